Source: an optimization exercise on an open RTL-to-GDS flow (aim: small area, a short achievable clock period and few clock cycles). Production flows keep margins and buffers that such runs may drop.
Where RTL was checked, it was by simulation tests only, not by an equivalence proof against the original.
Runs are listed by start time; runs that overlapped did not see each other's results, and the first one shown may already differ from the original design.
Not every run is shown, and edits may drop behaviour that the tests do not exercise.
For runs 2 to 6, 9, 11 to 13, 15, 18, 19, 21 to 27 and 30, only the layout was checked, not whether the RTL still works.

**design/flow/config.mk**
```make
export PLATFORM = sky130hd
export DESIGN_NAME = GCD
export DESIGN_NICKNAME = GCD
export VERILOG_FILES = /design/flow/design.v
export SDC_FILE = /design/flow/constraint.sdc
export NUM_CORES = 4
export LEC_CHECK = 0
export CAP_MARGIN = 20
export CORE_MARGIN = 2
export CORE_UTILIZATION = 40
export SLEW_MARGIN = 20
```
**design/flow/constraint.sdc**
```tcl
create_clock -name core_clock -period 38.0 [get_ports {clk}]
set_input_delay 7.6000 -clock core_clock [delete_from_list [all_inputs] [get_ports {clk}]]
set_output_delay 7.6000 -clock core_clock [all_outputs]
set_load 0.01 [all_outputs]
```
**design/flow/design.v**
```verilog
`timescale 1ns / 1ps
module GCD(
    input         clk,
    input         rst,         
    input         start,       
    input  [15:0] a_in,
    input  [15:0] b_in,
    output        done,        
    output [15:0] Gcd,
    output [55:0] seg          
    );
    wire [3:0] ones, tens, hundreds, thousand1, thousand10, thousand100, million, million10;
    wire [6:0] _ones, _tens, _hundreds, _thousand1, _thousand10, _thousand100, _million, _million10;
    wire [55:0] disarray;
    reg [15:0] A, B, Temp, Rem, Quo;
    reg [15:0] GcdReg;
    reg        DoneReg;
    reg        Busy;
    reg [2:0] STATE;
    conversion c1(ones, _ones); conversion c6(tens, _tens); conversion c2(hundreds, _hundreds); conversion c3(thousand1, _thousand1); conversion c4(thousand10, _thousand10); conversion c5(thousand100, _thousand100);
    BCD BcdConversion({11'd0, GcdReg}, ones, tens, hundreds, thousand1, thousand10, thousand100, million, million10);
    conversion c7(million, _million); conversion c8(million10, _million10);
    assign disarray = {_million10,_million,_thousand100,_thousand10,_thousand1,_hundreds,_tens,_ones};
    assign seg = disarray;
    assign Gcd = GcdReg;
    assign done = DoneReg;
always @ (posedge clk) begin
    if (rst) begin
        Busy    <= 1'b0;
        DoneReg <= 1'b0;
        STATE   <= 3'd6;
    end else begin
        DoneReg <= 1'b0;
        if (!Busy) begin
            if (start) begin
                A     <= a_in;
                B     <= b_in;
                Busy  <= 1'b1;
                STATE <= 3'd6;
            end
        end else begin
            case (STATE)
            3'd0:    begin Quo <= A / B; STATE <= 3'd1; end
            3'd1:    begin Rem <= A % B; STATE <= 3'd2; end
            3'd2:    begin Temp <= B; STATE <= 3'd3; end
            3'd3:    begin A <= Temp; STATE <= 3'd4; end
            3'd4:    begin B <= Rem; STATE <= 3'd5; end
            3'd5:    begin Temp <= B; STATE <= 3'd6; end
            3'd6:    begin if (B != 16'd0) STATE <= 3'd0;
                     else STATE <= 3'd7; end
            3'd7:    begin GcdReg <= A; DoneReg <= 1'b1; Busy <= 1'b0; STATE <= 3'd6; end
            default: STATE <= 3'd7;
            endcase
        end
    end
end
endmodule
module BCD(
input [26:0] binary,
output reg [3:0] ones,
output reg [3:0] tens,
output reg [3:0] hundreds,
output reg [3:0] thousand1,
output reg [3:0] thousand10,
output reg [3:0] thousand100,
output reg [3:0] million,
output reg [3:0] million10
);
integer i;
always @ (binary) begin
ones = 4'b0000; tens = 4'b0000; hundreds = 4'b0000; thousand1 = 4'b0000; thousand10 = 4'b0000; thousand100 = 4'b0000; million = 4'b0000; million10 = 4'b0000;
for (i=26;i>=0;i=i-1) begin
if (million10 >= 4'b0101)
    million10 = million10 + 3;
if (million >= 4'b0101)
        million = million + 3;
if (thousand100 >= 4'b0101)
        thousand100 = thousand100 + 3;
if (thousand10 >= 4'b0101)
        thousand10 = thousand10 + 3;
if (thousand1 >= 4'b0101)
        thousand1 = thousand1 + 3;
if (hundreds >= 4'b0101)
        hundreds = hundreds + 3;
if (tens >= 4'b0101)
        tens = tens + 3;
if (ones >= 4'b0101)
        ones = ones + 3;
million10 = million10 << 1;
million10[0] = million[3];
million = million << 1;
million[0] = thousand100[3];
thousand100 = thousand100 << 1;
thousand100[0] = thousand10[3];
thousand10 = thousand10 << 1;
thousand10[0] = thousand1[3];
thousand1 = thousand1 << 1;
thousand1[0] = hundreds[3];
hundreds = hundreds << 1;
hundreds[0] = tens[3];
tens = tens << 1;
tens[0] = ones[3];
ones = ones << 1;
ones[0] = binary[i];
end
if (million10 == 4'b0000) begin million10 = 4'b1111;
    if (million == 4'b0000) begin million = 4'b1111;
        if (thousand100 == 4'b0000) begin thousand100 = 4'b1111;
            if (thousand10 == 4'b0000) begin thousand10 = 4'b1111;
                if (thousand1 == 4'b0000) begin thousand1 = 4'b1111;
                    if (hundreds == 4'b0000) begin hundreds = 4'b1111;
                        if (tens == 4'b0000) begin tens = 4'b1111;
                            if (ones == 4'b0000) begin ones = 4'b1111;
end
    end
        end
            end
                end
                    end
                        end
                            end
end
endmodule
module conversion(
    input [3:0]number,
    output reg [6:0]led
    );
    always @(number[3:0]) begin
        case (number[3:0])
            4'b0000: led = ~(7'b0111111);
            4'b0001: led = ~(7'b0000110);
            4'b0010: led = ~(7'b1011011);
            4'b0011: led = ~(7'b1001111);
            4'b0100: led = ~(7'b1100110);
            4'b0101: led = ~(7'b1101101);
            4'b0110: led = ~(7'b1111101);
            4'b0111: led = ~(7'b0000111);
            4'b1000: led = ~(7'b1111111);
            4'b1001: led = ~(7'b1101111);
            4'b1111: led = ~(7'b0000000);
            default: led = ~(7'b0000000);
        endcase
    end
endmodule
```
**design/flow/run.sh**
```bash
#!/bin/bash
# synth_recipe.tcl (not shown) runs the flow's synth.tcl, then flattens the netlist and writes it again
# the make line also repeats each setting of config.mk as NAME=value (left out here)
make -C /OpenROAD-flow-scripts/flow DESIGN_CONFIG=/design/flow/config.mk WORK_HOME=/design/flow/orfs CLKGATE_MAP_FILE= SYNTH_SCRIPT=/design/flow/synth_recipe.tcl finish
```
==> impl_metrics.yaml, run 1 <==
status:
  status: "finished clean"
yosys:
  synthArstFlopShare_pct: 0
  synth_adder_area_share_pct: 19.6
  ys.flop_type: "edfxtp_1"
  synth_compound_area_share_pct: 25.2
  synthMuxAreaShare_pct: 9.81
  ys_seq_elements: 85
  synth_xor_area_share_pct: 2.47
  synth_area_leaders: "ha_1 (19%), edfxtp_1 (16%), mux2_2 (6.6%), o21a_1 (5.1%), nor3_1 (4.1%)"
  synth.distinct_cells: 112
  synthesis.instances: 1851
  ys_seq_area_share_pct: 16.4
  yosysTopAreaCell: "ha_1"
  avgSynthCellArea_sq_um: 8.22
  synth.top_cell.area_share_pct: 19.5
  netlist_area_sq_um: 15200
  ys_warn_count: 3
  synth_edf_count: 80
  synth-simple-area-share_pct: 21.0
  synth_top_family_by_area: "compound AO/OA/AOI/OAI gates"
floorplan:
  start_util_pct: 40.5
  die_x_um: 199
  die_y_um: 199
  die_area_sq_um: 39600
  rows: 71
  ios: 108
  core_area_sq_um: 37600
global_route:
  use_met3_pct: 1.92
  grtUsageTotal_pct: 19.1
  gr-usage-met2_pct: 31.3
  grt_max_degree: 43
  grt_pass1_wl_um: 62200
  gr-max-usage-layer: "met2"
  grt_use_met1_pct: 26.9
  gr-total-overflow: 0
  grt_pass1_vias: 12700
  antenna_found_initial: 2
job:
  maxCapViolCount: 0
sta:
  period_minus_slack_ns: 35.86
  fmax_mhz: 27.9
  clock_skew_ns: 0.0102
  drv_slew: 0
  setup_tns_ns: 0
  worstMarginPinSlew_ns: 1.07
  slew_headroom_pct: 28.8
  hold_viol: 0
  finalSetupViolations: 0
  min_period_over_period_pct: 94.4
setup_path:
  cp-start-kind: "flip-flop"
  cp.required_ns: 38.11
  crit_path_max_incr_delay_ns: 0.66
  crit_family: "compound AO/OA/AOI/OAI gates"
  crit_top_cell: "o21a_1"
  cpMaxStageDelayCell: "or4b_2"
  path_class: "reg -> reg"
  worstPathMaxFanout: 14
  worstPathArrival_ns: 35.96
  worstSetupEndpointType: "flip-flop"
  crit_buf_inv: 6
layout:
  final_core_util_pct: 46.3
  fin_nets: 2224
  area_growth_pct: 14.2
  layout-drive-gt1-share_pct: 13.3
drt:
  vias: 13900
  drtIter0Drc: 671
  wl_per_cell_um: 15.9
  drtPass1Iterations: 6
  final_antenna_net_count: 0
  finalWirelength_um: 39300
  drc: 0
  routed_via_density: 5.63
clock_network:
  cts_buffers: 9
  cts_sinks: 85
  clockBufferDepth: 2
  insertion_delay_ns: 0.36
  tritoncts: "built"
  clk_pin_slew_worst_paths_ns: 0.08
  cts_root_buf: "clkbuf_16"
  htreeDepth: 3
placement:
  dp_hpwl_um: 30900
  io_buffers: 88
  gp_congestion: 0.869
worst_hold_path:
  hp-class: "reg -> reg"
==> metal layers <==
layer  share of wire, %  vias up  wire [um]
met1                 49     6505      19400
li1                   -     7128          -
met5              0.033        -         13
met3                3.5       51       1380
met2                 45      210      17700
met4                1.8        2        711
==> Yosys cell counts, types with 6 or more instances <==
master	n
nor3_1	124
nand4_1	13
nor4_1	12
o31ai_1	57
o221ai_1	6
ha_1	237
a211oi_2	7
a21oi_1	98
or2_1	8
mux2i_1	36
o2111ai_1	10
nor2_1	130
inv_1	119
xnor2_1	29
or3_1	18
or4_1	10
nand3_1	35
and2_1	22
o21a_1	104
mux2_2	89
a31oi_1	18
o31a_1	6
xor2_1	12
a31o_1	6
a21o_1	47
nand2b_1	44
nand2_1	123
buf_4	21
clkbuf_1	39
o211ai_1	11
and3_1	11
or2_2	9
edfxtp_1	80
a32o_1	6
o21ai_0	61
nor2b_1	32
o21ai_1	10
o21bai_1	9
==> state kept, by name, indices dropped and copies added, names as in the netlist <==
| signal | cells |
|---|---|
| Temp | 16 |
| B | 16 |
| DoneReg | 1 |
| A | 16 |
| GcdReg | 16 |
| Busy | 1 |
| STATE | 3 |
| Rem | 16 |
==> cells in the final DEF (no fill, tap or decap), drive strengths merged, types with 36 or more instances in the layout <==
cell type	netlist	final
mux2i	41	41
clkdlybuf4s50	0	88
nand2b	44	44
o21a	104	104
a21oi	100	100
nand2	124	124
edfxtp	80	80
nor2	130	130
a21o	48	50
o31ai	59	59
buf	31	51
nand3	36	36
inv	123	128
nor3	126	126
mux2	93	93
ha	237	237
o21ai	72	72
==> logic make-up after synthesis <==
kind of cell / after synthesis
other: 1
buffers and inverters: 194
AOI/OAI and AO/OA: 531
xor gates and xnor gates: 42
adders and majority gates: 238
muxes: 134
and+or+nand+nor: 626
DFF: 85
==> per-stage QoR <==
stage | hold slack, ns | setup WS (ns) | area, sq um | cells
after floorplan | 0.426 | 0.424 | 15300 | 1869
after global placement | 0.443 | 0.647 | 16600 | 2416
after detailed placement | 0.453 | -0.266 | 16600 | 2416
after CTS | 0.472 | 0.0312 | 16900 | 2435
after global routing | 0.500 | -0.210 | 17400 | 2468
final | 0.471 | 2.14 | 17400 | 2468
==> cell type report <==
type                    instances  area (sq um)
diodes                          1          2.50
clock buffers                   9           225
clock inverters                 7          75.1
fillers                      3669         20200
inverters                     124           465
multi-input cells            1592         12200
flip-flops and latches         85          2500
well taps                     511           639
repair buffers                139          1270
==> timing repair <==
item | in CTS | in global routing
pin swaps | 1 | 18
resized for setup | 1 | 51
gates cloned | 0 | 5
buffers inserted | 3 | 27
setup endpoints to repair | 16 | 16
hold buffers | 0 | 0
==> final timing paths <==
kind | to | cells past startpoint | start | slack, ns
worst min-delay path | Temp[5]$_DFFE_PP_ | 0 | B[5]$_DFFE_PP_ | 0.47
worst max-delay path | Rem[13]$_DFFE_PP_ | 184 | B[13]$_DFFE_PP_ | 2.14
worst max register to register | Rem[13]$_DFFE_PP_ | 184 | B[13]$_DFFE_PP_ | 2.14
worst min register to register | Temp[5]$_DFFE_PP_ | 0 | B[5]$_DFFE_PP_ | 0.47
Testbench counts, summed over its fixed seeds: cycles 199,224.
Power of run 1 is left out: the tool's default activity adds up to more than one toggle a clock period on the data nets, which glitch-free logic cannot reach.
==> run 2, diff against run 1 <==
==> design/flow/design.v (replaced) <==
`timescale 1ns / 1ps
module GCD(
    input         clk,
    input         rst,         
    input         start,       
    input  [15:0] a_in,
    input  [15:0] b_in,
    output        done,        
    output [15:0] Gcd,
    output [55:0] seg          
    );
    localparam STEPS = 3;      
    reg [15:0] A, B;
    reg        Busy;
    reg        DoneReg;
    reg [3:0]  D0, D1, D2, D3;  
    reg [2:0]  D4;              
    wire [15:0] R    = A | B;             
    wire [15:0] T    = R & (~R + 16'd1);  
    wire        Term = (A == 16'd0) || (B == 16'd0);
    function [31:0] gstep(input [15:0] a, input [15:0] b, input [15:0] t);
        reg        ao, bo;
        reg [16:0] dab, dba;
        begin
            ao  = |(a & t);
            bo  = |(b & t);
            dab = {1'b0, a} - {1'b0, b};
            dba = {1'b0, b} - {1'b0, a};
            if (!ao)           gstep = {1'b0, a[15:1], b};
            else if (!bo)      gstep = {a, 1'b0, b[15:1]};
            else if (!dab[16]) gstep = {dab[16:1], b};
            else               gstep = {a, dba[16:1]};
        end
    endfunction
    reg [15:0] an, bn;
    integer s;
    always @* begin
        an = A; bn = B;
        for (s = 0; s < STEPS; s = s + 1)
            {an, bn} = gstep(an, bn, T);
    end
    reg [19:0] bcd;
    reg [3:0]  d0, d1, d2, d3;
    reg [2:0]  d4;
    integer i;
    always @* begin
        bcd = 20'd0;
        for (i = 15; i >= 0; i = i - 1) begin
            if (bcd[3:0]   >= 4'd5) bcd[3:0]   = bcd[3:0]   + 4'd3;
            if (bcd[7:4]   >= 4'd5) bcd[7:4]   = bcd[7:4]   + 4'd3;
            if (bcd[11:8]  >= 4'd5) bcd[11:8]  = bcd[11:8]  + 4'd3;
            if (bcd[15:12] >= 4'd5) bcd[15:12] = bcd[15:12] + 4'd3;
            bcd = {bcd[18:0], R[i]};
        end
        d4 = bcd[18:16];
        d3 = bcd[15:12];
        d2 = bcd[11:8];
        d1 = bcd[7:4];
        d0 = bcd[3:0];
        if (d4 == 3'd0) begin
            if (d3 == 4'd0) begin
                d3 = 4'hF;
                if (d2 == 4'd0) begin
                    d2 = 4'hF;
                    if (d1 == 4'd0) begin
                        d1 = 4'hF;
                        if (d0 == 4'd0) d0 = 4'hF;
                    end
                end
            end
        end
    end
    function [6:0] seg7(input [3:0] d);
        case (d)
            4'd0: seg7 = 7'b1000000;
            4'd1: seg7 = 7'b1111001;
            4'd2: seg7 = 7'b0100100;
            4'd3: seg7 = 7'b0110000;
            4'd4: seg7 = 7'b0011001;
            4'd5: seg7 = 7'b0010010;
            4'd6: seg7 = 7'b0000010;
            4'd7: seg7 = 7'b1111000;
            4'd8: seg7 = 7'b0000000;
            4'd9: seg7 = 7'b0010000;
            default: seg7 = 7'b1111111;
        endcase
    endfunction
    assign seg  = {7'h7F, 7'h7F, 7'h7F,
                   seg7(D4 == 3'd0 ? 4'hF : {1'b0, D4}),
                   seg7(D3), seg7(D2), seg7(D1), seg7(D0)};
    assign Gcd  = R;
    assign done = DoneReg;
    always @(posedge clk) begin
        D0 <= d0; D1 <= d1; D2 <= d2; D3 <= d3; D4 <= d4;
        if (start) begin
            A <= a_in;
            B <= b_in;
        end else begin
            A <= an;
            B <= bn;
        end
        if (rst) begin
            Busy    <= 1'b0;
            DoneReg <= 1'b0;
        end else begin
            DoneReg <= Busy && Term && !start;
            if (start)     Busy <= 1'b1;
            else if (Term) Busy <= 1'b0;
        end
    end
endmodule
==> impl_metrics.yaml, run 2 <==
setup_path:
  worstPathArrival_ns: 16.17
  worstPathMaxFanout: 14
  crit_top_cell: "ha_1"
  crit_path_max_incr_delay_ns: 0.47
  cpMaxStageDelayCell: "dfxtp_1"
  cp.required_ns: 38.24
  worstSetupEndpointType: "flip-flop"
  crit_buf_inv: 10
  crit_family: "compound AO/OA/AOI/OAI gates"
  cp-start-kind: "flip-flop"
  path_class: "reg -> reg"
layout:
  fin_nets: 2534
  final_common_cell: "nor2_1"
  diodes: 0
  layout-drive-gt1-share_pct: 7.72
  final_cell_mix: "nor2_1 (222), nand2_1 (183), inv_1 (181)"
  area_growth_pct: 8.43
  design_area_sq_um: 17700
  fill_cells: 4221
  top_regs: "A x16, B x16"
floorplan:
  core_area_sq_um: 40600
  die_area_sq_um: 42500
  rows: 74
  start_util_pct: 40.3
  die_x_um: 206
  die_y_um: 206
  ios: 108
sta:
  period_minus_slack_ns: 15.93
  clock_skew_ns: 0.00887
  hold_viol: 0
  setup_tns_ns: 0
  drv_slew: 0
  min_period_over_period_pct: 41.9
  worstMarginPinSlew_ns: 1.11
  slew_headroom_pct: 24.4
  fmax_mhz: 62.8
  finalSetupViolations: 0
  rsz0062_at_grt: "no"
yosys:
  ys_seq_elements: 65
  ys_seq_area_share_pct: 7.97
  synth_common_cells: "nor2_1 (223), nand2_1 (183), inv_1 (181), a21oi_1 (178), ha_1 (165)"
  synth.top_cell.area_share_pct: 12.6
  synthesis.instances: 2332
  ys_warn_count: 1
  yosysTopAreaCell: "ha_1"
  netlist_area_sq_um: 16300
  ys.flop_type: "dfxtp_1"
  synth_area_leaders: "ha_1 (13%), dfxtp_1 (8.0%), a21oi_1 (5.5%), nor2_1 (5.1%), nand2_1 (4.2%)"
  avgSynthCellArea_sq_um: 7.00
  synth.distinct_cells: 133
  synthArstFlopShare_pct: 0
  yosys.cell_count.top_type: "nor2_1"
  synth_edf_count: 0
global_route:
  antenna_found_initial: 0
  grt_max_degree: 61
  grt_pass1_vias: 16600
  gr-total-overflow: 0
  grt_pass1_wl_um: 88300
  grtUsageTotal_pct: 25.9
clock_network:
  clk_pin_slew_worst_paths_ns: 0.06
  tritoncts: "built"
  htreeDepth: 3
  cts_sinks: 65
  insertion_delay_ns: 0.37
  ctsResizeCount: 0
  post_cts_buffers: 0
  cts_buffers: 9
  clockBufferDepth: 2
  cts_root_buf: "clkbuf_16"
  ctsHoldBuffers: 0
drt:
  wl_per_cell_um: 19.5
  drtPass1Iterations: 5
  drtIter0Drc: 1549
  drc: 0
  final_antenna_net_count: 0
  vias: 17500
  routed_via_density: 6.11
  finalWirelength_um: 55800
worst_hold_path:
  hp-class: "reg -> reg"
job:
  maxCapViolCount: 0
placement:
  gp_congestion: 1.02
  io_buffers: 86
  place_area_sq_um: 17400
  dp_hpwl_um: 45000
status:
  status: "finished clean"
==> run 2: cell count changes in the layout (fill, tap and decap cells not counted), sizes merged, moves of 41 or more <==
cell | before | now
edfxtp | 80 | 0
nand2 | 124 | 185
nor2 | 130 | 227
xnor2 | 30 | 74
dfxtp | 5 | 65
ha | 237 | 165
o21ai | 72 | 155
o21a | 104 | 16
mux2 | 93 | 26
a21oi | 100 | 185
inv | 128 | 192
o31ai | 59 | 18
nor3 | 126 | 54
==> run 2: cells by family after synthesis <==
family | Yosys count | share of synthesized area (%)
AO/OA/AOI/OAI | 823 | 35.5
flip-flops | 65 | 7.97
other | 1 | 0.0230
XOR/XNOR | 101 | 5.99
adder cells (fa/ha/maj) | 171 | 13.4
multiplexers | 93 | 6.32
AND/OR/NAND/NOR | 735 | 22.1
buffers and inverters | 343 | 8.68
==> run 2: metrics by stage <==
step	hold slack [ns]	util (%)	cells	setup slack (ns)
2_1_floorplan	0.412	-	2352	24.11
3_3_place_gp	0.425	43.0	2849	22.85
3_5_place_dp	0.431	43.0	2849	22.24
4_1_cts	0.445	43.7	2864	22.14
5_1_grt	0.468	43.7	2864	20.53
6_report	0.445	43.7	2864	22.07
==> run 2: layout make-up <==
cell class / instances / area [sq um] / share of cell area [%]
inverter: 197 / 739 / 4.18
clock inverter: 4 / 20.0 / 0.113
sequential: 65 / 1300 / 7.35
multi-input combinational: 1944 / 13700 / 77.3
clock buffer: 11 / 243 / 1.37
timing repair buffer: 111 / 1040 / 5.89
tap: 532 / 666 / 3.76
==> run 2: worst paths after layout <==
check,startpoint,end,slack (ns),cells past startpoint
setup / recovery,A[15]$_DFF_P_,seg7$func$/design/flow/design.v:90$5478.$result[3]$_DFF_P_,22.07,75
hold / removal,Busy$_SDFFE_PP0P_,DoneReg$_SDFF_PP0_,0.44,2
setup reg to reg,A[15]$_DFF_P_,seg7$func$/design/flow/design.v:90$5478.$result[3]$_DFF_P_,22.07,75
hold reg to reg,Busy$_SDFFE_PP0P_,DoneReg$_SDFF_PP0_,0.44,2
==> run 2: routing by layer <==
metal	routed length [um]	vias to the layer above	global-route usage, %
met3	2520	138	2.84
li1	-	8508	-
met2	26900	628	45.3
met5	0	-	0
met4	2770	0	12.7
met1	23600	8218	31.4
==> run 2: tightest hold or removal path, delay by kind of cell (launching register included) <==
family	cells	cell delay (ns)
and+or+nand+nor	1	0.06
DFF	1	0.31
AOI/OAI and AO/OA	1	0.04
Power of run 2 is left out for the same reason.
==> run 3, diff against run 2 <==
==> design/flow/design.v (replaced) <==
`timescale 1ns / 1ps
module GCD(
    input         clk,
    input         rst,         
    input         start,       
    input  [15:0] a_in,
    input  [15:0] b_in,
    output        done,        
    output [15:0] Gcd,
    output [55:0] seg          
    );
    localparam STEPS = 3;      
    reg [16:0] F, G;
    reg [5:0]  D;
    reg [3:0]  K;
    reg        Busy;
    reg        Slow;           
    reg        Low;            
    reg [2:0]  Cnt;            
    reg        DoneReg;
    reg [18:0] Dg;             
    function [43:0] gstep(input [16:0] f, input [16:0] g, input [5:0] d,
                          input [3:0] k);
        reg        sub, swap;
        reg [17:0] sm;
        reg [16:0] fo, go;
        reg [5:0]  dx;
        reg [1:0]  dec;
        begin
            sub  = !(f[1] ^ g[1]);
            sm   = {g[16], g} + ({f[16], f} ^ {18{sub}}) + {17'd0, sub};
            swap = d[5];
            case ({f[0], g[0]})
            2'b00: begin    
                fo = {f[16], f[16:1]};
                go = {g[16], g[16:1]};
            end
            2'b01: begin    
                fo = g;
                go = {f[16], f[16:1]};
            end
            2'b10: begin    
                fo = f;
                go = g[1] ? {g[16], g[16:1]} : {{2{g[16]}}, g[16:2]};
            end
            default: begin
                fo = swap ? g : f;
                go = sm[2] ? {sm[17], sm[17:2]} : {{2{sm[17]}}, sm[17:3]};
            end
            endcase
            dx  = ((!f[0] && g[0]) || (f[0] && g[0] && swap)) ? ~d : d;
            dec = !f[0] ? 2'd0
                : !g[0] ? (g[1] ? 2'd1 : 2'd2)
                : swap  ? (sm[2] ? 2'd0 : 2'd1)
                :         (sm[2] ? 2'd1 : 2'd2);
            gstep = {fo, go, dx - {4'd0, dec}, k + {3'd0, !f[0] && !g[0]}};
        end
    endfunction
    reg [16:0] fn, gn, fp, gp;
    reg [5:0]  dn;
    reg [3:0]  kn, kp;
    integer s;
    always @* begin
        fn = F; gn = G; dn = D; kn = K;
        fp = F; gp = G; kp = K;
        for (s = 0; s < STEPS; s = s + 1) begin
            if (s == STEPS - 1) begin fp = fn; gp = gn; kp = kn; end
            {fn, gn, dn, kn} = gstep(fn, gn, dn, kn);
        end
    end
    wire        TermP = (gp == 17'd0) && (fp[0] || fp == 17'd0);
    wire [16:0] Absf  = fp[16] ? -fp : fp;
    wire        Big   = |Absf[15:8];
    wire        Fast  = !Big && (kp == 4'd0);
    function [3:0] add3(input [3:0] x);
        case (x)
            4'd5: add3 = 4'd8;
            4'd6: add3 = 4'd9;
            4'd7: add3 = 4'd10;
            4'd8: add3 = 4'd11;
            4'd9: add3 = 4'd12;
            default: add3 = x;
        endcase
    endfunction
    function [9:0] bcd8(input [7:0] v);
        reg [11:0] r;
        integer i;
        begin
            r = 12'd0;
            for (i = 7; i >= 0; i = i - 1) begin
                r[3:0] = add3(r[3:0]);
                r[7:4] = add3(r[7:4]);
                r = {r[10:0], v[i]};
            end
            bcd8 = r[9:0];
        end
    endfunction
    function [18:0] dabble(input [18:0] d, input bit_in);
        dabble = {d[17:16],
                  add3(d[15:12]), add3(d[11:8]), add3(d[7:4]), add3(d[3:0]),
                  bit_in};
    endfunction
    wire [9:0] B8 = bcd8(Big ? Absf[15:8] : Absf[7:0]);
    wire z4 = (Dg[18:16] == 3'd0);
    wire z3 = z4 && (Dg[15:12] == 4'd0);
    wire z2 = z3 && (Dg[11:8] == 4'd0);
    wire z1 = z2 && (Dg[7:4] == 4'd0);
    wire z0 = z1 && (Dg[3:0] == 4'd0);
    function [6:0] seg7(input blank, input [3:0] d);
        if (blank) seg7 = 7'b1111111;
        else case (d)
            4'd0: seg7 = 7'b1000000;
            4'd1: seg7 = 7'b1111001;
            4'd2: seg7 = 7'b0100100;
            4'd3: seg7 = 7'b0110000;
            4'd4: seg7 = 7'b0011001;
            4'd5: seg7 = 7'b0010010;
            4'd6: seg7 = 7'b0000010;
            4'd7: seg7 = 7'b1111000;
            4'd8: seg7 = 7'b0000000;
            4'd9: seg7 = 7'b0010000;
            default: seg7 = 7'b1111111;
        endcase
    endfunction
    assign seg  = {7'h7F, 7'h7F, 7'h7F,
                   seg7(z4, {1'b0, Dg[18:16]}),
                   seg7(z3, Dg[15:12]), seg7(z2, Dg[11:8]),
                   seg7(z1, Dg[7:4]), seg7(z0, Dg[3:0])};
    assign Gcd  = F[15:0];
    assign done = DoneReg;
    wire Conv = Busy && !Slow && TermP;
    always @(posedge clk) begin
        if (start) begin
            F <= {1'b0, a_in};
            G <= {1'b0, b_in};
            D <= 6'd0;
            K <= 4'd0;
        end else if (Slow) begin
            if (!Low) begin
                F <= {F[15:0], 1'b0};
                K <= K - 4'd1;
            end
        end else begin
            F <= Conv ? Absf : fn;
            G <= gn;
            D <= dn;
            K <= kn;
        end
        if (Slow) Dg <= dabble(Dg, Low ? F[Cnt] : 1'b0);
        else      Dg <= {9'd0, B8};
        if (Slow) Cnt <= Cnt - 3'd1;
        else      Cnt <= 3'd7;
        if (rst) begin
            Busy    <= 1'b0;
            Slow    <= 1'b0;
            DoneReg <= 1'b0;
        end else begin
            DoneReg <= 1'b0;
            if (start) begin
                Busy <= 1'b1;
            end else if (Slow) begin
                if (Low) begin
                    if (Cnt == 3'd0) begin
                        Low <= 1'b0;
                        if (K == 4'd0) begin
                            Slow    <= 1'b0;
                            Busy    <= 1'b0;
                            DoneReg <= 1'b1;
                        end
                    end
                end else if (K == 4'd1) begin
                    Slow    <= 1'b0;
                    Busy    <= 1'b0;
                    DoneReg <= 1'b1;
                end
            end else if (Conv) begin
                if (Fast) begin
                    Busy    <= 1'b0;
                    DoneReg <= 1'b1;
                end else begin
                    Slow <= 1'b1;
                    Low  <= Big;
                end
            end
        end
    end
endmodule
--- a/design/flow/config.mk
+++ b/design/flow/config.mk
@@ -5,6 +5,7 @@
 export SDC_FILE = /design/flow/constraint.sdc
 export NUM_CORES = 4
 export LEC_CHECK = 0
+export ABC_AREA = 1
 export CAP_MARGIN = 20
 export CORE_MARGIN = 2
 export CORE_UTILIZATION = 40
==> impl_metrics.yaml, run 3 <==
clock_network:
  ctsResizeCount: 0
  tritoncts: "built"
  cts_root_buf: "clkbuf_16"
  ctsHoldBuffers: 0
  clockBufferDepth: 2
  post_cts_buffers: 0
  cts_sinks: 98
  htreeDepth: 3
  insertion_delay_ns: 0.37
  clk_pin_slew_worst_paths_ns: 0.07
  cts_buffers: 9
yosys:
  synth.top_cell.area_share_pct: 13.3
  netlist_area_sq_um: 14700
  ys_seq_area_share_pct: 15.6
  synth.distinct_cells: 64
  synth_edf_count: 33
  synth_area_leaders: "nand2_1 (13%), dfxtp_1 (8.9%), ha_1 (8.8%), inv_1 (8.1%), o21ai_0 (6.9%)"
  ys.flop_type: "dfxtp_1"
  yosysTopAreaCell: "nand2_1"
  synthesis.instances: 2365
  synth_common_cells: "nand2_1 (519), inv_1 (315), o21ai_0 (202), a21oi_1 (182), nand3_1 (163)"
  ys_warn_count: 1
  synthArstFlopShare_pct: 0
  ys_seq_elements: 98
  yosys.cell_count.top_type: "nand2_1"
  avgSynthCellArea_sq_um: 6.21
global_route:
  grt_max_degree: 45
  grt_pass1_vias: 15100
  grtUsageTotal_pct: 27.3
  grt_pass1_wl_um: 82500
  antenna_found_initial: 0
  gr-total-overflow: 0
drt:
  drc: 0
  wl_per_cell_um: 18.5
  routed_via_density: 5.55
  final_antenna_net_count: 0
  drtPass1Iterations: 5
  vias: 15800
  drtIter0Drc: 1545
  finalWirelength_um: 52800
floorplan:
  rows: 70
  die_area_sq_um: 38300
  die_x_um: 196
  start_util_pct: 40.4
  die_y_um: 196
  core_area_sq_um: 36300
  ios: 108
setup_path:
  crit_buf_inv: 2
  path_class: "reg -> out"
  cpMaxStageDelayCell: "clkdlybuf4s50_1"
  worstPathArrival_ns: 3.78
  worstPathMaxFanout: 8
  cp-start-kind: "flip-flop"
  cp.required_ns: 30.40
  worstSetupEndpointType: "output port"
  crit_chain: "nor3_1 -> nand4_1 -> nor3_1 -> inv_1 -> nor4_2 -> nand4_1 -> nand2_1 -> clkdlybuf4s50_1"
  crit_family: "simple AND/OR/NAND/NOR gates"
  crit_path_max_incr_delay_ns: 0.55
layout:
  area_growth_pct: 8.74
  final_cell_mix: "nand2_1 (519), inv_1 (314), o21ai_0 (202)"
  layout-drive-gt1-share_pct: 9.72
  diodes: 0
  final_common_cell: "nand2_1"
  fin_nets: 2523
sta:
  slew_headroom_pct: 35.9
  clock_skew_ns: 0.0117
  hold_viol: 0
  rsz0062_at_grt: "no"
  min_period_over_period_pct: 29.9
  worstMarginPinSlew_ns: 0.959
  fmax_mhz: 87.9
  finalSetupViolations: 0
  period_minus_slack_ns: 11.38
  setup_tns_ns: 0
  drv_slew: 0
job:
  maxCapViolCount: 0
placement:
  gp_congestion: 0.982
  io_buffers: 86
  dp_hpwl_um: 41800
worst_hold_path:
  hp-class: "reg -> reg"
status:
  status: "finished clean"
run 3: per-layer routing:
metal | global-route usage, % | wire length, um | vias to the layer above
met3 | 3.56 | 3880 | 122
met4 | 12.8 | 2500 | 0
li1 | - | - | 7786
met5 | 0 | 0 | -
met2 | 46.1 | 24500 | 614
met1 | 34.5 | 21900 | 7324
run 3: final cells by class:
class,instances,area (sq um)
fillers,3850,20400
multi-input cells,1812,10500
flip-flops and latches,98,2290
inverters,359,1360
repair buffers,101,981
well taps,468,586
clock buffers,10,239
clock inverters,6,60.1
run 3: through the flow:
stage	area, sq um	instances	util, %	setup WS [ns]	hold slack (ns)
floorplan	14800	2385	-	28.14	0.410
global placement	15700	2837	43.1	26.77	0.422
detailed placement	15700	2837	43.1	26.62	0.429
CTS	15900	2853	43.9	26.19	0.445
global route	16000	2854	43.9	25.98	0.479
finish	16000	2854	43.9	26.62	0.446
run 3: cells by family after synthesis:
family          Yosys count  synth area share, %
simple gates           1010                 32.4
compound gates          569                 22.5
fa+ha+maj               107                 9.32
buf+inv                 475                 13.7
other cells               1               0.0255
xor+xnor                105                 6.47
flops                    98                 15.6
run 3: worst paths after layout:
check	slack [ns]	end	cells after the start	start
max	26.62	seg[0]	8	Dg[17]$_SDFF_PN0_
min	0.45	Cnt[0]$_SDFF_PN1_	1	Cnt[0]$_SDFF_PN1_
max reg2reg	28.25	D[4]$_SDFFE_PP0N_	40	G[1]$_DFFE_PN_
min reg2reg	0.45	Cnt[0]$_SDFF_PN1_	1	Cnt[0]$_SDFF_PN1_
run 3: worst reg2reg max path: cells and delay by family (launching register included):
family                     cells  cell delay (ns)
DFF                            1             0.37
and+or+nand+nor               15             2.99
xor gates and xnor gates       2             0.49
buffers and inverters         11             2.63
AOI/OAI and AO/OA              6             1.22
adders and majority gates      6             1.96
Power of run 3 is left out for the same reason.
==> run 4, diff against run 3 <==
--- a/design/flow/config.mk
+++ b/design/flow/config.mk
@@ -5,7 +5,7 @@
 export SDC_FILE = /design/flow/constraint.sdc
 export NUM_CORES = 4
 export LEC_CHECK = 0
-export ABC_AREA = 1
+export ABC_CLOCK_PERIOD_IN_PS = 9000
 export CAP_MARGIN = 20
 export CORE_MARGIN = 2
 export CORE_UTILIZATION = 40
==> impl_metrics.yaml, run 4 <==
sta:
  rsz0062_at_grt: "no"
  finalSetupViolations: 0
  worstMarginPinSlew_ns: 1.07
  clock_skew_ns: 0.0167
  setup_tns_ns: 0
  min_period_over_period_pct: 32.8
  slew_headroom_pct: 28.4
  drv_slew: 0
  hold_viol: 0
  fmax_mhz: 80.3
  period_minus_slack_ns: 12.46
setup_path:
  cpMaxStageDelayCell: "xnor2_2"
  cp.required_ns: 38.22
  worstPathArrival_ns: 12.68
  reg2reg_from: "G[1]$_DFFE_PN_"
  path_class: "reg -> reg"
  crit_path_max_incr_delay_ns: 0.91
  critPathLaunch: "G[1]$_DFFE_PN_"
  worstPathMaxFanout: 29
  cp-start-kind: "flip-flop"
  worstSetupEndpointType: "flip-flop"
  crit_top_cell: "ha_1"
clock_network:
  cts_sinks: 98
  clockBufferDepth: 2
  tritoncts: "built"
  cts_buffers: 9
  clk_pin_slew_worst_paths_ns: 0.08
  post_cts_buffers: 0
  ctsHoldBuffers: 0
  htreeDepth: 3
  cts_root_buf: "clkbuf_16"
  insertion_delay_ns: 0.36
  ctsResizeCount: 0
placement:
  io_buffers: 86
  gp_congestion: 0.984
  dp_hpwl_um: 43400
worst_hold_path:
  hp-class: "reg -> reg"
  hp-start: "Cnt[0]$_SDFF_PN1_"
yosys:
  avgSynthCellArea_sq_um: 7.40
  netlist_area_sq_um: 14900
  ys_warn_count: 1
  yosysTopAreaCell: "dfxtp_1"
  synthArstFlopShare_pct: 0
  ys.flop_type: "dfxtp_1"
  synth_area_leaders: "dfxtp_1 (8.7%), ha_1 (8.6%), edfxtp_1 (6.6%), a21oi_1 (5.3%), xnor2_1 (5.1%)"
  synthesis.instances: 2014
  yosys.cell_count.top_type: "nand2_1"
  synth.distinct_cells: 110
  synth.top_cell.area_share_pct: 8.73
  ys_seq_area_share_pct: 15.4
  ys_seq_elements: 98
  synth_edf_count: 33
  synth_common_cells: "nand2_1 (191), a21oi_1 (158), nor2_1 (145), o21ai_0 (129), clkbuf_1 (113)"
floorplan:
  core_area_sq_um: 36600
  ios: 108
  die_x_um: 197
  die_area_sq_um: 38800
  die_y_um: 197
  start_util_pct: 40.7
  rows: 70
drt:
  drc: 0
  routed_via_density: 6.46
  finalWirelength_um: 56900
  vias: 15900
  final_antenna_net_count: 0
  drtPass1Iterations: 9
  wl_per_cell_um: 23.1
  drtIter0Drc: 2128
status:
  status: "finished clean"
layout:
  diodes: 0
  layout-drive-gt1-share_pct: 7.27
  final_cell_mix: "nand2_1 (191), a21oi_1 (158), nor2_1 (145)"
  final_common_cell: "nand2_1"
  fin_nets: 2132
  area_growth_pct: 8.67
job:
  maxCapViolCount: 0
global_route:
  grt_pass1_vias: 14900
  grtUsageTotal_pct: 28.5
  grt_max_degree: 50
  antenna_found_initial: 1
  gr-total-overflow: 0
  grt_pass1_wl_um: 86200
[run 4: cell types whose count changed in the layout (fill, tap and decap cells not counted), moves of 31 or more]
cell / change
nand2_1: -328
inv_1: -222
nand3_1: -121
o21ai_0: -74
xnor2_1: +65
nand2_2: -54
xor2_1: -51
mux2i_1: +42
a21o_1: +35
nand2b_1: +34
a221oi_1: +32
inv_2: -31
[run 4: critical path: cells and delay by family (launching register included)]
family | cells | cell delay (ns)
DFF | 1 | 0.72
and+or+nand+nor | 10 | 2.82
xor gates and xnor gates | 8 | 3.03
buffers and inverters | 5 | 1.62
AOI/OAI and AO/OA | 7 | 1.95
adders and majority gates | 6 | 2.14
[run 4: cells by family (layout without fill, tap and decap cells)]
kind of cell / Yosys count / in the layout / share of synthesized area (%)
fa+ha+maj: 108 / 108 / 9.25
other cells: 1 / 21 / 0.0252
flops: 98 / 98 / 15.4
mux: 58 / 58 / 4.18
simple gates: 620 / 620 / 20.3
compound gates: 734 / 734 / 35.4
xor+xnor: 121 / 121 / 7.39
buf+inv: 274 / 235 / 8.03
[run 4: routing by layer]
metal / GRT usage [%] / share of wire [%] / vias to the layer above
met5: 0 / 0 / -
met3: 4.64 / 8.4 / 170
li1: - / - / 7472
met4: 14.6 / 5.3 / 0
met2: 45.2 / 45 / 765
met1: 37.3 / 42 / 7512
[run 4: final cells by class]
| cell class | count | area (sq um) |
|---|---|---|
| tap | 468 | 586 |
| fill | 3684 | 20400 |
| clock inverter | 7 | 80.1 |
| multi-input combinational | 1662 | 11500 |
| inverter | 99 | 372 |
| clock buffer | 9 | 225 |
| sequential | 98 | 2290 |
| timing repair buffer | 120 | 1110 |
[run 4: worst paths after layout]
check / cells after the start / slack, ns / to
setup reg to reg: 36 / 25.54 / D[4]$_SDFFE_PP0N_
hold / removal: 1 / 0.47 / Cnt[0]$_SDFF_PN1_
setup / recovery: 36 / 25.54 / D[4]$_SDFFE_PP0N_
hold reg to reg: 1 / 0.47 / Cnt[0]$_SDFF_PN1_
[run 4: per-stage QoR]
step	instances	area (sq um)	worst slack, ns	hold slack, ns	utilization [%]
after floorplan	2034	15000	27.96	0.424	-
after global placement	2447	15900	25.72	0.462	43.4
after detailed placement	2447	15900	25.42	0.456	43.4
after CTS	2463	16200	25.35	0.473	44.2
after global routing	2463	16200	24.53	0.488	44.2
final	2463	16200	25.54	0.472	44.2
Power of run 4 is left out for the same reason.
==> run 5, diff against run 4 <==
--- a/design/flow/design.v
+++ b/design/flow/design.v
@@ -9,7 +9,7 @@
     output [15:0] Gcd,
     output [55:0] seg          
     );
-    localparam STEPS = 3;      
+    localparam STEPS = 2;      
     reg [16:0] F, G;
     reg [5:0]  D;
     reg [3:0]  K;
@@ -69,7 +69,7 @@
         end
     end
     wire        TermP = (gp == 17'd0) && (fp[0] || fp == 17'd0);
-    wire [16:0] Absf  = fp[16] ? -fp : fp;
+    wire [16:0] Absf  = {fp[16:1] ^ {16{fp[16]}}, fp[0]};
     wire        Big   = |Absf[15:8];
     wire        Fast  = !Big && (kp == 4'd0);
     function [3:0] add3(input [3:0] x);
@@ -101,34 +101,39 @@
                   bit_in};
     endfunction
     wire [9:0] B8 = bcd8(Big ? Absf[15:8] : Absf[7:0]);
-    wire z4 = (Dg[18:16] == 3'd0);
-    wire z3 = z4 && (Dg[15:12] == 4'd0);
-    wire z2 = z3 && (Dg[11:8] == 4'd0);
-    wire z1 = z2 && (Dg[7:4] == 4'd0);
-    wire z0 = z1 && (Dg[3:0] == 4'd0);
-    function [6:0] seg7(input blank, input [3:0] d);
-        if (blank) seg7 = 7'b1111111;
-        else case (d)
-            4'd0: seg7 = 7'b1000000;
-            4'd1: seg7 = 7'b1111001;
-            4'd2: seg7 = 7'b0100100;
-            4'd3: seg7 = 7'b0110000;
-            4'd4: seg7 = 7'b0011001;
-            4'd5: seg7 = 7'b0010010;
-            4'd6: seg7 = 7'b0000010;
-            4'd7: seg7 = 7'b1111000;
-            4'd8: seg7 = 7'b0000000;
-            4'd9: seg7 = 7'b0010000;
-            default: seg7 = 7'b1111111;
-        endcase
+    function [4:0] zflags(input [18:0] d);
+        reg z4, z3, z2, z1, z0;
+        begin
+            z4 = (d[18:16] == 3'd0);
+            z3 = z4 && (d[15:12] == 4'd0);
+            z2 = z3 && (d[11:8] == 4'd0);
+            z1 = z2 && (d[7:4] == 4'd0);
+            z0 = z1 && (d[3:0] == 4'd0);
+            zflags = {z4, z3, z2, z1, z0};
+        end
     endfunction
+    function [6:0] seg7(input blank, input [3:0] x);
+        reg a, b, c, d, e, f, g;
+        begin
+            a = (!x[3] && !x[2] && !x[1] && x[0]) || (x[2] && !x[1] && !x[0]);
+            b = x[2] && (x[1] ^ x[0]);
+            c = !x[2] && x[1] && !x[0];
+            d = a || (x[2] && x[1] && x[0]);
+            e = x[0] || (x[2] && !x[1]);
+            f = (!x[3] && !x[2] && (x[1] || x[0])) || (x[2] && x[1] && x[0]);
+            g = (!x[3] && !x[2] && !x[1]) || (x[2] && x[1] && x[0]);
+            seg7 = {g, f, e, d, c, b, a} | {7{blank}};
+        end
+    endfunction
+    reg [4:0] Zr;              
     assign seg  = {7'h7F, 7'h7F, 7'h7F,
-                   seg7(z4, {1'b0, Dg[18:16]}),
-                   seg7(z3, Dg[15:12]), seg7(z2, Dg[11:8]),
-                   seg7(z1, Dg[7:4]), seg7(z0, Dg[3:0])};
+                   seg7(Zr[4], {1'b0, Dg[18:16]}),
+                   seg7(Zr[3], Dg[15:12]), seg7(Zr[2], Dg[11:8]),
+                   seg7(Zr[1], Dg[7:4]), seg7(Zr[0], Dg[3:0])};
     assign Gcd  = F[15:0];
     assign done = DoneReg;
     wire Conv = Busy && !Slow && TermP;
+    wire [18:0] DgNext = dabble(Dg, Low ? F[Cnt] : 1'b0);
     always @(posedge clk) begin
         if (start) begin
             F <= {1'b0, a_in};
@@ -146,8 +151,14 @@
             D <= dn;
             K <= kn;
         end
-        if (Slow) Dg <= dabble(Dg, Low ? F[Cnt] : 1'b0);
-        else      Dg <= {9'd0, B8};
+        if (Slow) begin
+            Dg <= DgNext;
+            Zr <= zflags(DgNext);
+        end else begin
+            Dg <= {9'd0, B8};
+            Zr <= {2'b11, Absf[7:0] < 8'd100, Absf[7:0] < 8'd10,
+                   Absf[7:0] == 8'd0};
+        end
         if (Slow) Cnt <= Cnt - 3'd1;
         else      Cnt <= 3'd7;
         if (rst) begin
--- a/design/flow/config.mk
+++ b/design/flow/config.mk
@@ -5,7 +5,7 @@
 export SDC_FILE = /design/flow/constraint.sdc
 export NUM_CORES = 4
 export LEC_CHECK = 0
-export ABC_CLOCK_PERIOD_IN_PS = 9000
+export ABC_AREA = 1
 export CAP_MARGIN = 20
 export CORE_MARGIN = 2
 export CORE_UTILIZATION = 40
==> impl_metrics.yaml, run 5 <==
status:
  status: "finished clean"
layout:
  fill_cells: 2888
  layout-drive-gt1-share_pct: 6.74
  diodes: 0
  fin_nets: 1899
  area_growth_pct: 10.3
  largest-register: "Dg"
  top_regs: "Dg x19, F x17, G x17"
  final_cell_mix: "nand2_1 (407), inv_1 (187), nor2_1 (147)"
  final_common_cell: "nand2_1"
  largest_reg_flops: 19
setup_path:
  crit_family: "buffers and inverters"
  critPathLaunch: "Dg[8]$_DFF_P_"
  worstSetupEndpointType: "output port"
  reg2reg_slack_ns: 31.62
  cp-start-kind: "flip-flop"
  reg2reg_from: "G[1]$_DFFE_PN_"
  crit_chain: "inv_1 -> ha_1 -> o311ai_0 -> clkdlybuf4s50_1"
  worstPathMaxFanout: 6
  crit_buf_inv: 2
  reg2reg_to: "D[5]$_SDFFE_PP0N_"
  cp.required_ns: 30.40
  cpMaxStageDelayCell: "clkdlybuf4s50_1"
  worstPathArrival_ns: 2.11
  path_class: "reg -> out"
  worst_r2r_path_depth: 29
  crit_path_max_incr_delay_ns: 0.60
sta:
  finalSetupViolations: 0
  fmax_mhz: 103
  whs_ns: 0.468
  min_period_over_period_pct: 25.5
  setup_tns_ns: 0
  worstMarginPinSlew_ns: 0.930
  rsz0062_at_grt: "no"
  hold_viol: 0
  period_minus_slack_ns: 9.71
  drv_slew: 0
  slew_headroom_pct: 37.8
  clock_skew_ns: 0.00611
yosys:
  synthArstFlopShare_pct: 0
  synth_edf_count: 33
  synth.top_cell.area_share_pct: 14.0
  ys_seq_area_share_pct: 16.8
  ys_warn_count: 1
  synth.distinct_cells: 58
  synth_area_leaders: "nand2_1 (14%), edfxtp_1 (9.1%), ha_1 (8.2%), dfxtp_1 (7.7%), a21oi_1 (6.5%)"
  synth_common_cells: "nand2_1 (407), inv_1 (188), nor2_1 (147), a21oi_1 (141), nand3_1 (139)"
  ys.flop_type: "dfxtp_1"
  avgSynthCellArea_sq_um: 6.19
  ys_seq_elements: 75
  yosysTopAreaCell: "nand2_1"
  netlist_area_sq_um: 10900
  synthesis.instances: 1763
  yosys.cell_count.top_type: "nand2_1"
drt:
  wl_met3_um: 3100
  vias: 12000
  wl_per_cell_um: 17.7
  drc: 0
  route.met2.wl_um: 15900
  drtPass1Iterations: 8
  final_antenna_net_count: 0
  finalWirelength_um: 37900
  routed_via_density: 5.62
  drtIter0Drc: 1163
  top_layer: "met4"
  wl_met1_um: 18000
global_route:
  grt_max_degree: 44
  antenna_found_initial: 0
  grt_pass1_wl_um: 59600
  gr-total-overflow: 0
  grt_pass1_vias: 10700
  grtUsageTotal_pct: 26.2
clock_network:
  insertion_delay_ns: 0.36
  cts_sinks: 75
  post_cts_buffers: 0
  ctsHoldBuffers: 0
  clk_pin_slew_worst_paths_ns: 0.07
  htreeDepth: 3
  clockBufferDepth: 2
  ctsResizeCount: 0
  cts_root_buf: "clkbuf_16"
  tritoncts: "built"
  cts_buffers: 9
placement:
  dp_hpwl_um: 29000
  io_buffers: 86
  gp_congestion: 0.993
worst_hold_path:
  hp-start: "Dg[17]$_SDFF_PN0_"
  whs_path_depth: 2
  hold_end: "Dg[18]$_SDFF_PN0_"
  hp-class: "reg -> reg"
floorplan:
  die_y_um: 169
  die_x_um: 169
  die_area_sq_um: 28600
  rows: 60
  start_util_pct: 40.6
  core_area_sq_um: 26900
  ios: 108
job:
  maxCapViolCount: 0
[run 5: how the worst max path moves through the flow]
stage | end | slack, ns | cells after the start
after floorplan | F[12]$_DFFE_PP_ | 28.87 | 5
after global placement | F[15]$_DFFE_PP_ | 28.07 | 5
after detailed placement | F[14]$_DFFE_PP_ | 28.39 | 4
after CTS | seg[19] | 28.27 | 4
after global routing | seg[5] | 28.11 | 4
final | seg[19] | 28.29 | 4
[run 5: kinds of logic after synthesis]
logic type / count (synthesis) / synth area share, %
AO/OA/AOI/OAI: 428 / 23.2
XOR/XNOR: 75 / 6.15
adder cells (fa/ha/maj): 74 / 8.61
buffers and inverters: 305 / 12.7
flip-flops: 75 / 16.8
other: 1 / 0.0343
AND/OR/NAND/NOR: 805 / 32.6
[run 5: metal layers]
| metal | vias up | GRT usage (%) |
|---|---|---|
| met5 | - | 0 |
| met4 | 0 | 7.66 |
| met3 | 43 | 3.85 |
| met2 | 504 | 38.4 |
| met1 | 5532 | 39.5 |
| li1 | 5923 | - |
[run 5: final cells by class]
type                            count  area (sq um)  area share, %
Multi-Input combinational cell   1403          7780           64.6
Clock inverter                      7          63.8          0.530
Clock buffer                        9           225           1.87
Sequential cell                    75          1830           15.2
Timing Repair Buffer               99           958           7.96
Inverter                          202           758           6.29
Tap cell                          341           427           3.54
[run 5: worst min-delay path, cell delays in order, from the launching register on]
cell and delay, ns:
dfxtp_1 0.33, nand2_1 0.07, inv_1 0.03
[run 5: metrics by stage]
| step | setup WS [ns] | utilization (%) | instances | instance area [sq um] |
|---|---|---|---|---|
| finish | 28.29 | 44.8 | 2136 | 12000 |
| floorplan | 28.87 | - | 1783 | 11000 |
| detailed placement | 28.39 | 43.7 | 2120 | 11800 |
| global placement | 28.07 | 43.7 | 2120 | 11800 |
| CTS | 28.27 | 44.8 | 2136 | 12000 |
| global route | 28.11 | 44.8 | 2136 | 12000 |
Power of run 5 is left out for the same reason.
==> run 6, diff against run 5 <==
--- a/design/flow/design.v
+++ b/design/flow/design.v
@@ -9,7 +9,7 @@
     output [15:0] Gcd,
     output [55:0] seg          
     );
-    localparam STEPS = 2;      
+    localparam STEPS = 3;      
     reg [16:0] F, G;
     reg [5:0]  D;
     reg [3:0]  K;
==> impl_metrics.yaml, run 6 <==
floorplan:
  die_y_um: 188
  start_util_pct: 40.5
  ios: 108
  die_area_sq_um: 35400
  die_x_um: 188
  core_area_sq_um: 33400
  rows: 67
yosys:
  synth.distinct_cells: 72
  yosys.cell_count.top_type: "nand2_1"
  synth_edf_count: 33
  yosysTopAreaCell: "nand2_1"
  ys_warn_count: 1
  synth_area_leaders: "nand2_1 (13%), ha_1 (8.8%), edfxtp_1 (7.3%), a21oi_1 (7.2%), nand3_1 (7.2%)"
  synthesis.instances: 2209
  synthArstFlopShare_pct: 0
  ys.flop_type: "dfxtp_1"
  netlist_area_sq_um: 13600
  ys_seq_area_share_pct: 13.5
  synth.top_cell.area_share_pct: 13.0
  avgSynthCellArea_sq_um: 6.14
  synth_common_cells: "nand2_1 (468), inv_1 (254), a21oi_1 (195), nand3_1 (195), o21ai_0 (178)"
  ys_seq_elements: 75
drt:
  drtPass1Iterations: 6
  wl_per_cell_um: 19.4
  drtIter0Drc: 1797
  routed_via_density: 5.77
  finalWirelength_um: 51700
  vias: 15400
  drc: 0
  final_antenna_net_count: 0
sta:
  setup_ws_ns: 27.61
  fmax_mhz: 96.2
  drv_slew: 0
  finalSetupViolations: 0
  clock_skew_ns: 0.00709
  slew_headroom_pct: 34.9
  setup_tns_ns: 0
  worstMarginPinSlew_ns: 0.976
  period_minus_slack_ns: 10.39
  hold_viol: 0
  min_period_over_period_pct: 27.4
  rsz0062_at_grt: "no"
global_route:
  grt_pass1_wl_um: 79800
  grtUsageTotal_pct: 28.5
  use_met3_pct: 3.16
  gr-usage-met2_pct: 44.2
  gr-max-usage-layer: "met2"
  grt_pass1_vias: 13900
  grt_use_met1_pct: 40.4
  antenna_found_initial: 0
  grt_max_degree: 47
  gr-total-overflow: 0
layout:
  multiInputGateArea_sq_um: 10100
  final_cell_mix: "nand2_1 (468), inv_1 (254), a21oi_1 (195), nand3_1 (195), o21ai_0 (178)"
  largest-register: "Dg"
  largest_reg_flops: 19
  final_core_util_pct: 44.2
  final_common_cell: "nand2_1"
  instances_no_fill: 2671
  diodes: 0
  area_growth_pct: 9.14
  seq_area_sq_um: 1830
  fin_nets: 2352
  layout-drive-gt1-share_pct: 7.02
  top_regs: "Dg x19, F x17, G x17"
  fill_cells: 3539
worst_hold_path:
  whs_path_depth: 2
  hp-start: "Busy$_SDFFE_PP0P_"
  hold_end: "Busy$_SDFFE_PP0P_"
  hp-class: "reg -> reg"
setup_path:
  crit_family: "buffers and inverters"
  crit_chain: "clkdlybuf4s50_1 -> buf_4 -> nor2_1 -> clkinv_1 -> o211ai_1"
  crit_buf_inv: 3
  reg2reg_slack_ns: 28.97
  cp.required_ns: 38.15
  reg2reg_from: "G[1]$_DFFE_PN_"
  worstPathMaxFanout: 36
  cp-start-kind: "input port"
  worstPathArrival_ns: 10.54
  worstSetupEndpointType: "flip-flop"
  worst_r2r_path_depth: 40
  crit_path_max_incr_delay_ns: 0.99
  reg2reg_to: "D[4]$_SDFFE_PP0N_"
  path_class: "in -> reg"
  cpMaxStageDelayCell: "clkinv_1"
clock_network:
  cts_buffers: 9
  tritoncts: "built"
  cts_sinks: 75
  clockBufferDepth: 2
  post_cts_buffers: 0
  htreeDepth: 3
  insertion_delay_ns: 0.35
  ctsResizeCount: 0
  cts_root_buf: "clkbuf_16"
  ctsHoldBuffers: 0
  clk_pin_slew_worst_paths_ns: 0.07
placement:
  gp_congestion: 0.955
  place_ws_ns: 27.24
  io_buffers: 86
  dp_cells: 2655
  dp_hpwl_um: 41300
job:
  maxCapViolCount: 0
status:
  status: "finished clean"
-- run 6: cell types whose count changed after synthesis, sizes merged, moves of 13 or more --
cell    delta
a21oi     +54
clkbuf    +13
ha        +23
inv       +79
nand2     +74
nand3     +62
nand4     +16
nor2      -21
o21ai     +56
o22ai     +13
xor2      +16
-- run 6: per-layer routing --
layer / wire (um) / up-vias
met3: 3950 / 91
met2: 22500 / 707
li1: - / 7480
met4: 1930 / 0
met5: 0 / -
met1: 23300 / 7140
-- run 6: cells by family after synthesis --
kind of cell	after synthesis	share of synthesized area, %
flip-flops	75	13.5
XOR/XNOR	102	6.64
adder cells (fa/ha/maj)	99	9.36
other	1	0.0277
buffers and inverters	407	12.9
AO/OA/AOI/OAI	586	25.6
AND/OR/NAND/NOR	939	31.9
-- run 6: metrics by stage --
stage	area [sq um]	hold WS (ns)
floorplan	13600	0.433
global placement	14500	0.447
detailed placement	14500	0.461
CTS	14800	0.471
global route	14800	0.492
finish	14800	0.470
-- run 6: layout make-up --
class	instances	area share (%)
inverters	283	7.25
flip-flops and latches	75	12.4
clock buffers	10	1.55
clock inverters	6	0.482
multi-input cells	1747	67.9
repair buffers	102	6.63
well taps	448	3.79
-- run 6: worst register-to-register path, delay by kind of cell, from the launching register on --
family          cells  cell delay [ns]
xor+xnor            4             0.83
fa+ha+maj           6             2.11
flops               1             0.33
compound gates      4             0.51
simple gates       19             4.19
buf+inv             7             0.96
-- run 6: worst max-delay path by stage --
stage | start | endpoint | slack, ns | depth (start not counted)
3_3_place_gp | start | F[13]$_DFFE_PP_ | 27.43 | 5
4_1_cts | start | F[14]$_DFFE_PP_ | 27.62 | 5
5_1_grt | start | F[14]$_DFFE_PP_ | 27.32 | 5
3_5_place_dp | start | F[14]$_DFFE_PP_ | 27.24 | 5
2_1_floorplan | start | F[13]$_DFFE_PP_ | 28.96 | 4
6_report | start | F[14]$_DFFE_PP_ | 27.61 | 5
Power of run 6 is left out for the same reason.
==> run 7, diff against run 6 <==
--- a/design/flow/design.v
+++ b/design/flow/design.v
@@ -11,7 +11,7 @@
     );
     localparam STEPS = 3;      
     reg [16:0] F, G;
-    reg [5:0]  D;
+    reg [4:0]  D;
     reg [3:0]  K;
     reg        Busy;
     reg        Slow;           
@@ -19,17 +19,17 @@
     reg [2:0]  Cnt;            
     reg        DoneReg;
     reg [18:0] Dg;             
-    function [43:0] gstep(input [16:0] f, input [16:0] g, input [5:0] d,
+    function [42:0] gstep(input [16:0] f, input [16:0] g, input [4:0] d,
                           input [3:0] k);
         reg        sub, swap;
-        reg [17:0] sm;
+        reg [15:0] sq;
         reg [16:0] fo, go;
-        reg [5:0]  dx;
+        reg [4:0]  dx;
         reg [1:0]  dec;
         begin
             sub  = !(f[1] ^ g[1]);
-            sm   = {g[16], g} + ({f[16], f} ^ {18{sub}}) + {17'd0, sub};
-            swap = d[5];
+            sq   = {g[16], g[16:2]} + ({f[16], f[16:2]} ^ {16{sub}}) + 16'd1;
+            swap = d[4];
             case ({f[0], g[0]})
             2'b00: begin    
                 fo = {f[16], f[16:1]};
@@ -45,19 +45,19 @@
             end
             default: begin
                 fo = swap ? g : f;
-                go = sm[2] ? {sm[17], sm[17:2]} : {{2{sm[17]}}, sm[17:3]};
+                go = sq[0] ? {sq[15], sq} : {{2{sq[15]}}, sq[15:1]};
             end
             endcase
             dx  = ((!f[0] && g[0]) || (f[0] && g[0] && swap)) ? ~d : d;
             dec = !f[0] ? 2'd0
                 : !g[0] ? (g[1] ? 2'd1 : 2'd2)
-                : swap  ? (sm[2] ? 2'd0 : 2'd1)
-                :         (sm[2] ? 2'd1 : 2'd2);
-            gstep = {fo, go, dx - {4'd0, dec}, k + {3'd0, !f[0] && !g[0]}};
+                : swap  ? (sq[0] ? 2'd0 : 2'd1)
+                :         (sq[0] ? 2'd1 : 2'd2);
+            gstep = {fo, go, dx - {3'd0, dec}, k + {3'd0, !f[0] && !g[0]}};
         end
     endfunction
     reg [16:0] fn, gn, fp, gp;
-    reg [5:0]  dn;
+    reg [4:0]  dn;
     reg [3:0]  kn, kp;
     integer s;
     always @* begin
@@ -138,7 +138,7 @@
         if (start) begin
             F <= {1'b0, a_in};
             G <= {1'b0, b_in};
-            D <= 6'd0;
+            D <= 5'd0;
             K <= 4'd0;
         end else if (Slow) begin
             if (!Low) begin
==> impl_metrics.yaml, run 7 <==
status:
  status: "finished clean"
yosys:
  yosysTopAreaCell: "nand2_1"
  ys_seq_elements: 74
  ys_warn_count: 1
  yosys.cell_count.top_type: "nand2_1"
  synthesis.instances: 2035
  ys.flop_type: "dfxtp_1"
  synth_area_leaders: "nand2_1 (14%), ha_1 (9.3%), edfxtp_1 (7.9%), inv_1 (7.9%), dfxtp_1 (6.5%)"
  netlist_area_sq_um: 12500
  synth_edf_count: 33
  synthArstFlopShare_pct: 0
  avgSynthCellArea_sq_um: 6.16
  ys_seq_area_share_pct: 14.4
  synth.top_cell.area_share_pct: 13.5
  synth.distinct_cells: 56
  synth_common_cells: "nand2_1 (452), inv_1 (263), nand3_1 (158), a21oi_1 (156), o21ai_0 (146)"
clock_network:
  cts_sinks: 74
  ctsResizeCount: 0
  cts_root_buf: "clkbuf_16"
  cts_buffers: 9
  tritoncts: "built"
  ctsHoldBuffers: 0
  clk_pin_slew_worst_paths_ns: 0.06
  post_cts_buffers: 0
  htreeDepth: 3
  insertion_delay_ns: 0.36
  clockBufferDepth: 2
placement:
  dp_hpwl_um: 35300
  io_buffers: 86
  gp_congestion: 0.976
  dp_cells: 2431
worst_hold_path:
  hold_end: "Dg[18]$_SDFF_PN0_"
  hp-class: "reg -> reg"
  whs_path_depth: 2
  hp-start: "Dg[17]$_SDFF_PN0_"
setup_path:
  worst_r2r_path_depth: 38
  path_class: "in -> reg"
  reg2reg_from: "G[1]$_DFFE_PN_"
  cpMaxStageDelayCell: "inv_1"
  reg2reg_slack_ns: 29.26
  cp-start-kind: "input port"
  reg2reg_to: "G[15]$_DFFE_PN_"
  worstPathArrival_ns: 10.07
  crit_path_max_incr_delay_ns: 0.75
  crit_family: "buffers and inverters"
  worstSetupEndpointType: "flip-flop"
  cp.required_ns: 38.26
  worstPathMaxFanout: 31
  crit_buf_inv: 3
  crit_chain: "clkdlybuf4s50_1 -> buf_4 -> inv_1 -> nand2_1 -> o22ai_1"
sta:
  clock_skew_ns: 0.00989
  whs_ns: 0.471
  setup_tns_ns: 0
  worstMarginPinSlew_ns: 1.01
  period_minus_slack_ns: 9.81
  min_period_over_period_pct: 25.8
  drv_slew: 0
  slew_headroom_pct: 32.4
  rsz0062_at_grt: "no"
  fmax_mhz: 102
  finalSetupViolations: 0
  hold_viol: 0
floorplan:
  ios: 108
  core_area_sq_um: 30700
  die_x_um: 181
  die_y_um: 181
  rows: 64
  start_util_pct: 40.8
  die_area_sq_um: 32800
drt:
  finalWirelength_um: 45500
  drc: 0
  drtPass1Iterations: 6
  drtIter0Drc: 1610
  wl_per_cell_um: 18.6
  vias: 14200
  routed_via_density: 5.79
  final_antenna_net_count: 0
global_route:
  antenna_found_initial: 0
  grtUsageTotal_pct: 27.1
  grt_pass1_vias: 12700
  grt_max_degree: 48
  gr-total-overflow: 0
  grt_pass1_wl_um: 70900
layout:
  final_core_util_pct: 44.8
  fin_nets: 2181
  largest_reg_flops: 19
  top_regs: "Dg x19, F x17, G x17"
  final_common_cell: "nand2_1"
  final_cell_mix: "nand2_1 (452), inv_1 (262), nand3_1 (158)"
  area_growth_pct: 9.91
  seq_area_sq_um: 1810
  layout-drive-gt1-share_pct: 5.07
  diodes: 0
  multiInputGateArea_sq_um: 9090
  instances_no_fill: 2447
  largest-register: "Dg"
  fill_cells: 3306
job:
  maxCapViolCount: 0
-- run 7: metal layers --
layer / track usage [%] / vias to the layer above / part of all wire, %
met5: 0 / - / 0
met4: 10.7 / 0 / 4.2
met3: 5.44 / 98 / 10
met2: 40.2 / 688 / 41
met1: 38.2 / 6513 / 44
li1: - / 6863 / -
-- run 7: cells by family (layout without fill, tap and decap cells) --
family | count (synthesis) | count (layout) | synth area share (%)
AOI/OAI and AO/OA | 522 | 522 | 25.0
xor gates and xnor gates | 112 | 112 | 8.00
adders and majority gates | 100 | 100 | 10.4
buffers and inverters | 408 | 404 | 13.8
DFF | 74 | 74 | 14.4
muxes | 1 | 1 | 0.0798
other | 1 | 21 | 0.0299
and+or+nand+nor | 817 | 817 | 28.2
-- run 7: final cells by class --
type / instances / share of cell area (%)
multi-input cells: 1573 / 66.0
clock buffers: 11 / 2.00
clock inverters: 5 / 0.290
repair buffers: 105 / 7.28
inverters: 283 / 7.72
flip-flops and latches: 74 / 13.1
well taps: 396 / 3.59
-- run 7: tightest hold or removal path, stage by stage (launching register included) --
cell and delay [ns]:
dfxtp_1 0.33, nand2_1 0.07, inv_1 0.03
-- run 7: per-stage QoR --
stage	worst slack [ns]	area, sq um
final	28.19	13800
after global routing	27.99	13800
after CTS	28.13	13800
after detailed placement	27.75	13500
after global placement	27.93	13400
after floorplan	29.16	12600
-- run 7: how the worst max path moves through the flow --
stage	startpoint	endpoint	slack (ns)	cells after the start
global placement	start	F[9]$_DFFE_PP_	27.93	5
floorplan	Dg[8]$_DFF_P_	seg[19]	29.16	3
finish	start	K[2]$_SDFFE_PP0P_	28.19	5
CTS	start	F[2]$_DFFE_PP_	28.13	5
global route	start	K[2]$_SDFFE_PP0P_	27.99	5
detailed placement	start	F[2]$_DFFE_PP_	27.75	5
Testbench counts for the RTL of run 7, summed over its fixed seeds: cycles 22,027.
Power of run 7 is left out for the same reason.
==> run 8, diff against run 7 <==
--- a/design/flow/config.mk
+++ b/design/flow/config.mk
@@ -5,8 +5,9 @@
 export SDC_FILE = /design/flow/constraint.sdc
 export NUM_CORES = 4
 export LEC_CHECK = 0
-export ABC_AREA = 1
+export ABC_CLOCK_PERIOD_IN_PS = 8000
 export CAP_MARGIN = 20
 export CORE_MARGIN = 2
 export CORE_UTILIZATION = 40
+export GPL_TIMING_DRIVEN = 0
 export SLEW_MARGIN = 20
==> impl_metrics.yaml, run 8 <==
status:
  status: "finished clean"
sta:
  clock_skew_ns: 0.00983
  slew_headroom_pct: 20.7
  whs_ns: 0.459
  hold_viol: 0
  worstMarginPinSlew_ns: 1.19
  min_period_over_period_pct: 35.8
  drv_slew: 0
  period_minus_slack_ns: 13.61
  fmax_mhz: 73.5
  rsz0062_at_grt: "no"
  finalSetupViolations: 0
  setup_tns_ns: 0
global_route:
  gr-total-overflow: 0
  antenna_found_initial: 2
  grt_max_degree: 17
  grt_pass1_vias: 13300
  grt_pass1_wl_um: 80100
  grtUsageTotal_pct: 30.6
yosys:
  synth_top_family_by_area: "compound AO/OA/AOI/OAI gates"
  synth_xor_area_share_pct: 7.27
  yosysTopAreaCell: "ha_1"
  synth_area_leaders: "ha_1 (8.9%), edfxtp_1 (7.5%), dfxtp_1 (6.3%), a21oi_1 (5.8%), xnor2_1 (5.7%)"
  ys_seq_elements: 74
  synthMuxAreaShare_pct: 7.78
  synth_adder_area_share_pct: 10.0
  ys_seq_area_share_pct: 13.8
  yosys.cell_count.top_type: "nand2_1"
  avgSynthCellArea_sq_um: 7.36
  ys_warn_count: 1
  synth_edf_count: 33
  synth_common_cells: "nand2_1 (175), a21oi_1 (153), nor2_1 (142), o21ai_0 (137), ha_1 (93)"
  synthArstFlopShare_pct: 0
  ys.flop_type: "dfxtp_1"
  synth-simple-area-share_pct: 18.0
  netlist_area_sq_um: 13100
  synth.top_cell.area_share_pct: 8.86
  synth_compound_area_share_pct: 34.2
  synthesis.instances: 1783
  synth.distinct_cells: 103
floorplan:
  die_area_sq_um: 34300
  die_x_um: 185
  start_util_pct: 40.5
  die_y_um: 185
  core_area_sq_um: 32500
  rows: 66
  ios: 108
clock_network:
  htreeDepth: 3
  insertion_delay_ns: 0.35
  ctsHoldBuffers: 0
  clockBufferDepth: 2
  clk_pin_slew_worst_paths_ns: 0.06
  cts_root_buf: "clkbuf_16"
  post_cts_buffers: 0
  tritoncts: "built"
  cts_buffers: 9
  ctsResizeCount: 0
  cts_sinks: 74
setup_path:
  worstPathMaxFanout: 10
  crit_top_cell: "o21ai_0"
  worstPathArrival_ns: 13.67
  cp.required_ns: 38.06
  crit_path_max_incr_delay_ns: 0.95
  cpMaxStageDelayCell: "xnor2_1"
  path_class: "reg -> reg"
  worstSetupEndpointType: "flip-flop"
  cp-start-kind: "flip-flop"
  reg2reg_slack_ns: 24.39
drt:
  drtIter0Drc: 1780
  final_antenna_net_count: 0
  routed_via_density: 6.24
  wl_met3_um: 5070
  wl_per_cell_um: 22.7
  finalWirelength_um: 53300
  top_layer: "met5"
  wl_met1_um: 23800
  drc: 0
  route.met2.wl_um: 22400
  vias: 14700
  drtPass1Iterations: 7
worst_hold_path:
  hp-class: "reg -> reg"
layout:
  design_area_sq_um: 14900
  layout-drive-gt1-share_pct: 9.03
  largest_reg_flops: 19
  final_common_cell: "nand2_1"
  final_cell_mix: "nand2_1 (175), a21oi_1 (152), nor2_1 (142)"
  diodes: 0
  top_regs: "Dg x19, F x17, G x17"
  fin_nets: 2035
  largest-register: "Dg"
  area_growth_pct: 13.7
placement:
  place_area_sq_um: 14600
  io_buffers: 85
  gp_congestion: 0.999
  dp_hpwl_um: 42300
job:
  maxCapViolCount: 0
run 8: cell types whose count changed after synthesis, sizes merged, moves of 48 or more:
cell / change
nand2: -307
inv: -181
nand3: -139
xor2: -70
xnor2: +67
mux2i: +65
o211ai: -48
run 8: stage by stage:
step | setup slack [ns] | std cells | util [%]
finish | 24.39 | 2347 | 46.0
global placement | 24.63 | 2330 | 45.0
floorplan | 27.99 | 1803 | -
global route | 23.70 | 2347 | 46.0
detailed placement | 24.89 | 2331 | 45.0
CTS | 24.83 | 2347 | 46.0
run 8: worst paths after layout:
kind	startpoint	to	cells after the start
hold / removal	Cnt[0]$_SDFF_PN1_	Cnt[0]$_SDFF_PN1_	1
setup / recovery	G[1]$_DFFE_PN_	G[15]$_DFFE_PN_	37
hold reg to reg	Cnt[0]$_SDFF_PN1_	Cnt[0]$_SDFF_PN1_	1
setup reg to reg	G[1]$_DFFE_PN_	G[15]$_DFFE_PN_	37
run 8: critical path: cells and delay by family, from the launching register on:
| kind | cells | cell delay, ns |
|---|---|---|
| buffers and inverters | 7 | 3.81 |
| adders and majority gates | 3 | 1.04 |
| and+or+nand+nor | 2 | 0.22 |
| xor gates and xnor gates | 7 | 3.21 |
| AOI/OAI and AO/OA | 18 | 4.63 |
| DFF | 1 | 0.39 |
run 8: final cells by class:
cell class                 count  area [sq um]
fill                        3296         17500
inverter                      97           364
buffer                       155           797
tap                          442           553
sequential                    74          1810
multi-input combinational   1477         10200
clock buffer                  13           283
clock inverter                 3          17.5
timing repair buffer          86           856
run 8: layer usage:
| layer | track usage (%) | up-vias |
|---|---|---|
| met5 | 0 | - |
| met2 | 45.6 | 772 |
| met4 | 11.4 | 4 |
| li1 | - | 6814 |
| met3 | 5.27 | 112 |
| met1 | 43.7 | 6951 |
run 8: cells by family (layout without fill, tap and decap cells):
group / count (synthesis) / after routing
adders and majority gates: 101 / 101
buffers and inverters: 252 / 354
muxes: 96 / 96
DFF: 74 / 74
and+or+nand+nor: 507 / 507
other: 1 / 21
AOI/OAI and AO/OA: 643 / 643
xor gates and xnor gates: 109 / 109
Power of run 8 is left out for the same reason.
==> run 9, diff against run 8 <==
--- a/design/flow/design.v
+++ b/design/flow/design.v
@@ -9,7 +9,7 @@
     output [15:0] Gcd,
     output [55:0] seg          
     );
-    localparam STEPS = 3;      
+    localparam STEPS = 4;      
     reg [16:0] F, G;
     reg [4:0]  D;
     reg [3:0]  K;
@@ -21,38 +21,26 @@
     reg [18:0] Dg;             
     function [42:0] gstep(input [16:0] f, input [16:0] g, input [4:0] d,
                           input [3:0] k);
-        reg        sub, swap;
+        reg        sub, swap, odd2;
         reg [15:0] sq;
+        reg [17:0] x;
         reg [16:0] fo, go;
         reg [4:0]  dx;
-        reg [1:0]  dec;
+        reg [1:0]  sh, dec;
         begin
             sub  = !(f[1] ^ g[1]);
             sq   = {g[16], g[16:2]} + ({f[16], f[16:2]} ^ {16{sub}}) + 16'd1;
             swap = d[4];
-            case ({f[0], g[0]})
-            2'b00: begin    
-                fo = {f[16], f[16:1]};
-                go = {g[16], g[16:1]};
-            end
-            2'b01: begin    
-                fo = g;
-                go = {f[16], f[16:1]};
-            end
-            2'b10: begin    
-                fo = f;
-                go = g[1] ? {g[16], g[16:1]} : {{2{g[16]}}, g[16:2]};
-            end
-            default: begin
-                fo = swap ? g : f;
-                go = sq[0] ? {sq[15], sq} : {{2{sq[15]}}, sq[15:1]};
-            end
-            endcase
-            dx  = ((!f[0] && g[0]) || (f[0] && g[0] && swap)) ? ~d : d;
-            dec = !f[0] ? 2'd0
-                : !g[0] ? (g[1] ? 2'd1 : 2'd2)
-                : swap  ? (sq[0] ? 2'd0 : 2'd1)
-                :         (sq[0] ? 2'd1 : 2'd2);
+            odd2 = f[0] && g[0];
+            x    = odd2 ? {sq[15], sq, 1'b0}
+                 : (f[0] || !g[0]) ? {g[16], g} : {f[16], f};
+            sh   = (!f[0] || x[1]) ? 2'd1 : x[2] ? 2'd2 : 2'd3;
+            go   = (sh == 2'd1) ? x[17:1]
+                 : (sh == 2'd2) ? {x[17], x[17:2]} : {{2{x[17]}}, x[17:3]};
+            fo   = !f[0] ? (g[0] ? g : {f[16], f[16:1]})
+                         : (odd2 && swap) ? g : f;
+            dx   = ((!f[0] && g[0]) || (odd2 && swap)) ? ~d : d;
+            dec  = !f[0] ? 2'd0 : (odd2 && swap) ? sh - 2'd1 : sh;
             gstep = {fo, go, dx - {3'd0, dec}, k + {3'd0, !f[0] && !g[0]}};
         end
     endfunction
@@ -135,7 +123,7 @@
     wire Conv = Busy && !Slow && TermP;
     wire [18:0] DgNext = dabble(Dg, Low ? F[Cnt] : 1'b0);
     always @(posedge clk) begin
-        if (start) begin
+        if (!Busy) begin
             F <= {1'b0, a_in};
             G <= {1'b0, b_in};
             D <= 5'd0;
==> design/flow/config.mk (replaced) <==
export PLATFORM = sky130hd
export DESIGN_NAME = GCD
export DESIGN_NICKNAME = GCD
export VERILOG_FILES = /design/flow/design.v
export SDC_FILE = /design/flow/constraint.sdc
export NUM_CORES = 4
export LEC_CHECK = 0
export ABC_AREA = 1
export CAP_MARGIN = 20
export CORE_MARGIN = 2
export CORE_UTILIZATION = 40
export SLEW_MARGIN = 20
==> impl_metrics.yaml, run 9 <==
status:
  status: "finished clean"
clock_network:
  tritoncts: "built"
  htreeDepth: 3
  insertion_delay_ns: 0.35
  clk_pin_slew_worst_paths_ns: 0.07
  cts_buffers: 9
  cts_sinks: 74
  ctsHoldBuffers: 0
  clockBufferDepth: 2
  post_cts_buffers: 0
  cts_root_buf: "clkbuf_16"
  ctsResizeCount: 0
yosys:
  synth.top_cell.area_share_pct: 16.1
  synthMuxAreaShare_pct: 0
  synth_top_family_by_area: "simple AND/OR/NAND/NOR gates"
  synth-simple-area-share_pct: 36.3
  synth_area_leaders: "nand2_1 (16%), ha_1 (8.6%), inv_1 (8.5%), edfxtp_1 (7.1%), nand3_1 (6.4%)"
  synth_edf_count: 33
  synth_xor_area_share_pct: 7.43
  synth_adder_area_share_pct: 9.99
  ys_seq_area_share_pct: 13.0
  yosysTopAreaCell: "nand2_1"
  ys_warn_count: 1
  yosys.cell_count.top_type: "nand2_1"
  ys.flop_type: "dfxtp_1"
  synth_common_cells: "nand2_1 (597), inv_1 (315), nand3_1 (179), nor2_1 (158), a21oi_1 (131)"
  synth.distinct_cells: 79
  netlist_area_sq_um: 13900
  synthesis.instances: 2266
  avgSynthCellArea_sq_um: 6.13
  ys_seq_elements: 74
  synth_compound_area_share_pct: 19.3
  synthArstFlopShare_pct: 0
sta:
  period_minus_slack_ns: 12.03
  rsz0062_at_grt: "no"
  drv_slew: 0
  fmax_mhz: 83.1
  slew_headroom_pct: 33.7
  setup_tns_ns: 0
  worstMarginPinSlew_ns: 0.995
  finalSetupViolations: 0
  clock_skew_ns: 0.0114
  min_period_over_period_pct: 31.7
  hold_viol: 0
drt:
  drc: 0
  routed_via_density: 5.53
  vias: 15300
  final_antenna_net_count: 0
  drtIter0Drc: 1477
  finalWirelength_um: 51200
  drtPass1Iterations: 7
  wl_per_cell_um: 18.5
placement:
  gp_congestion: 1.02
  dp_hpwl_um: 42000
  io_buffers: 86
global_route:
  grtUsageTotal_pct: 27.7
  gr-total-overflow: 0
  antenna_found_initial: 0
  grt_pass1_wl_um: 78400
  grt_max_degree: 36
  grt_pass1_vias: 13900
setup_path:
  crit_path_max_incr_delay_ns: 0.58
  cpMaxStageDelayCell: "xor2_1"
  worst_r2r_path_depth: 58
  cp-start-kind: "flip-flop"
  reg2reg_slack_ns: 25.97
  crit_buf_inv: 8
  path_class: "reg -> reg"
  crit_family: "simple AND/OR/NAND/NOR gates"
  cp.required_ns: 38.09
  worstPathArrival_ns: 12.12
  crit_top_cell: "nand2_1"
  reg2reg_to: "G[13]$_DFFE_PP_"
  worstSetupEndpointType: "flip-flop"
  reg2reg_from: "F[1]$_DFFE_PP_"
  worstPathMaxFanout: 15
worst_hold_path:
  hp-start: "Cnt[0]$_SDFF_PN1_"
  whs_path_depth: 1
  hold_end: "Cnt[0]$_SDFF_PN1_"
  hp-class: "reg -> reg"
floorplan:
  die_area_sq_um: 36300
  start_util_pct: 40.4
  die_x_um: 190
  ios: 108
  rows: 68
  die_y_um: 190
  core_area_sq_um: 34400
layout:
  fin_nets: 2442
  largest_reg_flops: 19
  diodes: 0
  largest-register: "Dg"
  layout-drive-gt1-share_pct: 7.89
  top_regs: "Dg x19, F x17, G x17"
  final_cell_mix: "nand2_1 (597), inv_1 (315), nand3_1 (179)"
  final_common_cell: "nand2_1"
  area_growth_pct: 9.45
job:
  maxCapViolCount: 0
[run 9: worst max path at each step]
stage                         startpoint              end  slack (ns)  depth (start not counted)
final                     F[1]$_DFFE_PP_  G[13]$_DFFE_PP_       25.97                         58
after global routing      F[1]$_DFFE_PP_  G[13]$_DFFE_PP_       24.94                         58
after CTS                 F[1]$_DFFE_PP_  G[13]$_DFFE_PP_       26.16                         58
after detailed placement  F[1]$_DFFE_PP_  G[13]$_DFFE_PP_       26.25                         58
after global placement    F[1]$_DFFE_PP_  G[13]$_DFFE_PP_       26.45                         59
after floorplan           F[1]$_DFFE_PP_  G[13]$_DFFE_PP_       26.85                         61
[run 9: area by class of cell]
cell class	instances	area (sq um)
timing repair buffer	98	951
clock buffer	10	250
clock inverter	6	52.6
inverter	351	1350
multi-input combinational	1768	10200
tap	455	569
sequential	74	1810
fill	3666	19200
[run 9: stage by stage]
step / utilization [%] / instance area, sq um / setup slack (ns) / hold WS, ns / cells
final: 44.3 / 15200 / 25.97 / 0.453 / 2762
after global routing: 44.3 / 15200 / 24.94 / 0.481 / 2762
after CTS: 44.3 / 15200 / 26.16 / 0.450 / 2762
after detailed placement: 43.4 / 14900 / 26.25 / 0.434 / 2746
after global placement: 43.4 / 14900 / 26.45 / 0.434 / 2746
after floorplan: - / 14000 / 26.85 / 0.410 / 2286
[run 9: cell families (layout without fill, tap and decap cells)]
group,after synthesis,in the layout
flip-flops,74,74
AO/OA/AOI/OAI,430,430
XOR/XNOR,117,117
buffers and inverters,444,465
adder cells (fa/ha/maj),105,105
AND/OR/NAND/NOR,1095,1095
other,1,21
[run 9: worst reg2reg max path: cells and delay by family, from the launching register on]
kind | cells | cell delay (ns)
AOI/OAI and AO/OA | 15 | 2.18
xor gates and xnor gates | 7 | 1.76
adders and majority gates | 8 | 2.70
buffers and inverters | 8 | 1.18
DFF | 1 | 0.54
and+or+nand+nor | 20 | 3.44
[run 9: routing by layer]
layer,vias to the layer above,wire length (um),global-route usage (%)
met2,625,22000,42.7
met1,7021,23400,39.3
li1,7506,-,-
met3,114,3420,2.72
met4,0,2330,11.6
met5,-,0,0
Power of run 9 is left out for the same reason.
==> run 10, diff against run 9 <==
--- a/design/flow/design.v
+++ b/design/flow/design.v
@@ -9,7 +9,7 @@
     output [15:0] Gcd,
     output [55:0] seg          
     );
-    localparam STEPS = 4;      
+    localparam STEPS = 3;      
     reg [16:0] F, G;
     reg [4:0]  D;
     reg [3:0]  K;
==> impl_metrics.yaml, run 10 <==
status:
  status: "finished clean"
yosys:
  avgSynthCellArea_sq_um: 6.21
  synth.top_cell.area_share_pct: 15.0
  ys_seq_elements: 74
  synth_common_cells: "nand2_1 (450), inv_1 (286), nand3_1 (134), nor2_1 (124), a21oi_1 (105)"
  synthArstFlopShare_pct: 0
  netlist_area_sq_um: 11300
  ys.flop_type: "dfxtp_1"
  synth.distinct_cells: 61
  synthesis.instances: 1815
  synth_area_leaders: "nand2_1 (15%), inv_1 (9.5%), edfxtp_1 (8.8%), ha_1 (8.3%), dfxtp_1 (7.3%)"
  ys_warn_count: 1
  yosys.cell_count.top_type: "nand2_1"
  yosysTopAreaCell: "nand2_1"
  ys_seq_area_share_pct: 16.1
  synth_edf_count: 33
sta:
  slew_headroom_pct: 31.2
  setup_ws_ns: 28.37
  min_period_over_period_pct: 25.3
  rsz0062_at_grt: "no"
  drv_slew: 0
  worstMarginPinSlew_ns: 1.03
  hold_viol: 0
  setup_tns_ns: 0
  finalSetupViolations: 0
  clock_skew_ns: 0.0130
  period_minus_slack_ns: 9.63
  fmax_mhz: 104
layout:
  seq_area_sq_um: 1810
  largest_reg_flops: 19
  area_growth_pct: 11.2
  fill_cells: 2988
  largest-register: "Dg"
  final_cell_mix: "nand2_1 (450), inv_1 (286), nand3_1 (134)"
  layout-drive-gt1-share_pct: 5.75
  multiInputGateArea_sq_um: 7860
  design_area_sq_um: 12500
  fin_nets: 1973
  final_common_cell: "nand2_1"
  top_regs: "Dg x19, F x17, G x17"
drt:
  routed_via_density: 5.47
  wl_per_cell_um: 17.4
  drtIter0Drc: 1349
  drc: 0
  finalWirelength_um: 38900
  vias: 12300
  drtPass1Iterations: 6
  final_antenna_net_count: 0
floorplan:
  start_util_pct: 40.5
  core_area_sq_um: 27800
  rows: 61
  die_y_um: 172
  ios: 108
  die_x_um: 172
  die_area_sq_um: 29500
global_route:
  grt_max_degree: 38
  grtUsageTotal_pct: 26.2
  gr-total-overflow: 0
  grt_pass1_wl_um: 60000
  grt_pass1_vias: 11100
  antenna_found_initial: 0
setup_path:
  worstPathArrival_ns: 2.03
  worstSetupEndpointType: "output port"
  crit_path_max_incr_delay_ns: 0.60
  cpMaxStageDelayCell: "clkdlybuf4s50_1"
  crit_chain: "inv_1 -> ha_1 -> o311ai_0 -> clkdlybuf4s50_1"
  crit_buf_inv: 2
  path_class: "reg -> out"
  cp-start-kind: "flip-flop"
  crit_family: "buffers and inverters"
  worstPathMaxFanout: 6
  cp.required_ns: 30.40
clock_network:
  clockBufferDepth: 2
  cts_sinks: 74
  cts_root_buf: "clkbuf_16"
  ctsHoldBuffers: 0
  clk_pin_slew_worst_paths_ns: 0.06
  insertion_delay_ns: 0.34
  cts_buffers: 9
  ctsResizeCount: 0
  htreeDepth: 3
  post_cts_buffers: 0
  tritoncts: "built"
placement:
  io_buffers: 86
  place_area_sq_um: 12200
  gp_congestion: 1.01
  dp_hpwl_um: 31900
  place_ws_ns: 28.72
worst_hold_path:
  hp-class: "reg -> reg"
job:
  maxCapViolCount: 0
## run 10: cell type report
cell class	instances	share of cell area [%]
antenna	1	0.0200
clock buffer	9	1.80
clock inverter	7	0.609
inverter	304	9.13
multi-input combinational	1372	62.8
sequential	74	14.5
tap	378	3.78
timing repair buffer	95	7.41
## run 10: cells by family (layout without fill, tap and decap cells)
| family | after synthesis | in the layout | share of synthesized area [%] |
|---|---|---|---|
| AND/OR/NAND/NOR | 806 | 806 | 31.2 |
| buffers and inverters | 389 | 415 | 14.8 |
| other | 1 | 22 | 0.0333 |
| flip-flops | 74 | 74 | 16.1 |
| XOR/XNOR | 97 | 97 | 7.61 |
| adder cells (fa/ha/maj) | 82 | 82 | 9.57 |
| AO/OA/AOI/OAI | 366 | 366 | 20.7 |
## run 10: final timing paths
path / from / to / slack [ns] / depth (start not counted)
max reg2reg: F[1]$_DFFE_PP_ / G[13]$_DFFE_PP_ / 29.06 / 46
max: Dg[4]$_DFF_P_ / seg[12] / 28.37 / 4
min: Cnt[0]$_SDFF_PN1_ / Cnt[0]$_SDFF_PN1_ / 0.45 / 1
min reg2reg: Cnt[0]$_SDFF_PN1_ / Cnt[0]$_SDFF_PN1_ / 0.45 / 1
## run 10: worst register-to-register path, delay by kind of cell (launching register included)
kind | cells | cell delay, ns
compound gates | 15 | 3.38
simple gates | 16 | 1.82
fa+ha+maj | 5 | 1.72
buf+inv | 6 | 0.77
xor+xnor | 4 | 0.61
flops | 1 | 0.50
## run 10: metal layers
layer / global-route usage (%) / vias up / wire length, um
met5: 0 / - / 0
met4: 6.50 / 0 / 949
met3: 4.72 / 61 / 3760
met2: 41.7 / 547 / 17200
met1: 36.4 / 5607 / 17100
li1: - / 6035 / -
## run 10: per-stage QoR
stage,hold slack [ns],instances,utilization [%]
final,0.452,2240,45.1
after global routing,0.475,2239,45.1
after CTS,0.451,2239,45.1
after detailed placement,0.436,2223,44.0
after global placement,0.438,2223,44.0
after floorplan,0.411,1835,-
Testbench counts for the RTL of run 10, summed over its fixed seeds: cycles 20,374.
Power of run 10 is left out for the same reason.
==> run 11, diff against run 10 <==
--- a/design/flow/design.v
+++ b/design/flow/design.v
@@ -18,7 +18,7 @@
     reg        Low;            
     reg [2:0]  Cnt;            
     reg        DoneReg;
-    reg [18:0] Dg;             
+    reg [34:0] Sg;             
     function [42:0] gstep(input [16:0] f, input [16:0] g, input [4:0] d,
                           input [3:0] k);
         reg        sub, swap, odd2;
@@ -88,7 +88,8 @@
                   add3(d[15:12]), add3(d[11:8]), add3(d[7:4]), add3(d[3:0]),
                   bit_in};
     endfunction
-    wire [9:0] B8 = bcd8(Big ? Absf[15:8] : Absf[7:0]);
+    wire [7:0] V8 = Big ? Absf[15:8] : Absf[7:0];
+    wire [9:0] B8 = bcd8(V8);
     function [4:0] zflags(input [18:0] d);
         reg z4, z3, z2, z1, z0;
         begin
@@ -113,11 +114,24 @@
             seg7 = {g, f, e, d, c, b, a} | {7{blank}};
         end
     endfunction
-    reg [4:0] Zr;              
-    assign seg  = {7'h7F, 7'h7F, 7'h7F,
-                   seg7(Zr[4], {1'b0, Dg[18:16]}),
-                   seg7(Zr[3], Dg[15:12]), seg7(Zr[2], Dg[11:8]),
-                   seg7(Zr[1], Dg[7:4]), seg7(Zr[0], Dg[3:0])};
+    function [3:0] unseg7(input [6:0] s);
+        reg a, b, c, d, e, f, g;
+        begin
+            {g, f, e, d, c, b, a} = s;
+            unseg7 = {!a && !b && !c && !d && !f && !g,
+                      (b && !c) || (a && !f) || (g && f && !a),
+                      (f && !(g && a)) || (b && !e),
+                      e && !c && !(a && !f)};
+        end
+    endfunction
+    function [34:0] segs(input [18:0] d, input [4:0] z);
+        segs = {seg7(z[4], {1'b0, d[18:16]}), seg7(z[3], d[15:12]),
+                seg7(z[2], d[11:8]), seg7(z[1], d[7:4]), seg7(z[0], d[3:0])};
+    endfunction
+    wire [3:0]  Dg4 = unseg7(Sg[34:28]);
+    wire [18:0] Dg  = {Dg4[2:0], unseg7(Sg[27:21]), unseg7(Sg[20:14]),
+                       unseg7(Sg[13:7]), unseg7(Sg[6:0])};
+    assign seg  = {7'h7F, 7'h7F, 7'h7F, Sg};
     assign Gcd  = F[15:0];
     assign done = DoneReg;
     wire Conv = Busy && !Slow && TermP;
@@ -139,14 +153,9 @@
             D <= dn;
             K <= kn;
         end
-        if (Slow) begin
-            Dg <= DgNext;
-            Zr <= zflags(DgNext);
-        end else begin
-            Dg <= {9'd0, B8};
-            Zr <= {2'b11, Absf[7:0] < 8'd100, Absf[7:0] < 8'd10,
-                   Absf[7:0] == 8'd0};
-        end
+        if (Slow) Sg <= segs(DgNext, zflags(DgNext));
+        else      Sg <= segs({9'd0, B8}, {2'b11, V8 < 8'd100, V8 < 8'd10,
+                                          V8 == 8'd0});
         if (Slow) Cnt <= Cnt - 3'd1;
         else      Cnt <= 3'd7;
         if (rst) begin
--- a/design/flow/config.mk
+++ b/design/flow/config.mk
@@ -9,4 +9,5 @@
 export CAP_MARGIN = 20
 export CORE_MARGIN = 2
 export CORE_UTILIZATION = 40
+export CTS_BUF_LIST = sky130_fd_sc_hd__clkbuf_8
 export SLEW_MARGIN = 20
==> impl_metrics.yaml, run 11 <==
status:
  status: "finished clean"
global_route:
  grt_max_degree: 36
  grt_pass1_wl_um: 64600
  grt_pass1_vias: 11700
  antenna_found_initial: 0
  gr-total-overflow: 0
  grtUsageTotal_pct: 26.8
yosys:
  synth.distinct_cells: 61
  ys.flop_type: "dfxtp_1"
  synthesis.instances: 1899
  avgSynthCellArea_sq_um: 6.15
  synthArstFlopShare_pct: 0
  synth_edf_count: 33
  netlist_area_sq_um: 11700
  ys_seq_elements: 85
  yosys.cell_count.top_type: "nand2_1"
  synth_common_cells: "nand2_1 (501), inv_1 (289), nand3_1 (132), nor2_1 (129), a21oi_1 (114)"
  ys_seq_area_share_pct: 17.4
  synth_area_leaders: "nand2_1 (16%), inv_1 (9.3%), dfxtp_1 (8.9%), edfxtp_1 (8.5%), ha_1 (7.1%)"
  yosysTopAreaCell: "nand2_1"
  synth.top_cell.area_share_pct: 16.1
  ys_warn_count: 1
setup_path:
  crit_buf_inv: 8
  crit_top_cell: "nand2_1"
  worstSetupEndpointType: "flip-flop"
  crit_path_max_incr_delay_ns: 0.72
  cp-start-kind: "flip-flop"
  reg2reg_from: "F[1]$_DFFE_PP_"
  worstPathMaxFanout: 15
  worstPathArrival_ns: 9.84
  reg2reg_to: "D[4]$_SDFFE_PN0N_"
  crit_end: "D[4]$_SDFFE_PN0N_"
  worst_r2r_path_depth: 42
  critPathLaunch: "F[1]$_DFFE_PP_"
  reg2reg_slack_ns: 28.42
  crit_cells: 42
  cpMaxStageDelayCell: "nor2_1"
  crit_family: "simple AND/OR/NAND/NOR gates"
  cp.required_ns: 38.27
  path_class: "reg -> reg"
sta:
  setup_tns_ns: 0
  period_minus_slack_ns: 9.58
  drv_slew: 0
  slew_headroom_pct: 29.4
  min_period_over_period_pct: 25.2
  clock_skew_ns: 0.0133
  rsz0062_at_grt: "no"
  finalSetupViolations: 0
  fmax_mhz: 104
  hold_viol: 0
  worstMarginPinSlew_ns: 1.06
layout:
  largest_reg_flops: 35
  final_cell_mix: "nand2_1 (501), inv_1 (289), nand3_1 (132)"
  diodes: 0
  multiInputGateArea_sq_um: 8050
  largest-register: "Sg"
  layout-drive-gt1-share_pct: 6.32
  top_regs: "Sg x35, F x17, G x17"
  area_growth_pct: 10.3
  seq_area_sq_um: 2030
  fin_nets: 2050
  fill_cells: 3072
  final_common_cell: "nand2_1"
drt:
  wl_per_cell_um: 18.0
  routed_via_density: 5.47
  drtPass1Iterations: 6
  final_antenna_net_count: 0
  drc: 0
  vias: 12800
  drtIter0Drc: 1246
  finalWirelength_um: 42000
placement:
  io_buffers: 86
  dp_hpwl_um: 34000
  gp_congestion: 1.04
floorplan:
  rows: 62
  ios: 108
  core_area_sq_um: 28700
  start_util_pct: 40.7
  die_y_um: 175
  die_area_sq_um: 30600
  die_x_um: 175
clock_network:
  ctsResizeCount: 0
  insertion_delay_ns: 0.37
  htreeDepth: 3
  clockBufferDepth: 2
  cts_buffers: 9
  ctsHoldBuffers: 0
  cts_root_buf: "clkbuf_8"
  post_cts_buffers: 0
  cts_sinks: 85
  clk_pin_slew_worst_paths_ns: 0.10
  tritoncts: "built"
job:
  maxCapViolCount: 0
worst_hold_path:
  hp-class: "reg -> reg"
[run 11: cell type report]
type / instances / area share (%)
Multi-Input combinational cell: 1441 / 62.5
Inverter: 311 / 9.11
Clock buffer: 9 / 0.962
Clock inverter: 7 / 0.719
Timing Repair Buffer: 94 / 7.18
Sequential cell: 85 / 15.8
Tap cell: 384 / 3.73
[run 11: worst min path at each step]
stage	startpoint	end	slack [ns]	cells after the start
CTS	Cnt[0]$_SDFF_PN1_	Cnt[0]$_SDFF_PN1_	0.43	1
detailed placement	Cnt[0]$_SDFF_PN1_	Cnt[0]$_SDFF_PN1_	0.41	1
global placement	Cnt[0]$_SDFF_PN1_	Cnt[0]$_SDFF_PN1_	0.41	1
floorplan	Cnt[0]$_SDFF_PN1_	Cnt[0]$_SDFF_PN1_	0.39	1
finish	Cnt[0]$_SDFF_PN1_	Cnt[0]$_SDFF_PN1_	0.43	1
global route	Cnt[0]$_SDFF_PN1_	Cnt[0]$_SDFF_PN1_	0.46	1
[run 11: stage by stage]
stage          instance area (sq um)  hold slack (ns)  setup slack (ns)  cells  util, %
2_1_floorplan                  11800            0.389             29.06   1919        -
3_3_place_gp                   12600            0.406             28.34   2314     44.1
3_5_place_dp                   12600            0.406             28.08   2314     44.1
4_1_cts                        12900            0.431             28.03   2330     44.8
5_1_grt                        12900            0.459             27.66   2331     44.9
6_report                       12900            0.429             28.42   2331     44.9
[run 11: metal layers]
layer	global-route usage, %	part of all wire, %	vias to the layer above
met3	3.72	7.4	91
met2	42.4	44	538
met1	36.7	45	5848
met5	0	0	-
met4	10.7	4.4	0
li1	-	-	6280
[run 11: logic make-up after synthesis]
| logic type | after synthesis | share of synthesized area (%) |
|---|---|---|
| compound gates | 363 | 19.4 |
| other cells | 1 | 0.0321 |
| fa+ha+maj | 73 | 8.27 |
| buf+inv | 393 | 14.4 |
| simple gates | 891 | 33.5 |
| mux | 1 | 0.0964 |
| xor+xnor | 92 | 6.90 |
| flops | 85 | 17.4 |
[run 11: worst register-to-register path, delay by kind of cell, from the launching register on]
kind / cells / cell delay (ns)
and+or+nand+nor: 14 / 3.19
xor gates and xnor gates: 6 / 1.23
buffers and inverters: 8 / 1.04
adders and majority gates: 8 / 2.67
DFF: 1 / 0.55
AOI/OAI and AO/OA: 6 / 0.79
Power of run 11 is left out for the same reason.
==> run 12, diff against run 11 <==
--- a/design/flow/config.mk
+++ b/design/flow/config.mk
@@ -9,5 +9,4 @@
 export CAP_MARGIN = 20
 export CORE_MARGIN = 2
 export CORE_UTILIZATION = 40
-export CTS_BUF_LIST = sky130_fd_sc_hd__clkbuf_8
 export SLEW_MARGIN = 20
==> impl_metrics.yaml, run 12 <==
sta:
  setup_ws_ns: 28.44
  period_minus_slack_ns: 9.56
  setup_tns_ns: 0
  hold_viol: 0
  clock_skew_ns: 0.00895
  fmax_mhz: 105
  finalSetupViolations: 0
  rsz0062_at_grt: "no"
  drv_slew: 0
  min_period_over_period_pct: 25.2
  slew_headroom_pct: 28.0
  worstMarginPinSlew_ns: 1.08
clock_network:
  htreeDepth: 3
  cts_buffers: 9
  cts_sinks: 85
  clk_pin_slew_worst_paths_ns: 0.07
  post_cts_buffers: 0
  ctsHoldBuffers: 0
  ctsResizeCount: 0
  clockBufferDepth: 2
  insertion_delay_ns: 0.35
  cts_root_buf: "clkbuf_16"
  tritoncts: "built"
setup_path:
  worstSetupEndpointType: "flip-flop"
  reg2reg_from: "F[1]$_DFFE_PP_"
  crit_family: "simple AND/OR/NAND/NOR gates"
  worstPathMaxFanout: 15
  crit_buf_inv: 8
  path_class: "reg -> reg"
  crit_top_cell: "nand2_1"
  cpMaxStageDelayCell: "nor2_1"
  cp.required_ns: 38.24
  cp-start-kind: "flip-flop"
  crit_path_max_incr_delay_ns: 0.74
  critPathLaunch: "F[1]$_DFFE_PP_"
  worstPathArrival_ns: 9.80
yosys:
  yosys.cell_count.top_type: "nand2_1"
  netlist_area_sq_um: 11700
  synth.distinct_cells: 61
  synth_area_leaders: "nand2_1 (16%), inv_1 (9.3%), dfxtp_1 (8.9%), edfxtp_1 (8.5%), ha_1 (7.1%)"
  synth_edf_count: 33
  synth.top_cell.area_share_pct: 16.1
  ys_seq_elements: 85
  synthesis.instances: 1899
  ys_warn_count: 1
  synth_common_cells: "nand2_1 (501), inv_1 (289), nand3_1 (132), nor2_1 (129), a21oi_1 (114)"
  synthArstFlopShare_pct: 0
  yosysTopAreaCell: "nand2_1"
  ys_seq_area_share_pct: 17.4
  ys.flop_type: "dfxtp_1"
  avgSynthCellArea_sq_um: 6.15
global_route:
  grt_pass1_vias: 11600
  grtUsageTotal_pct: 26.8
  gr-total-overflow: 0
  grt_max_degree: 36
  antenna_found_initial: 0
  grt_pass1_wl_um: 64600
floorplan:
  start_util_pct: 40.7
  core_area_sq_um: 28700
  rows: 62
  die_y_um: 175
  die_x_um: 175
  die_area_sq_um: 30600
  ios: 108
layout:
  final_common_cell: "nand2_1"
  design_area_sq_um: 13000
  top_regs: "Sg x35, F x17, G x17"
  largest_reg_flops: 35
  final_core_util_pct: 45.2
  largest-register: "Sg"
  final_cell_mix: "nand2_1 (501), inv_1 (289), nand3_1 (132)"
  diodes: 0
  multiInputGateArea_sq_um: 8050
  fin_nets: 2050
  layout-drive-gt1-share_pct: 6.32
  fill_cells: 3050
  area_growth_pct: 11.1
  seq_area_sq_um: 2030
placement:
  io_buffers: 86
  place_ws_ns: 28.08
  dp_hpwl_um: 34000
  gp_congestion: 1.04
  place_area_sq_um: 12600
drt:
  vias: 12700
  final_antenna_net_count: 0
  wl_per_cell_um: 18.0
  drtPass1Iterations: 8
  drc: 0
  drtIter0Drc: 1336
  finalWirelength_um: 41900
  routed_via_density: 5.47
worst_hold_path:
  hp-class: "reg -> reg"
  hp-start: "Cnt[0]$_SDFF_PN1_"
status:
  status: "finished clean"
job:
  maxCapViolCount: 0
==> run 12: changes by cell type in the layout (fill, tap and decap cells not counted) <==
cell	previous run	this run
clkbuf_16	0	9
clkbuf_8	9	0
==> run 12: area by class of cell <==
type	instances	area share (%)
multi-input cells	1441	62.0
flip-flops and latches	85	15.7
inverters	311	9.04
repair buffers	94	7.13
well taps	384	3.70
clock buffers	9	1.74
clock inverters	7	0.714
==> run 12: metal layers <==
metal	vias to the layer above	wire [um]	global-route usage [%]
met1	5814	18500	36.8
met5	-	0	0
met4	0	1790	10.6
met3	97	3300	3.89
met2	548	18300	42.5
li1	6285	-	-
==> run 12: cells by family (layout without fill, tap and decap cells) <==
family	count (synthesis)	after routing	synth area share [%]
xor+xnor	92	92	6.90
flops	85	85	17.4
fa+ha+maj	73	73	8.27
mux	1	1	0.0964
simple gates	891	891	33.5
compound gates	363	363	19.4
buf+inv	393	421	14.4
other cells	1	21	0.0321
==> run 12: path summary, 6_finish.rpt <==
kind                            slack (ns)  cells after the start                end
worst max-delay path                 28.44                     42  D[4]$_SDFFE_PN0N_
worst min-delay path                  0.42                      1  Cnt[0]$_SDFF_PN1_
worst max register to register       28.44                     42  D[4]$_SDFFE_PN0N_
worst min register to register        0.42                      1  Cnt[0]$_SDFF_PN1_
==> run 12: stage by stage <==
step | std cells | hold slack (ns)
2_1_floorplan | 1919 | 0.389
6_report | 2331 | 0.420
4_1_cts | 2330 | 0.424
3_3_place_gp | 2314 | 0.406
3_5_place_dp | 2314 | 0.406
5_1_grt | 2331 | 0.450
Power of run 12 is left out for the same reason.
==> run 13, diff against run 12 <==
--- a/design/flow/config.mk
+++ b/design/flow/config.mk
@@ -8,5 +8,7 @@
 export ABC_AREA = 1
 export CAP_MARGIN = 20
 export CORE_MARGIN = 2
-export CORE_UTILIZATION = 40
+export CORE_UTILIZATION = 65
+export CTS_BUF_LIST = sky130_fd_sc_hd__clkbuf_8
+export PLACE_DENSITY = 0.8
 export SLEW_MARGIN = 20
==> impl_metrics.yaml, run 13 <==
status:
  status: "finished clean"
yosys:
  synth_edf_count: 33
  ys_seq_elements: 85
  synth_common_cells: "nand2_1 (501), inv_1 (289), nand3_1 (132), nor2_1 (129), a21oi_1 (114)"
  yosys.cell_count.top_type: "nand2_1"
  ys_seq_area_share_pct: 17.4
  netlist_area_sq_um: 11700
  ys_warn_count: 1
  yosysTopAreaCell: "nand2_1"
  synthArstFlopShare_pct: 0
  synth.top_cell.area_share_pct: 16.1
  ys.flop_type: "dfxtp_1"
  avgSynthCellArea_sq_um: 6.15
  synth.distinct_cells: 61
  synth_area_leaders: "nand2_1 (16%), inv_1 (9.3%), dfxtp_1 (8.9%), edfxtp_1 (8.5%), ha_1 (7.1%)"
  synthesis.instances: 1899
drt:
  finalWirelength_um: 38500
  wl_per_cell_um: 17.7
  routed_via_density: 6.02
  drc: 0
  final_antenna_net_count: 0
  drtPass1Iterations: 7
  vias: 13100
  drtIter0Drc: 1756
sta:
  period_minus_slack_ns: 9.57
  rsz0062_at_grt: "no"
  min_period_over_period_pct: 25.2
  hold_viol: 0
  clock_skew_ns: 0.0159
  finalSetupViolations: 0
  drv_slew: 0
  fmax_mhz: 104
  setup_tns_ns: 0
  worstMarginPinSlew_ns: 1.08
  slew_headroom_pct: 27.7
layout:
  final_common_cell: "nand2_1"
  top_regs: "Sg x35, F x17, G x17"
  largest-register: "Sg"
  fill_cells: 1633
  layout-drive-gt1-share_pct: 6.26
  area_growth_pct: 8.62
  fin_nets: 2051
  largest_reg_flops: 35
  diodes: 0
  final_cell_mix: "nand2_1 (501), inv_1 (291), nand3_1 (132)"
setup_path:
  cpMaxStageDelayCell: "nor2_1"
  crit_top_cell: "nand2_1"
  worst_r2r_path_depth: 43
  worstPathMaxFanout: 15
  worstPathArrival_ns: 9.84
  reg2reg_slack_ns: 28.43
  cp-start-kind: "flip-flop"
  crit_path_max_incr_delay_ns: 0.74
  cp.required_ns: 38.27
  worstSetupEndpointType: "flip-flop"
  path_class: "reg -> reg"
global_route:
  grt_pass1_vias: 11900
  grt_max_degree: 37
  gr-total-overflow: 0
  antenna_found_initial: 0
  grtUsageTotal_pct: 39.0
  grt_pass1_wl_um: 60500
placement:
  io_buffers: 86
  dp_hpwl_um: 30900
  gp_congestion: 1.02
clock_network:
  ctsResizeCount: 0
  insertion_delay_ns: 0.37
  cts_sinks: 85
  tritoncts: "built"
  cts_buffers: 9
  clockBufferDepth: 2
  ctsHoldBuffers: 0
  cts_root_buf: "clkbuf_8"
  clk_pin_slew_worst_paths_ns: 0.09
  post_cts_buffers: 0
  htreeDepth: 3
floorplan:
  rows: 49
  ios: 108
  die_x_um: 138
  die_area_sq_um: 19000
  start_util_pct: 65.7
  die_y_um: 138
  core_area_sq_um: 17800
worst_hold_path:
  whs_path_depth: 1
  hp-class: "reg -> reg"
job:
  maxCapViolCount: 0
run 13: cell counts after synthesis:
Identical to the previous run, type by type.
run 13: kinds of logic (layout without fill, tap and decap cells):
kind of cell,Yosys count,count (layout),synth area share (%)
flip-flops,85,85,17.4
XOR/XNOR,92,92,6.90
multiplexers,1,1,0.0964
AND/OR/NAND/NOR,891,891,33.5
other,1,21,0.0321
buffers and inverters,393,422,14.4
AO/OA/AOI/OAI,363,363,19.4
adder cells (fa/ha/maj),73,73,8.27
run 13: layout make-up:
class / count / area [sq um] / area share [%]
multi-input cells: 1441 / 8050 / 63.5
well taps: 229 / 287 / 2.26
clock buffers: 9 / 124 / 0.977
clock inverters: 7 / 90.1 / 0.710
repair buffers: 95 / 928 / 7.32
inverters: 311 / 1170 / 9.25
flip-flops and latches: 85 / 2030 / 16.0
run 13: per-layer routing:
| layer | GRT usage (%) | wire length [um] | part of all wire (%) | vias to the layer above |
|---|---|---|---|---|
| met4 | 19.0 | 2130 | 5.5 | 0 |
| met1 | 50.8 | 15300 | 40 | 5912 |
| met2 | 62.5 | 16800 | 44 | 750 |
| met3 | 7.27 | 4270 | 11 | 150 |
| li1 | - | - | - | 6286 |
| met5 | 0 | 0 | 0 | - |
run 13: worst max-delay path, delay by kind of cell (launching register included):
kind / cells / cell delay (ns)
simple gates: 14 / 3.21
compound gates: 6 / 0.84
flops: 1 / 0.56
buf+inv: 9 / 1.30
fa+ha+maj: 8 / 2.60
xor+xnor: 6 / 0.93
run 13: per-stage QoR:
step,area (sq um),setup WS (ns),std cells,hold slack (ns),util (%)
detailed placement,12500,28.69,2161,0.428,70.1
finish,12700,28.43,2177,0.451,71.3
CTS,12700,28.66,2177,0.450,71.3
floorplan,11800,29.06,1919,0.389,-
global route,12700,27.72,2177,0.484,71.3
global placement,12500,28.97,2161,0.403,70.1
run 13: path summary, 6_finish.rpt:
kind,startpoint,end
worst min register to register,Cnt[0]$_SDFF_PN1_,Cnt[0]$_SDFF_PN1_
worst min-delay path,Cnt[0]$_SDFF_PN1_,Cnt[0]$_SDFF_PN1_
worst max register to register,F[1]$_DFFE_PP_,D[4]$_SDFFE_PN0N_
worst max-delay path,F[1]$_DFFE_PP_,D[4]$_SDFFE_PN0N_
Power of run 13 is left out for the same reason.
==> run 14, diff against run 13 <==
==> design/flow/design.v: back to that of run 10 <==
==> impl_metrics.yaml, run 14 <==
yosys:
  synthArstFlopShare_pct: 0
  yosys.cell_count.top_type: "nand2_1"
  avgSynthCellArea_sq_um: 6.21
  ys_seq_area_share_pct: 16.1
  ys_seq_elements: 74
  ys.flop_type: "dfxtp_1"
  synthesis.instances: 1815
  synth_area_leaders: "nand2_1 (15%), inv_1 (9.5%), edfxtp_1 (8.8%), ha_1 (8.3%), dfxtp_1 (7.3%)"
  synth_common_cells: "nand2_1 (450), inv_1 (286), nand3_1 (134), nor2_1 (124), a21oi_1 (105)"
  ys_warn_count: 1
  synth_edf_count: 33
  synth.distinct_cells: 61
  synth.top_cell.area_share_pct: 15.0
  yosysTopAreaCell: "nand2_1"
  netlist_area_sq_um: 11300
layout:
  layout-drive-gt1-share_pct: 5.75
  fin_nets: 1972
  final_cell_mix: "nand2_1 (450), inv_1 (286), nand3_1 (134)"
  final_common_cell: "nand2_1"
  largest-register: "Dg"
  top_regs: "Dg x19, F x17, G x17"
  largest_reg_flops: 19
  area_growth_pct: 8.56
  fill_cells: 1581
  diodes: 0
sta:
  min_period_over_period_pct: 25.5
  period_minus_slack_ns: 9.67
  worstMarginPinSlew_ns: 1.01
  finalSetupViolations: 0
  drv_slew: 0
  hold_viol: 0
  slew_headroom_pct: 32.4
  clock_skew_ns: 0.0173
  setup_tns_ns: 0
  fmax_mhz: 103
  rsz0062_at_grt: "no"
drt:
  drtIter0Drc: 1385
  vias: 12500
  finalWirelength_um: 36400
  wl_per_cell_um: 17.5
  final_antenna_net_count: 0
  drc: 0
  drtPass1Iterations: 8
  routed_via_density: 6.01
global_route:
  grt_pass1_wl_um: 56000
  grt_max_degree: 38
  grtUsageTotal_pct: 38.5
  antenna_found_initial: 0
  grt_pass1_vias: 10900
  gr-total-overflow: 0
clock_network:
  ctsResizeCount: 0
  clockBufferDepth: 2
  insertion_delay_ns: 0.36
  cts_buffers: 9
  tritoncts: "built"
  ctsHoldBuffers: 0
  htreeDepth: 3
  post_cts_buffers: 0
  cts_sinks: 74
  cts_root_buf: "clkbuf_8"
  clk_pin_slew_worst_paths_ns: 0.08
setup_path:
  worstSetupEndpointType: "output port"
  path_class: "reg -> out"
  cp.required_ns: 30.40
  worstPathArrival_ns: 2.07
  worstPathMaxFanout: 6
  cp-start-kind: "flip-flop"
floorplan:
  die_area_sq_um: 18400
  ios: 108
  rows: 48
  die_y_um: 136
  start_util_pct: 65.8
  core_area_sq_um: 17100
  die_x_um: 136
placement:
  io_buffers: 86
  dp_hpwl_um: 29200
  gp_congestion: 1.05
job:
  maxCapViolCount: 0
status:
  status: "finished clean"
worst_hold_path:
  hp-class: "reg -> reg"
-- run 14: cell types whose count changed after synthesis, moves of 8 or more --
cell and change:
nand2_1 -51, a221oi_1 +12, dfxtp_1 -11, o21a_1 -10, xor2_1 +10, a21oi_1 -9, buf_2 +9, ha_1 +9
nand2_4 -8, nor3_1 -8
-- run 14: path summary, 6_finish.rpt --
| check | depth (start not counted) | from | slack [ns] | to |
|---|---|---|---|---|
| worst max-delay path | 4 | Dg[4]$_DFF_P_ | 28.33 | seg[12] |
| worst min-delay path | 2 | Dg[17]$_SDFF_PN0_ | 0.48 | Dg[18]$_SDFF_PN0_ |
| worst max register to register | 46 | F[1]$_DFFE_PP_ | 28.84 | G[12]$_DFFE_PP_ |
| worst min register to register | 2 | Dg[17]$_SDFF_PN0_ | 0.48 | Dg[18]$_SDFF_PN0_ |
-- run 14: worst max-delay path, stage by stage, from the launching register on --
cell,delay (ns)
dfxtp_1,0.43
inv_1,0.13
ha_1,0.23
o311ai_0,0.33
clkdlybuf4s50_1,0.60
-- run 14: logic make-up (layout without fill, tap and decap cells) --
kind of cell,after synthesis,after routing,synth area share (%)
and+or+nand+nor,806,806,31.2
buffers and inverters,389,414,14.8
AOI/OAI and AO/OA,366,366,20.7
xor gates and xnor gates,97,97,7.61
adders and majority gates,82,82,9.57
DFF,74,74,16.1
other,1,21,0.0333
-- run 14: metal layers --
metal | wire length, um | vias up | track usage (%)
met5 | 0 | - | 0
li1 | - | 6026 | -
met4 | 1180 | 0 | 12.7
met2 | 15500 | 703 | 58.0
met1 | 15400 | 5724 | 54.7
met3 | 4370 | 80 | 8.34
-- run 14: metrics by stage --
step / worst slack [ns] / area [sq um] / util (%) / hold slack, ns / cells
CTS: 28.31 / 12200 / 71.4 / 0.488 / 2085
floorplan: 29.16 / 11300 / - / 0.411 / 1835
global placement: 28.77 / 12000 / 70.2 / 0.432 / 2069
detailed placement: 28.69 / 12000 / 70.2 / 0.468 / 2069
finish: 28.33 / 12200 / 71.4 / 0.485 / 2085
global route: 27.90 / 12200 / 71.4 / 0.501 / 2085
-- run 14: layout make-up --
cell class / instances / area [sq um] / share of cell area [%]
Clock inverter: 7 / 83.8 / 0.685
Inverter: 304 / 1140 / 9.35
Timing Repair Buffer: 94 / 921 / 7.53
Multi-Input combinational cell: 1372 / 7860 / 64.3
Clock buffer: 9 / 124 / 1.01
Sequential cell: 74 / 1810 / 14.8
Tap cell: 225 / 282 / 2.30
Testbench counts for the RTL of run 14, summed over its fixed seeds: cycles 20,374.
Power of run 14 is left out for the same reason.
==> run 15, diff against run 14 <==
--- a/design/flow/design.v
+++ b/design/flow/design.v
@@ -18,7 +18,7 @@
     reg        Low;            
     reg [2:0]  Cnt;            
     reg        DoneReg;
-    reg [18:0] Dg;             
+    reg [34:0] Sg;             
     function [42:0] gstep(input [16:0] f, input [16:0] g, input [4:0] d,
                           input [3:0] k);
         reg        sub, swap, odd2;
@@ -58,6 +58,7 @@
     end
     wire        TermP = (gp == 17'd0) && (fp[0] || fp == 17'd0);
     wire [16:0] Absf  = {fp[16:1] ^ {16{fp[16]}}, fp[0]};
+    wire        Big16 = |Absf[15:12];
     wire        Big   = |Absf[15:8];
     wire        Fast  = !Big && (kp == 4'd0);
     function [3:0] add3(input [3:0] x);
@@ -88,7 +89,8 @@
                   add3(d[15:12]), add3(d[11:8]), add3(d[7:4]), add3(d[3:0]),
                   bit_in};
     endfunction
-    wire [9:0] B8 = bcd8(Big ? Absf[15:8] : Absf[7:0]);
+    wire [7:0] V8 = Big16 ? Absf[15:8] : Big ? Absf[11:4] : Absf[7:0];
+    wire [9:0] B8 = bcd8(V8);
     function [4:0] zflags(input [18:0] d);
         reg z4, z3, z2, z1, z0;
         begin
@@ -113,20 +115,33 @@
             seg7 = {g, f, e, d, c, b, a} | {7{blank}};
         end
     endfunction
-    reg [4:0] Zr;              
-    assign seg  = {7'h7F, 7'h7F, 7'h7F,
-                   seg7(Zr[4], {1'b0, Dg[18:16]}),
-                   seg7(Zr[3], Dg[15:12]), seg7(Zr[2], Dg[11:8]),
-                   seg7(Zr[1], Dg[7:4]), seg7(Zr[0], Dg[3:0])};
+    function [3:0] unseg7(input [6:0] s);
+        reg a, b, c, d, e, f, g;
+        begin
+            {g, f, e, d, c, b, a} = s;
+            unseg7 = {!a && !b && !c && !d && !f && !g,
+                      (b && !c) || (a && !f) || (g && f && !a),
+                      (f && !(g && a)) || (b && !e),
+                      e && !c && !(a && !f)};
+        end
+    endfunction
+    function [34:0] segs(input [18:0] d, input [4:0] z);
+        segs = {seg7(z[4], {1'b0, d[18:16]}), seg7(z[3], d[15:12]),
+                seg7(z[2], d[11:8]), seg7(z[1], d[7:4]), seg7(z[0], d[3:0])};
+    endfunction
+    wire [3:0]  Dg4 = unseg7(Sg[34:28]);
+    wire [18:0] Dg  = {Dg4[2:0], unseg7(Sg[27:21]), unseg7(Sg[20:14]),
+                       unseg7(Sg[13:7]), unseg7(Sg[6:0])};
+    assign seg  = {7'h7F, 7'h7F, 7'h7F, Sg};
     assign Gcd  = F[15:0];
     assign done = DoneReg;
     wire Conv = Busy && !Slow && TermP;
     wire [18:0] DgNext = dabble(Dg, Low ? F[Cnt] : 1'b0);
     always @(posedge clk) begin
+        G <= Busy ? gn : {1'b0, b_in};
+        D <= Busy ? dn : 5'd0;
         if (!Busy) begin
             F <= {1'b0, a_in};
-            G <= {1'b0, b_in};
-            D <= 5'd0;
             K <= 4'd0;
         end else if (Slow) begin
             if (!Low) begin
@@ -135,20 +150,13 @@
             end
         end else begin
             F <= Conv ? Absf : fn;
-            G <= gn;
-            D <= dn;
             K <= kn;
         end
-        if (Slow) begin
-            Dg <= DgNext;
-            Zr <= zflags(DgNext);
-        end else begin
-            Dg <= {9'd0, B8};
-            Zr <= {2'b11, Absf[7:0] < 8'd100, Absf[7:0] < 8'd10,
-                   Absf[7:0] == 8'd0};
-        end
+        Sg <= segs(Slow ? DgNext : {9'd0, B8},
+                   Slow ? zflags(DgNext)
+                        : {2'b11, V8 < 8'd100, V8 < 8'd10, V8 == 8'd0});
         if (Slow) Cnt <= Cnt - 3'd1;
-        else      Cnt <= 3'd7;
+        else      Cnt <= {Big16, 2'b11};
         if (rst) begin
             Busy    <= 1'b0;
             Slow    <= 1'b0;
--- a/design/flow/config.mk
+++ b/design/flow/config.mk
@@ -8,7 +8,6 @@
 export ABC_AREA = 1
 export CAP_MARGIN = 20
 export CORE_MARGIN = 2
-export CORE_UTILIZATION = 65
+export CORE_UTILIZATION = 40
 export CTS_BUF_LIST = sky130_fd_sc_hd__clkbuf_8
-export PLACE_DENSITY = 0.8
 export SLEW_MARGIN = 20
==> impl_metrics.yaml, run 15 <==
layout:
  top_regs: "Sg x35, F x17, G x17"
  diodes: 0
  largest_reg_flops: 35
  multiInputGateArea_sq_um: 7960
  final_common_cell: "nand2_1"
  fill_cells: 2993
  largest-register: "Sg"
  final_cell_mix: "nand2_1 (479), inv_1 (270), nand3_1 (147)"
  fin_nets: 2025
  layout-drive-gt1-share_pct: 6.34
  seq_area_sq_um: 1870
  area_growth_pct: 11.0
yosys:
  ys_warn_count: 1
  synth_edf_count: 17
  synth_area_leaders: "nand2_1 (16%), dfxtp_1 (12%), inv_1 (8.9%), ha_1 (7.0%), nand3_1 (6.5%)"
  avgSynthCellArea_sq_um: 6.07
  synth.distinct_cells: 63
  yosys.cell_count.top_type: "nand2_1"
  synthArstFlopShare_pct: 0
  ys_seq_area_share_pct: 16.4
  synth_common_cells: "nand2_1 (479), inv_1 (269), nand3_1 (147), nor2_1 (135), a21oi_1 (119)"
  yosysTopAreaCell: "nand2_1"
  ys.flop_type: "dfxtp_1"
  synthesis.instances: 1874
  ys_seq_elements: 85
  synth.top_cell.area_share_pct: 15.8
  netlist_area_sq_um: 11400
global_route:
  grt_pass1_vias: 11200
  antenna_found_initial: 1
  grt_pass1_wl_um: 62700
  grtUsageTotal_pct: 26.3
  grt_max_degree: 43
  gr-total-overflow: 0
floorplan:
  ios: 108
  rows: 61
  core_area_sq_um: 27900
  die_x_um: 173
  die_y_um: 173
  die_area_sq_um: 29800
  start_util_pct: 40.7
clock_network:
  cts_root_buf: "clkbuf_8"
  tritoncts: "built"
  clk_pin_slew_worst_paths_ns: 0.10
  post_cts_buffers: 0
  cts_sinks: 85
  cts_buffers: 9
  ctsResizeCount: 0
  htreeDepth: 3
  clockBufferDepth: 2
  ctsHoldBuffers: 0
  insertion_delay_ns: 0.38
setup_path:
  crit_path_max_incr_delay_ns: 0.70
  cp-start-kind: "flip-flop"
  worstPathMaxFanout: 15
  crit_family: "simple AND/OR/NAND/NOR gates"
  crit_top_cell: "nor2_1"
  worstSetupEndpointType: "flip-flop"
  path_class: "reg -> reg"
  cp.required_ns: 38.29
  cpMaxStageDelayCell: "nor2_1"
  worstPathArrival_ns: 10.41
  crit_buf_inv: 7
placement:
  gp_congestion: 0.979
  dp_hpwl_um: 32600
  io_buffers: 86
worst_hold_path:
  hp-class: "reg -> reg"
drt:
  final_antenna_net_count: 0
  vias: 12600
  finalWirelength_um: 40400
  wl_per_cell_um: 17.6
  drc: 0
  drtPass1Iterations: 5
  routed_via_density: 5.47
  drtIter0Drc: 1253
sta:
  worstMarginPinSlew_ns: 1.05
  fmax_mhz: 98.8
  drv_slew: 0
  hold_viol: 0
  period_minus_slack_ns: 10.12
  rsz0062_at_grt: "no"
  slew_headroom_pct: 29.4
  setup_tns_ns: 0
  finalSetupViolations: 0
  clock_skew_ns: 0.0181
  min_period_over_period_pct: 26.6
job:
  maxCapViolCount: 0
status:
  status: "finished clean"
## run 15: cell types whose count changed in the layout (fill, tap and decap cells not counted), moves of 14 or more
cell / delta
nand2_1: +29
dfxtp_1: +27
o21ai_0: +23
edfxtp_1: -16
inv_1: -16
a21oi_1: +14
## run 15: kinds of logic (layout without fill, tap and decap cells)
logic type / after synthesis / after routing / share of synthesized area, %
AND/OR/NAND/NOR: 869 / 869 / 33.9
buffers and inverters: 381 / 411 / 14.3
AO/OA/AOI/OAI: 379 / 379 / 20.2
XOR/XNOR: 88 / 88 / 6.84
flip-flops: 85 / 85 / 16.4
adder cells (fa/ha/maj): 71 / 71 / 8.27
other: 1 / 21 / 0.0330
## run 15: per-stage QoR
step / worst slack, ns / hold WS [ns] / cells / util [%] / cell area, sq um
4_1_cts: 28.10 / 0.466 / 2302 / 45.2 / 12600
3_5_place_dp: 28.16 / 0.442 / 2286 / 44.3 / 12400
3_3_place_gp: 28.51 / 0.432 / 2286 / 44.3 / 12400
5_1_grt: 27.01 / 0.523 / 2302 / 45.2 / 12600
2_1_floorplan: 29.27 / 0.410 / 1894 / - / 11500
6_report: 27.88 / 0.466 / 2302 / 45.2 / 12600
## run 15: final cells by class
| type | instances | area share, % |
|---|---|---|
| clock inverter | 7 | 0.961 |
| timing repair buffer | 97 | 7.47 |
| sequential | 85 | 14.8 |
| clock buffer | 9 | 0.981 |
| inverter | 298 | 8.99 |
| multi-input combinational | 1428 | 63.0 |
| tap | 378 | 3.74 |
## run 15: layer usage
layer / track usage (%) / routed length (um) / part of all wire (%)
met5: 0 / 12 / 0.030
met4: 7.34 / 1220 / 3.0
met3: 4.33 / 3350 / 8.3
met2: 41.5 / 17500 / 43
met1: 36.9 / 18300 / 45
## run 15: worst paths after layout
path | start | to | slack (ns) | depth (start not counted)
setup / recovery | F[1]$_DFFE_PP_ | G[12]$_DFF_P_ | 27.88 | 46
hold / removal | Cnt[0]$_SDFF_PN1_ | Cnt[0]$_SDFF_PN1_ | 0.47 | 1
setup reg to reg | F[1]$_DFFE_PP_ | G[12]$_DFF_P_ | 27.88 | 46
hold reg to reg | Cnt[0]$_SDFF_PN1_ | Cnt[0]$_SDFF_PN1_ | 0.47 | 1
Power of run 15 is left out for the same reason.
==> run 16, diff against run 15 <==
--- a/design/flow/design.v
+++ b/design/flow/design.v
@@ -18,7 +18,7 @@
     reg        Low;            
     reg [2:0]  Cnt;            
     reg        DoneReg;
-    reg [34:0] Sg;             
+    reg [18:0] Dg;             
     function [42:0] gstep(input [16:0] f, input [16:0] g, input [4:0] d,
                           input [3:0] k);
         reg        sub, swap, odd2;
@@ -115,24 +115,11 @@
             seg7 = {g, f, e, d, c, b, a} | {7{blank}};
         end
     endfunction
-    function [3:0] unseg7(input [6:0] s);
-        reg a, b, c, d, e, f, g;
-        begin
-            {g, f, e, d, c, b, a} = s;
-            unseg7 = {!a && !b && !c && !d && !f && !g,
-                      (b && !c) || (a && !f) || (g && f && !a),
-                      (f && !(g && a)) || (b && !e),
-                      e && !c && !(a && !f)};
-        end
-    endfunction
-    function [34:0] segs(input [18:0] d, input [4:0] z);
-        segs = {seg7(z[4], {1'b0, d[18:16]}), seg7(z[3], d[15:12]),
-                seg7(z[2], d[11:8]), seg7(z[1], d[7:4]), seg7(z[0], d[3:0])};
-    endfunction
-    wire [3:0]  Dg4 = unseg7(Sg[34:28]);
-    wire [18:0] Dg  = {Dg4[2:0], unseg7(Sg[27:21]), unseg7(Sg[20:14]),
-                       unseg7(Sg[13:7]), unseg7(Sg[6:0])};
-    assign seg  = {7'h7F, 7'h7F, 7'h7F, Sg};
+    reg [4:0] Zr;              
+    assign seg  = {7'h7F, 7'h7F, 7'h7F,
+                   seg7(Zr[4], {1'b0, Dg[18:16]}),
+                   seg7(Zr[3], Dg[15:12]), seg7(Zr[2], Dg[11:8]),
+                   seg7(Zr[1], Dg[7:4]), seg7(Zr[0], Dg[3:0])};
     assign Gcd  = F[15:0];
     assign done = DoneReg;
     wire Conv = Busy && !Slow && TermP;
@@ -152,9 +139,13 @@
             F <= Conv ? Absf : fn;
             K <= kn;
         end
-        Sg <= segs(Slow ? DgNext : {9'd0, B8},
-                   Slow ? zflags(DgNext)
-                        : {2'b11, V8 < 8'd100, V8 < 8'd10, V8 == 8'd0});
+        if (Slow) begin
+            Dg <= DgNext;
+            Zr <= zflags(DgNext);
+        end else begin
+            Dg <= {9'd0, B8};
+            Zr <= {2'b11, V8 < 8'd100, V8 < 8'd10, V8 == 8'd0};
+        end
         if (Slow) Cnt <= Cnt - 3'd1;
         else      Cnt <= {Big16, 2'b11};
         if (rst) begin
==> impl_metrics.yaml, run 16 <==
status:
  status: "finished clean"
yosys:
  synthArstFlopShare_pct: 0
  synth_xor_area_share_pct: 6.63
  ys_seq_area_share_pct: 14.5
  ys_warn_count: 1
  ys_seq_elements: 74
  synth_common_cells: "nand2_1 (472), inv_1 (287), nand3_1 (130), nor2_1 (123), a21oi_1 (114)"
  synth_top_family_by_area: "simple AND/OR/NAND/NOR gates"
  synthMuxAreaShare_pct: 0.0881
  ys.flop_type: "dfxtp_1"
  synth.top_cell.area_share_pct: 15.6
  synth_adder_area_share_pct: 9.49
  netlist_area_sq_um: 11400
  synth-simple-area-share_pct: 33.3
  synth_edf_count: 17
  yosysTopAreaCell: "nand2_1"
  synthesis.instances: 1866
  yosys.cell_count.top_type: "nand2_1"
  synth.distinct_cells: 68
  avgSynthCellArea_sq_um: 6.09
  synth_compound_area_share_pct: 21.0
  synth_area_leaders: "nand2_1 (16%), dfxtp_1 (10%), inv_1 (9.5%), ha_1 (8.3%), nand3_1 (5.7%)"
drt:
  final_antenna_net_count: 0
  routed_via_density: 5.42
  drtIter0Drc: 1244
  vias: 12400
  finalWirelength_um: 40200
  drc: 0
  wl_per_cell_um: 17.5
  drtPass1Iterations: 5
job:
  maxCapViolCount: 0
global_route:
  use_met3_pct: 5.41
  antenna_found_initial: 1
  grt_max_degree: 38
  gr-usage-met2_pct: 40.0
  grt_pass1_vias: 11300
  grt_pass1_wl_um: 62500
  grtUsageTotal_pct: 26.2
  gr-max-usage-layer: "met2"
  grt_use_met1_pct: 36.9
  gr-total-overflow: 0
clock_network:
  clockBufferDepth: 2
  ctsResizeCount: 0
  cts_root_buf: "clkbuf_8"
  htreeDepth: 3
  clk_pin_slew_worst_paths_ns: 0.10
  post_cts_buffers: 0
  cts_sinks: 74
  ctsHoldBuffers: 0
  insertion_delay_ns: 0.37
  cts_buffers: 9
  tritoncts: "built"
placement:
  io_buffers: 86
  gp_congestion: 1.03
  dp_hpwl_um: 32800
floorplan:
  die_area_sq_um: 29800
  ios: 108
  die_y_um: 173
  start_util_pct: 40.8
  rows: 61
  core_area_sq_um: 27900
  die_x_um: 173
setup_path:
  worstSetupEndpointType: "output port"
  cp.required_ns: 30.40
  worstPathArrival_ns: 2.11
  cp-start-kind: "flip-flop"
  path_class: "reg -> out"
  worstPathMaxFanout: 6
sta:
  finalSetupViolations: 0
  worstMarginPinSlew_ns: 1.22
  setup_tns_ns: 0
  period_minus_slack_ns: 9.71
  slew_headroom_pct: 18.7
  drv_slew: 0
  min_period_over_period_pct: 25.6
  hold_viol: 0
  fmax_mhz: 103
  rsz0062_at_grt: "no"
  clock_skew_ns: 0.0160
layout:
  final_core_util_pct: 45.0
  multiInputGateArea_sq_um: 8110
  area_growth_pct: 10.3
  seq_area_sq_um: 1650
  largest_reg_flops: 19
  top_regs: "Dg x19, F x17, G x17"
  final_cell_mix: "nand2_1 (472), inv_1 (287), nand3_1 (130)"
  fin_nets: 2024
  fill_cells: 3008
  largest-register: "Dg"
  final_common_cell: "nand2_1"
  layout-drive-gt1-share_pct: 7.06
worst_hold_path:
  hp-class: "reg -> reg"
[run 16: changes by cell type after synthesis, moves of 5 or more]
| cell | change |
|---|---|
| nand3_1 | -17 |
| nor2_4 | +5 |
| dfxtp_1 | -11 |
| inv_1 | +18 |
| clkbuf_1 | -15 |
| nor2_1 | -12 |
| or2_2 | +5 |
| nand2_1 | -7 |
| o21ai_0 | -7 |
| ha_1 | +11 |
| buf_2 | +12 |
| a21oi_1 | -5 |
| nand2_4 | +6 |
| o21ai_1 | +7 |
[run 16: cell type report]
class                           instances  share of cell area, %
Clock buffer                            9                  0.988
Tap cell                              378                   3.77
Inverter                              309                   9.25
Timing Repair Buffer                   95                   7.41
Clock inverter                          7                  0.649
Antenna cell                            1                 0.0200
Sequential cell                        74                   13.2
Multi-Input combinational cell       1418                   64.7
[run 16: final timing paths]
path	start	to	slack, ns	cells past startpoint
max	Dg[4]$_DFF_P_	seg[12]	28.29	4
min	Cnt[0]$_SDFF_PN1_	Cnt[0]$_SDFF_PN1_	0.46	1
max reg2reg	F[1]$_DFFE_PP_	G[11]$_DFF_P_	28.78	49
min reg2reg	Cnt[0]$_SDFF_PN1_	Cnt[0]$_SDFF_PN1_	0.46	1
[run 16: cells by family (layout without fill, tap and decap cells)]
logic type / Yosys count / in the layout
AOI/OAI and AO/OA: 383 / 383
xor gates and xnor gates: 86 / 86
adders and majority gates: 82 / 82
buffers and inverters: 394 / 420
DFF: 74 / 74
muxes: 1 / 1
other: 1 / 22
and+or+nand+nor: 845 / 845
[run 16: worst max-delay path: stages, from the launching register on]
cell and delay, ns:
dfxtp_1 0.43, inv_1 0.13, ha_1 0.23, o311ai_0 0.35
clkdlybuf4s50_1 0.60
[run 16: metal layers]
| metal | routed length, um | vias to the layer above |
|---|---|---|
| li1 | - | 6170 |
| met1 | 18600 | 5623 |
| met2 | 16900 | 537 |
| met3 | 3490 | 79 |
| met4 | 1200 | 0 |
| met5 | 0 | - |
[run 16: metrics by stage]
step	hold WS [ns]	instance area (sq um)	instances	setup slack, ns
global route	0.482	12500	2290	28.13
CTS	0.466	12500	2290	28.24
finish	0.460	12500	2291	28.29
detailed placement	0.439	12300	2274	28.66
global placement	0.438	12300	2274	28.71
floorplan	0.410	11400	1886	29.14
Testbench counts for the RTL of run 16, summed over its fixed seeds: cycles 19,906.
Power of run 16 is left out for the same reason.
==> run 17, diff against run 16 <==
--- a/design/flow/design.v
+++ b/design/flow/design.v
@@ -102,28 +102,51 @@
             zflags = {z4, z3, z2, z1, z0};
         end
     endfunction
-    function [6:0] seg7(input blank, input [3:0] x);
+    function [18:0] blank(input [18:0] d);
+        reg [4:0] z;
+        begin
+            z = zflags(d);
+            blank = d | {3'd0, {4{z[3]}}, {4{z[2]}}, {4{z[1]}}, {4{z[0]}}};
+        end
+    endfunction
+    function [18:0] unblank(input [18:0] d);
+        unblank = {d[18:16],
+                   d[15:12] & {4{d[15:12] != 4'hF}}, d[11:8] & {4{d[11:8] != 4'hF}},
+                   d[7:4] & {4{d[7:4] != 4'hF}}, d[3:0] & {4{d[3:0] != 4'hF}}};
+    endfunction
+    function [6:0] seg7(input [3:0] x);
         reg a, b, c, d, e, f, g;
         begin
-            a = (!x[3] && !x[2] && !x[1] && x[0]) || (x[2] && !x[1] && !x[0]);
-            b = x[2] && (x[1] ^ x[0]);
-            c = !x[2] && x[1] && !x[0];
+            a = (!x[3] && !x[2] && !x[1] && x[0]) || (x[2] && !x[1] && !x[0])
+                || (x[3] && x[2]);
+            b = (x[2] && (x[1] ^ x[0])) || (x[3] && x[2]);
+            c = (!x[2] && x[1] && !x[0]) || (x[3] && x[2]);
             d = a || (x[2] && x[1] && x[0]);
             e = x[0] || (x[2] && !x[1]);
             f = (!x[3] && !x[2] && (x[1] || x[0])) || (x[2] && x[1] && x[0]);
             g = (!x[3] && !x[2] && !x[1]) || (x[2] && x[1] && x[0]);
-            seg7 = {g, f, e, d, c, b, a} | {7{blank}};
-        end
-    endfunction
-    reg [4:0] Zr;              
-    assign seg  = {7'h7F, 7'h7F, 7'h7F,
-                   seg7(Zr[4], {1'b0, Dg[18:16]}),
-                   seg7(Zr[3], Dg[15:12]), seg7(Zr[2], Dg[11:8]),
-                   seg7(Zr[1], Dg[7:4]), seg7(Zr[0], Dg[3:0])};
+            seg7 = {g, f, e, d, c, b, a};
+        end
+    endfunction
+    function [6:0] seg7t(input [2:0] y);
+        reg a, b, c, d, e, f, g;
+        begin
+            a = !y[1] && (!y[2] || !y[0]);
+            b = (y[2] && (y[1] ^ y[0])) || (!y[2] && !y[1] && !y[0]);
+            c = !y[2] && !y[0];
+            d = a;
+            e = y[0] || !y[1];
+            f = !y[2] || (y[1] && y[0]);
+            g = !y[2] && !y[1];
+            seg7t = {g, f, e, d, c, b, a};
+        end
+    endfunction
+    assign seg  = {7'h7F, 7'h7F, 7'h7F, seg7t(Dg[18:16]),
+                   seg7(Dg[15:12]), seg7(Dg[11:8]), seg7(Dg[7:4]), seg7(Dg[3:0])};
     assign Gcd  = F[15:0];
     assign done = DoneReg;
     wire Conv = Busy && !Slow && TermP;
-    wire [18:0] DgNext = dabble(Dg, Low ? F[Cnt] : 1'b0);
+    wire [18:0] DgNext = blank(dabble(unblank(Dg), Low ? F[Cnt] : 1'b0));
     always @(posedge clk) begin
         G <= Busy ? gn : {1'b0, b_in};
         D <= Busy ? dn : 5'd0;
@@ -139,13 +162,9 @@
             F <= Conv ? Absf : fn;
             K <= kn;
         end
-        if (Slow) begin
-            Dg <= DgNext;
-            Zr <= zflags(DgNext);
-        end else begin
-            Dg <= {9'd0, B8};
-            Zr <= {2'b11, V8 < 8'd100, V8 < 8'd10, V8 == 8'd0};
-        end
+        if (Slow) Dg <= DgNext;
+        else      Dg <= {3'd0, 4'hF, {2'd0, B8[9:8]} | {4{V8 < 8'd100}},
+                         B8[7:4] | {4{V8 < 8'd10}}, B8[3:0] | {4{V8 == 8'd0}}};
         if (Slow) Cnt <= Cnt - 3'd1;
         else      Cnt <= {Big16, 2'b11};
         if (rst) begin
==> impl_metrics.yaml, run 17 <==
setup_path:
  crit_chain: "inv_1 -> ha_1 -> o21ai_0 -> clkdlybuf4s50_1"
  cp.required_ns: 30.40
  crit_path_max_incr_delay_ns: 0.56
  worstPathArrival_ns: 1.98
  worstPathMaxFanout: 8
  worstSetupEndpointType: "output port"
  crit_family: "buffers and inverters"
  cp-start-kind: "flip-flop"
  crit_buf_inv: 2
  path_class: "reg -> out"
  cpMaxStageDelayCell: "clkdlybuf4s50_1"
drt:
  vias: 12600
  wl_met3_um: 4040
  wl_per_cell_um: 17.9
  finalWirelength_um: 40500
  route.met2.wl_um: 16900
  final_antenna_net_count: 0
  wl_met1_um: 18400
  drtPass1Iterations: 7
  routed_via_density: 5.54
  drtIter0Drc: 1427
  drc: 0
  top_layer: "met4"
global_route:
  grt_pass1_wl_um: 62100
  grtUsageTotal_pct: 27.4
  grt_pass1_vias: 11300
  gr-total-overflow: 0
  antenna_found_initial: 0
  grt_max_degree: 44
sta:
  fmax_mhz: 104
  rsz0062_at_grt: "no"
  clock_skew_ns: 0.0141
  hold_viol: 0
  slew_headroom_pct: 28.6
  setup_tns_ns: 0
  worstMarginPinSlew_ns: 1.07
  drv_slew: 0
  min_period_over_period_pct: 25.2
  period_minus_slack_ns: 9.58
  setup_ws_ns: 28.42
  finalSetupViolations: 0
yosys:
  synthesis.instances: 1847
  netlist_area_sq_um: 11100
  yosys.cell_count.top_type: "nand2_1"
  synthArstFlopShare_pct: 0
  ys_seq_elements: 69
  synth.top_cell.area_share_pct: 17.0
  synth_common_cells: "nand2_1 (502), inv_1 (250), nand3_1 (148), nor2_1 (123), a21oi_1 (109)"
  ys_seq_area_share_pct: 14.0
  ys.flop_type: "dfxtp_1"
  synth.distinct_cells: 61
  synth_area_leaders: "nand2_1 (17%), dfxtp_1 (9.4%), ha_1 (8.6%), inv_1 (8.4%), nand3_1 (6.7%)"
  synth_edf_count: 17
  ys_warn_count: 1
  avgSynthCellArea_sq_um: 6.02
  yosysTopAreaCell: "nand2_1"
layout:
  final_common_cell: "nand2_1"
  fin_nets: 2001
  largest-register: "Dg"
  design_area_sq_um: 12300
  largest_reg_flops: 19
  area_growth_pct: 10.3
  layout-drive-gt1-share_pct: 6.30
  final_cell_mix: "nand2_1 (502), inv_1 (253), nand3_1 (148)"
  top_regs: "Dg x19, F x17, G x17"
  multiInputGateArea_sq_um: 8070
  seq_area_sq_um: 1550
  fill_cells: 2943
clock_network:
  cts_sinks: 69
  clockBufferDepth: 2
  htreeDepth: 3
  tritoncts: "built"
  clk_pin_slew_worst_paths_ns: 0.08
  ctsHoldBuffers: 0
  post_cts_buffers: 0
  cts_root_buf: "clkbuf_8"
  cts_buffers: 9
  insertion_delay_ns: 0.37
  ctsResizeCount: 0
floorplan:
  core_area_sq_um: 27600
  rows: 61
  ios: 108
  die_area_sq_um: 29100
  die_x_um: 171
  start_util_pct: 40.3
  die_y_um: 171
worst_hold_path:
  hp-class: "reg -> reg"
placement:
  dp_hpwl_um: 32600
  gp_congestion: 1.00
  place_area_sq_um: 12000
  io_buffers: 86
  place_ws_ns: 28.44
job:
  maxCapViolCount: 0
status:
  status: "finished clean"
-- run 17: path summary, 6_finish.rpt --
path	startpoint	end	slack, ns	cells after the start
worst max-delay path	Dg[8]$_DFF_P_	seg[19]	28.42	4
worst min-delay path	Cnt[0]$_SDFF_PN1_	Cnt[0]$_SDFF_PN1_	0.43	1
worst max register to register	F[1]$_DFFE_PP_	D[4]$_SDFF_PN0_	28.77	41
worst min register to register	Cnt[0]$_SDFF_PN1_	Cnt[0]$_SDFF_PN1_	0.43	1
-- run 17: kinds of logic after synthesis --
kind of cell    share of synthesized area, %
buf+inv                                 14.2
flops                                   14.0
xor+xnor                                7.75
other cells                           0.0337
compound gates                          19.4
simple gates                            34.8
fa+ha+maj                               9.82
-- run 17: per-layer routing --
metal / vias to the layer above / GRT usage, %
met5: - / 0
met2: 586 / 41.1
met3: 88 / 6.32
met1: 5791 / 38.9
met4: 0 / 7.80
li1: 6105 / -
-- run 17: per-stage QoR --
stage	hold WS, ns	std cells	util (%)
global placement	0.408	2249	43.7
floorplan	0.389	1867	-
CTS	0.426	2265	44.4
global route	0.447	2266	44.5
finish	0.426	2267	44.5
detailed placement	0.409	2249	43.7
-- run 17: final cells by class --
type | instances | share of cell area (%)
well taps | 378 | 3.86
diodes | 1 | 0.0204
clock buffers | 11 | 1.24
clock inverters | 5 | 0.378
flip-flops and latches | 69 | 12.7
multi-input cells | 1435 | 65.8
inverters | 273 | 8.40
repair buffers | 95 | 7.61
Testbench counts for the RTL of run 17, summed over its fixed seeds: cycles 19,906.
Power of run 17 is left out for the same reason.
==> run 18, diff against run 17 <==
--- a/design/flow/design.v
+++ b/design/flow/design.v
@@ -56,7 +56,9 @@
             {fn, gn, dn, kn} = gstep(fn, gn, dn, kn);
         end
     end
-    wire        TermP = (gp == 17'd0) && (fp[0] || fp == 17'd0);
+    wire [16:0] Xfg   = fp ^ gp;
+    wire        TermP = ((gp == 17'd0) && (fp[0] || fp == 17'd0))
+                     || (fp[0] && gp[0] && (&Xfg[16:1] || !(|Xfg[16:1])));
     wire [16:0] Absf  = {fp[16:1] ^ {16{fp[16]}}, fp[0]};
     wire        Big16 = |Absf[15:12];
     wire        Big   = |Absf[15:8];
==> impl_metrics.yaml, run 18 <==
status:
  status: "finished clean"
sta:
  slew_headroom_pct: 28.4
  min_period_over_period_pct: 25.8
  period_minus_slack_ns: 9.79
  drv_slew: 0
  fmax_mhz: 102
  hold_viol: 0
  setup_tns_ns: 0
  whs_ns: 0.458
  clock_skew_ns: 0.0155
  finalSetupViolations: 0
  worstMarginPinSlew_ns: 1.07
  rsz0062_at_grt: "no"
clock_network:
  tritoncts: "built"
  cts_root_buf: "clkbuf_8"
  post_cts_buffers: 0
  ctsHoldBuffers: 0
  insertion_delay_ns: 0.37
  cts_sinks: 69
  clockBufferDepth: 2
  ctsResizeCount: 0
  clk_pin_slew_worst_paths_ns: 0.08
  cts_buffers: 9
  htreeDepth: 3
setup_path:
  reg2reg_from: "F[1]$_DFFE_PP_"
  worstPathMaxFanout: 16
  path_class: "reg -> reg"
  crit_family: "simple AND/OR/NAND/NOR gates"
  crit_top_cell: "nand2_1"
  reg2reg_slack_ns: 28.21
  cp.required_ns: 38.26
  cpMaxStageDelayCell: "xnor2_2"
  worst_r2r_path_depth: 37
  cp-start-kind: "flip-flop"
  crit_buf_inv: 5
  worstSetupEndpointType: "flip-flop"
  reg2reg_to: "D[4]$_SDFF_PN0_"
  worstPathArrival_ns: 10.05
  crit_path_max_incr_delay_ns: 0.87
yosys:
  ys_warn_count: 1
  yosysTopAreaCell: "nand2_1"
  yosys.cell_count.top_type: "nand2_1"
  synth_area_leaders: "nand2_1 (17%), inv_1 (9.4%), dfxtp_1 (9.0%), ha_1 (8.3%), xor2_1 (6.4%)"
  synth_common_cells: "nand2_1 (537), inv_1 (290), nand3_1 (138), nor2_1 (123), a21oi_1 (112)"
  ys.flop_type: "dfxtp_1"
  synthArstFlopShare_pct: 0
  ys_seq_area_share_pct: 13.4
  synth.top_cell.area_share_pct: 17.4
  synthesis.instances: 1951
  ys_seq_elements: 69
  synth.distinct_cells: 62
  avgSynthCellArea_sq_um: 5.93
  synth_edf_count: 17
  netlist_area_sq_um: 11600
layout:
  layout-drive-gt1-share_pct: 6.06
  diodes: 0
  final_cell_mix: "nand2_1 (537), inv_1 (290), nand3_1 (138)"
  fill_cells: 3082
  top_regs: "Dg x19, F x17, G x17"
  area_growth_pct: 10.1
  largest_reg_flops: 19
  final_common_cell: "nand2_1"
  largest-register: "Dg"
  fin_nets: 2110
global_route:
  antenna_found_initial: 0
  gr-total-overflow: 0
  grtUsageTotal_pct: 26.9
  grt_max_degree: 38
  grt_pass1_wl_um: 64400
  grt_pass1_vias: 11600
drt:
  final_antenna_net_count: 0
  wl_per_cell_um: 17.6
  drtIter0Drc: 1429
  drc: 0
  routed_via_density: 5.43
  finalWirelength_um: 41900
  vias: 12900
  drtPass1Iterations: 6
placement:
  io_buffers: 86
  gp_congestion: 0.980
  dp_hpwl_um: 34200
floorplan:
  die_area_sq_um: 30300
  ios: 108
  rows: 62
  die_x_um: 174
  start_util_pct: 40.4
  die_y_um: 174
  core_area_sq_um: 28600
job:
  maxCapViolCount: 0
worst_hold_path:
  hp-class: "reg -> reg"
  hp-start: "Cnt[0]$_SDFF_PN1_"
  hold_end: "Cnt[0]$_SDFF_PN1_"
  whs_path_depth: 1
[run 18: kinds of logic (layout without fill, tap and decap cells)]
group,after synthesis,after routing,synth area share [%]
buffers and inverters,396,421,14.6
DFF,69,69,13.4
adders and majority gates,84,84,9.54
xor gates and xnor gates,102,102,7.78
and+or+nand+nor,939,939,35.9
other,1,21,0.0324
AOI/OAI and AO/OA,360,360,18.7
[run 18: how the worst max path moves through the flow]
stage / slack [ns] / start / cells past startpoint / endpoint
finish: 28.21 / F[1]$_DFFE_PP_ / 37 / D[4]$_SDFF_PN0_
floorplan: 29.20 / Dg[6]$_DFF_P_ / 5 / seg[10]
CTS: 28.06 / F[1]$_DFFE_PP_ / 38 / D[4]$_SDFF_PN0_
global placement: 28.42 / F[1]$_DFFE_PP_ / 37 / D[4]$_SDFF_PN0_
global route: 27.58 / F[1]$_DFFE_PP_ / 38 / D[4]$_SDFF_PN0_
detailed placement: 28.08 / F[1]$_DFFE_PP_ / 38 / D[4]$_SDFF_PN0_
[run 18: metal layers]
metal / GRT usage (%) / vias up / wire (um)
met2: 41.2 / 542 / 17900
met4: 7.39 / 0 / 1070
met5: 0 / - / 0
met1: 38.2 / 5900 / 19400
li1: - / 6418 / -
met3: 5.62 / 73 / 3580
[run 18: through the flow]
| stage | utilization (%) | cell area (sq um) | worst slack [ns] | instances |
|---|---|---|---|---|
| after floorplan | - | 11600 | 29.20 | 1971 |
| after global placement | 43.8 | 12500 | 28.42 | 2363 |
| after detailed placement | 43.8 | 12500 | 28.08 | 2363 |
| after CTS | 44.5 | 12700 | 28.06 | 2379 |
| after global routing | 44.5 | 12700 | 27.58 | 2380 |
| final | 44.5 | 12700 | 28.21 | 2380 |
[run 18: cell type report]
cell class,count,area (sq um),share of cell area [%]
Clock inverter,7,73.8,0.580
Tap cell,384,480,3.77
Multi-Input combinational cell,1506,8420,66.1
Sequential cell,69,1550,12.2
Inverter,313,1180,9.24
Clock buffer,9,124,0.972
Timing Repair Buffer,92,910,7.14
Power of run 18 is left out for the same reason.
==> run 19, diff against run 18 <==
--- a/design/flow/design.v
+++ b/design/flow/design.v
@@ -11,7 +11,7 @@
     );
     localparam STEPS = 3;      
     reg [16:0] F, G;
-    reg [4:0]  D;
+    reg [1:0]  D;
     reg [3:0]  K;
     reg        Busy;
     reg        Slow;           
@@ -19,18 +19,19 @@
     reg [2:0]  Cnt;            
     reg        DoneReg;
     reg [18:0] Dg;             
-    function [42:0] gstep(input [16:0] f, input [16:0] g, input [4:0] d,
+    function [39:0] gstep(input [16:0] f, input [16:0] g, input [1:0] d,
                           input [3:0] k);
         reg        sub, swap, odd2;
         reg [15:0] sq;
         reg [17:0] x;
         reg [16:0] fo, go;
-        reg [4:0]  dx;
+        reg [1:0]  dx, dq;
+        reg [3:0]  dw;
         reg [1:0]  sh, dec;
         begin
             sub  = !(f[1] ^ g[1]);
             sq   = {g[16], g[16:2]} + ({f[16], f[16:2]} ^ {16{sub}}) + 16'd1;
-            swap = d[4];
+            swap = d[1];
             odd2 = f[0] && g[0];
             x    = odd2 ? {sq[15], sq, 1'b0}
                  : (f[0] || !g[0]) ? {g[16], g} : {f[16], f};
@@ -41,11 +42,13 @@
                          : (odd2 && swap) ? g : f;
             dx   = ((!f[0] && g[0]) || (odd2 && swap)) ? ~d : d;
             dec  = !f[0] ? 2'd0 : (odd2 && swap) ? sh - 2'd1 : sh;
-            gstep = {fo, go, dx - {3'd0, dec}, k + {3'd0, !f[0] && !g[0]}};
+            dw   = {{2{dx[1]}}, dx} - {2'd0, dec};
+            dq   = (dw[3] && dw[2:1] != 2'b11) ? 2'b10 : dw[1:0];
+            gstep = {fo, go, dq, k + {3'd0, !f[0] && !g[0]}};
         end
     endfunction
     reg [16:0] fn, gn, fp, gp;
-    reg [4:0]  dn;
+    reg [1:0]  dn;
     reg [3:0]  kn, kp;
     integer s;
     always @* begin
@@ -151,7 +154,7 @@
     wire [18:0] DgNext = blank(dabble(unblank(Dg), Low ? F[Cnt] : 1'b0));
     always @(posedge clk) begin
         G <= Busy ? gn : {1'b0, b_in};
-        D <= Busy ? dn : 5'd0;
+        D <= Busy ? dn : 2'd0;
         if (!Busy) begin
             F <= {1'b0, a_in};
             K <= 4'd0;
==> impl_metrics.yaml, run 19 <==
yosys:
  yosysTopAreaCell: "nand2_1"
  ys_warn_count: 1
  synthesis.instances: 1895
  avgSynthCellArea_sq_um: 6.04
  synth.distinct_cells: 66
  synth_area_leaders: "nand2_1 (16%), inv_1 (9.1%), ha_1 (8.7%), dfxtp_1 (8.6%), xor2_1 (5.8%)"
  synth_edf_count: 17
  yosys.cell_count.top_type: "nand2_1"
  synthArstFlopShare_pct: 0
  synth.top_cell.area_share_pct: 16.0
  ys_seq_area_share_pct: 13.0
  netlist_area_sq_um: 11500
  ys_seq_elements: 66
  ys.flop_type: "dfxtp_1"
  synth_common_cells: "nand2_1 (488), inv_1 (278), nor2_1 (129), nand3_1 (128), a21oi_1 (112)"
layout:
  fill_cells: 3011
  largest_reg_flops: 19
  final_common_cell: "nand2_1"
  top_regs: "Dg x19, F x17, G x17"
  layout-drive-gt1-share_pct: 6.54
  area_growth_pct: 10.1
  largest-register: "Dg"
  final_cell_mix: "nand2_1 (488), inv_1 (278), nor2_1 (129)"
  diodes: 0
  fin_nets: 2059
setup_path:
  crit_path_max_incr_delay_ns: 0.89
  worstPathMaxFanout: 18
  cpMaxStageDelayCell: "xnor2_2"
  path_class: "reg -> reg"
  cp-start-kind: "flip-flop"
  crit_top_cell: "inv_1"
  worstPathArrival_ns: 9.99
  worstSetupEndpointType: "flip-flop"
  cp.required_ns: 38.26
floorplan:
  die_x_um: 173
  rows: 61
  die_y_um: 173
  ios: 108
  die_area_sq_um: 30000
  core_area_sq_um: 28000
  start_util_pct: 40.9
drt:
  finalWirelength_um: 42200
  drtIter0Drc: 1374
  wl_met1_um: 19100
  top_layer: "met4"
  vias: 12800
  route.met2.wl_um: 18200
  wl_per_cell_um: 18.2
  drtPass1Iterations: 6
  final_antenna_net_count: 0
  routed_via_density: 5.54
  drc: 0
  wl_met3_um: 3730
sta:
  fmax_mhz: 103
  period_minus_slack_ns: 9.74
  clock_skew_ns: 0.0134
  finalSetupViolations: 0
  drv_slew: 0
  slew_headroom_pct: 24.1
  whs_ns: 0.458
  setup_tns_ns: 0
  min_period_over_period_pct: 25.6
  hold_viol: 0
  worstMarginPinSlew_ns: 1.12
  rsz0062_at_grt: "no"
clock_network:
  ctsResizeCount: 0
  clockBufferDepth: 2
  post_cts_buffers: 0
  ctsHoldBuffers: 0
  tritoncts: "built"
  cts_buffers: 9
  insertion_delay_ns: 0.37
  htreeDepth: 3
  cts_root_buf: "clkbuf_8"
  cts_sinks: 66
  clk_pin_slew_worst_paths_ns: 0.08
worst_hold_path:
  hp-class: "reg -> reg"
global_route:
  gr-total-overflow: 0
  antenna_found_initial: 0
  grtUsageTotal_pct: 27.3
  grt_pass1_wl_um: 65100
  grt_pass1_vias: 11700
  grt_max_degree: 35
job:
  maxCapViolCount: 0
placement:
  dp_hpwl_um: 34300
  gp_congestion: 1.00
  io_buffers: 86
status:
  status: "finished clean"
## run 19: cell count changes after synthesis, sizes merged, moves of 4 or more
cell,previous run,this run
inv,312,304
a32oi,2,6
xor2,86,77
o21bai,0,7
nor3,19,14
nand2,576,518
nand3,141,135
a31oi,19,26
nor2,140,148
o2111ai,0,4
## run 19: worst max-delay path: cells and delay by family, from the launching register on
kind | cells | cell delay (ns)
xor+xnor | 4 | 1.47
buf+inv | 9 | 1.16
fa+ha+maj | 8 | 2.68
flops | 1 | 0.54
compound gates | 7 | 1.75
simple gates | 8 | 1.96
## run 19: area by class of cell
| cell class | instances | area, sq um | area share [%] |
|---|---|---|---|
| timing repair buffer | 95 | 928 | 7.36 |
| sequential | 66 | 1490 | 11.8 |
| clock buffer | 9 | 124 | 0.982 |
| inverter | 305 | 1160 | 9.18 |
| tap | 378 | 473 | 3.75 |
| clock inverter | 7 | 68.8 | 0.546 |
| multi-input combinational | 1459 | 8370 | 66.4 |
## run 19: logic make-up after synthesis
| kind of cell | after synthesis | synth area share (%) |
|---|---|---|
| simple gates | 880 | 34.6 |
| buf+inv | 390 | 14.6 |
| compound gates | 380 | 20.7 |
| xor+xnor | 90 | 6.95 |
| fa+ha+maj | 88 | 10.1 |
| flops | 66 | 13.0 |
| other cells | 1 | 0.0327 |
## run 19: metrics by stage
step                setup WS [ns]  cells  utilization [%]  area, sq um
floorplan                   29.19   1915                -        11500
global placement            28.76   2303             44.3        12400
detailed placement          28.51   2303             44.3        12400
CTS                         28.41   2319             45.0        12600
global route                27.51   2319             45.0        12600
finish                      28.26   2319             45.0        12600
## run 19: worst paths after layout
| kind | to | start | cells after the start | slack, ns |
|---|---|---|---|---|
| worst max-delay path | D[1]$_SDFF_PN0_ | F[1]$_DFFE_PP_ | 36 | 28.26 |
| worst min-delay path | Cnt[0]$_SDFF_PN1_ | Cnt[0]$_SDFF_PN1_ | 1 | 0.46 |
| worst max register to register | D[1]$_SDFF_PN0_ | F[1]$_DFFE_PP_ | 36 | 28.26 |
| worst min register to register | Cnt[0]$_SDFF_PN1_ | Cnt[0]$_SDFF_PN1_ | 1 | 0.46 |
## run 19: routing by layer
| metal | vias to the layer above | track usage [%] |
|---|---|---|
| li1 | 6307 | - |
| met1 | 5905 | 38.1 |
| met2 | 552 | 42.8 |
| met3 | 81 | 5.04 |
| met4 | 0 | 8.12 |
| met5 | - | 0 |
Power of run 19 is left out for the same reason.
==> run 20, diff against run 19 <==
--- a/design/flow/design.v
+++ b/design/flow/design.v
@@ -18,7 +18,7 @@
     reg        Low;            
     reg [2:0]  Cnt;            
     reg        DoneReg;
-    reg [18:0] Dg;             
+    reg [34:0] Sg;             
     function [39:0] gstep(input [16:0] f, input [16:0] g, input [1:0] d,
                           input [3:0] k);
         reg        sub, swap, odd2;
@@ -107,51 +107,41 @@
             zflags = {z4, z3, z2, z1, z0};
         end
     endfunction
-    function [18:0] blank(input [18:0] d);
-        reg [4:0] z;
-        begin
-            z = zflags(d);
-            blank = d | {3'd0, {4{z[3]}}, {4{z[2]}}, {4{z[1]}}, {4{z[0]}}};
-        end
-    endfunction
-    function [18:0] unblank(input [18:0] d);
-        unblank = {d[18:16],
-                   d[15:12] & {4{d[15:12] != 4'hF}}, d[11:8] & {4{d[11:8] != 4'hF}},
-                   d[7:4] & {4{d[7:4] != 4'hF}}, d[3:0] & {4{d[3:0] != 4'hF}}};
-    endfunction
-    function [6:0] seg7(input [3:0] x);
+    function [6:0] seg7(input blank, input [3:0] x);
         reg a, b, c, d, e, f, g;
         begin
-            a = (!x[3] && !x[2] && !x[1] && x[0]) || (x[2] && !x[1] && !x[0])
-                || (x[3] && x[2]);
-            b = (x[2] && (x[1] ^ x[0])) || (x[3] && x[2]);
-            c = (!x[2] && x[1] && !x[0]) || (x[3] && x[2]);
+            a = (!x[3] && !x[2] && !x[1] && x[0]) || (x[2] && !x[1] && !x[0]);
+            b = x[2] && (x[1] ^ x[0]);
+            c = !x[2] && x[1] && !x[0];
             d = a || (x[2] && x[1] && x[0]);
             e = x[0] || (x[2] && !x[1]);
             f = (!x[3] && !x[2] && (x[1] || x[0])) || (x[2] && x[1] && x[0]);
             g = (!x[3] && !x[2] && !x[1]) || (x[2] && x[1] && x[0]);
-            seg7 = {g, f, e, d, c, b, a};
+            seg7 = {g, f, e, d, c, b, a} | {7{blank}};
         end
     endfunction
-    function [6:0] seg7t(input [2:0] y);
+    function [3:0] unseg7(input [6:0] s);
         reg a, b, c, d, e, f, g;
         begin
-            a = !y[1] && (!y[2] || !y[0]);
-            b = (y[2] && (y[1] ^ y[0])) || (!y[2] && !y[1] && !y[0]);
-            c = !y[2] && !y[0];
-            d = a;
-            e = y[0] || !y[1];
-            f = !y[2] || (y[1] && y[0]);
-            g = !y[2] && !y[1];
-            seg7t = {g, f, e, d, c, b, a};
+            {g, f, e, d, c, b, a} = s;
+            unseg7 = {!a && !b && !c && !d && !f && !g,
+                      (b && !c) || (a && !f) || (g && f && !a),
+                      (f && !(g && a)) || (b && !e),
+                      e && !c && !(a && !f)};
         end
     endfunction
-    assign seg  = {7'h7F, 7'h7F, 7'h7F, seg7t(Dg[18:16]),
-                   seg7(Dg[15:12]), seg7(Dg[11:8]), seg7(Dg[7:4]), seg7(Dg[3:0])};
+    function [34:0] segs(input [18:0] d, input [4:0] z);
+        segs = {seg7(z[4], {1'b0, d[18:16]}), seg7(z[3], d[15:12]),
+                seg7(z[2], d[11:8]), seg7(z[1], d[7:4]), seg7(z[0], d[3:0])};
+    endfunction
+    wire [3:0]  Dg4 = unseg7(Sg[34:28]);
+    wire [18:0] Dg  = {Dg4[2:0], unseg7(Sg[27:21]), unseg7(Sg[20:14]),
+                       unseg7(Sg[13:7]), unseg7(Sg[6:0])};
+    assign seg  = {7'h7F, 7'h7F, 7'h7F, Sg};
     assign Gcd  = F[15:0];
     assign done = DoneReg;
     wire Conv = Busy && !Slow && TermP;
-    wire [18:0] DgNext = blank(dabble(unblank(Dg), Low ? F[Cnt] : 1'b0));
+    wire [18:0] DgNext = dabble(Dg, Low ? F[Cnt] : 1'b0);
     always @(posedge clk) begin
         G <= Busy ? gn : {1'b0, b_in};
         D <= Busy ? dn : 2'd0;
@@ -167,9 +157,9 @@
             F <= Conv ? Absf : fn;
             K <= kn;
         end
-        if (Slow) Dg <= DgNext;
-        else      Dg <= {3'd0, 4'hF, {2'd0, B8[9:8]} | {4{V8 < 8'd100}},
-                         B8[7:4] | {4{V8 < 8'd10}}, B8[3:0] | {4{V8 == 8'd0}}};
+        Sg <= segs(Slow ? DgNext : {9'd0, B8},
+                   Slow ? zflags(DgNext)
+                        : {2'b11, V8 < 8'd100, V8 < 8'd10, V8 == 8'd0});
         if (Slow) Cnt <= Cnt - 3'd1;
         else      Cnt <= {Big16, 2'b11};
         if (rst) begin
==> impl_metrics.yaml, run 20 <==
status:
  status: "finished clean"
yosys:
  yosys.cell_count.top_type: "nand2_1"
  netlist_area_sq_um: 11500
  synth.top_cell.area_share_pct: 16.2
  avgSynthCellArea_sq_um: 6.08
  ys_seq_elements: 82
  synth_common_cells: "nand2_1 (497), inv_1 (268), nor2_1 (140), nand3_1 (136), a21oi_1 (103)"
  ys_seq_area_share_pct: 15.7
  synthArstFlopShare_pct: 0
  synth.distinct_cells: 65
  synth_area_leaders: "nand2_1 (16%), dfxtp_1 (11%), inv_1 (8.7%), ha_1 (7.3%), nand3_1 (5.9%)"
  ys_warn_count: 1
  synth_edf_count: 17
  yosysTopAreaCell: "nand2_1"
  synthesis.instances: 1894
  ys.flop_type: "dfxtp_1"
floorplan:
  die_area_sq_um: 30200
  start_util_pct: 40.3
  die_x_um: 174
  rows: 62
  ios: 108
  core_area_sq_um: 28500
  die_y_um: 174
clock_network:
  tritoncts: "built"
  ctsHoldBuffers: 0
  htreeDepth: 3
  clockBufferDepth: 2
  insertion_delay_ns: 0.38
  clk_pin_slew_worst_paths_ns: 0.10
  cts_sinks: 82
  cts_root_buf: "clkbuf_8"
  cts_buffers: 9
  post_cts_buffers: 0
  ctsResizeCount: 0
global_route:
  grtUsageTotal_pct: 26.0
  grt_pass1_wl_um: 62800
  grt_pass1_vias: 11300
  antenna_found_initial: 0
  grt_max_degree: 33
  gr-total-overflow: 0
layout:
  top_regs: "Sg x35, F x17, G x17"
  area_growth_pct: 9.96
  final_common_cell: "nand2_1"
  largest_reg_flops: 35
  layout-drive-gt1-share_pct: 7.17
  largest-register: "Sg"
  final_cell_mix: "nand2_1 (497), inv_1 (268), nor2_1 (140)"
  fin_nets: 2043
  diodes: 0
drt:
  wl_per_cell_um: 17.3
  drc: 0
  finalWirelength_um: 40100
  final_antenna_net_count: 0
  routed_via_density: 5.37
  vias: 12500
  drtIter0Drc: 1278
  drtPass1Iterations: 6
sta:
  hold_viol: 0
  finalSetupViolations: 0
  clock_skew_ns: 0.0135
  setup_tns_ns: 0
  fmax_mhz: 102
  period_minus_slack_ns: 9.76
  slew_headroom_pct: 28.5
  worstMarginPinSlew_ns: 1.07
  drv_slew: 0
  rsz0062_at_grt: "no"
  min_period_over_period_pct: 25.7
placement:
  gp_congestion: 0.994
  io_buffers: 86
  dp_hpwl_um: 32700
setup_path:
  cp-start-kind: "flip-flop"
  worstPathMaxFanout: 16
  worstPathArrival_ns: 10.03
  reg2reg_slack_ns: 28.24
  cp.required_ns: 38.27
  path_class: "reg -> reg"
  cpMaxStageDelayCell: "xnor2_2"
  worstSetupEndpointType: "flip-flop"
  crit_top_cell: "nand2_1"
  crit_path_max_incr_delay_ns: 0.85
job:
  maxCapViolCount: 0
worst_hold_path:
  hp-class: "reg -> reg"
run 20: cell types whose count changed in the layout (fill, tap and decap cells not counted), sizes merged, moves of 8 or more:
cell,before,now
a31oi,26,15
dfxtp,49,65
ha,80,67
nand2,518,531
nand3,135,146
nand3b,13,5
nand4,31,21
o211ai,8,19
o221ai,33,24
o22ai,26,38
run 20: metal layers:
metal / vias to the layer above / share of wire [%] / wire length, um / GRT usage [%]
li1: 6223 / - / - / -
met1: 5674 / 47 / 18800 / 37.8
met2: 522 / 42 / 17000 / 40.0
met3: 54 / 8.4 / 3350 / 3.93
met4: 0 / 2.3 / 905 / 6.69
met5: - / 0 / 0 / 0
run 20: final timing paths:
| kind | from | endpoint | cells after the start |
|---|---|---|---|
| worst max-delay path | F[1]$_DFFE_PP_ | G[13]$_DFF_P_ | 51 |
| worst min register to register | Cnt[0]$_SDFF_PN1_ | Cnt[0]$_SDFF_PN1_ | 1 |
| worst min-delay path | Cnt[0]$_SDFF_PN1_ | Cnt[0]$_SDFF_PN1_ | 1 |
| worst max register to register | F[1]$_DFFE_PP_ | G[13]$_DFF_P_ | 51 |
run 20: layout make-up:
| cell class | count | area, sq um |
|---|---|---|
| Tap cell | 384 | 480 |
| Sequential cell | 82 | 1810 |
| Inverter | 302 | 1150 |
| Fill cell | 3081 | 15900 |
| Multi-Input combinational cell | 1446 | 8120 |
| Timing Repair Buffer | 92 | 906 |
| Clock buffer | 9 | 124 |
| Clock inverter | 7 | 76.3 |
run 20: logic make-up after synthesis:
group           Yosys count  synth area share [%]
compound gates          358                  19.1
xor+xnor                 94                  7.15
fa+ha+maj                75                  8.67
buf+inv                 386                  14.5
flops                    82                  15.7
other cells               1                0.0326
simple gates            898                  34.8
run 20: critical path, delay by kind of cell, from the launching register on:
| family | cells | cell delay [ns] |
|---|---|---|
| adders and majority gates | 5 | 1.94 |
| AOI/OAI and AO/OA | 13 | 1.69 |
| buffers and inverters | 10 | 1.12 |
| xor gates and xnor gates | 7 | 1.77 |
| and+or+nand+nor | 16 | 2.57 |
| DFF | 1 | 0.56 |
run 20: stage by stage:
step | hold WS, ns | cells | worst slack, ns | util [%] | instance area [sq um]
3_3_place_gp | 0.423 | 2306 | 28.66 | 43.7 | 12500
4_1_cts | 0.455 | 2322 | 28.38 | 44.4 | 12700
2_1_floorplan | 0.401 | 1914 | 29.13 | - | 11600
6_report | 0.453 | 2322 | 28.24 | 44.4 | 12700
5_1_grt | 0.477 | 2322 | 27.17 | 44.4 | 12700
3_5_place_dp | 0.435 | 2306 | 28.42 | 43.7 | 12500
Testbench counts for the RTL of run 20, summed over its fixed seeds: cycles 18,861.
Power of run 20 is left out for the same reason.
==> run 21, diff against run 20 <==
--- a/design/flow/design.v
+++ b/design/flow/design.v
@@ -18,16 +18,16 @@
     reg        Low;            
     reg [2:0]  Cnt;            
     reg        DoneReg;
-    reg [34:0] Sg;             
+    reg [18:0] Dg;             
     function [39:0] gstep(input [16:0] f, input [16:0] g, input [1:0] d,
                           input [3:0] k);
         reg        sub, swap, odd2;
         reg [15:0] sq;
         reg [17:0] x;
         reg [16:0] fo, go;
-        reg [1:0]  dx, dq;
-        reg [3:0]  dw;
-        reg [1:0]  sh, dec;
+        reg [1:0]  dq;
+        reg        e2, e1, e0, s1, s2, s3;
+        reg [1:0]  sh;
         begin
             sub  = !(f[1] ^ g[1]);
             sq   = {g[16], g[16:2]} + ({f[16], f[16:2]} ^ {16{sub}}) + 16'd1;
@@ -40,10 +40,15 @@
                  : (sh == 2'd2) ? {x[17], x[17:2]} : {{2{x[17]}}, x[17:3]};
             fo   = !f[0] ? (g[0] ? g : {f[16], f[16:1]})
                          : (odd2 && swap) ? g : f;
-            dx   = ((!f[0] && g[0]) || (odd2 && swap)) ? ~d : d;
-            dec  = !f[0] ? 2'd0 : (odd2 && swap) ? sh - 2'd1 : sh;
-            dw   = {{2{dx[1]}}, dx} - {2'd0, dec};
-            dq   = (dw[3] && dw[2:1] != 2'b11) ? 2'b10 : dw[1:0];
+            e2   = odd2 && swap && !d[0];            
+            e1   = odd2 && swap ? d[0] : !d[1] && d[0];
+            e0   = !odd2 || !swap ? (d == 2'b00) : 1'b0;
+            s1   = sh == 2'd1;
+            s2   = sh == 2'd2;
+            s3   = sh == 2'd3;
+            dq   = !f[0] ? (g[0] ? ~d : d)
+                 : {!((e2 && !s3) || (e1 && s1)),
+                    (e2 && (s1 || s3)) || (e1 && s2) || (e0 && s1)};
             gstep = {fo, go, dq, k + {3'd0, !f[0] && !g[0]}};
         end
     endfunction
@@ -107,41 +112,51 @@
             zflags = {z4, z3, z2, z1, z0};
         end
     endfunction
-    function [6:0] seg7(input blank, input [3:0] x);
+    function [18:0] blank(input [18:0] d);
+        reg [4:0] z;
+        begin
+            z = zflags(d);
+            blank = d | {3'd0, {4{z[3]}}, {4{z[2]}}, {4{z[1]}}, {4{z[0]}}};
+        end
+    endfunction
+    function [18:0] unblank(input [18:0] d);
+        unblank = {d[18:16],
+                   d[15:12] & {4{d[15:12] != 4'hF}}, d[11:8] & {4{d[11:8] != 4'hF}},
+                   d[7:4] & {4{d[7:4] != 4'hF}}, d[3:0] & {4{d[3:0] != 4'hF}}};
+    endfunction
+    function [6:0] seg7(input [3:0] x);
         reg a, b, c, d, e, f, g;
         begin
-            a = (!x[3] && !x[2] && !x[1] && x[0]) || (x[2] && !x[1] && !x[0]);
-            b = x[2] && (x[1] ^ x[0]);
-            c = !x[2] && x[1] && !x[0];
+            a = (!x[3] && !x[2] && !x[1] && x[0]) || (x[2] && !x[1] && !x[0])
+                || (x[3] && x[2]);
+            b = (x[2] && (x[1] ^ x[0])) || (x[3] && x[2]);
+            c = (!x[2] && x[1] && !x[0]) || (x[3] && x[2]);
             d = a || (x[2] && x[1] && x[0]);
             e = x[0] || (x[2] && !x[1]);
             f = (!x[3] && !x[2] && (x[1] || x[0])) || (x[2] && x[1] && x[0]);
             g = (!x[3] && !x[2] && !x[1]) || (x[2] && x[1] && x[0]);
-            seg7 = {g, f, e, d, c, b, a} | {7{blank}};
-        end
-    endfunction
-    function [3:0] unseg7(input [6:0] s);
+            seg7 = {g, f, e, d, c, b, a};
+        end
+    endfunction
+    function [6:0] seg7t(input [2:0] y);
         reg a, b, c, d, e, f, g;
         begin
-            {g, f, e, d, c, b, a} = s;
-            unseg7 = {!a && !b && !c && !d && !f && !g,
-                      (b && !c) || (a && !f) || (g && f && !a),
-                      (f && !(g && a)) || (b && !e),
-                      e && !c && !(a && !f)};
-        end
-    endfunction
-    function [34:0] segs(input [18:0] d, input [4:0] z);
-        segs = {seg7(z[4], {1'b0, d[18:16]}), seg7(z[3], d[15:12]),
-                seg7(z[2], d[11:8]), seg7(z[1], d[7:4]), seg7(z[0], d[3:0])};
-    endfunction
-    wire [3:0]  Dg4 = unseg7(Sg[34:28]);
-    wire [18:0] Dg  = {Dg4[2:0], unseg7(Sg[27:21]), unseg7(Sg[20:14]),
-                       unseg7(Sg[13:7]), unseg7(Sg[6:0])};
-    assign seg  = {7'h7F, 7'h7F, 7'h7F, Sg};
+            a = !y[1] && (!y[2] || !y[0]);
+            b = (y[2] && (y[1] ^ y[0])) || (!y[2] && !y[1] && !y[0]);
+            c = !y[2] && !y[0];
+            d = a;
+            e = y[0] || !y[1];
+            f = !y[2] || (y[1] && y[0]);
+            g = !y[2] && !y[1];
+            seg7t = {g, f, e, d, c, b, a};
+        end
+    endfunction
+    assign seg  = {7'h7F, 7'h7F, 7'h7F, seg7t(Dg[18:16]),
+                   seg7(Dg[15:12]), seg7(Dg[11:8]), seg7(Dg[7:4]), seg7(Dg[3:0])};
     assign Gcd  = F[15:0];
     assign done = DoneReg;
     wire Conv = Busy && !Slow && TermP;
-    wire [18:0] DgNext = dabble(Dg, Low ? F[Cnt] : 1'b0);
+    wire [18:0] DgNext = blank(dabble(unblank(Dg), Low ? F[Cnt] : 1'b0));
     always @(posedge clk) begin
         G <= Busy ? gn : {1'b0, b_in};
         D <= Busy ? dn : 2'd0;
@@ -157,9 +172,9 @@
             F <= Conv ? Absf : fn;
             K <= kn;
         end
-        Sg <= segs(Slow ? DgNext : {9'd0, B8},
-                   Slow ? zflags(DgNext)
-                        : {2'b11, V8 < 8'd100, V8 < 8'd10, V8 == 8'd0});
+        if (Slow) Dg <= DgNext;
+        else      Dg <= {3'd0, 4'hF, {2'd0, B8[9:8]} | {4{V8 < 8'd100}},
+                         B8[7:4] | {4{V8 < 8'd10}}, B8[3:0] | {4{V8 == 8'd0}}};
         if (Slow) Cnt <= Cnt - 3'd1;
         else      Cnt <= {Big16, 2'b11};
         if (rst) begin
==> impl_metrics.yaml, run 21 <==
layout:
  diodes: 0
  layout-drive-gt1-share_pct: 8.88
  fin_nets: 2077
  largest_reg_flops: 19
  area_growth_pct: 9.61
  final_common_cell: "nand2_1"
  final_cell_mix: "nand2_1 (519), inv_1 (275), nand3_1 (137)"
  largest-register: "Dg"
  top_regs: "Dg x19, F x17, G x17"
clock_network:
  post_cts_buffers: 0
  cts_buffers: 9
  cts_sinks: 66
  insertion_delay_ns: 0.37
  ctsResizeCount: 0
  tritoncts: "built"
  cts_root_buf: "clkbuf_8"
  ctsHoldBuffers: 0
  htreeDepth: 3
  clk_pin_slew_worst_paths_ns: 0.08
  clockBufferDepth: 2
floorplan:
  die_area_sq_um: 30200
  die_x_um: 174
  die_y_um: 174
  start_util_pct: 40.5
  rows: 62
  ios: 108
  core_area_sq_um: 28500
setup_path:
  cpMaxStageDelayCell: "xnor2_2"
  path_class: "reg -> reg"
  cp-start-kind: "flip-flop"
  cp.required_ns: 38.25
  worstSetupEndpointType: "flip-flop"
  worstPathArrival_ns: 10.33
  crit_top_cell: "nand2_1"
  crit_path_max_incr_delay_ns: 0.89
  worstPathMaxFanout: 20
yosys:
  synth_adder_area_share_pct: 8.49
  ys_warn_count: 1
  synth.top_cell.area_share_pct: 16.9
  avgSynthCellArea_sq_um: 5.98
  ys_seq_area_share_pct: 12.9
  synth_xor_area_share_pct: 6.65
  synth_compound_area_share_pct: 20.4
  ys.flop_type: "dfxtp_1"
  synthMuxAreaShare_pct: 0
  yosys.cell_count.top_type: "nand2_1"
  synth-simple-area-share_pct: 36.6
  synth_area_leaders: "nand2_1 (17%), inv_1 (8.9%), dfxtp_1 (8.5%), ha_1 (7.8%), nand3_1 (5.9%)"
  synth_edf_count: 17
  synthesis.instances: 1930
  ys_seq_elements: 66
  synth_common_cells: "nand2_1 (519), inv_1 (275), nand3_1 (137), a21oi_1 (116), nor2_1 (115)"
  synth_top_family_by_area: "simple AND/OR/NAND/NOR gates"
  synthArstFlopShare_pct: 0
  netlist_area_sq_um: 11500
  synth.distinct_cells: 64
  yosysTopAreaCell: "nand2_1"
drt:
  finalWirelength_um: 42800
  final_antenna_net_count: 0
  wl_per_cell_um: 18.2
  drtIter0Drc: 1509
  routed_via_density: 5.51
  drc: 0
  drtPass1Iterations: 6
  vias: 13000
global_route:
  grtUsageTotal_pct: 27.4
  grt_pass1_vias: 11700
  grt_max_degree: 41
  gr-total-overflow: 0
  grt_pass1_wl_um: 65500
  antenna_found_initial: 0
sta:
  period_minus_slack_ns: 10.08
  hold_viol: 0
  rsz0062_at_grt: "no"
  finalSetupViolations: 0
  setup_tns_ns: 0
  min_period_over_period_pct: 26.5
  clock_skew_ns: 0.0183
  fmax_mhz: 99.2
  worstMarginPinSlew_ns: 1.07
  slew_headroom_pct: 28.6
  drv_slew: 0
placement:
  dp_hpwl_um: 34800
  gp_congestion: 0.990
  io_buffers: 86
job:
  maxCapViolCount: 0
worst_hold_path:
  hp-class: "reg -> reg"
status:
  status: "finished clean"
==> run 21: cell count changes after synthesis, moves of 8 or more <==
cell | previous run | this run
nor2_1 | 140 | 115
nand2_1 | 497 | 519
dfxtp_1 | 65 | 49
o22ai_1 | 36 | 22
a21oi_1 | 103 | 116
nand2_4 | 4 | 15
buf_2 | 15 | 7
clkbuf_1 | 22 | 30
nor2_4 | 7 | 15
==> run 21: cell families (layout without fill, tap and decap cells) <==
| logic type | Yosys count | count (layout) |
|---|---|---|
| AO/OA/AOI/OAI | 378 | 378 |
| XOR/XNOR | 86 | 86 |
| adder cells (fa/ha/maj) | 76 | 76 |
| flip-flops | 66 | 66 |
| other | 1 | 21 |
| buffers and inverters | 400 | 421 |
| AND/OR/NAND/NOR | 923 | 923 |
==> run 21: critical path: cells and delay by family, from the launching register on <==
kind | cells | cell delay, ns
AND/OR/NAND/NOR | 18 | 2.96
XOR/XNOR | 6 | 2.36
AO/OA/AOI/OAI | 14 | 1.67
adder cells (fa/ha/maj) | 5 | 1.66
buffers and inverters | 8 | 0.78
flip-flops | 1 | 0.53
==> run 21: per-layer routing <==
| metal | vias up | share of wire [%] | track usage, % |
|---|---|---|---|
| met4 | 0 | 2.9 | 8.33 |
| li1 | 6379 | - | - |
| met1 | 5999 | 45 | 38.3 |
| met5 | - | 0 | 0 |
| met2 | 530 | 44 | 43.8 |
| met3 | 71 | 8.1 | 3.81 |
==> run 21: path summary, 6_finish.rpt <==
path / startpoint / end / slack, ns / cells after the start
min: Cnt[0]$_SDFF_PN1_ / Cnt[0]$_SDFF_PN1_ / 0.46 / 1
max reg2reg: F[1]$_DFFE_PP_ / G[13]$_DFF_P_ / 27.92 / 51
max: F[1]$_DFFE_PP_ / G[13]$_DFF_P_ / 27.92 / 51
min reg2reg: Cnt[0]$_SDFF_PN1_ / Cnt[0]$_SDFF_PN1_ / 0.46 / 1
==> run 21: through the flow <==
| step | utilization [%] | hold WS, ns | setup slack, ns | cell area, sq um | instances |
|---|---|---|---|---|---|
| floorplan | - | 0.410 | 29.03 | 11600 | 1950 |
| global placement | 43.7 | 0.440 | 28.24 | 12500 | 2339 |
| detailed placement | 43.7 | 0.441 | 28.06 | 12500 | 2339 |
| CTS | 44.3 | 0.458 | 28.03 | 12700 | 2355 |
| global route | 44.3 | 0.476 | 27.04 | 12700 | 2355 |
| finish | 44.3 | 0.459 | 27.92 | 12700 | 2355 |
==> run 21: final cells by class <==
cell class / instances / area [sq um]
sequential: 66 / 1490
timing repair buffer: 94 / 921
multi-input combinational: 1484 / 8410
inverter: 311 / 1170
tap: 384 / 480
clock inverter: 5 / 35.0
fill: 3128 / 15900
clock buffer: 11 / 151
Power of run 21 is left out for the same reason.
==> run 22, diff against run 21 <==
--- a/design/flow/design.v
+++ b/design/flow/design.v
@@ -25,9 +25,9 @@
         reg [15:0] sq;
         reg [17:0] x;
         reg [16:0] fo, go;
-        reg [1:0]  dq;
-        reg        e2, e1, e0, s1, s2, s3;
-        reg [1:0]  sh;
+        reg [1:0]  dx, dq;
+        reg [3:0]  dw;
+        reg [1:0]  sh, dec;
         begin
             sub  = !(f[1] ^ g[1]);
             sq   = {g[16], g[16:2]} + ({f[16], f[16:2]} ^ {16{sub}}) + 16'd1;
@@ -40,15 +40,10 @@
                  : (sh == 2'd2) ? {x[17], x[17:2]} : {{2{x[17]}}, x[17:3]};
             fo   = !f[0] ? (g[0] ? g : {f[16], f[16:1]})
                          : (odd2 && swap) ? g : f;
-            e2   = odd2 && swap && !d[0];            
-            e1   = odd2 && swap ? d[0] : !d[1] && d[0];
-            e0   = !odd2 || !swap ? (d == 2'b00) : 1'b0;
-            s1   = sh == 2'd1;
-            s2   = sh == 2'd2;
-            s3   = sh == 2'd3;
-            dq   = !f[0] ? (g[0] ? ~d : d)
-                 : {!((e2 && !s3) || (e1 && s1)),
-                    (e2 && (s1 || s3)) || (e1 && s2) || (e0 && s1)};
+            dx   = ((!f[0] && g[0]) || (odd2 && swap)) ? ~d : d;
+            dec  = !f[0] ? 2'd0 : (odd2 && swap) ? sh - 2'd1 : sh;
+            dw   = {{2{dx[1]}}, dx} - {2'd0, dec};
+            dq   = (dw[3] && dw[2:1] != 2'b11) ? 2'b10 : dw[1:0];
             gstep = {fo, go, dq, k + {3'd0, !f[0] && !g[0]}};
         end
     endfunction
@@ -67,10 +62,12 @@
     wire [16:0] Xfg   = fp ^ gp;
     wire        TermP = ((gp == 17'd0) && (fp[0] || fp == 17'd0))
                      || (fp[0] && gp[0] && (&Xfg[16:1] || !(|Xfg[16:1])));
-    wire [16:0] Absf  = {fp[16:1] ^ {16{fp[16]}}, fp[0]};
+    wire [16:0] Absf0 = {fp[16:1] ^ {16{fp[16]}}, fp[0]};
+    wire [1:0]  Ks    = (kp[3:2] != 2'd0) ? 2'd3 : kp[1:0];
+    wire [16:0] Absf  = Absf0 << Ks;
     wire        Big16 = |Absf[15:12];
     wire        Big   = |Absf[15:8];
-    wire        Fast  = !Big && (kp == 4'd0);
+    wire        Fast  = !Big && (kp[3:2] == 2'd0);
     function [3:0] add3(input [3:0] x);
         case (x)
             4'd5: add3 = 4'd8;
@@ -170,7 +167,7 @@
             end
         end else begin
             F <= Conv ? Absf : fn;
-            K <= kn;
+            K <= Conv ? kp - {2'd0, Ks} : kn;
         end
         if (Slow) Dg <= DgNext;
         else      Dg <= {3'd0, 4'hF, {2'd0, B8[9:8]} | {4{V8 < 8'd100}},
==> impl_metrics.yaml, run 22 <==
setup_path:
  worstSetupEndpointType: "flip-flop"
  cpMaxStageDelayCell: "xor2_2"
  crit_top_cell: "nand2_1"
  cp.required_ns: 38.26
  crit_path_max_incr_delay_ns: 0.84
  worstPathMaxFanout: 16
  cp-start-kind: "flip-flop"
  worstPathArrival_ns: 9.94
  path_class: "reg -> reg"
floorplan:
  rows: 63
  die_y_um: 178
  die_x_um: 178
  ios: 108
  start_util_pct: 40.7
  core_area_sq_um: 29700
  die_area_sq_um: 31600
layout:
  largest_reg_flops: 19
  design_area_sq_um: 13200
  top_regs: "Dg x19, F x17, G x17"
  area_growth_pct: 9.13
  final_cell_mix: "nand2_1 (521), inv_1 (280), nand3_1 (192)"
  diodes: 0
  seq_area_sq_um: 1490
  fin_nets: 2179
  largest-register: "Dg"
  multiInputGateArea_sq_um: 8930
  final_common_cell: "nand2_1"
  final_core_util_pct: 44.4
  layout-drive-gt1-share_pct: 6.71
  fill_cells: 3198
yosys:
  synth_area_leaders: "nand2_1 (16%), inv_1 (8.6%), ha_1 (8.4%), dfxtp_1 (8.1%), nand3_1 (8.0%)"
  synth.top_cell.area_share_pct: 16.2
  ys_warn_count: 1
  synth_edf_count: 17
  avgSynthCellArea_sq_um: 5.97
  yosysTopAreaCell: "nand2_1"
  synthesis.instances: 2025
  ys_seq_area_share_pct: 12.3
  ys_seq_elements: 66
  synth_common_cells: "nand2_1 (521), inv_1 (276), nand3_1 (192), nor2_1 (137), a21oi_1 (116)"
  netlist_area_sq_um: 12100
  ys.flop_type: "dfxtp_1"
  yosys.cell_count.top_type: "nand2_1"
  synth.distinct_cells: 62
  synthArstFlopShare_pct: 0
placement:
  place_area_sq_um: 13000
  io_buffers: 86
  gp_congestion: 1.01
  dp_hpwl_um: 35400
clock_network:
  ctsResizeCount: 0
  insertion_delay_ns: 0.35
  clockBufferDepth: 2
  post_cts_buffers: 0
  cts_sinks: 66
  cts_root_buf: "clkbuf_8"
  tritoncts: "built"
  clk_pin_slew_worst_paths_ns: 0.07
  htreeDepth: 3
  cts_buffers: 9
  ctsHoldBuffers: 0
drt:
  drc: 0
  wl_per_cell_um: 17.7
  wl_met1_um: 19900
  drtIter0Drc: 1396
  final_antenna_net_count: 0
  wl_met3_um: 3940
  route.met2.wl_um: 18300
  drtPass1Iterations: 7
  finalWirelength_um: 43300
  routed_via_density: 5.57
  vias: 13600
  top_layer: "met5"
status:
  status: "finished clean"
sta:
  fmax_mhz: 103
  worstMarginPinSlew_ns: 1.06
  period_minus_slack_ns: 9.67
  rsz0062_at_grt: "no"
  drv_slew: 0
  clock_skew_ns: 0.00666
  hold_viol: 0
  setup_tns_ns: 0
  slew_headroom_pct: 28.8
  min_period_over_period_pct: 25.5
  finalSetupViolations: 0
global_route:
  antenna_found_initial: 1
  grt_pass1_wl_um: 68000
  grtUsageTotal_pct: 27.2
  grt_pass1_vias: 12400
  gr-total-overflow: 0
  grt_max_degree: 35
worst_hold_path:
  hp-class: "reg -> reg"
job:
  maxCapViolCount: 0
-- run 22: changes by cell type in the layout (fill, tap and decap cells not counted), moves of 8 or more --
cell	previous run	this run
inv_2	34	20
nor3_1	15	23
nor2_1	115	137
o21ai_1	14	6
ha_1	72	81
o21ai_0	85	99
nand3_1	137	192
-- run 22: final timing paths --
kind | start | cells past startpoint | slack (ns) | end
worst max-delay path | F[1]$_DFFE_PP_ | 44 | 28.33 | G[13]$_DFF_P_
worst min-delay path | Cnt[0]$_SDFF_PN1_ | 1 | 0.46 | Cnt[0]$_SDFF_PN1_
worst max register to register | F[1]$_DFFE_PP_ | 44 | 28.33 | G[13]$_DFF_P_
worst min register to register | Cnt[0]$_SDFF_PN1_ | 1 | 0.46 | Cnt[0]$_SDFF_PN1_
-- run 22: worst max-delay path: cells and delay by family (launching register included) --
kind                       cells  cell delay [ns]
and+or+nand+nor               17             3.00
adders and majority gates      5             1.99
xor gates and xnor gates       6             1.66
AOI/OAI and AO/OA             10             1.59
buffers and inverters          6             0.86
DFF                            1             0.49
-- run 22: cells by family (layout without fill, tap and decap cells) --
| family | count (synthesis) | after routing | synth area share, % |
|---|---|---|---|
| and+or+nand+nor | 989 | 989 | 36.6 |
| AOI/OAI and AO/OA | 389 | 389 | 20.1 |
| xor gates and xnor gates | 88 | 88 | 6.44 |
| adders and majority gates | 91 | 91 | 10.0 |
| other | 1 | 21 | 0.0310 |
| muxes | 1 | 1 | 0.0932 |
| DFF | 66 | 66 | 12.3 |
| buffers and inverters | 400 | 413 | 14.4 |
-- run 22: area by class of cell --
cell class	count	share of cell area (%)
well taps	390	3.70
multi-input cells	1579	67.7
clock inverters	6	0.569
flip-flops and latches	66	11.3
repair buffers	95	7.04
clock buffers	10	1.04
inverters	302	8.62
-- run 22: per-stage QoR --
step	worst slack [ns]	cells	hold WS, ns
after floorplan	29.20	2045	0.410
after global placement	28.79	2432	0.439
after detailed placement	28.55	2432	0.437
after CTS	28.43	2448	0.453
after global routing	27.52	2448	0.492
final	28.33	2448	0.456
-- run 22: routing by layer --
| metal | global-route usage, % | vias to the layer above |
|---|---|---|
| met4 | 7.34 | 2 |
| met2 | 42.1 | 562 |
| met1 | 38.8 | 6278 |
| met3 | 4.65 | 66 |
| met5 | 0 | - |
| li1 | - | 6716 |
Power of run 22 is left out for the same reason.
==> run 23, diff against run 22 <==
--- a/design/flow/design.v
+++ b/design/flow/design.v
@@ -59,15 +59,11 @@
             {fn, gn, dn, kn} = gstep(fn, gn, dn, kn);
         end
     end
-    wire [16:0] Xfg   = fp ^ gp;
-    wire        TermP = ((gp == 17'd0) && (fp[0] || fp == 17'd0))
-                     || (fp[0] && gp[0] && (&Xfg[16:1] || !(|Xfg[16:1])));
-    wire [16:0] Absf0 = {fp[16:1] ^ {16{fp[16]}}, fp[0]};
-    wire [1:0]  Ks    = (kp[3:2] != 2'd0) ? 2'd3 : kp[1:0];
-    wire [16:0] Absf  = Absf0 << Ks;
+    wire        TermP = (gp == 17'd0) && (fp[0] || fp == 17'd0);
+    wire [16:0] Absf  = {fp[16:1] ^ {16{fp[16]}}, fp[0]};
     wire        Big16 = |Absf[15:12];
     wire        Big   = |Absf[15:8];
-    wire        Fast  = !Big && (kp[3:2] == 2'd0);
+    wire        Fast  = !Big && (kp == 4'd0);
     function [3:0] add3(input [3:0] x);
         case (x)
             4'd5: add3 = 4'd8;
@@ -167,7 +163,7 @@
             end
         end else begin
             F <= Conv ? Absf : fn;
-            K <= Conv ? kp - {2'd0, Ks} : kn;
+            K <= kn;
         end
         if (Slow) Dg <= DgNext;
         else      Dg <= {3'd0, 4'hF, {2'd0, B8[9:8]} | {4{V8 < 8'd100}},
==> impl_metrics.yaml, run 23 <==
status:
  status: "finished clean"
yosys:
  yosys.cell_count.top_type: "nand2_1"
  ys_seq_area_share_pct: 13.3
  synth_area_leaders: "nand2_1 (17%), inv_1 (9.3%), ha_1 (8.9%), dfxtp_1 (8.8%), nand3_1 (6.8%)"
  synth_common_cells: "nand2_1 (496), inv_1 (276), nand3_1 (152), nor2_1 (119), a21oi_1 (111)"
  synth.top_cell.area_share_pct: 16.6
  ys_warn_count: 1
  synth.distinct_cells: 68
  yosysTopAreaCell: "nand2_1"
  synth_edf_count: 17
  avgSynthCellArea_sq_um: 6.01
  netlist_area_sq_um: 11200
  ys_seq_elements: 66
  synthArstFlopShare_pct: 0
  ys.flop_type: "dfxtp_1"
  synthesis.instances: 1862
layout:
  final_common_cell: "nand2_1"
  diodes: 0
  fin_nets: 2027
  largest_reg_flops: 19
  top_regs: "Dg x19, F x17, G x17"
  area_growth_pct: 10.5
  largest-register: "Dg"
  final_cell_mix: "nand2_1 (496), inv_1 (276), nand3_1 (152)"
  layout-drive-gt1-share_pct: 7.23
clock_network:
  post_cts_buffers: 0
  cts_sinks: 66
  ctsResizeCount: 0
  cts_buffers: 9
  ctsHoldBuffers: 0
  insertion_delay_ns: 0.37
  tritoncts: "built"
  htreeDepth: 3
  clockBufferDepth: 2
  cts_root_buf: "clkbuf_8"
  clk_pin_slew_worst_paths_ns: 0.08
sta:
  min_period_over_period_pct: 25.2
  drv_slew: 0
  slew_headroom_pct: 30.7
  worstMarginPinSlew_ns: 1.04
  fmax_mhz: 104
  setup_tns_ns: 0
  clock_skew_ns: 0.0145
  rsz0062_at_grt: "no"
  hold_viol: 0
  finalSetupViolations: 0
  period_minus_slack_ns: 9.57
floorplan:
  rows: 61
  die_x_um: 171
  die_area_sq_um: 29300
  core_area_sq_um: 27600
  die_y_um: 171
  start_util_pct: 40.5
  ios: 108
drt:
  final_antenna_net_count: 0
  wl_met3_um: 3490
  vias: 12400
  route.met2.wl_um: 17200
  drtIter0Drc: 1150
  drc: 0
  wl_met1_um: 17700
  wl_per_cell_um: 17.1
  finalWirelength_um: 39200
  routed_via_density: 5.44
  top_layer: "met4"
  drtPass1Iterations: 6
global_route:
  grt_pass1_vias: 11200
  grt_max_degree: 38
  grt_pass1_wl_um: 60700
  grtUsageTotal_pct: 26.4
  gr-total-overflow: 0
  antenna_found_initial: 0
setup_path:
  crit_buf_inv: 2
  reg2reg_from: "F[1]$_DFFE_PP_"
  crit_path_max_incr_delay_ns: 0.57
  worstSetupEndpointType: "output port"
  crit_cells: 4
  cp-start-kind: "flip-flop"
  worst_r2r_path_depth: 48
  cp.required_ns: 30.40
  crit_chain: "inv_1 -> ha_1 -> o21ai_0 -> clkdlybuf4s50_1"
  cpMaxStageDelayCell: "clkdlybuf4s50_1"
  crit_end: "seg[19]"
  path_class: "reg -> out"
  critPathLaunch: "Dg[8]$_DFF_P_"
  crit_family: "buffers and inverters"
  reg2reg_to: "G[12]$_DFF_P_"
  reg2reg_slack_ns: 28.63
  worstPathArrival_ns: 1.97
  worstPathMaxFanout: 8
placement:
  gp_congestion: 0.993
  dp_hpwl_um: 31800
  io_buffers: 86
worst_hold_path:
  whs_path_depth: 1
  hp-class: "reg -> reg"
job:
  maxCapViolCount: 0
-- run 23: changes by cell type after synthesis, moves of 11 or more --
cell      previous run  this run
nand3_1            192       152
o21ai_0             99        70
nand2_1            521       496
nor2_1             137       119
o221ai_1            37        19
o21ai_1              6        17
-- run 23: metrics by stage --
step	utilization, %	instances	cell area [sq um]	setup WS (ns)	hold WS, ns
2_1_floorplan	-	1882	11300	29.19	0.410
3_3_place_gp	44.0	2271	12200	28.88	0.429
3_5_place_dp	44.0	2271	12200	28.82	0.437
4_1_cts	44.8	2287	12400	28.45	0.458
5_1_grt	44.8	2287	12400	27.73	0.494
6_report	44.8	2287	12400	28.43	0.456
-- run 23: worst register-to-register path, delay by kind of cell, from the launching register on --
| kind | cells | cell delay [ns] |
|---|---|---|
| AO/OA/AOI/OAI | 14 | 2.62 |
| adder cells (fa/ha/maj) | 6 | 1.99 |
| buffers and inverters | 9 | 1.39 |
| flip-flops | 1 | 0.69 |
| AND/OR/NAND/NOR | 12 | 1.43 |
| XOR/XNOR | 7 | 1.19 |
-- run 23: how the worst min path moves through the flow --
stage | start | to
floorplan | Cnt[0]$_SDFF_PN1_ | Cnt[0]$_SDFF_PN1_
global placement | Cnt[0]$_SDFF_PN1_ | Cnt[0]$_SDFF_PN1_
detailed placement | Cnt[0]$_SDFF_PN1_ | Cnt[0]$_SDFF_PN1_
CTS | Cnt[0]$_SDFF_PN1_ | Cnt[0]$_SDFF_PN1_
global route | Cnt[0]$_SDFF_PN1_ | Cnt[0]$_SDFF_PN1_
finish | Cnt[0]$_SDFF_PN1_ | Cnt[0]$_SDFF_PN1_
-- run 23: logic make-up after synthesis --
| logic type | count (synthesis) | share of synthesized area (%) |
|---|---|---|
| xor+xnor | 78 | 6.17 |
| other cells | 1 | 0.0335 |
| compound gates | 345 | 19.2 |
| flops | 66 | 13.3 |
| simple gates | 893 | 35.8 |
| buf+inv | 391 | 15.1 |
| fa+ha+maj | 88 | 10.4 |
-- run 23: routing by layer --
layer	GRT usage (%)	up-vias
met5	0	-
met2	41.6	532
met3	4.30	61
met4	6.78	0
met1	37.3	5699
li1	-	6150
-- run 23: cell type report --
type / count / area, sq um
clock buffer: 9 / 124
clock inverter: 7 / 75.1
fill: 2999 / 15300
inverter: 303 / 1150
multi-input combinational: 1425 / 8090
sequential: 66 / 1490
tap: 378 / 473
timing repair buffer: 99 / 958
Power of run 23 is left out for the same reason.
==> run 24, diff against run 23 <==
--- a/design/flow/design.v
+++ b/design/flow/design.v
@@ -18,7 +18,7 @@
     reg        Low;            
     reg [2:0]  Cnt;            
     reg        DoneReg;
-    reg [18:0] Dg;             
+    reg [34:0] Sg;             
     function [39:0] gstep(input [16:0] f, input [16:0] g, input [1:0] d,
                           input [3:0] k);
         reg        sub, swap, odd2;
@@ -105,51 +105,41 @@
             zflags = {z4, z3, z2, z1, z0};
         end
     endfunction
-    function [18:0] blank(input [18:0] d);
-        reg [4:0] z;
-        begin
-            z = zflags(d);
-            blank = d | {3'd0, {4{z[3]}}, {4{z[2]}}, {4{z[1]}}, {4{z[0]}}};
-        end
-    endfunction
-    function [18:0] unblank(input [18:0] d);
-        unblank = {d[18:16],
-                   d[15:12] & {4{d[15:12] != 4'hF}}, d[11:8] & {4{d[11:8] != 4'hF}},
-                   d[7:4] & {4{d[7:4] != 4'hF}}, d[3:0] & {4{d[3:0] != 4'hF}}};
-    endfunction
-    function [6:0] seg7(input [3:0] x);
+    function [6:0] seg7(input blank, input [3:0] x);
         reg a, b, c, d, e, f, g;
         begin
-            a = (!x[3] && !x[2] && !x[1] && x[0]) || (x[2] && !x[1] && !x[0])
-                || (x[3] && x[2]);
-            b = (x[2] && (x[1] ^ x[0])) || (x[3] && x[2]);
-            c = (!x[2] && x[1] && !x[0]) || (x[3] && x[2]);
+            a = (!x[3] && !x[2] && !x[1] && x[0]) || (x[2] && !x[1] && !x[0]);
+            b = x[2] && (x[1] ^ x[0]);
+            c = !x[2] && x[1] && !x[0];
             d = a || (x[2] && x[1] && x[0]);
             e = x[0] || (x[2] && !x[1]);
             f = (!x[3] && !x[2] && (x[1] || x[0])) || (x[2] && x[1] && x[0]);
             g = (!x[3] && !x[2] && !x[1]) || (x[2] && x[1] && x[0]);
-            seg7 = {g, f, e, d, c, b, a};
+            seg7 = {g, f, e, d, c, b, a} | {7{blank}};
         end
     endfunction
-    function [6:0] seg7t(input [2:0] y);
+    function [3:0] unseg7(input [6:0] s);
         reg a, b, c, d, e, f, g;
         begin
-            a = !y[1] && (!y[2] || !y[0]);
-            b = (y[2] && (y[1] ^ y[0])) || (!y[2] && !y[1] && !y[0]);
-            c = !y[2] && !y[0];
-            d = a;
-            e = y[0] || !y[1];
-            f = !y[2] || (y[1] && y[0]);
-            g = !y[2] && !y[1];
-            seg7t = {g, f, e, d, c, b, a};
+            {g, f, e, d, c, b, a} = s;
+            unseg7 = {!a && !b && !c && !d && !f && !g,
+                      (b && !c) || (a && !f) || (g && f && !a),
+                      (f && !(g && a)) || (b && !e),
+                      e && !c && !(a && !f)};
         end
     endfunction
-    assign seg  = {7'h7F, 7'h7F, 7'h7F, seg7t(Dg[18:16]),
-                   seg7(Dg[15:12]), seg7(Dg[11:8]), seg7(Dg[7:4]), seg7(Dg[3:0])};
+    function [34:0] segs(input [18:0] d, input [4:0] z);
+        segs = {seg7(z[4], {1'b0, d[18:16]}), seg7(z[3], d[15:12]),
+                seg7(z[2], d[11:8]), seg7(z[1], d[7:4]), seg7(z[0], d[3:0])};
+    endfunction
+    wire [3:0]  Dg4 = unseg7(Sg[34:28]);
+    wire [18:0] Dg  = {Dg4[2:0], unseg7(Sg[27:21]), unseg7(Sg[20:14]),
+                       unseg7(Sg[13:7]), unseg7(Sg[6:0])};
+    assign seg  = {7'h7F, 7'h7F, 7'h7F, Sg};
     assign Gcd  = F[15:0];
     assign done = DoneReg;
     wire Conv = Busy && !Slow && TermP;
-    wire [18:0] DgNext = blank(dabble(unblank(Dg), Low ? F[Cnt] : 1'b0));
+    wire [18:0] DgNext = dabble(Dg, Low ? F[Cnt] : 1'b0);
     always @(posedge clk) begin
         G <= Busy ? gn : {1'b0, b_in};
         D <= Busy ? dn : 2'd0;
@@ -165,9 +155,9 @@
             F <= Conv ? Absf : fn;
             K <= kn;
         end
-        if (Slow) Dg <= DgNext;
-        else      Dg <= {3'd0, 4'hF, {2'd0, B8[9:8]} | {4{V8 < 8'd100}},
-                         B8[7:4] | {4{V8 < 8'd10}}, B8[3:0] | {4{V8 == 8'd0}}};
+        Sg <= segs(Slow ? DgNext : {9'd0, B8},
+                   Slow ? zflags(DgNext)
+                        : {2'b11, V8 < 8'd100, V8 < 8'd10, V8 == 8'd0});
         if (Slow) Cnt <= Cnt - 3'd1;
         else      Cnt <= {Big16, 2'b11};
         if (rst) begin
==> impl_metrics.yaml, run 24 <==
status:
  status: "finished clean"
worst_hold_path:
  hp-class: "reg -> reg"
yosys:
  synth_compound_area_share_pct: 21.6
  synth_top_family_by_area: "simple AND/OR/NAND/NOR gates"
  ys.flop_type: "dfxtp_1"
  yosys.cell_count.top_type: "nand2_1"
  avgSynthCellArea_sq_um: 6.07
  netlist_area_sq_um: 11100
  synth-simple-area-share_pct: 32.3
  synth.distinct_cells: 65
  synthMuxAreaShare_pct: 0.101
  synth_edf_count: 17
  synth.top_cell.area_share_pct: 15.6
  synth_area_leaders: "nand2_1 (16%), dfxtp_1 (12%), inv_1 (8.9%), ha_1 (7.5%), a21oi_1 (5.3%)"
  synth_adder_area_share_pct: 8.80
  ys_seq_elements: 82
  ys_seq_area_share_pct: 16.3
  synthArstFlopShare_pct: 0
  synth_common_cells: "nand2_1 (461), inv_1 (265), nor2_1 (142), a21oi_1 (117), nand3_1 (108)"
  yosysTopAreaCell: "nand2_1"
  synthesis.instances: 1832
  ys_warn_count: 1
  synth_xor_area_share_pct: 6.13
layout:
  top_regs: "Sg x35, F x17, G x17"
  multiInputGateArea_sq_um: 7750
  fin_nets: 1988
  seq_area_sq_um: 1810
  layout-drive-gt1-share_pct: 6.74
  area_growth_pct: 10.7
  fill_cells: 2963
  largest-register: "Sg"
  largest_reg_flops: 35
  final_cell_mix: "nand2_1 (461), inv_1 (265), nor2_1 (142)"
  diodes: 0
  final_common_cell: "nand2_1"
clock_network:
  cts_buffers: 9
  clk_pin_slew_worst_paths_ns: 0.11
  cts_sinks: 82
  tritoncts: "built"
  insertion_delay_ns: 0.40
  clockBufferDepth: 2
  htreeDepth: 3
  cts_root_buf: "clkbuf_8"
  post_cts_buffers: 0
  ctsHoldBuffers: 0
  ctsResizeCount: 0
global_route:
  antenna_found_initial: 1
  grt_pass1_vias: 11000
  grt_pass1_wl_um: 60700
  grtUsageTotal_pct: 26.7
  grt_max_degree: 37
  gr-total-overflow: 0
floorplan:
  die_y_um: 171
  core_area_sq_um: 27600
  start_util_pct: 40.4
  rows: 61
  ios: 108
  die_x_um: 171
  die_area_sq_um: 29100
sta:
  finalSetupViolations: 0
  min_period_over_period_pct: 25.0
  worstMarginPinSlew_ns: 1.06
  clock_skew_ns: 0.0245
  drv_slew: 0
  hold_viol: 0
  slew_headroom_pct: 29.0
  fmax_mhz: 105
  setup_tns_ns: 0
  rsz0062_at_grt: "no"
  period_minus_slack_ns: 9.49
setup_path:
  worstPathMaxFanout: 15
  worstPathArrival_ns: 9.82
  cpMaxStageDelayCell: "xnor2_2"
  cp.required_ns: 38.33
  cp-start-kind: "flip-flop"
  crit_path_max_incr_delay_ns: 0.85
  worstSetupEndpointType: "flip-flop"
  path_class: "reg -> reg"
  crit_top_cell: "a21oi_1"
drt:
  vias: 12300
  final_antenna_net_count: 0
  finalWirelength_um: 39800
  drtIter0Drc: 1483
  drc: 0
  wl_per_cell_um: 17.6
  drtPass1Iterations: 6
  routed_via_density: 5.42
placement:
  gp_congestion: 1.00
  dp_hpwl_um: 32000
  io_buffers: 86
job:
  maxCapViolCount: 0
run 24: critical path, delay by kind of cell, from the launching register on:
kind | cells | cell delay [ns]
buffers and inverters | 8 | 0.85
xor gates and xnor gates | 4 | 1.32
DFF | 1 | 0.50
and+or+nand+nor | 14 | 2.19
AOI/OAI and AO/OA | 18 | 2.81
adders and majority gates | 5 | 1.71
run 24: logic make-up (layout without fill, tap and decap cells):
kind of cell               Yosys count  in the layout
muxes                                1              1
adders and majority gates           74             74
other                                1             21
AOI/OAI and AO/OA                  392            392
buffers and inverters              380            412
xor gates and xnor gates            77             77
DFF                                 82             82
and+or+nand+nor                    825            825
run 24: final timing paths:
path	start	end	slack, ns	depth (start not counted)
setup / recovery	F[1]$_DFFE_PP_	G[11]$_DFF_P_	28.51	49
hold / removal	Cnt[0]$_SDFF_PN1_	Cnt[0]$_SDFF_PN1_	0.49	1
setup reg to reg	F[1]$_DFFE_PP_	G[11]$_DFF_P_	28.51	49
hold reg to reg	Cnt[0]$_SDFF_PN1_	Cnt[0]$_SDFF_PN1_	0.49	1
run 24: cell type report:
cell class	count	area share, %
Clock inverter	7	0.610
Inverter	299	9.14
Timing Repair Buffer	97	7.67
Sequential cell	82	14.7
Tap cell	378	3.84
Multi-Input combinational cell	1390	63.0
Clock buffer	9	1.01
run 24: per-stage QoR:
step	utilization, %	cells	area, sq um	setup slack [ns]	hold slack [ns]
after CTS	44.7	2262	12300	28.61	0.492
final	44.7	2262	12300	28.51	0.493
after global placement	43.9	2246	12100	28.90	0.464
after global routing	44.7	2262	12300	27.56	0.516
after floorplan	-	1852	11200	29.02	0.435
after detailed placement	43.9	2246	12100	28.65	0.467
run 24: routing by layer:
| metal | vias up | track usage, % | wire length, um |
|---|---|---|---|
| met5 | - | 0 | 0 |
| met4 | 0 | 11.1 | 1740 |
| met3 | 98 | 3.35 | 3250 |
| met2 | 564 | 41.3 | 17000 |
| met1 | 5527 | 37.5 | 17800 |
| li1 | 6077 | - | - |
Power of run 24 is left out for the same reason.
==> run 25, diff against run 24 <==
==> design/flow/design.v: back to that of run 23 <==
==> design/flow/flow/run.sh (new file) <==
#!/bin/bash
set -euo pipefail
bash standard.sh finish SETUP_SLACK_MARGIN=29 > standard.log 2>&1
==> design/flow/standard.sh (new file) <==
#!/bin/bash
# synth_recipe.tcl (not shown) runs the flow's synth.tcl, then flattens the netlist and writes it again
# the make line also repeats each setting of config.mk as NAME=value (left out here)
make -C /OpenROAD-flow-scripts/flow DESIGN_CONFIG=/design/flow/config.mk WORK_HOME=/design/flow/orfs CLKGATE_MAP_FILE= SYNTH_SCRIPT=/design/flow/synth_recipe.tcl "${@:-finish}"
removed: design/flow/run.sh
==> impl_metrics.yaml, run 25 <==
global_route:
  antenna_found_initial: 0
  grt_pass1_vias: 11400
  gr-total-overflow: 0
  grt_pass1_wl_um: 61500
  grtUsageTotal_pct: 26.7
  grt_max_degree: 38
floorplan:
  die_x_um: 171
  die_area_sq_um: 29300
  die_y_um: 171
  start_util_pct: 40.5
  rows: 61
  core_area_sq_um: 27600
  ios: 108
yosys:
  ys_seq_elements: 66
  yosysTopAreaCell: "nand2_1"
  ys_seq_area_share_pct: 13.3
  synthesis.instances: 1862
  netlist_area_sq_um: 11200
  synth_area_leaders: "nand2_1 (17%), inv_1 (9.3%), ha_1 (8.9%), dfxtp_1 (8.8%), nand3_1 (6.8%)"
  synth.distinct_cells: 68
  synth_common_cells: "nand2_1 (496), inv_1 (276), nand3_1 (152), nor2_1 (119), a21oi_1 (111)"
  ys.flop_type: "dfxtp_1"
  avgSynthCellArea_sq_um: 6.01
  ys_warn_count: 1
  synthArstFlopShare_pct: 0
  synth.top_cell.area_share_pct: 16.6
  synth_edf_count: 17
  yosys.cell_count.top_type: "nand2_1"
layout:
  final_common_cell: "nand2_1"
  layout-drive-gt1-share_pct: 12.8
  diodes: 0
  fill_cells: 2994
  area_growth_pct: 13.9
  top_regs: "Dg x19, F x17, G x17"
  final_cell_mix: "nand2_1 (495), inv_1 (267), nand3_1 (152)"
  fin_nets: 2069
  seq_area_sq_um: 1550
  multiInputGateArea_sq_um: 8190
  largest-register: "Dg"
  largest_reg_flops: 19
clock_network:
  cts_root_buf: "clkbuf_8"
  ctsHoldBuffers: 0
  cts_sinks: 66
  tritoncts: "built"
  htreeDepth: 3
  clockBufferDepth: 2
  cts_buffers: 9
  clk_pin_slew_worst_paths_ns: 0.09
  insertion_delay_ns: 0.37
drt:
  vias: 12700
  finalWirelength_um: 40100
  final_antenna_net_count: 0
  drtPass1Iterations: 6
  drtIter0Drc: 1230
  routed_via_density: 5.47
  wl_per_cell_um: 17.2
  drc: 0
setup_path:
  cp.required_ns: 30.40
  critPathLaunch: "Dg[2]$_DFF_P_"
  worstPathMaxFanout: 7
  worstSetupEndpointType: "output port"
  reg2reg_from: "F[1]$_DFFE_PP_"
  worstPathArrival_ns: 1.45
  path_class: "reg -> out"
  cp-start-kind: "flip-flop"
sta:
  clock_skew_ns: 0.0142
  worstMarginPinSlew_ns: 1.04
  slew_headroom_pct: 30.4
  setup_tns_ns: 0
  period_minus_slack_ns: 9.05
  finalSetupViolations: 0
  hold_viol: 0
  fmax_mhz: 111
  min_period_over_period_pct: 23.8
  rsz0062_at_grt: "yes"
  drv_slew: 0
placement:
  io_buffers: 86
  dp_hpwl_um: 31800
  gp_congestion: 0.993
job:
  maxCapViolCount: 0
worst_hold_path:
  hp-start: "Cnt[0]$_SDFF_PN1_"
  hp-class: "reg -> reg"
status:
  status: "finished clean"
run 25: per-stage QoR:
stage	util [%]	area (sq um)	std cells	hold slack, ns	worst slack (ns)
finish	46.1	12700	2329	0.457	28.95
global route	46.1	12700	2329	0.494	28.87
CTS	45.6	12600	2318	0.458	28.83
detailed placement	44.0	12200	2271	0.437	28.82
global placement	44.0	12200	2271	0.429	28.88
floorplan	-	11300	1882	0.410	29.19
run 25: what timing repair did:
action                                  CTS  global route
gates resized for setup                 129            51
buffers inserted                         31            11
endpoints found under the setup margin   57            37
hold endpoints to repair                  0             0
pin swaps                                 0             7
run 25: area by class of cell:
| type | instances | area share [%] |
|---|---|---|
| multi-input cells | 1425 | 64.2 |
| repair buffers | 141 | 9.24 |
| clock inverters | 7 | 0.589 |
| flip-flops and latches | 66 | 12.2 |
| clock buffers | 9 | 0.972 |
| well taps | 378 | 3.71 |
| inverters | 303 | 9.10 |
run 25: path summary, 6_finish.rpt:
check	end	slack, ns	depth (start not counted)
setup / recovery	seg[3]	28.95	6
hold reg to reg	Cnt[0]$_SDFF_PN1_	0.46	1
setup reg to reg	G[12]$_DFF_P_	29.78	48
hold / removal	Cnt[0]$_SDFF_PN1_	0.46	1
run 25: kinds of logic (layout without fill, tap and decap cells):
| logic type | count (synthesis) | count (layout) | share of synthesized area (%) |
|---|---|---|---|
| buf+inv | 391 | 460 | 15.1 |
| flops | 66 | 66 | 13.3 |
| xor+xnor | 78 | 78 | 6.17 |
| simple gates | 893 | 893 | 35.8 |
| fa+ha+maj | 88 | 88 | 10.4 |
| compound gates | 345 | 345 | 19.2 |
| other cells | 1 | 21 | 0.0335 |
run 25: per-layer routing:
layer | wire, um | track usage (%)
met4 | 967 | 7.22
met1 | 17900 | 37.3
met3 | 3410 | 4.83
met2 | 17800 | 42.2
met5 | 0 | 0
run 25: critical path: stages (launching register included):
cell	delay, ns
dfxtp_4	0.40
inv_4	0.05
nor3_2	0.21
inv_1	0.09
buf_6	0.13
nand3_1	0.06
buf_2	0.13
Power of run 25 is left out for the same reason.
==> run 26, diff against run 25 <==
==> design/flow/flow/run.sh (replaced) <==
#!/bin/bash
set -euo pipefail
bash standard.sh finish SETUP_SLACK_MARGIN=29.5 > standard.log 2>&1
==> impl_metrics.yaml, run 26 <==
floorplan:
  die_x_um: 171
  core_area_sq_um: 27600
  rows: 61
  start_util_pct: 40.5
  ios: 108
  die_area_sq_um: 29300
  die_y_um: 171
yosys:
  synth.top_cell.area_share_pct: 16.6
  ys.flop_type: "dfxtp_1"
  synth_edf_count: 17
  yosysTopAreaCell: "nand2_1"
  avgSynthCellArea_sq_um: 6.01
  synthesis.instances: 1862
  ys_warn_count: 1
  synth_common_cells: "nand2_1 (496), inv_1 (276), nand3_1 (152), nor2_1 (119), a21oi_1 (111)"
  ys_seq_area_share_pct: 13.3
  netlist_area_sq_um: 11200
  synth_area_leaders: "nand2_1 (17%), inv_1 (9.3%), ha_1 (8.9%), dfxtp_1 (8.8%), nand3_1 (6.8%)"
  synth.distinct_cells: 68
  synthArstFlopShare_pct: 0
  ys_seq_elements: 66
  yosys.cell_count.top_type: "nand2_1"
sta:
  rsz0062_at_grt: "yes"
  hold_viol: 0
  period_minus_slack_ns: 8.96
  min_period_over_period_pct: 23.6
  setup_tns_ns: 0
  fmax_mhz: 112
  finalSetupViolations: 0
  drv_slew: 0
  clock_skew_ns: 0.0191
  worstMarginPinSlew_ns: 1.03
  slew_headroom_pct: 31.3
drt:
  route.met2.wl_um: 18200
  final_antenna_net_count: 0
  wl_met1_um: 18200
  drc: 0
  finalWirelength_um: 41300
  drtPass1Iterations: 8
  routed_via_density: 5.43
  drtIter0Drc: 1262
  top_layer: "met4"
  vias: 12900
  wl_met3_um: 3590
  wl_per_cell_um: 17.3
layout:
  fin_nets: 2122
  layout-drive-gt1-share_pct: 19.0
  final_common_cell: "nand2_1"
  area_growth_pct: 20.3
  largest_reg_flops: 19
  diodes: 0
  final_cell_mix: "nand2_1 (474), inv_1 (260), nand3_1 (148)"
  top_regs: "Dg x19, F x17, G x17"
  largest-register: "Dg"
setup_path:
  reg2reg_from: "F[1]$_DFFE_PP_"
  worst_r2r_path_depth: 50
  cp-start-kind: "flip-flop"
  reg2reg_to: "G[13]$_DFF_P_"
  crit_path_max_incr_delay_ns: 0.37
  reg2reg_slack_ns: 29.84
  worstSetupEndpointType: "output port"
  worstPathArrival_ns: 1.36
  cpMaxStageDelayCell: "dfxtp_4"
  crit_chain: "buf_6 -> o21ai_4 -> nand2_2 -> nand2_1 -> buf_2"
  cp.required_ns: 30.40
  worstPathMaxFanout: 2
  path_class: "reg -> out"
placement:
  gp_congestion: 0.982
  dp_hpwl_um: 31600
  io_buffers: 86
global_route:
  grt_pass1_vias: 11700
  grt_pass1_wl_um: 62400
  grt_max_degree: 38
  gr-total-overflow: 0
  grtUsageTotal_pct: 27.1
  antenna_found_initial: 0
worst_hold_path:
  whs_path_depth: 1
  hp-start: "Cnt[0]$_SDFF_PN1_"
  hp-class: "reg -> reg"
  hold_end: "Cnt[0]$_SDFF_PN1_"
clock_network:
  clockBufferDepth: 2
  clk_pin_slew_worst_paths_ns: 0.09
  htreeDepth: 3
  tritoncts: "built"
  cts_root_buf: "clkbuf_8"
  cts_buffers: 9
  insertion_delay_ns: 0.38
  cts_sinks: 66
job:
  maxCapViolCount: 0
status:
  status: "finished clean"
-- run 26: cell counts after synthesis --
No cell type changed its count.
-- run 26: how the worst max path moves through the flow --
stage,startpoint,endpoint,slack [ns],cells past startpoint
2_1_floorplan,Dg[5]$_DFF_P_,seg[8],29.49,4
3_3_place_gp,F[1]$_DFFE_PP_,D[1]$_SDFF_PN0_,28.85,41
3_5_place_dp,F[1]$_DFFE_PP_,D[1]$_SDFF_PN0_,28.76,41
4_1_cts,Dg[13]$_SDFF_PN1_,seg[26],29.07,6
5_1_grt,Dg[13]$_SDFF_PN1_,seg[24],28.99,7
6_report,Dg[5]$_DFF_P_,seg[7],29.04,5
-- run 26: layout make-up --
type	instances	area, sq um
clock inverter	7	73.8
fill	2886	14200
timing repair buffer	194	1580
clock buffer	9	124
multi-input combinational	1425	8460
tap	378	473
sequential	66	1560
inverter	303	1200
-- run 26: metrics by stage --
step / cell area [sq um] / hold WS (ns) / std cells / utilization, % / setup slack [ns]
2_1_floorplan: 11300 / 0.410 / 1882 / - / 29.49
3_3_place_gp: 12200 / 0.429 / 2270 / 44.2 / 28.85
3_5_place_dp: 12200 / 0.438 / 2270 / 44.2 / 28.76
4_1_cts: 12900 / 0.457 / 2341 / 46.8 / 29.07
5_1_grt: 13500 / 0.488 / 2382 / 48.7 / 28.99
6_report: 13500 / 0.465 / 2382 / 48.7 / 29.04
-- run 26: routing by layer --
layer | track usage (%) | vias to the layer above
met5 | 0 | -
met4 | 9.17 | 0
met3 | 5.20 | 87
met2 | 43.2 | 533
met1 | 36.7 | 5974
li1 | - | 6342
-- run 26: logic make-up (layout without fill, tap and decap cells) --
logic type | after synthesis | in the layout | synth area share (%)
xor gates and xnor gates | 78 | 78 | 6.17
DFF | 66 | 66 | 13.3
other | 1 | 21 | 0.0335
and+or+nand+nor | 893 | 893 | 35.8
AOI/OAI and AO/OA | 345 | 345 | 19.2
adders and majority gates | 88 | 88 | 10.4
buffers and inverters | 391 | 513 | 15.1
-- run 26: timing repair --
item,CTS,global route
endpoints found under the hold margin,0,0
hold buffers,0,0
setup endpoints to repair,67,78
resized for setup,319,65
pin swaps,25,20
buffers inserted,55,41
-- run 26: critical path: cells and delay by family (launching register included) --
family / cells / cell delay, ns
buf+inv: 2 / 0.27
flops: 1 / 0.37
compound gates: 1 / 0.17
simple gates: 2 / 0.16
Power of run 26 is left out for the same reason.
==> run 27, diff against run 26 <==
--- a/design/flow/design.v
+++ b/design/flow/design.v
@@ -59,7 +59,9 @@
             {fn, gn, dn, kn} = gstep(fn, gn, dn, kn);
         end
     end
-    wire        TermP = (gp == 17'd0) && (fp[0] || fp == 17'd0);
+    wire [16:0] Xfg   = fp ^ gp;
+    wire        TermP = ((gp == 17'd0) && (fp[0] || fp == 17'd0))
+                     || (fp[0] && gp[0] && (&Xfg[16:1] || !(|Xfg[16:1])));
     wire [16:0] Absf  = {fp[16:1] ^ {16{fp[16]}}, fp[0]};
     wire        Big16 = |Absf[15:12];
     wire        Big   = |Absf[15:8];
==> design/flow/flow/run.sh (replaced) <==
#!/bin/bash
set -euo pipefail
bash standard.sh finish SETUP_SLACK_MARGIN=29 > standard.log 2>&1
==> impl_metrics.yaml, run 27 <==
status:
  status: "finished clean"
layout:
  top_regs: "Dg x19, F x17, G x17"
  area_growth_pct: 13.4
  largest-register: "Dg"
  final_common_cell: "nand2_1"
  layout-drive-gt1-share_pct: 11.6
  final_core_util_pct: 46.4
  final_cell_mix: "nand2_1 (487), inv_1 (269), nor2_1 (125), nand3_1 (125), a21oi_1 (110)"
  diodes: 0
  instances_no_fill: 2355
  largest_reg_flops: 19
  fin_nets: 2095
yosys:
  synth.top_cell.area_share_pct: 16.0
  ys_seq_area_share_pct: 13.0
  synthArstFlopShare_pct: 0
  synthesis.instances: 1895
  synth_common_cells: "nand2_1 (488), inv_1 (278), nor2_1 (129), nand3_1 (128), a21oi_1 (112)"
  yosysTopAreaCell: "nand2_1"
  yosys.cell_count.top_type: "nand2_1"
  ys.flop_type: "dfxtp_1"
  synth.distinct_cells: 66
  synth_area_leaders: "nand2_1 (16%), inv_1 (9.1%), ha_1 (8.7%), dfxtp_1 (8.6%), xor2_1 (5.8%)"
  ys_seq_elements: 66
  avgSynthCellArea_sq_um: 6.04
  synth_edf_count: 17
  netlist_area_sq_um: 11500
  ys_warn_count: 1
setup_path:
  cp-start-kind: "flip-flop"
  cp.required_ns: 30.40
  worstSetupEndpointType: "output port"
  path_class: "reg -> out"
  worstPathMaxFanout: 5
  worstPathArrival_ns: 1.44
floorplan:
  core_area_sq_um: 28000
  start_util_pct: 40.9
  rows: 61
  die_x_um: 173
  ios: 108
  die_area_sq_um: 30000
  die_y_um: 173
sta:
  min_period_over_period_pct: 23.8
  worstMarginPinSlew_ns: 0.966
  fmax_mhz: 111
  slew_headroom_pct: 34.8
  finalSetupViolations: 0
  rsz0062_at_grt: "yes"
  drv_slew: 0
  hold_viol: 0
  period_minus_slack_ns: 9.04
  setup_tns_ns: 0
  clock_skew_ns: 0.0152
clock_network:
  insertion_delay_ns: 0.37
  tritoncts: "built"
  ctsHoldBuffers: 0
  htreeDepth: 3
  cts_buffers: 9
  cts_sinks: 66
  cts_root_buf: "clkbuf_8"
  clk_pin_slew_worst_paths_ns: 0.08
  clockBufferDepth: 2
drt:
  drtPass1Iterations: 5
  final_antenna_net_count: 0
  vias: 13100
  wl_per_cell_um: 18.3
  drc: 0
  drtIter0Drc: 1323
  routed_via_density: 5.57
  finalWirelength_um: 43200
placement:
  dp_hpwl_um: 34300
  gp_congestion: 1.00
  dp_cells: 2303
  io_buffers: 86
global_route:
  antenna_found_initial: 0
  grt_max_degree: 35
  grtUsageTotal_pct: 27.7
  gr-total-overflow: 0
  grt_pass1_vias: 11800
  grt_pass1_wl_um: 66100
worst_hold_path:
  hp-class: "reg -> reg"
job:
  maxCapViolCount: 0
run 27: cell types whose count changed after synthesis, sizes merged, moves of 11 or more:
| cell | before | now |
|---|---|---|
| o21ai | 92 | 112 |
| nor2 | 136 | 148 |
| xor2 | 66 | 77 |
| o221ai | 19 | 33 |
| o211ai | 23 | 8 |
| nand3b | 2 | 13 |
| nand3 | 161 | 135 |
run 27: area by class of cell:
type,count,area (sq um)
clock buffer,9,124
fill,2989,15000
clock inverter,7,68.8
sequential,66,1550
multi-input combinational,1459,8500
inverter,305,1160
timing repair buffer,131,1100
tap,378,473
run 27: per-stage QoR:
stage               hold WS (ns)  cell area, sq um  setup slack (ns)
CTS                        0.452             12800             28.97
detailed placement         0.433             12400             28.51
floorplan                  0.410             11500             29.19
global route               0.481             13000             28.92
global placement           0.429             12400             28.76
finish                     0.460             13000             28.96
run 27: logic make-up (layout without fill, tap and decap cells):
family	Yosys count	count (layout)	share of synthesized area, %
AND/OR/NAND/NOR	880	880	34.6
buffers and inverters	390	452	14.6
AO/OA/AOI/OAI	380	380	20.7
XOR/XNOR	90	90	6.95
adder cells (fa/ha/maj)	88	88	10.1
flip-flops	66	66	13.0
other	1	21	0.0327
run 27: worst paths after layout:
check,start,end,slack (ns),depth (start not counted)
max,Dg[0]$_DFF_P_,seg[3],28.96,6
min,Cnt[0]$_SDFF_PN1_,Cnt[0]$_SDFF_PN1_,0.46,1
max reg2reg,F[1]$_DFFE_PP_,D[1]$_SDFF_PN0_,29.60,39
min reg2reg,Cnt[0]$_SDFF_PN1_,Cnt[0]$_SDFF_PN1_,0.46,1
run 27: layer usage:
metal  vias to the layer above  wire, um  GRT usage [%]
met5                         -         0              0
li1                       6380         -              -
met2                       599     18700           43.3
met4                         0      1370           9.04
met3                        89      3800           5.02
met1                      6052     19300           38.5
run 27: worst max-delay path, stage by stage, from the launching register on:
cell and delay (ns):
dfxtp_4 0.36, inv_2 0.06, nor3_2 0.22, inv_1 0.11, buf_4 0.14, nand3_1 0.06
buf_2 0.13
run 27: what timing repair did:
action,in CTS,in global routing
buffers inserted,27,9
endpoints found under the hold margin,0,0
resized for setup,122,44
pin swaps,2,5
endpoints found under the setup margin,65,36
Power of run 27 is left out for the same reason.
==> run 28, diff against run 27 <==
==> design/flow/design.v: back to that of run 20 <==
==> impl_metrics.yaml, run 28 <==
status:
  status: "finished clean"
clock_network:
  cts_root_buf: "clkbuf_8"
  tritoncts: "built"
  clk_pin_slew_worst_paths_ns: 0.08
  cts_buffers: 9
  htreeDepth: 3
  cts_sinks: 82
  clockBufferDepth: 2
  ctsHoldBuffers: 0
  insertion_delay_ns: 0.38
placement:
  place_area_sq_um: 12500
  io_buffers: 86
  dp_hpwl_um: 32700
  gp_congestion: 0.994
yosys:
  ys_seq_area_share_pct: 15.7
  netlist_area_sq_um: 11500
  ys_seq_elements: 82
  synthMuxAreaShare_pct: 0
  synth-simple-area-share_pct: 34.8
  synth_xor_area_share_pct: 7.15
  avgSynthCellArea_sq_um: 6.08
  ys.flop_type: "dfxtp_1"
  synth_compound_area_share_pct: 19.1
  synth_edf_count: 17
  synth_adder_area_share_pct: 8.67
  yosys.cell_count.top_type: "nand2_1"
  synth.distinct_cells: 65
  ys_warn_count: 1
  synthesis.instances: 1894
  yosysTopAreaCell: "nand2_1"
  synth_common_cells: "nand2_1 (497), inv_1 (268), nor2_1 (140), nand3_1 (136), a21oi_1 (103)"
  synth.top_cell.area_share_pct: 16.2
  synthArstFlopShare_pct: 0
  synth_area_leaders: "nand2_1 (16%), dfxtp_1 (11%), inv_1 (8.7%), ha_1 (7.3%), nand3_1 (5.9%)"
  synth_top_family_by_area: "simple AND/OR/NAND/NOR gates"
layout:
  fill_cells: 3068
  final_core_util_pct: 45.3
  area_growth_pct: 12.3
  fin_nets: 2068
  final_common_cell: "nand2_1"
  largest_reg_flops: 35
  top_regs: "Sg x35, F x17, G x17"
  layout-drive-gt1-share_pct: 8.97
  largest-register: "Sg"
  design_area_sq_um: 12900
  final_cell_mix: "nand2_1 (495), inv_1 (268), nor2_1 (138)"
  diodes: 0
setup_path:
  cp-start-kind: "flip-flop"
  crit_buf_inv: 1
  cp.required_ns: 30.40
  cpMaxStageDelayCell: "clkdlybuf4s50_1"
  worst_r2r_path_depth: 40
  crit_path_max_incr_delay_ns: 0.57
  worstPathArrival_ns: 1.36
  crit_chain: "clkdlybuf4s50_1"
  worstSetupEndpointType: "output port"
  path_class: "reg -> out"
  crit_family: "buffers and inverters"
  crit_cells: 1
  worstPathMaxFanout: 2
sta:
  worstMarginPinSlew_ns: 1.09
  rsz0062_at_grt: "yes"
  hold_viol: 0
  period_minus_slack_ns: 8.96
  finalSetupViolations: 0
  min_period_over_period_pct: 23.6
  slew_headroom_pct: 27.4
  drv_slew: 0
  clock_skew_ns: 0.0108
  fmax_mhz: 112
  setup_tns_ns: 0
floorplan:
  start_util_pct: 40.3
  ios: 108
  die_area_sq_um: 30200
  core_area_sq_um: 28500
  rows: 62
  die_x_um: 174
  die_y_um: 174
drt:
  wl_per_cell_um: 17.3
  finalWirelength_um: 40600
  drtPass1Iterations: 8
  drtIter0Drc: 1172
  vias: 12600
  routed_via_density: 5.38
  drc: 0
  final_antenna_net_count: 0
worst_hold_path:
  whs_path_depth: 1
  hp-class: "reg -> reg"
global_route:
  grt_max_degree: 33
  grtUsageTotal_pct: 26.2
  gr-total-overflow: 0
  antenna_found_initial: 0
  grt_pass1_vias: 11400
  grt_pass1_wl_um: 63200
job:
  maxCapViolCount: 0
-- run 28: cell count changes after synthesis, moves of 9 or more --
cell,delta
a21oi_1,-9
nor2_1,+11
o22ai_1,+11
inv_1,-10
ha_1,-13
o211ai_1,+11
nand4_1,-11
a31oi_1,-11
nand2_1,+9
dfxtp_1,+16
-- run 28: area by class of cell --
| cell class | instances | area (sq um) | area share, % |
|---|---|---|---|
| Multi-Input combinational cell | 1446 | 8180 | 63.3 |
| Sequential cell | 82 | 1810 | 14.0 |
| Inverter | 302 | 1150 | 8.86 |
| Timing Repair Buffer | 117 | 1110 | 8.56 |
| Tap cell | 384 | 480 | 3.72 |
| Clock buffer | 9 | 124 | 0.958 |
| Clock inverter | 7 | 76.3 | 0.590 |
-- run 28: cells by family after synthesis --
| group | count (synthesis) |
|---|---|
| AO/OA/AOI/OAI | 358 |
| buffers and inverters | 386 |
| AND/OR/NAND/NOR | 898 |
| adder cells (fa/ha/maj) | 75 |
| other | 1 |
| XOR/XNOR | 94 |
| flip-flops | 82 |
-- run 28: routing by layer --
metal / up-vias / share of wire (%) / track usage [%]
li1: 6282 / - / -
met3: 55 / 8.2 / 4.21
met4: 0 / 2.3 / 6.93
met2: 520 / 43 / 40.8
met1: 5762 / 47 / 37.5
met5: - / 0 / 0
-- run 28: worst paths after layout --
check	start	end	slack, ns
worst min-delay path	Cnt[0]$_SDFF_PN1_	Cnt[0]$_SDFF_PN1_	0.45
worst max-delay path	F[3]$_DFFE_PP_	Gcd[3]	29.04
worst max register to register	F[1]$_DFFE_PP_	D[1]$_SDFF_PN0_	29.75
worst min register to register	Cnt[0]$_SDFF_PN1_	Cnt[0]$_SDFF_PN1_	0.45
-- run 28: metrics by stage --
step | hold WS [ns] | instances | setup slack [ns]
finish | 0.451 | 2347 | 29.04
global placement | 0.423 | 2306 | 28.66
CTS | 0.455 | 2340 | 29.01
global route | 0.477 | 2347 | 28.97
detailed placement | 0.435 | 2306 | 28.42
floorplan | 0.401 | 1914 | 29.13
-- run 28: what timing repair did --
action                                  4_1_cts  5_1_grt
setup buffers                                18        7
gates cloned                                  0        0
pin swaps                                     0        2
endpoints found under the setup margin       36       36
hold endpoints to repair                      0        0
resized for setup                             2       23
Testbench counts for the RTL of run 28, summed over its fixed seeds: cycles 18,861.
Power of run 28 is left out for the same reason.
==> run 29, diff against run 28 <==
==> design/flow/flow/run.sh (replaced) <==
#!/bin/bash
set -euo pipefail
bash standard.sh finish SETUP_SLACK_MARGIN=29 \
    "BUFFER_PORTS_ARGS=-buffer_cell sky130_fd_sc_hd__buf_1" > standard.log 2>&1
==> impl_metrics.yaml, run 29 <==
yosys:
  ys.flop_type: "dfxtp_1"
  ys_seq_area_share_pct: 15.7
  synthArstFlopShare_pct: 0
  synth_area_leaders: "nand2_1 (16%), dfxtp_1 (11%), inv_1 (8.7%), ha_1 (7.3%), nand3_1 (5.9%)"
  synthesis.instances: 1894
  synth.top_cell.area_share_pct: 16.2
  synth_edf_count: 17
  yosysTopAreaCell: "nand2_1"
  ys_seq_elements: 82
  yosys.cell_count.top_type: "nand2_1"
  netlist_area_sq_um: 11500
  synth_common_cells: "nand2_1 (497), inv_1 (268), nor2_1 (140), nand3_1 (136), a21oi_1 (103)"
  avgSynthCellArea_sq_um: 6.08
  ys_warn_count: 1
  synth.distinct_cells: 65
layout:
  seq_area_sq_um: 1810
  layout-drive-gt1-share_pct: 7.98
  final_core_util_pct: 42.9
  top_regs: "Sg x35, F x17, G x17"
  largest_reg_flops: 35
  area_growth_pct: 6.40
  diodes: 0
  instances_no_fill: 2338
  final_cell_mix: "nand2_1 (497), inv_1 (272), nor2_1 (138)"
  fill_cells: 3134
  fin_nets: 2059
  final_common_cell: "nand2_1"
  largest-register: "Sg"
  design_area_sq_um: 12300
  multiInputGateArea_sq_um: 8160
global_route:
  gr-total-overflow: 0
  grtUsageTotal_pct: 25.9
  grt_pass1_vias: 11500
  antenna_found_initial: 0
  grt_pass1_wl_um: 62300
  grt_max_degree: 33
clock_network:
  cts_sinks: 82
  ctsHoldBuffers: 0
  htreeDepth: 3
  cts_root_buf: "clkbuf_8"
  tritoncts: "built"
  clockBufferDepth: 2
  cts_buffers: 9
  clk_pin_slew_worst_paths_ns: 0.09
  insertion_delay_ns: 0.37
drt:
  vias: 12600
  wl_per_cell_um: 17.1
  final_antenna_net_count: 0
  drc: 0
  finalWirelength_um: 40100
  drtPass1Iterations: 6
  routed_via_density: 5.40
  drtIter0Drc: 1354
setup_path:
  cpMaxStageDelayCell: "edfxtp_1"
  reg2reg_slack_ns: 29.76
  crit_family: "flip-flops"
  crit_path_max_incr_delay_ns: 0.76
  worstPathMaxFanout: 10
  cp-start-kind: "flip-flop"
  cp.required_ns: 30.40
  path_class: "reg -> out"
  worstPathArrival_ns: 1.34
  crit_chain: "buf_1"
  crit_buf_inv: 1
  worstSetupEndpointType: "output port"
sta:
  period_minus_slack_ns: 8.94
  fmax_mhz: 112
  drv_slew: 0
  finalSetupViolations: 0
  min_period_over_period_pct: 23.5
  hold_viol: 0
  worstMarginPinSlew_ns: 0.952
  slew_headroom_pct: 36.3
  clock_skew_ns: 0.0172
  setup_tns_ns: 0
  rsz0062_at_grt: "no"
floorplan:
  start_util_pct: 40.3
  die_area_sq_um: 30200
  rows: 62
  die_y_um: 174
  die_x_um: 174
  core_area_sq_um: 28500
  ios: 108
worst_hold_path:
  hp-class: "reg -> reg"
placement:
  dp_cells: 2308
  io_buffers: 86
  place_area_sq_um: 11900
  dp_hpwl_um: 32500
  gp_congestion: 1.01
job:
  maxCapViolCount: 0
status:
  status: "finished clean"
-- run 29: cell count changes in the layout (fill, tap and decap cells not counted), sizes merged, moves of 2 or more --
cell,change
clkdlybuf4s50,-85
buf,+77
clkinv,+2
clkinvlp,-2
-- run 29: path summary, 6_finish.rpt --
check / start / to / depth (start not counted)
worst max-delay path: F[0]$_DFFE_PP_ / Gcd[0] / 1
worst min register to register: Cnt[0]$_SDFF_PN1_ / Cnt[0]$_SDFF_PN1_ / 1
worst max register to register: F[1]$_DFFE_PP_ / G[12]$_DFF_P_ / 54
worst min-delay path: Cnt[0]$_SDFF_PN1_ / Cnt[0]$_SDFF_PN1_ / 1
-- run 29: what timing repair did --
action | CTS | global route
setup buffers | 2 | 12
endpoints found under the setup margin | 14 | 33
resized for setup | 2 | 12
pin swaps | 1 | 2
-- run 29: cells by family after synthesis --
family,count (synthesis),synth area share [%]
flops,82,15.7
xor+xnor,94,7.15
compound gates,358,19.1
buf+inv,386,14.5
other cells,1,0.0326
simple gates,898,34.8
fa+ha+maj,75,8.67
-- run 29: stage by stage --
| step | hold slack, ns | setup WS, ns |
|---|---|---|
| after floorplan | 0.401 | 29.13 |
| after global placement | 0.422 | 28.68 |
| after detailed placement | 0.426 | 28.44 |
| after CTS | 0.447 | 29.06 |
| after global routing | 0.479 | 29.03 |
| final | 0.448 | 29.06 |
-- run 29: routing by layer --
metal | vias to the layer above | GRT usage, % | part of all wire [%]
li1 | 6261 | - | -
met1 | 5736 | 36.4 | 45
met2 | 547 | 40.3 | 43
met3 | 84 | 5.11 | 9.2
met4 | 0 | 7.04 | 3.0
met5 | - | 0 | 0
-- run 29: area by class of cell --
type,instances,area share (%)
Clock buffer,9,1.01
Clock inverter,7,0.276
Inverter,302,9.35
Multi-Input combinational cell,1446,66.6
Sequential cell,82,14.8
Tap cell,384,3.92
Timing Repair Buffer,108,4.04
Power of run 29 is left out for the same reason.
==> run 30, diff against run 29 <==
--- a/design/flow/design.v
+++ b/design/flow/design.v
@@ -62,10 +62,12 @@
     wire [16:0] Xfg   = fp ^ gp;
     wire        TermP = ((gp == 17'd0) && (fp[0] || fp == 17'd0))
                      || (fp[0] && gp[0] && (&Xfg[16:1] || !(|Xfg[16:1])));
-    wire [16:0] Absf  = {fp[16:1] ^ {16{fp[16]}}, fp[0]};
+    wire [16:0] Absf0 = {fp[16:1] ^ {16{fp[16]}}, fp[0]};
+    wire [1:0]  Ks    = (kp[3:2] != 2'd0) ? 2'd3 : kp[1:0];
+    wire [16:0] Absf  = Absf0 << Ks;
     wire        Big16 = |Absf[15:12];
     wire        Big   = |Absf[15:8];
-    wire        Fast  = !Big && (kp == 4'd0);
+    wire        Fast  = !Big && (kp[3:2] == 2'd0);
     function [3:0] add3(input [3:0] x);
         case (x)
             4'd5: add3 = 4'd8;
@@ -155,7 +157,7 @@
             end
         end else begin
             F <= Conv ? Absf : fn;
-            K <= kn;
+            K <= Conv ? kp - {2'd0, Ks} : kn;
         end
         Sg <= segs(Slow ? DgNext : {9'd0, B8},
                    Slow ? zflags(DgNext)
==> design/flow/flow/run.sh (replaced) <==
#!/bin/bash
set -euo pipefail
bash standard.sh finish SETUP_SLACK_MARGIN=29.3 \
    "BUFFER_PORTS_ARGS=-buffer_cell sky130_fd_sc_hd__buf_1" > standard.log 2>&1
==> impl_metrics.yaml, run 30 <==
yosys:
  synth_edf_count: 17
  synth_adder_area_share_pct: 8.84
  ys_seq_elements: 82
  synth_top_family_by_area: "simple AND/OR/NAND/NOR gates"
  netlist_area_sq_um: 11900
  synth.distinct_cells: 66
  synth_common_cells: "nand2_1 (486), inv_1 (268), nand3_1 (141), nor2_1 (132), o21ai_0 (120)"
  yosysTopAreaCell: "nand2_1"
  synthesis.instances: 1945
  synth_compound_area_share_pct: 21.8
  synth-simple-area-share_pct: 33.3
  yosys.cell_count.top_type: "nand2_1"
  avgSynthCellArea_sq_um: 6.11
  ys_warn_count: 1
  synth.top_cell.area_share_pct: 15.3
  ys.flop_type: "dfxtp_1"
  synth_xor_area_share_pct: 6.62
  ys_seq_area_share_pct: 15.2
  synthMuxAreaShare_pct: 0
  synth_area_leaders: "nand2_1 (15%), dfxtp_1 (11%), inv_1 (8.5%), ha_1 (7.2%), nand3_1 (5.9%)"
  synthArstFlopShare_pct: 0
sta:
  fmax_mhz: 115
  worstMarginPinSlew_ns: 0.956
  slew_headroom_pct: 36.1
  min_period_over_period_pct: 22.8
  setup_tns_ns: 0
  hold_viol: 0
  finalSetupViolations: 0
  period_minus_slack_ns: 8.67
  clock_skew_ns: 0.0219
  rsz0062_at_grt: "no"
  drv_slew: 0
layout:
  final_cell_mix: "nand2_1 (478), inv_1 (270), nand3_1 (133)"
  diodes: 0
  largest_reg_flops: 35
  layout-drive-gt1-share_pct: 11.6
  fin_nets: 2148
  top_regs: "Sg x35, F x17, G x17"
  multiInputGateArea_sq_um: 8660
  final_common_cell: "nand2_1"
  seq_area_sq_um: 1810
  area_growth_pct: 9.77
  fill_cells: 3243
  largest-register: "Sg"
  design_area_sq_um: 13100
clock_network:
  insertion_delay_ns: 0.40
  cts_sinks: 82
  clk_pin_slew_worst_paths_ns: 0.08
  clockBufferDepth: 2
  cts_buffers: 9
  cts_root_buf: "clkbuf_8"
  htreeDepth: 3
  tritoncts: "built"
drt:
  wl_per_cell_um: 18.3
  top_layer: "met5"
  drtIter0Drc: 1391
  drc: 0
  finalWirelength_um: 44500
  final_antenna_net_count: 0
  routed_via_density: 5.60
  route.met2.wl_um: 19600
  drtPass1Iterations: 5
  wl_met3_um: 3710
  vias: 13600
  wl_met1_um: 19800
setup_path:
  critPathLaunch: "F[1]$_DFFE_PP_"
  reg2reg_from: "F[1]$_DFFE_PP_"
  crit_chain: "clkbuf_2"
  crit_buf_inv: 1
  worstSetupEndpointType: "output port"
  path_class: "reg -> out"
  reg2reg_to: "G[14]$_DFF_P_"
  cp.required_ns: 30.40
  cpMaxStageDelayCell: "edfxtp_1"
  worstPathMaxFanout: 5
  worst_r2r_path_depth: 41
  worstPathArrival_ns: 1.07
  crit_path_max_incr_delay_ns: 0.50
  cp-start-kind: "flip-flop"
  crit_family: "flip-flops"
  reg2reg_slack_ns: 29.79
global_route:
  antenna_found_initial: 1
  grt_max_degree: 34
  grt_pass1_vias: 11900
  grt_pass1_wl_um: 66900
  gr-total-overflow: 0
  grtUsageTotal_pct: 27.7
floorplan:
  die_area_sq_um: 31100
  ios: 108
  start_util_pct: 40.3
  rows: 63
  die_x_um: 176
  die_y_um: 176
  core_area_sq_um: 29500
placement:
  io_buffers: 86
  place_area_sq_um: 12300
  gp_congestion: 1.01
  dp_hpwl_um: 35200
worst_hold_path:
  whs_path_depth: 1
  hp-start: "Cnt[0]$_SDFF_PN1_"
  hold_end: "Cnt[0]$_SDFF_PN1_"
  hp-class: "reg -> reg"
job:
  maxCapViolCount: 0
status:
  status: "finished clean"
-- run 30: worst max path at each step --
stage               cells after the start                end
detailed placement                     48  K[2]$_SDFFE_PN0P_
finish                                  1             Gcd[1]
global route                           59      G[13]$_DFF_P_
floorplan                              53      G[13]$_DFF_P_
global placement                       45  K[2]$_SDFFE_PN0P_
CTS                                    48  K[2]$_SDFFE_PN0P_
-- run 30: logic make-up after synthesis --
kind of cell / after synthesis
AOI/OAI and AO/OA: 414
xor gates and xnor gates: 89
adders and majority gates: 78
buffers and inverters: 394
DFF: 82
other: 1
and+or+nand+nor: 887
-- run 30: layer usage --
layer,global-route usage (%),vias up
li1,-,6571
met1,38.0,6332
met2,43.5,620
met3,4.69,83
met4,10.0,2
met5,0,-
-- run 30: timing repair --
item                                    in CTS  in global routing
pin swaps                                    0                  8
hold endpoints to repair                     0                  0
gates resized for setup                     14                 39
hold buffers                                 0                  0
endpoints found under the setup margin      48                 35
setup buffers                               12                 37
gates cloned                                 0                  2
-- run 30: area by class of cell --
class / count / area share [%]
sequential: 82 / 13.9
timing repair buffer: 145 / 5.90
clock buffer: 10 / 1.05
clock inverter: 6 / 0.259
inverter: 306 / 8.86
multi-input combinational: 1491 / 66.3
tap: 390 / 3.74
-- run 30: metrics by stage --
stage / cells / util [%] / worst slack (ns) / hold WS [ns]
after floorplan: 1965 / - / 29.58 / 0.410
after global placement: 2363 / 41.8 / 28.42 / 0.434
after detailed placement: 2363 / 41.8 / 28.17 / 0.431
after CTS: 2391 / 42.8 / 29.27 / 0.451
after global routing: 2430 / 44.3 / 29.27 / 0.471
final: 2430 / 44.3 / 29.33 / 0.451
Power of run 30 is left out for the same reason.
==> run 31, diff against run 30 <==
--- a/design/flow/design.v
+++ b/design/flow/design.v
@@ -62,12 +62,10 @@
     wire [16:0] Xfg   = fp ^ gp;
     wire        TermP = ((gp == 17'd0) && (fp[0] || fp == 17'd0))
                      || (fp[0] && gp[0] && (&Xfg[16:1] || !(|Xfg[16:1])));
-    wire [16:0] Absf0 = {fp[16:1] ^ {16{fp[16]}}, fp[0]};
-    wire [1:0]  Ks    = (kp[3:2] != 2'd0) ? 2'd3 : kp[1:0];
-    wire [16:0] Absf  = Absf0 << Ks;
+    wire [16:0] Absf  = {fp[16:1] ^ {16{fp[16]}}, fp[0]};
     wire        Big16 = |Absf[15:12];
     wire        Big   = |Absf[15:8];
-    wire        Fast  = !Big && (kp[3:2] == 2'd0);
+    wire        Fast  = !Big && (kp == 4'd0);
     function [3:0] add3(input [3:0] x);
         case (x)
             4'd5: add3 = 4'd8;
@@ -157,7 +155,7 @@
             end
         end else begin
             F <= Conv ? Absf : fn;
-            K <= Conv ? kp - {2'd0, Ks} : kn;
+            K <= kn;
         end
         Sg <= segs(Slow ? DgNext : {9'd0, B8},
                    Slow ? zflags(DgNext)
==> design/flow/flow/run.sh (replaced) <==
#!/bin/bash
set -euo pipefail
bash standard.sh finish SETUP_SLACK_MARGIN=29.6 \
    "BUFFER_PORTS_ARGS=-buffer_cell sky130_fd_sc_hd__buf_1" > standard.log 2>&1
==> impl_metrics.yaml, run 31 <==
drt:
  vias: 13100
  drc: 0
  wl_per_cell_um: 17.1
  finalWirelength_um: 40900
  drtIter0Drc: 1368
  drtPass1Iterations: 6
  final_antenna_net_count: 0
  routed_via_density: 5.45
sta:
  setup_tns_ns: 0
  worstMarginPinSlew_ns: 1.05
  rsz0062_at_grt: "yes"
  drv_slew: 0
  period_minus_slack_ns: 8.59
  slew_headroom_pct: 29.9
  clock_skew_ns: 0.0149
  fmax_mhz: 116
  finalSetupViolations: 0
  min_period_over_period_pct: 22.6
  hold_viol: 0
yosys:
  synth_common_cells: "nand2_1 (497), inv_1 (268), nor2_1 (140), nand3_1 (136), a21oi_1 (103)"
  yosys.cell_count.top_type: "nand2_1"
  synth_area_leaders: "nand2_1 (16%), dfxtp_1 (11%), inv_1 (8.7%), ha_1 (7.3%), nand3_1 (5.9%)"
  ys.flop_type: "dfxtp_1"
  ys_seq_elements: 82
  ys_warn_count: 1
  netlist_area_sq_um: 11500
  yosysTopAreaCell: "nand2_1"
  synth.top_cell.area_share_pct: 16.2
  avgSynthCellArea_sq_um: 6.08
  synth.distinct_cells: 65
  synthArstFlopShare_pct: 0
  synth_edf_count: 17
  synthesis.instances: 1894
  ys_seq_area_share_pct: 15.7
global_route:
  grt_pass1_wl_um: 63400
  grt_max_degree: 32
  grt_pass1_vias: 11700
  antenna_found_initial: 1
  grtUsageTotal_pct: 26.1
  gr-total-overflow: 0
layout:
  area_growth_pct: 15.0
  largest_reg_flops: 35
  layout-drive-gt1-share_pct: 16.2
  largest-register: "Sg"
  diodes: 0
  final_common_cell: "nand2_1"
  fin_nets: 2118
  final_cell_mix: "nand2_1 (493), inv_1 (269), nor2_1 (137)"
  fill_cells: 2990
  top_regs: "Sg x35, F x17, G x17"
clock_network:
  cts_root_buf: "clkbuf_8"
  ctsHoldBuffers: 0
  clk_pin_slew_worst_paths_ns: 0.08
  tritoncts: "built"
  htreeDepth: 3
  cts_buffers: 9
  insertion_delay_ns: 0.37
  clockBufferDepth: 2
  cts_sinks: 82
setup_path:
  reg2reg_from: "F[2]$_DFFE_PP_"
  worstPathArrival_ns: 0.99
  worst_r2r_path_depth: 53
  worstPathMaxFanout: 2
  crit_chain: "buf_1"
  crit_buf_inv: 1
  reg2reg_to: "G[13]$_DFF_P_"
  crit_family: "flip-flops"
  cp.required_ns: 30.40
  crit_path_max_incr_delay_ns: 0.46
  cp-start-kind: "flip-flop"
  reg2reg_slack_ns: 29.94
  cpMaxStageDelayCell: "edfxtp_1"
  path_class: "reg -> out"
  worstSetupEndpointType: "output port"
floorplan:
  die_area_sq_um: 30200
  die_x_um: 174
  ios: 108
  die_y_um: 174
  core_area_sq_um: 28500
  rows: 62
  start_util_pct: 40.3
placement:
  io_buffers: 86
  dp_hpwl_um: 31900
  gp_congestion: 1.01
status:
  status: "finished clean"
worst_hold_path:
  hp-start: "Cnt[0]$_SDFF_PN1_"
  hold_end: "Cnt[0]$_SDFF_PN1_"
  whs_path_depth: 1
  hp-class: "reg -> reg"
job:
  maxCapViolCount: 0
## run 31: through the flow
step                      worst slack (ns)  hold slack, ns  area (sq um)  instances  utilization, %
after global routing                 29.39           0.472         13200       2397            46.4
after detailed placement             28.55           0.426         12000       2309            41.9
final                                29.41           0.451         13200       2397            46.4
after CTS                            29.40           0.445         12800       2367            44.9
after floorplan                      29.71           0.401         11600       1914               -
after global placement               28.70           0.430         12000       2309            41.9
## run 31: worst max-delay path by stage
stage,startpoint,endpoint,cells after the start
after global routing,F[2]$_DFFE_PP_,Gcd[2],1
final,F[2]$_DFFE_PP_,Gcd[2],1
after floorplan,start,Low$_DFFE_PP_,2
after CTS,F[2]$_DFFE_PP_,Gcd[2],1
after global placement,F[1]$_DFFE_PP_,G[13]$_DFF_P_,51
after detailed placement,F[1]$_DFFE_PP_,G[13]$_DFF_P_,51
## run 31: final cells by class
type	count	area [sq um]	area share (%)
multi-input combinational	1446	8300	62.7
clock inverter	7	93.8	0.709
clock buffer	9	124	0.935
inverter	302	1150	8.65
sequential	82	1860	14.0
tap	384	480	3.63
timing repair buffer	167	1240	9.37
## run 31: kinds of logic (layout without fill, tap and decap cells)
| logic type | after synthesis | in the layout | synth area share, % |
|---|---|---|---|
| AND/OR/NAND/NOR | 898 | 898 | 34.8 |
| buffers and inverters | 386 | 485 | 14.5 |
| AO/OA/AOI/OAI | 358 | 358 | 19.1 |
| XOR/XNOR | 94 | 94 | 7.15 |
| flip-flops | 82 | 82 | 15.7 |
| adder cells (fa/ha/maj) | 75 | 75 | 8.67 |
| other | 1 | 21 | 0.0326 |
## run 31: layer usage
layer / vias to the layer above / part of all wire [%] / global-route usage (%)
met5: - / 0 / 0
met4: 0 / 3.1 / 8.02
met3: 85 / 8.4 / 4.91
met2: 571 / 43 / 41.0
met1: 6022 / 45 / 36.2
li1: 6381 / - / -
## run 31: repair_timing
action / CTS / global route
gates resized for setup: 114 / 63
pin swaps: 1 / 10
setup buffers: 42 / 30
setup endpoints to repair: 91 / 89
Testbench counts for the RTL of run 31, summed over its fixed seeds: cycles 18,861.
Power of run 31 is left out for the same reason.
==> run 32, diff against run 31 <==
==> design/flow/flow/run.sh (replaced) <==
#!/bin/bash
set -euo pipefail
bash standard.sh finish SETUP_SLACK_MARGIN=29.3 \
    "BUFFER_PORTS_ARGS=-buffer_cell sky130_fd_sc_hd__buf_1" > standard.log 2>&1
==> impl_metrics.yaml, run 32 <==
sta:
  clock_skew_ns: 0.0193
  whs_ns: 0.462
  worstMarginPinSlew_ns: 0.966
  drv_slew: 0
  finalSetupViolations: 0
  rsz0062_at_grt: "yes"
  slew_headroom_pct: 35.4
  min_period_over_period_pct: 22.8
  fmax_mhz: 115
  period_minus_slack_ns: 8.67
  setup_tns_ns: 0
  hold_viol: 0
global_route:
  grtUsageTotal_pct: 25.9
  grt_pass1_vias: 11500
  grt_pass1_wl_um: 62300
  gr-total-overflow: 0
  grt_max_degree: 32
  antenna_found_initial: 0
drt:
  routed_via_density: 5.39
  drc: 0
  wl_per_cell_um: 17.1
  finalWirelength_um: 40200
  final_antenna_net_count: 0
  vias: 12700
  drtPass1Iterations: 7
  drtIter0Drc: 1225
yosys:
  netlist_area_sq_um: 11500
  synth_area_leaders: "nand2_1 (16%), dfxtp_1 (11%), inv_1 (8.7%), ha_1 (7.3%), nand3_1 (5.9%)"
  synth.top_cell.area_share_pct: 16.2
  ys_warn_count: 1
  synthArstFlopShare_pct: 0
  ys_seq_area_share_pct: 15.7
  yosys.cell_count.top_type: "nand2_1"
  ys.flop_type: "dfxtp_1"
  yosysTopAreaCell: "nand2_1"
  synth_edf_count: 17
  synth.distinct_cells: 65
  avgSynthCellArea_sq_um: 6.08
  synth_common_cells: "nand2_1 (497), inv_1 (268), nor2_1 (140), nand3_1 (136), a21oi_1 (103)"
  synthesis.instances: 1894
  ys_seq_elements: 82
clock_network:
  cts_sinks: 82
  clockBufferDepth: 2
  cts_root_buf: "clkbuf_8"
  insertion_delay_ns: 0.38
  clk_pin_slew_worst_paths_ns: 0.08
  htreeDepth: 3
  tritoncts: "built"
  cts_buffers: 9
  ctsHoldBuffers: 0
setup_path:
  crit_path_max_incr_delay_ns: 0.52
  worstSetupEndpointType: "output port"
  cp-start-kind: "flip-flop"
  crit_family: "flip-flops"
  crit_chain: "clkbuf_2"
  cp.required_ns: 30.40
  crit_buf_inv: 1
  path_class: "reg -> out"
  worstPathArrival_ns: 1.07
  worstPathMaxFanout: 6
  cpMaxStageDelayCell: "edfxtp_1"
layout:
  diodes: 0
  fin_nets: 2072
  largest-register: "Sg"
  seq_area_sq_um: 1810
  final_core_util_pct: 43.5
  largest_reg_flops: 35
  top_regs: "Sg x35, F x17, G x17"
  multiInputGateArea_sq_um: 8200
  final_common_cell: "nand2_1"
  area_growth_pct: 7.83
  layout-drive-gt1-share_pct: 9.00
  final_cell_mix: "nand2_1 (496), inv_1 (270), nor2_1 (138)"
  instances_no_fill: 2351
  fill_cells: 3164
floorplan:
  die_y_um: 174
  ios: 108
  rows: 62
  core_area_sq_um: 28500
  die_x_um: 174
  start_util_pct: 40.3
  die_area_sq_um: 30200
placement:
  dp_hpwl_um: 32600
  io_buffers: 86
  gp_congestion: 1.02
  dp_cells: 2307
worst_hold_path:
  hp-class: "reg -> reg"
job:
  maxCapViolCount: 0
status:
  status: "finished clean"
## run 32: kinds of logic (layout without fill, tap and decap cells)
group           Yosys count  in the layout  share of synthesized area [%]
compound gates          358            358                           19.1
xor+xnor                 94             94                           7.15
fa+ha+maj                75             75                           8.67
buf+inv                 386            439                           14.5
flops                    82             82                           15.7
other cells               1             21                         0.0326
simple gates            898            898                           34.8
## run 32: worst paths after layout
check / startpoint / to / slack, ns / cells after the start
max: F[2]$_DFFE_PP_ / Gcd[2] / 29.33 / 1
min: Cnt[0]$_SDFF_PN1_ / Cnt[0]$_SDFF_PN1_ / 0.46 / 1
max reg2reg: F[1]$_DFFE_PP_ / G[13]$_DFF_P_ / 29.89 / 52
min reg2reg: Cnt[0]$_SDFF_PN1_ / Cnt[0]$_SDFF_PN1_ / 0.46 / 1
## run 32: area by class of cell
class                      count  area share (%)
sequential                    82            14.6
clock inverter                 7           0.494
timing repair buffer         121            4.82
multi-input combinational   1446            66.0
tap                          384            3.87
inverter                     302            9.23
clock buffer                   9           0.997
## run 32: metrics by stage
stage               worst slack (ns)  area (sq um)
floorplan                      29.44         11600
global placement               28.70         11900
detailed placement             28.45         11900
CTS                            29.30         12300
global route                   29.25         12400
finish                         29.33         12400
## run 32: routing by layer
| layer | vias to the layer above | wire length [um] | track usage [%] |
|---|---|---|---|
| li1 | 6294 | - | - |
| met1 | 5758 | 17800 | 35.1 |
| met2 | 531 | 17100 | 40.1 |
| met3 | 87 | 3850 | 6.56 |
| met4 | 0 | 1430 | 8.51 |
| met5 | - | 0 | 0 |
## run 32: timing repair
action                     in CTS  in global routing
gates resized for setup         4                 25
setup endpoints to repair      51                 37
gates cloned                    0                  0
pin swaps                       1                  2
buffers inserted               16                 12
Power of run 32 is left out for the same reason.
==> run 33, diff against run 32 <==
==> design/flow/flow/run.sh (replaced) <==
#!/bin/bash
set -euo pipefail
bash standard.sh finish SETUP_SLACK_MARGIN=29.4 \
    "BUFFER_PORTS_ARGS=-buffer_cell sky130_fd_sc_hd__buf_1" > standard.log 2>&1
==> impl_metrics.yaml, run 33 <==
layout:
  layout-drive-gt1-share_pct: 9.45
  diodes: 0
  top_regs: "Sg x35, F x17, G x17"
  largest_reg_flops: 35
  final_cell_mix: "nand2_1 (495), inv_1 (270), nor2_1 (138)"
  final_common_cell: "nand2_1"
  fin_nets: 2074
  largest-register: "Sg"
  area_growth_pct: 8.16
placement:
  gp_congestion: 1.02
  dp_hpwl_um: 32600
  io_buffers: 86
floorplan:
  ios: 108
  start_util_pct: 40.3
  core_area_sq_um: 28500
  die_area_sq_um: 30200
  die_y_um: 174
  rows: 62
  die_x_um: 174
clock_network:
  cts_root_buf: "clkbuf_8"
  htreeDepth: 3
  tritoncts: "built"
  ctsHoldBuffers: 0
  insertion_delay_ns: 0.38
  cts_sinks: 82
  clockBufferDepth: 2
  clk_pin_slew_worst_paths_ns: 0.09
  cts_buffers: 9
sta:
  rsz0062_at_grt: "yes"
  fmax_mhz: 116
  drv_slew: 0
  setup_tns_ns: 0
  period_minus_slack_ns: 8.60
  finalSetupViolations: 0
  hold_viol: 0
  slew_headroom_pct: 35.8
  clock_skew_ns: 0.0188
  min_period_over_period_pct: 22.6
  worstMarginPinSlew_ns: 0.960
setup_path:
  worst_r2r_path_depth: 44
  worstPathMaxFanout: 2
  cpMaxStageDelayCell: "edfxtp_1"
  crit_chain: "buf_1"
  crit_cells: 1
  worstPathArrival_ns: 1.00
  crit_family: "flip-flops"
  cp-start-kind: "flip-flop"
  crit_buf_inv: 1
  crit_path_max_incr_delay_ns: 0.46
  cp.required_ns: 30.40
  worstSetupEndpointType: "output port"
  path_class: "reg -> out"
yosys:
  ys_seq_area_share_pct: 15.7
  yosys.cell_count.top_type: "nand2_1"
  synth_area_leaders: "nand2_1 (16%), dfxtp_1 (11%), inv_1 (8.7%), ha_1 (7.3%), nand3_1 (5.9%)"
  ys.flop_type: "dfxtp_1"
  synth.top_cell.area_share_pct: 16.2
  synth_edf_count: 17
  synth_common_cells: "nand2_1 (497), inv_1 (268), nor2_1 (140), nand3_1 (136), a21oi_1 (103)"
  synthesis.instances: 1894
  ys_warn_count: 1
  netlist_area_sq_um: 11500
  avgSynthCellArea_sq_um: 6.08
  synth.distinct_cells: 65
  yosysTopAreaCell: "nand2_1"
  ys_seq_elements: 82
  synthArstFlopShare_pct: 0
drt:
  drtPass1Iterations: 6
  drc: 0
  vias: 12700
  routed_via_density: 5.39
  wl_met3_um: 4040
  finalWirelength_um: 40300
  wl_per_cell_um: 17.1
  top_layer: "met4"
  final_antenna_net_count: 0
  route.met2.wl_um: 17200
  wl_met1_um: 17700
  drtIter0Drc: 1305
global_route:
  gr-total-overflow: 0
  grtUsageTotal_pct: 25.9
  grt_max_degree: 32
  grt_pass1_vias: 11500
  grt_pass1_wl_um: 62400
  antenna_found_initial: 0
status:
  status: "finished clean"
job:
  maxCapViolCount: 0
worst_hold_path:
  whs_path_depth: 1
  hp-class: "reg -> reg"
## run 33: cell families after synthesis
kind of cell    count (synthesis)  synth area share [%]
fa+ha+maj                      75                  8.67
flops                          82                  15.7
other cells                     1                0.0326
buf+inv                       386                  14.5
simple gates                  898                  34.8
compound gates                358                  19.1
xor+xnor                       94                  7.15
## run 33: through the flow
step / area (sq um) / cells / setup slack, ns / hold slack, ns / utilization [%]
2_1_floorplan: 11600 / 1914 / 29.44 / 0.401 / -
3_3_place_gp: 11900 / 2307 / 28.70 / 0.425 / 41.8
3_5_place_dp: 11900 / 2307 / 28.45 / 0.444 / 41.8
4_1_cts: 12300 / 2341 / 29.39 / 0.465 / 43.0
5_1_grt: 12500 / 2353 / 29.38 / 0.506 / 43.6
6_report: 12500 / 2353 / 29.40 / 0.463 / 43.6
## run 33: layout make-up
class                           count  area, sq um
Sequential cell                    82         1810
Inverter                          302         1150
Tap cell                          384          480
Fill cell                        3161        16100
Clock buffer                        9          124
Clock inverter                      7         61.3
Multi-Input combinational cell   1446         8220
Timing Repair Buffer              123          614
## run 33: path summary, 6_finish.rpt
| check | startpoint | end | slack (ns) |
|---|---|---|---|
| worst max-delay path | F[5]$_DFFE_PP_ | Gcd[5] | 29.40 |
| worst min register to register | Cnt[0]$_SDFF_PN1_ | Cnt[0]$_SDFF_PN1_ | 0.46 |
| worst max register to register | F[1]$_DFFE_PP_ | D[1]$_SDFF_PN0_ | 30.01 |
| worst min-delay path | Cnt[0]$_SDFF_PN1_ | Cnt[0]$_SDFF_PN1_ | 0.46 |
## run 33: routing by layer
layer	GRT usage (%)	up-vias
met1	35.1	5756
li1	-	6295
met2	40.3	549
met4	8.51	0
met5	0	-
met3	6.38	76
## run 33: timing repair
item / CTS / global route
cloned: 0 / 0
pin swaps: 1 / 3
buffers inserted: 18 / 12
setup endpoints to repair: 54 / 38
resized for setup: 4 / 33
Power of run 33 is left out for the same reason.
==> run 34, diff against run 33 <==
--- a/design/flow/config.mk
+++ b/design/flow/config.mk
@@ -8,6 +8,7 @@
 export ABC_AREA = 1
 export CAP_MARGIN = 20
 export CORE_MARGIN = 2
-export CORE_UTILIZATION = 40
+export CORE_UTILIZATION = 55
 export CTS_BUF_LIST = sky130_fd_sc_hd__clkbuf_8
+export PLACE_DENSITY = 0.7
 export SLEW_MARGIN = 20
==> impl_metrics.yaml, run 34 <==
status:
  status: "finished clean"
sta:
  clock_skew_ns: 0.0135
  slew_headroom_pct: 32.5
  period_minus_slack_ns: 8.75
  rsz0062_at_grt: "yes"
  finalSetupViolations: 0
  hold_viol: 0
  drv_slew: 0
  setup_tns_ns: 0
  fmax_mhz: 114
  min_period_over_period_pct: 23.0
  worstMarginPinSlew_ns: 1.01
clock_network:
  clk_pin_slew_worst_paths_ns: 0.09
  insertion_delay_ns: 0.37
  htreeDepth: 3
  tritoncts: "built"
  cts_buffers: 9
  clockBufferDepth: 2
  cts_sinks: 82
  cts_root_buf: "clkbuf_8"
  ctsHoldBuffers: 0
global_route:
  grtUsageTotal_pct: 34.5
  grt_pass1_wl_um: 60200
  antenna_found_initial: 0
  gr-total-overflow: 0
  grt_pass1_vias: 11300
  grt_max_degree: 33
setup_path:
  cpMaxStageDelayCell: "edfxtp_1"
  crit_path_max_incr_delay_ns: 0.42
  worstSetupEndpointType: "output port"
  worstPathMaxFanout: 2
  reg2reg_slack_ns: 29.84
  cp-start-kind: "flip-flop"
  cp.required_ns: 30.40
  crit_buf_inv: 3
  crit_family: "flip-flops"
  worstPathArrival_ns: 1.15
  path_class: "reg -> out"
  crit_chain: "buf_6 -> buf_6 -> buf_6"
  crit_top_cell: "buf_6"
yosys:
  synthArstFlopShare_pct: 0
  synth_top_family_by_area: "simple AND/OR/NAND/NOR gates"
  avgSynthCellArea_sq_um: 6.08
  synth_compound_area_share_pct: 19.1
  ys_seq_elements: 82
  yosysTopAreaCell: "nand2_1"
  synth_common_cells: "nand2_1 (497), inv_1 (268), nor2_1 (140), nand3_1 (136), a21oi_1 (103)"
  synth.top_cell.area_share_pct: 16.2
  yosys.cell_count.top_type: "nand2_1"
  synthesis.instances: 1894
  ys_seq_area_share_pct: 15.7
  synth.distinct_cells: 65
  synth_area_leaders: "nand2_1 (16%), dfxtp_1 (11%), inv_1 (8.7%), ha_1 (7.3%), nand3_1 (5.9%)"
  ys.flop_type: "dfxtp_1"
  ys_warn_count: 1
  synth_xor_area_share_pct: 7.15
  synth-simple-area-share_pct: 34.8
  synth_edf_count: 17
  netlist_area_sq_um: 11500
  synth_adder_area_share_pct: 8.67
  synthMuxAreaShare_pct: 0
floorplan:
  ios: 108
  start_util_pct: 56.5
  die_y_um: 149
  core_area_sq_um: 20400
  die_x_um: 149
  rows: 52
  die_area_sq_um: 22100
layout:
  final_common_cell: "nand2_1"
  top_regs: "Sg x35, F x17, G x17"
  largest-register: "Sg"
  diodes: 0
  layout-drive-gt1-share_pct: 9.69
  fin_nets: 2077
  area_growth_pct: 7.44
  final_cell_mix: "nand2_1 (496), inv_1 (268), nor2_1 (137)"
  largest_reg_flops: 35
drt:
  drtIter0Drc: 1335
  drtPass1Iterations: 6
  final_antenna_net_count: 0
  routed_via_density: 5.70
  wl_per_cell_um: 17.3
  finalWirelength_um: 38800
  vias: 12800
  drc: 0
job:
  maxCapViolCount: 0
placement:
  io_buffers: 86
  dp_hpwl_um: 31200
  gp_congestion: 1.04
worst_hold_path:
  hp-class: "reg -> reg"
-- run 34: cell counts after synthesis --
Identical to the previous run, type by type.
-- run 34: routing by layer --
layer	track usage, %	part of all wire, %	up-vias	wire length (um)
met1	50.7	45	5761	17400
met4	9.57	3.0	0	1180
met2	51.1	41	640	16100
met5	0	0	-	0
li1	-	-	6309	-
met3	6.75	11	77	4190
-- run 34: logic make-up (layout without fill, tap and decap cells) --
| family | count (synthesis) | after routing |
|---|---|---|
| simple gates | 898 | 898 |
| fa+ha+maj | 75 | 75 |
| xor+xnor | 94 | 94 |
| buf+inv | 386 | 444 |
| compound gates | 358 | 358 |
| other cells | 1 | 21 |
| flops | 82 | 82 |
-- run 34: through the flow --
stage / instance area [sq um] / hold WS (ns) / std cells / setup WS (ns) / utilization [%]
after floorplan: 11600 / 0.401 / 1914 / 29.44 / -
after global placement: 11800 / 0.421 / 2195 / 29.16 / 58.0
after detailed placement: 11800 / 0.428 / 2195 / 28.89 / 58.0
after CTS: 12200 / 0.448 / 2227 / 29.34 / 59.8
after global routing: 12400 / 0.471 / 2242 / 29.22 / 60.8
final: 12400 / 0.454 / 2242 / 29.25 / 60.8
-- run 34: cell type report --
| class | instances | area (sq um) |
|---|---|---|
| Clock buffer | 10 | 138 |
| Clock inverter | 6 | 95.1 |
| Fill cell | 2056 | 7990 |
| Inverter | 302 | 1150 |
| Multi-Input combinational cell | 1446 | 8190 |
| Sequential cell | 82 | 1810 |
| Tap cell | 270 | 338 |
| Timing Repair Buffer | 126 | 651 |
-- run 34: final timing paths --
path	end	cells past startpoint	start
hold / removal	Cnt[0]$_SDFF_PN1_	1	Cnt[0]$_SDFF_PN1_
setup reg to reg	D[1]$_SDFF_PN0_	39	F[1]$_DFFE_PP_
hold reg to reg	Cnt[0]$_SDFF_PN1_	1	Cnt[0]$_SDFF_PN1_
setup / recovery	Gcd[1]	3	F[1]$_DFFE_PP_
-- run 34: worst register-to-register path: cells and delay by family, from the launching register on --
kind	cells	cell delay [ns]
simple gates	12	2.55
fa+ha+maj	5	1.70
compound gates	7	1.45
buf+inv	11	1.44
xor+xnor	4	0.54
flops	1	0.42
-- run 34: what timing repair did --
item,4_1_cts,5_1_grt
resized for setup,6,31
pin swaps,0,3
setup buffers,16,15
setup endpoints to repair,35,38
Power of run 34 is left out for the same reason.

## static timing again, ports no longer ideal
How much do the figures lean on ideal ports? The routed layouts below were timed once more, with nothing changed but the port constraints. Step 1 (the two cells are an assumption about what drives the block):
set clk [get_ports {clk}]
set_driving_cell -lib_cell sky130_fd_sc_hd__clkbuf_16 $clk
set_driving_cell -lib_cell sky130_fd_sc_hd__buf_2 [delete_from_list [all_inputs] $clk]
Step 2 also shifts input and output timing later by t, the mid clock arrival at the registers, as if the neighbouring blocks saw the same clock. Three values: ideal, step 1, step 2; two values: the first two.
| run | shift t [ns] | slack for setup (ns) | cell pins on the clock port's net |
|---|---|---|---|
| run 1 | 0.398 | 2.143 / 2.143 / 2.143 | 1 |
| run 2 | 0.409 | 22.068 / 22.068 / 22.068 | 1 |
| run 3 | 0.409 | 26.620 / 26.572 / 26.981 | 1 |
| run 4 | 0.409 | 25.543 / 25.543 / 25.543 | 1 |
| run 5 | 0.407 | 28.291 / 28.244 / 28.354 | 1 |
| run 6 | 0.388 | 27.607 / 27.623 / 27.235 | 1 |
| run 7 | 0.395 | 28.190 / 28.213 / 27.818 | 1 |
| run 8 | 0.382 | 24.390 / 24.390 / 24.390 | 1 |
| run 9 | 0.379 | 25.966 / 25.966 / 25.966 | 1 |
| run 10 | 0.370 | 28.372 / 28.335 / 28.705 | 1 |
| run 11 | 0.402 | 28.425 / 28.425 / 28.425 | 1 |
| run 12 | 0.384 | 28.435 / 28.435 / 28.435 | 1 |
| run 13 | 0.398 | 28.429 / 28.429 / 28.429 | 1 |
| run 14 | 0.390 | 28.326 / 28.291 / 28.680 | 1 |
| run 15 | 0.413 | 27.883 / 27.883 / 27.883 | 1 |
| run 16 | 0.405 | 28.289 / 28.245 / 28.650 | 1 |
| run 17 | 0.407 | 28.421 / 28.381 / 28.766 | 1 |
| run 18 | 0.398 | 28.208 / 28.208 / 28.208 | 1 |
| run 19 | 0.399 | 28.264 / 28.264 / 28.264 | 1 |
| run 20 | 0.409 | 28.243 / 28.243 / 28.243 | 1 |
| run 21 | 0.407 | 27.921 / 27.921 / 27.921 | 1 |
| run 22 | 0.380 | 28.326 / 28.326 / 28.326 | 1 |
| run 23 | 0.406 | 28.427 / 28.385 / 28.625 | 1 |
| run 24 | 0.426 | 28.510 / 28.510 / 28.510 | 1 |
| run 25 | 0.408 | 28.953 / 28.911 / 29.220 | 1 |
| run 26 | 0.413 | 29.038 / 28.994 / 29.194 | 1 |
| run 27 | 0.397 | 28.956 / 28.922 / 29.033 | 1 |
| run 28 | 0.409 | 29.041 / 29.005 / 29.194 | 1 |
| run 29 | 0.396 | 29.060 / 29.027 / 29.422 | 1 |
| run 30 | 0.432 | 29.327 / 29.285 / 29.576 | 1 |
| run 31 | 0.399 | 29.414 / 29.380 / 29.538 | 1 |
| run 32 | 0.401 | 29.329 / 29.297 / 29.530 | 1 |
| run 33 | 0.402 | 29.398 / 29.366 / 29.532 | 1 |
| run 34 | 0.405 | 29.247 / 29.208 / 29.572 | 1 |
After both steps every run listed still meets setup and hold.
